Source: an optimization exercise on an open RTL-to-GDS flow (aim: small area). Production flows keep margins and buffers that such runs may drop. Where RTL was checked, it was by simulation tests only, not by an equivalence proof against the original. Order is by start time. A run may have started before the one above it ended, and the first run may already hold edits. Some runs may be left out. An edit can pass the tests and still lose a function that they never use. Function not checked in runs 2 to 5 and 7: the RTL went through the layout flow alone.

## design.v

```verilog
`timescale 1ns / 1ps
module chacha20_quarter#(parameter N = 32)(
    input wire [N-1:0] a,
    input wire [N-1:0] b,
    input wire [N-1:0] c,
    input wire [N-1:0] d,
    output wire [N-1:0] a_out,
    output wire [N-1:0] b_out,
    output wire [N-1:0] c_out,
    output wire [N-1:0] d_out
);
function [N-1:0] rotate_left;
    input [N-1:0] value;
    input integer amount;
    begin
        rotate_left = (value << amount) | (value >> (32 - amount));
    end
endfunction
wire [N-1:0] a1, b1, c1, d1;
wire [N-1:0] a2, b2, c2, d2;
assign a1 = a + b;
assign d1 = rotate_left(d ^ a1, 16);
assign c1 = c + d1;
assign b1 = rotate_left(b ^ c1, 12);
assign a2 = a1 + b1;
assign d2 = rotate_left(d1 ^ a2, 8);
assign c2 = c1 + d2;
assign b2 = rotate_left(b1 ^ c2, 7);
assign a_out = a2;
assign b_out = b2;
assign c_out = c2;
assign d_out = d2;
endmodule
`timescale 1ns / 1ps
module multiple_rounds#(parameter N = 32, parameter M= 20)(
  input clk, input rst,
  input wire [N-1:0] a,
  input wire [N-1:0] b,
  input wire [N-1:0] c,
  input wire [N-1:0] d,
  output wire [N-1:0] a_out,
  output wire [N-1:0] b_out,
  output wire [N-1:0] c_out,
  output wire [N-1:0] d_out,
  output reg ready);
  reg [N-1:0] a_hold_0;
  reg [N-1:0] b_hold_0;
  reg [N-1:0] c_hold_0;
  reg [N-1:0] d_hold_0;
  wire [N-1:0] a_next_0;
  wire [N-1:0] b_next_0;
  wire [N-1:0] c_next_0;
  wire [N-1:0] d_next_0;
  reg [N-1:0] a_hold_1;
  reg [N-1:0] b_hold_1;
  reg [N-1:0] c_hold_1;
  reg [N-1:0] d_hold_1;
  wire [N-1:0] a_next_1;
  wire [N-1:0] b_next_1;
  wire [N-1:0] c_next_1;
  wire [N-1:0] d_next_1;
  reg [N-1:0] a_hold_2;
  reg [N-1:0] b_hold_2;
  reg [N-1:0] c_hold_2;
  reg [N-1:0] d_hold_2;
  wire [N-1:0] a_next_2;
  wire [N-1:0] b_next_2;
  wire [N-1:0] c_next_2;
  wire [N-1:0] d_next_2;
  reg [N-1:0] a_hold_3;
  reg [N-1:0] b_hold_3;
  reg [N-1:0] c_hold_3;
  reg [N-1:0] d_hold_3;
  wire [N-1:0] a_next_3;
  wire [N-1:0] b_next_3;
  wire [N-1:0] c_next_3;
  wire [N-1:0] d_next_3;
  reg [N-1:0] a_hold_4;
  reg [N-1:0] b_hold_4;
  reg [N-1:0] c_hold_4;
  reg [N-1:0] d_hold_4;
  wire [N-1:0] a_next_4;
  wire [N-1:0] b_next_4;
  wire [N-1:0] c_next_4;
  wire [N-1:0] d_next_4;
  reg [N-1:0] a_hold_5;
  reg [N-1:0] b_hold_5;
  reg [N-1:0] c_hold_5;
  reg [N-1:0] d_hold_5;
  wire [N-1:0] a_next_5;
  wire [N-1:0] b_next_5;
  wire [N-1:0] c_next_5;
  wire [N-1:0] d_next_5;
  reg [N-1:0] a_hold_6;
  reg [N-1:0] b_hold_6;
  reg [N-1:0] c_hold_6;
  reg [N-1:0] d_hold_6;
  wire [N-1:0] a_next_6;
  wire [N-1:0] b_next_6;
  wire [N-1:0] c_next_6;
  wire [N-1:0] d_next_6;
  reg [N-1:0] a_hold_7;
  reg [N-1:0] b_hold_7;
  reg [N-1:0] c_hold_7;
  reg [N-1:0] d_hold_7;
  wire [N-1:0] a_next_7;
  wire [N-1:0] b_next_7;
  wire [N-1:0] c_next_7;
  wire [N-1:0] d_next_7;
  reg [N-1:0] a_hold_8;
  reg [N-1:0] b_hold_8;
  reg [N-1:0] c_hold_8;
  reg [N-1:0] d_hold_8;
  wire [N-1:0] a_next_8;
  wire [N-1:0] b_next_8;
  wire [N-1:0] c_next_8;
  wire [N-1:0] d_next_8;
  reg [N-1:0] a_hold_9;
  reg [N-1:0] b_hold_9;
  reg [N-1:0] c_hold_9;
  reg [N-1:0] d_hold_9;
  wire [N-1:0] a_next_9;
  wire [N-1:0] b_next_9;
  wire [N-1:0] c_next_9;
  wire [N-1:0] d_next_9;
  reg [N-1:0] a_hold_10;
  reg [N-1:0] b_hold_10;
  reg [N-1:0] c_hold_10;
  reg [N-1:0] d_hold_10;
  reg [4:0] count;
  reg [4:0] count_next;
  chacha20_quarter rounds_dut0(.a(a_hold_0),.b(b_hold_0),
                              .c(c_hold_0),.d(d_hold_0),
                              .a_out(a_next_0),.b_out(b_next_0),
                              .c_out(c_next_0),.d_out(d_next_0));
  chacha20_quarter rounds_dut1(.a(a_hold_1),.b(b_hold_1),
                              .c(c_hold_1),.d(d_hold_1),
                              .a_out(a_next_1),.b_out(b_next_1),
                              .c_out(c_next_1),.d_out(d_next_1));
  chacha20_quarter rounds_dut2(.a(a_hold_2),.b(b_hold_2),
                              .c(c_hold_2),.d(d_hold_2),
                              .a_out(a_next_2),.b_out(b_next_2),
                              .c_out(c_next_2),.d_out(d_next_2));
  chacha20_quarter rounds_dut3(.a(a_hold_3),.b(b_hold_3),
                              .c(c_hold_3),.d(d_hold_3),
                              .a_out(a_next_3),.b_out(b_next_3),
                              .c_out(c_next_3),.d_out(d_next_3));
  chacha20_quarter rounds_dut4(.a(a_hold_4),.b(b_hold_4),
                              .c(c_hold_4),.d(d_hold_4),
                              .a_out(a_next_4),.b_out(b_next_4),
                              .c_out(c_next_4),.d_out(d_next_4));
  chacha20_quarter rounds_dut5(.a(a_hold_5),.b(b_hold_5),
                              .c(c_hold_5),.d(d_hold_5),
                              .a_out(a_next_5),.b_out(b_next_5),
                              .c_out(c_next_5),.d_out(d_next_5)); 
  chacha20_quarter rounds_dut6(.a(a_hold_6),.b(b_hold_6),
                              .c(c_hold_6),.d(d_hold_6),
                              .a_out(a_next_6),.b_out(b_next_6),
                              .c_out(c_next_6),.d_out(d_next_6));   
  chacha20_quarter rounds_dut7(.a(a_hold_7),.b(b_hold_7),
                              .c(c_hold_7),.d(d_hold_7),
                              .a_out(a_next_7),.b_out(b_next_7),
                              .c_out(c_next_7),.d_out(d_next_7)); 
  chacha20_quarter rounds_dut8(.a(a_hold_8),.b(b_hold_8),
                              .c(c_hold_8),.d(d_hold_8),
                              .a_out(a_next_8),.b_out(b_next_8),
                              .c_out(c_next_8),.d_out(d_next_8));
  chacha20_quarter rounds_dut9(.a(a_hold_9),.b(b_hold_9),
                              .c(c_hold_9),.d(d_hold_9),
                              .a_out(a_next_9),.b_out(b_next_9),
                              .c_out(c_next_9),.d_out(d_next_9));                                                     
  always@(posedge clk or negedge rst)begin
    if(~rst)begin
      a_hold_0 <= 'b0;
      b_hold_0 <= 'b0;
      c_hold_0 <= 'b0;
      d_hold_0 <= 'b0;
    end
    else begin
      a_hold_0 <= a;
      b_hold_0 <= b;
      c_hold_0 <= c;
      d_hold_0 <= d;
    end
  end
  always@(posedge clk or negedge rst)begin
    if(~rst)begin
      a_hold_1 <= 'b0;
      b_hold_1 <= 'b0;
      c_hold_1 <= 'b0;
      d_hold_1 <= 'b0;
    end
    else begin
      a_hold_1 <= a_next_0;
      b_hold_1 <= b_next_0;
      c_hold_1 <= c_next_0;
      d_hold_1 <= d_next_0;
    end
  end
  always@(posedge clk or negedge rst)begin
    if(~rst)begin
      a_hold_2 <= 'b0;
      b_hold_2 <= 'b0;
      c_hold_2 <= 'b0;
      d_hold_2 <= 'b0;
    end
    else begin
      a_hold_2 <= a_next_1;
      b_hold_2 <= b_next_1;
      c_hold_2 <= c_next_1;
      d_hold_2 <= d_next_1;
    end
  end
  always@(posedge clk or negedge rst)begin
    if(~rst)begin
      a_hold_3 <= 'b0;
      b_hold_3 <= 'b0;
      c_hold_3 <= 'b0;
      d_hold_3 <= 'b0;
    end
    else begin
      a_hold_3 <= a_next_2;
      b_hold_3 <= b_next_2;
      c_hold_3 <= c_next_2;
      d_hold_3 <= d_next_2;
    end
  end
  always@(posedge clk or negedge rst)begin
    if(~rst)begin
      a_hold_4 <= 'b0;
      b_hold_4 <= 'b0;
      c_hold_4 <= 'b0;
      d_hold_4 <= 'b0;
    end
    else begin
      a_hold_4 <= a_next_3;
      b_hold_4 <= b_next_3;
      c_hold_4 <= c_next_3;
      d_hold_4 <= d_next_3;
    end
  end
  always@(posedge clk or negedge rst)begin
    if(~rst)begin
      a_hold_5 <= 'b0;
      b_hold_5 <= 'b0;
      c_hold_5 <= 'b0;
      d_hold_5 <= 'b0;
    end
    else begin
      a_hold_5 <= a_next_4;
      b_hold_5 <= b_next_4;
      c_hold_5 <= c_next_4;
      d_hold_5 <= d_next_4;
    end
  end 
  always@(posedge clk or negedge rst)begin
    if(~rst)begin
      a_hold_6 <= 'b0;
      b_hold_6 <= 'b0;
      c_hold_6 <= 'b0;
      d_hold_6 <= 'b0;
    end
    else begin
      a_hold_6 <= a_next_5;
      b_hold_6 <= b_next_5;
      c_hold_6 <= c_next_5;
      d_hold_6 <= d_next_5;
    end
  end 
  always@(posedge clk or negedge rst)begin
    if(~rst)begin
      a_hold_7 <= 'b0;
      b_hold_7 <= 'b0;
      c_hold_7 <= 'b0;
      d_hold_7 <= 'b0;
    end
    else begin
      a_hold_7 <= a_next_6;
      b_hold_7 <= b_next_6;
      c_hold_7 <= c_next_6;
      d_hold_7 <= d_next_6;
    end
  end 
  always@(posedge clk or negedge rst)begin
    if(~rst)begin
      a_hold_8 <= 'b0;
      b_hold_8 <= 'b0;
      c_hold_8 <= 'b0;
      d_hold_8 <= 'b0;
    end
    else begin
      a_hold_8 <= a_next_7;
      b_hold_8 <= b_next_7;
      c_hold_8 <= c_next_7;
      d_hold_8 <= d_next_7;
    end
  end
  always@(posedge clk or negedge rst)begin
    if(~rst)begin
      a_hold_9 <= 'b0;
      b_hold_9 <= 'b0;
      c_hold_9 <= 'b0;
      d_hold_9 <= 'b0;
    end
    else begin
      a_hold_9 <= a_next_8;
      b_hold_9 <= b_next_8;
      c_hold_9 <= c_next_8;
      d_hold_9 <= d_next_8;
    end
  end
  always@(posedge clk or negedge rst)begin
    if(~rst)begin
      a_hold_10 <= 'b0;
      b_hold_10 <= 'b0;
      c_hold_10 <= 'b0;
      d_hold_10 <= 'b0;
      ready <= 'b0;
    end
    else begin
      a_hold_10 <= a_next_9;
      b_hold_10 <= b_next_9;
      c_hold_10 <= c_next_9;
      d_hold_10 <= d_next_9;
      ready <= 1'b1;
    end
  end
  assign a_out = a_hold_10;
  assign b_out = b_hold_10;
  assign c_out = c_hold_10;
  assign d_out = d_hold_10;
endmodule
```

## run.sh

```bash
#!/bin/bash
# synth_recipe.tcl (not shown) runs the flow's synth.tcl, then flattens the netlist and writes it again
# the make line also repeats each setting of config.mk as NAME=value (left out here)
make -C /OpenROAD-flow-scripts/flow DESIGN_CONFIG=/design/flow/config.mk WORK_HOME=/design/flow/orfs CLKGATE_MAP_FILE= SYNTH_SCRIPT=/design/flow/synth_recipe.tcl finish
```

## config.mk

```make
export PLATFORM = sky130hd
export DESIGN_NAME = multiple_rounds
export DESIGN_NICKNAME = multiple_rounds
export VERILOG_FILES = /design/flow/design.v
export SDC_FILE = /design/flow/constraint.sdc
export NUM_CORES = 4
export LEC_CHECK = 0
export CAP_MARGIN = 20
export CORE_MARGIN = 2
export CORE_UTILIZATION = 45
export PLACE_DENSITY = 0.6
export SLEW_MARGIN = 20
```

## constraint.sdc

```tcl
create_clock -name core_clock -period 18.0 [get_ports {clk}]
set_input_delay 3.6000 -clock core_clock [delete_from_list [all_inputs] [get_ports {clk}]]
set_output_delay 3.6000 -clock core_clock [all_outputs]
set_load 0.01 [all_outputs]
```

==> summary.txt, run 1 <==
Core ar.=233000 um^2; critical path's slowest cell=xor2_1; share of synthesized registers carrying an async set or reset=100%; Post-Syn Area per Cell=between 9 and 10 um^2; CP Class=flop to flop; full die area=~240000 um^2; cell depth of the worst hold path=2; RSZ-0062 raised after global routing=no; worst hold path class=flop to flop; Synth Area in Compound Gates=about a fifth; synthesized area=around 110000 um^2; WHS Endpoint=d_hold_8[22]; Synth area leader=dfrtp_1; Post-Synth Simple-Gate Area=9.04%; Final HPWL DP=about 410 mm; cts hold-fix bufs=0; routed wire length=480 mm; met1 WL=approximately 210 mm; post-CTS sizing=0; Synth area leaders=dfrtp_1 (33%), ha_1 (15%), xor2_1 (13%); hold_sp=d_hold_7[30]; PortBufs=roughly 260; GRT Overall Usage=39.2%; vias in the first global route=85000; Syn Inst Count=around 11000; crit-path max cell delay=between 0.8 and 0.9 ns; Post-synth EDFFs=0; fmax=about 65 MHz; htree depth=4; warning count from the yosys run=2; mux cell area share after synthesis=less than 1%; Sum Neg Setup Slack=0 ns; Worst Path Arrival=about 16 ns; Iter 0 DRT Violations=around 11000; Syn Nets=12100; Synth top area share=33.5%; DR vias/cell=roughly 6.2; Hold WS=approximately 0.7 ns; via count=89600; FP Rows=roughly 180; Starting Density=a little under half; Die Ht=between 400 and 500 um; DRC=0; clock latency (worst-skew pair)=around 0.86 ns; initial antenna violation count=48; Die X=just under 500 um; Final ANT Viol Nets=0; CP Launch Type=flop; TritonCTS buffer count=~160; crit-path max FO=5; most frequent CP cell=xnor2_1; footprint of the multi-input gates=just under 70000 um^2; Synth-to-Final Area Change=12.0%; most numerous cell in the Yosys netlist=xor2_1; Max Clock Skew=~0.04 ns; Fin. Hold Viols=0; Slew HR=approximately 14%; Clock transition at path regs=roughly 0.070 ns; Wirelength per Cell=approximately 33 um; Final #Nets=about 12000; CTS tree=built; fin. max-slew vios=0; Post-synth top flop=dfrtp_1; register area share after synthesis=33.5%; placed inst area=approximately 110000 um^2; Post-Synth Adder-Cell Area=between 10% and 20%; post-synthesis register bit count=around 1400; Worst R2R Start=b_hold_9[0]; first-pass GRT wire length=~650 mm; Reg area=35300 um^2; max-cap viol count=0; worst-margin pin slew=roughly 1.3 ns; worst-case clock buffer depth=3; share of cells above drive strength 1=4.10%; Placed Cells=around 14000; Distinct cells, synth=~100; Final setup viols=0; setup bufs post-CTS=0; Pre-antenna DRT Iters=7; r2r setup slk=2.63 ns; largest net degree at the start of global routing=~160; GP Congestion=roughly 1.1; TritonCTS Sinks=around 1400; total gr overflow=0; # IOs=about 260; fin crit share=~85%; xor and xnor area share after synthesis=a little over a fifth; largest family of logic cells by synthesized area=XOR/XNOR gates; outcome=complete, no violations; R2R depth=48; final instance area=118000 um^2; Highest Signal Layer=met5; WP data required=18.72 ns; Met2 Routed Length=slightly below 200 mm; critical path capture point type=flop; post-route minimum period=approximately 15 ns; CTS root buf=clkbuf_16; WL met3=a little over 50 mm; Finished Layout Cells=~14000; FF-to-FF End=b_hold_10[6]; synth cell count leaders=xor2_1 (1504), dfrtp_1 (1409), ha_1 (1266); Filler cells=approximately 21000
==> layout by cell type (no fill, tap or decap), types with 34 or more instances in the layout <==
cell type,netlist,final
nor2_1,567,567
o21a_1,152,152
nor3_1,124,124
o211ai_1,64,64
and2_1,40,40
o31ai_1,54,54
nand4_1,87,87
o21ai_1,34,34
inv_1,352,352
or3_1,36,36
clkbuf_16,0,164
xnor2_1,878,870
clkdlybuf4s50_1,0,257
nand2b_1,131,131
buf_4,0,34
o21ai_0,481,481
xor2_1,1504,1499
nand3_1,177,177
o21bai_1,157,157
fa_1,40,40
a211oi_1,118,118
dfrtp_1,1409,1409
a31oi_1,92,92
and3_1,100,100
nor2b_1,125,125
a21o_1,601,601
nand2_1,478,478
a21oi_1,966,966
ha_1,1266,1266
==> cells by family after synthesis <==
family	after synthesis
multiplexers	3
adder cells (fa/ha/maj)	1306
AO/OA/AOI/OAI	3122
other	1
flip-flops	1409
AND/OR/NAND/NOR	1976
XOR/XNOR	2435
buffers and inverters	391
==> critical path: cells and delay by family, from the launching register on <==
family	cells	cell delay (ns)
buf+inv	2	0.14
flops	1	0.37
fa+ha+maj	6	2.17
xor+xnor	9	4.09
compound gates	27	7.79
simple gates	4	0.70
==> metal layers <==
metal,vias up,global-route usage (%)
li1,39000,-
met2,5061,55.4
met3,1116,11.3
met1,44400,55.0
met5,-,0.551
met4,29,17.8
==> layout make-up <==
type	count	share of cell area [%]
multi-input cells	8843	58.3
flip-flops and latches	1409	29.9
clock buffers	207	3.84
well taps	3132	3.32
repair buffers	295	2.46
inverters	352	1.12
clock inverters	91	1.05
diodes	20	0.0424
==> worst max-delay path by stage <==
| stage | start | to | cells after the start |
|---|---|---|---|
| 2_1_floorplan | b_hold_6[0] | b_hold_7[5] | 45 |
| 3_3_place_gp | b_hold_9[0] | b_hold_10[6] | 47 |
| 3_5_place_dp | b_hold_9[0] | b_hold_10[6] | 47 |
| 4_1_cts | b_hold_9[0] | b_hold_10[6] | 48 |
| 5_1_grt | b_hold_9[0] | b_hold_10[6] | 48 |
| 6_report | b_hold_9[0] | b_hold_10[6] | 48 |
==> metrics by stage <==
| stage | utilization, % | setup slack, ns |
|---|---|---|
| global placement | 48.1 | 3.27 |
| global route | 50.6 | 2.37 |
| finish | 50.7 | 2.63 |
| CTS | 50.6 | 3.38 |
| detailed placement | 48.1 | 3.53 |
| floorplan | - | 7.62 |
Power of run 1 is left out: the tool's default activity adds up to more than one toggle a clock period on the data nets, which glitch-free logic cannot reach.
==> run 2: too many edits to list; what changed since run 1 <==
design.v: 332 -> 14133 lines; modules unchanged: 0
  qr_fa: new, 4 lines
  qr_ha: new, 4 lines
  qr_xor2: new, 3 lines
  qr_xnor2: new, 3 lines
  qr_nand2: new, 3 lines
  qr_aoi21: new, 3 lines
  qr_oai21: new, 3 lines
  qr_mux2i: new, 3 lines
  qr_inv: new, 3 lines
  multiple_rounds: edited, 298 -> 14104 lines, shown in part
  removed: chacha20_quarter
  code outside the modules changed too, not shown
==> module qr_fa as of run 2 <==
module qr_fa(input A, input B, input CI, output S, output CO);
  assign S = ~(~A ^ B ^ CI);
  assign CO = (A & B) | (A & CI) | (B & CI);
endmodule
==> module qr_ha as of run 2 <==
module qr_ha(input A, input B, output S, output CO);
  assign S = A ^ B;
  assign CO = A & B;
endmodule
==> module qr_xor2 as of run 2 <==
module qr_xor2(input A, input B, output Y);
  assign Y = A ^ B;
endmodule
==> module qr_xnor2 as of run 2 <==
module qr_xnor2(input A, input B, output Y);
  assign Y = ~(A ^ B);
endmodule
==> module qr_nand2 as of run 2 <==
module qr_nand2(input A, input B, output Y);
  assign Y = ~(A & B);
endmodule
==> module qr_aoi21 as of run 2 <==
module qr_aoi21(input A1, input A2, input B1, output Y);
  assign Y = ~((A1 & A2) | B1);
endmodule
==> module qr_oai21 as of run 2 <==
module qr_oai21(input A1, input A2, input B1, output Y);
  assign Y = ~((A1 | A2) & B1);
endmodule
==> module qr_mux2i as of run 2 <==
module qr_mux2i(input SEL, input A0, input A1, output Y);
  assign Y = ~(SEL ? A1 : A0);
endmodule
==> module qr_inv as of run 2 <==
module qr_inv(input A, output Y);
  assign Y = ~A;
endmodule
==> module multiple_rounds as of run 2, first 110 of 14104 lines <==
module multiple_rounds #(parameter N = 32, parameter M = 20)(
  input clk, input rst,
  input wire [N-1:0] a,
  input wire [N-1:0] b,
  input wire [N-1:0] c,
  input wire [N-1:0] d,
  output wire [N-1:0] a_out,
  output wire [N-1:0] b_out,
  output wire [N-1:0] c_out,
  output wire [N-1:0] d_out,
  output reg ready);
  wire k0_s0;
  wire k0_c1;
  wire k0_z16;
  wire k0_p1;
  wire k0_cn2;
  wire k0_s1;
  wire k0_z17;
  wire k0_pn2;
  wire k0_gn2;
  wire k0_c3;
  wire k0_s2;
  wire k0_z18;
  wire k0_p3;
  wire k0_cn4;
  wire k0_s3;
  wire k0_z19;
  wire k0_pn4;
  wire k0_gn4;
  wire k0_c5;
  wire k0_s4;
  wire k0_z20;
  wire k0_p5;
  wire k0_cn6;
  wire k0_s5;
  wire k0_z21;
  wire k0_pn6;
  wire k0_gn6;
  wire k0_c7;
  wire k0_s6;
  wire k0_z22;
  wire k0_p7;
  wire k0_cn8;
  wire k0_s7;
  wire k0_z23;
  wire k0_pn8;
  wire k0_gn8;
  wire k0_c9;
  wire k0_s8;
  wire k0_z24;
  wire k0_p9;
  wire k0_cn10;
  wire k0_s9;
  wire k0_z25;
  wire k0_pn10;
  wire k0_gn10;
  wire k0_c11;
  wire k0_s10;
  wire k0_z26;
  wire k0_p11;
  wire k0_cn12;
  wire k0_s11;
  wire k0_z27;
  wire k0_pn12;
  wire k0_gn12;
  wire k0_c13;
  wire k0_s12;
  wire k0_z28;
  wire k0_p13;
  wire k0_cn14;
  wire k0_s13;
  wire k0_z29;
  wire k0_pn14;
  wire k0_gn14;
  wire k0_c15;
  wire k0_s14;
  wire k0_z30;
  wire k0_p15;
  wire k0_cn16;
  wire k0_s15;
  wire k0_z31;
  wire k0_pn16;
  wire k0_gn16;
  wire k0_c17;
  wire k0_s16;
  wire k0_z0;
  wire k0_p17;
  wire k0_cn18;
  wire k0_s17;
  wire k0_z1;
  wire k0_pn18;
  wire k0_gn18;
  wire k0_c19;
  wire k0_s18;
  wire k0_z2;
  wire k0_p19;
  wire k0_cn20;
  wire k0_s19;
  wire k0_z3;
  wire k0_pn20;
  wire k0_gn20;
  wire k0_c21;
  wire k0_s20;
  wire k0_z4;
  wire k0_p21;
  wire k0_cn22;
  wire k0_s21;
  wire k0_z5;
  wire k0_pn22;
  wire k0_gn22;
--- a/config.mk
+++ b/config.mk
@@ -10,3 +10,5 @@
 export CORE_UTILIZATION = 45
 export PLACE_DENSITY = 0.6
 export SLEW_MARGIN = 20
+export SYNTH_HIERARCHICAL = 1
+export SYNTH_MINIMUM_KEEP_SIZE = 0
==> summary.txt, run 2 <==
R2R depth=124 (+160%); Final #Nets=11500 (-8.2%); Iter 0 DRT Violations=5049 (-56%); fmax=47.3 MHz (-27%); Core ar.=164000 um^2 (-29%); most numerous cell in the Yosys netlist=xor2_1; Post-synth EDFFs=0 (unchanged); Top reg by flops=valid; routed wire length=346 mm (-28%); CP Launch Type=flop; crit-path max FO=3 (-2); Post-Syn Area per Cell=10.4 um^2 (+4.7%); crit-path max cell delay=0.59 ns (-0.29 ns); Syn Nets=7342 (-39%); FF-to-FF End=r3_k11_z24; most frequent CP cell=buf_4; fin. max-slew vios=4 (+4); Synth area leaders=dfxtp_1 (38%), xor2_1 (37%), mux2i_1 (8.1%); largest net degree at the start of global routing=129 (-17%); commonest non-fill, non-tap cell in the layout=buf_4; Die X=410 um (-16%); crit path to=r3_k11_z24; warning count from the yosys run=7 (+5); Synth top area share=38.2% (+4.7 points); total gr overflow=0 (unchanged); FP Rows=149 (-16%); Final setup viols=302 (+302); Final ANT Viol Nets=0 (unchanged); DRC=0 (unchanged); SO Viols=max-capacitance violations, max-slew violations, negative setup slack; Synth area leader=dfxtp_1; TritonCTS Sinks=1429 (+1.4%); first-pass GRT wire length=454 mm (-31%); via count=67900 (-24%); Hold WS=0.316 ns (-0.375 ns); CP Buf/Inv Count=54 (+52); TritonCTS buffer count=157 (-3.1%); synth cell count leaders=xor2_1 (3160), dfxtp_1 (1418); worst setup path start=r2_k5_s15; Post-synth top flop=dfxtp_1; Clock transition at path regs=0.06 ns (about the same); Reg area=28700 um^2 (-19%); Pre-antenna DRT Iters=6 (-1); clock latency (worst-skew pair)=0.83 ns (-0.03 ns); worst-case clock buffer depth=3 (unchanged); Slew HR=-4.86% (-19 points); commonest non-fill, non-tap cells in the layout=buf_4 (3628), xor2_1 (2585), dfxtp_1 (1390); critical path capture point type=flop; full die area=168000 um^2 (-29%); register area share after synthesis=38.6% (+5.1 points); Worst Path Arrival=21.77 ns (+5.68 ns); htree depth=4 (unchanged); WP data required=18.65 ns (-0.07 ns); Filler cells=11400 (-46%); Distinct cells, synth=13 (-87%); GRT Overall Usage=37.9% (-1.3 points); initial antenna violation count=15 (-69%); Max Clock Skew=0.0269 ns (-0.0130 ns); post-route minimum period=21.12 ns (+5.75 ns); Worst Setup Slack, final=-3.12 ns (-5.75 ns); footprint of the multi-input gates=56100 um^2 (-18%); max FFs per register=10; DR vias/cell=4.99 (-20%); r2r setup slk=-3.12 ns (-5.75 ns); share of cells above drive strength 1=47.5% (+43 points); Synth-to-Final Area Change=66.7%; share of synthesized registers carrying an async set or reset=0.770% (-99 points); vias in the first global route=66600 (-22%); Fin. Hold Viols=0 (unchanged); synthesized area=74300 um^2 (-29%); Starting Density=45.2% (about the same); post-synthesis register bit count=1429 (+1.4%); family with the most delay on the worst path=buffers and inverters; Final HPWL DP=274 mm (-34%); Wirelength per Cell=25.4 um (-24%); worst hold path class=flop to flop; critical path's slowest cell=xor2_4; PortBufs=258 (unchanged); Critical Path Stages=124 (+160%); CTS tree=built; RSZ-0062 raised after global routing=yes; CP Class=flop to flop; Syn Inst Count=7172 (-33%); outcome=finished with violations; # IOs=259 (unchanged); worst-margin pin slew=1.57 ns (+0.280 ns); Worst R2R Start=r2_k5_s15; GP Congestion=1.00 (-9.7%); Die Ht=410 um (-16%); max-cap viol count=1 (+1); CTS root buf=clkbuf_16; fin crit share=117% (+32 points)
## run 2: cell types whose count changed in the layout (fill, tap and decap cells not counted), moves of 352 or more
cell	change
a21o_1	-601
a21oi_1	-966
buf_4	+3594
dfrtp_1	-1399
dfxtp_1	+1390
ha_1	-1231
inv_1	-352
nor2_1	-567
o21ai_0	-481
xor2_1	+1086
xor2_2	+416
## run 2: worst min-delay path by stage
stage / slack, ns / endpoint / depth (start not counted) / from
after floorplan: 0.31 / r11_k38_s0 / 0 / r10_k38_s0
after global placement: 0.31 / r11_k38_s7 / 0 / r10_k38_s7
after detailed placement: 0.31 / r11_k38_z23 / 0 / r10_k38_z23
after CTS: 0.32 / r11_k38_z1 / 0 / r10_k38_z1
after global routing: 0.33 / r11_k39_z1 / 0 / r10_k39_z1
final: 0.32 / r11_k38_z1 / 0 / r10_k38_z1
## run 2: per-module statistics from Yosys (local to each module, per instance)
module	times used	flops+latches	cell area, um^2	cells inside
qr_nand2	600	0	3.75	1
qr_ha	40	0	12.5	1
qr_oai21	600	0	5.00	1
qr_xor2	3160	0	8.76	1
qr_xnor2	600	0	8.76	1
qr_mux2i	600	0	10.0	1
multiple_rounds	1	1429	29700	1572
## run 2: kinds of logic after synthesis
group / after synthesis / synth area share [%]
XOR/XNOR: 3760 / 44.3
flip-flops: 1429 / 38.6
AND/OR/NAND/NOR: 728 / 4.15
AO/OA/AOI/OAI: 600 / 4.04
multiplexers: 600 / 8.08
adder cells (fa/ha/maj): 40 / 0.673
buffers and inverters: 14 / 0.207
other: 1 / 0.00504
## run 2: cell type report
| cell class | instances | area share (%) |
|---|---|---|
| Multi-Input combinational cell | 5729 | 45.3 |
| Timing Repair Buffer | 3981 | 25.0 |
| Sequential cell | 1429 | 23.2 |
| Clock buffer | 213 | 3.62 |
| Tap cell | 2189 | 2.21 |
| Clock inverter | 73 | 0.694 |
| Antenna cell | 7 | 0.0141 |
## run 2: repair_timing
action	in CTS	in global routing
hold buffers	0	0
gates resized for setup	534	1288
pin swaps	251	704
buffers inserted	512	543
endpoints found under the setup margin	460	547
## run 2: metal layers
metal  share of wire [%]  track usage [%]  wire (um)  vias to the layer above
met5               0.018                0         64                        -
met4                 7.1             20.9      24700                       12
met3                 5.9             5.26      20300                     1049
met2                  49             66.8     169000                     2567
met1                  38             44.2     132000                    33400
li1                    -                -          -                    30900
## run 2: metrics by stage
step	setup TNS, ns	setup slack [ns]	instances	area (um^2)	util, %
after floorplan	-0.270	-0.0838	7172	74500	-
after global placement	-802.09	-4.85	12400	100000	61.0
after detailed placement	-929.13	-4.88	12400	100000	61.0
after CTS	-426.20	-2.65	13100	112000	68.4
after global routing	-734.14	-3.89	13600	124000	75.3
final	-379.31	-3.12	13600	124000	75.4
Power of run 2 is left out for the same reason.
==> run 3, diff against run 2 <==
--- a/config.mk
+++ b/config.mk
@@ -7,8 +7,9 @@
 export LEC_CHECK = 0
 export CAP_MARGIN = 20
 export CORE_MARGIN = 2
-export CORE_UTILIZATION = 45
-export PLACE_DENSITY = 0.6
+export CORE_UTILIZATION = 65
+export GPL_TIMING_DRIVEN = 0
+export PLACE_DENSITY = 0.72
 export SLEW_MARGIN = 20
 export SYNTH_HIERARCHICAL = 1
 export SYNTH_MINIMUM_KEEP_SIZE = 0
==> summary.txt, run 3 <==
post-synthesis register bit count=1429 (unchanged); TritonCTS buffer count=148 (-5.7%); outcome=stopped before the end; warning count from the yosys run=7 (unchanged); synthesized area=74300 um^2 (unchanged); PortBufs=258 (unchanged); Post-synth EDFFs=0 (unchanged); placed inst area=79000 um^2 (-21%); Failed at=5_1_grt; TritonCTS Sinks=1429 (unchanged); cts hold-fix bufs=0 (unchanged); most numerous cell in the Yosys netlist=xor2_1; Synth top area share=38.2% (unchanged); FP Rows=124 (-17%); Synth area leaders=dfxtp_1 (38%), xor2_1 (37%), mux2i_1 (8.1%); Syn Inst Count=7172 (unchanged); CTS root buf=clkbuf_16; htree depth=4 (unchanged); Post-Syn Area per Cell=10.4 um^2 (unchanged); worst-case clock buffer depth=3 (unchanged); largest net degree at the start of global routing=17; share of synthesized registers carrying an async set or reset=0.770% (unchanged); Post-synth top flop=dfxtp_1; Starting Density=65.3% (+20 points); GP Congestion=1.04 (+3.9%); Final HPWL DP=224 mm (-18%); register area share after synthesis=38.6% (unchanged); Synth area leader=dfxtp_1; # IOs=259 (unchanged); First Err=[ERROR GRT-0232] Routing congestion too high. Check the congestion heatmap in the GUI.; Die Ht=342 um (-17%); synth cell count leaders=xor2_1 (3160), dfxtp_1 (1418); Die X=342 um (-17%); Distinct cells, synth=13 (unchanged); Syn Nets=7342 (unchanged)
## run 3: per-module statistics from Yosys (local to each module, per instance)
module | flip-flops and latches | cell area (um^2) | copies in the design
qr_xnor2 | 0 | 8.76 | 600
qr_xor2 | 0 | 8.76 | 3160
qr_mux2i | 0 | 10.0 | 600
qr_ha | 0 | 12.5 | 40
qr_nand2 | 0 | 3.75 | 600
multiple_rounds | 1429 | 29700 | 1
qr_oai21 | 0 | 5.00 | 600
## run 3: what timing repair did
| item | in CTS |
|---|---|
| pin swaps | 667 |
| setup endpoints to repair | 707 |
| buffers inserted | 995 |
| gates resized for setup | 1843 |
## run 3: worst max path at each step
stage,from,endpoint,slack (ns),cells past startpoint
2_1_floorplan,r6_k21_s30,r7_k28_z19,-0.08,101
3_3_place_gp,r4_k14_z22,r5_k19_z31,-8.87,102
3_5_place_dp,r4_k13_s22,r5_k19_z31,-9.23,102
4_1_cts,r5_k17_s26,r6_k23_z4,-2.78,108
## run 3: kinds of logic after synthesis
logic type / Yosys count / synth area share [%]
simple gates: 728 / 4.15
fa+ha+maj: 40 / 0.673
compound gates: 600 / 4.04
other cells: 1 / 0.00504
mux: 600 / 8.08
xor+xnor: 3760 / 44.3
buf+inv: 14 / 0.207
flops: 1429 / 38.6
## run 3: metrics by stage
| step | setup TNS, ns | hold WS [ns] | util, % | std cells | setup WS (ns) |
|---|---|---|---|---|---|
| 4_1_cts | -492.67 | 0.313 | 90.7 | 10200 | -2.78 |
| 2_1_floorplan | -0.270 | 0.310 | - | 7172 | -0.0838 |
| 3_3_place_gp | -2344.90 | 0.310 | 69.3 | 8942 | -8.87 |
| 3_5_place_dp | -2597.96 | 0.312 | 69.3 | 8942 | -9.23 |
## Run 4: large edit since run 3, in outline
design.v: 14133 -> 15901 lines; modules unchanged: 9
  qr_mux2: new, 3 lines
  qr_nand2b: new, 3 lines
  multiple_rounds: edited, 14104 -> 15866 lines, shown in part
==> module qr_mux2 as of run 4 <==
module qr_mux2(input SEL, input A0, input A1, output Y);
  assign Y = SEL ? A1 : A0;
endmodule
==> module qr_nand2b as of run 4 <==
module qr_nand2b(input A_N, input B, output Y);
  assign Y = ~(~A_N & B);
endmodule
==> module multiple_rounds, changes in run 4, first 112 of 25454 lines <==
@@ -12,140 +12,162 @@
   wire k0_s0;
   wire k0_c1;
   wire k0_z16;
+  wire k0_p2;
   wire k0_p1;
-  wire k0_cn2;
   wire k0_s1;
-  wire k0_z17;
-  wire k0_pn2;
-  wire k0_gn2;
-  wire k0_c3;
+  wire k0_pb1;
+  wire k0_cn2;
   wire k0_s2;
+  wire k0_G1;
+  wire k0_cn3;
+  wire k0_z17;
   wire k0_z18;
-  wire k0_p3;
-  wire k0_cn4;
+  wire k0_p4;
+  wire k0_pn3;
   wire k0_s3;
-  wire k0_z19;
-  wire k0_pn4;
-  wire k0_gn4;
-  wire k0_c5;
+  wire k0_pb3;
+  wire k0_gn3;
+  wire k0_c4;
   wire k0_s4;
+  wire k0_Gn3;
+  wire k0_c5;
+  wire k0_z19;
   wire k0_z20;
+  wire k0_p6;
   wire k0_p5;
-  wire k0_cn6;
   wire k0_s5;
-  wire k0_z21;
-  wire k0_pn6;
-  wire k0_gn6;
-  wire k0_c7;
+  wire k0_pb5;
+  wire k0_cn6;
   wire k0_s6;
+  wire k0_G5;
+  wire k0_cn7;
+  wire k0_z21;
   wire k0_z22;
-  wire k0_p7;
-  wire k0_cn8;
+  wire k0_p8;
+  wire k0_pn7;
   wire k0_s7;
-  wire k0_z23;
-  wire k0_pn8;
-  wire k0_gn8;
-  wire k0_c9;
+  wire k0_pb7;
+  wire k0_gn7;
+  wire k0_c8;
   wire k0_s8;
+  wire k0_Gn7;
+  wire k0_c9;
+  wire k0_z23;
   wire k0_z24;
+  wire k0_p10;
   wire k0_p9;
-  wire k0_cn10;
   wire k0_s9;
-  wire k0_z25;
-  wire k0_pn10;
-  wire k0_gn10;
-  wire k0_c11;
+  wire k0_pb9;
+  wire k0_cn10;
   wire k0_s10;
+  wire k0_G9;
+  wire k0_cn11;
+  wire k0_z25;
   wire k0_z26;
-  wire k0_p11;
-  wire k0_cn12;
+  wire k0_p12;
+  wire k0_pn11;
   wire k0_s11;
-  wire k0_z27;
-  wire k0_pn12;
-  wire k0_gn12;
-  wire k0_c13;
+  wire k0_pb11;
+  wire k0_gn11;
+  wire k0_c12;
   wire k0_s12;
+  wire k0_Gn11;
+  wire k0_c13;
+  wire k0_z27;
   wire k0_z28;
+  wire k0_p14;
   wire k0_p13;
-  wire k0_cn14;
   wire k0_s13;
-  wire k0_z29;
-  wire k0_pn14;
-  wire k0_gn14;
-  wire k0_c15;
+  wire k0_pb13;
+  wire k0_cn14;
   wire k0_s14;
+  wire k0_G13;
==> config.mk (replaced) <==
export PLATFORM = sky130hd
export DESIGN_NAME = multiple_rounds
export DESIGN_NICKNAME = multiple_rounds
export VERILOG_FILES = /design/flow/design.v
export SDC_FILE = /design/flow/constraint.sdc
export NUM_CORES = 4
export LEC_CHECK = 0
export CAP_MARGIN = 0
export CORE_MARGIN = 2
export CORE_UTILIZATION = 60
export GPL_TIMING_DRIVEN = 1
export PLACE_DENSITY = 0.7
export SLEW_MARGIN = 0
export SYNTH_HIERARCHICAL = 1
export SYNTH_MINIMUM_KEEP_SIZE = 0
==> summary.txt, run 4 <==
outcome=stopped before the end; Failed at=5_1_grt; First Err=[ERROR GRT-0232] Routing congestion too high. Check the congestion heatmap in the GUI.; GR repair worst EP=r8_k38_s18$_DFF_P_/D; placed inst area=108000 um^2 (+37%); share of synthesized registers carrying an async set or reset=0.769% (about the same); Post-synth EDFFs=0 (unchanged); Synth area leaders=dfxtp_1 (33%), xor2_1 (32%), mux2i_1 (14%); Starting Density=60.3% (-4.9 points); Worst EP kind=sequential cell input; Syn Nets=8223 (+12%); TritonCTS Sinks=1430 (+0.070%); post-synthesis register bit count=1430 (+0.070%); PortBufs=258 (unchanged); Die Ht=381 um (+11%); Final HPWL DP=290 mm (+29%); synthesized area=85300 um^2 (+15%); Syn Inst Count=8053 (+12%); Post-synth top flop=dfxtp_1; CTS root buf=clkbuf_16; worst-case clock buffer depth=3 (unchanged); Post-Syn Area per Cell=10.6 um^2 (+2.2%); # IOs=259 (unchanged); register area share after synthesis=33.6% (-4.9 points); Distinct cells, synth=15 (+2); FP Rows=138 (+11%); Die X=381 um (+11%); TritonCTS buffer count=150 (+1.4%); synth cell count leaders=xor2_1 (3120), dfxtp_1 (1419), mux2i_1 (1200); most numerous cell in the Yosys netlist=xor2_1; Synth area leader=dfxtp_1; htree depth=4 (unchanged); warning count from the yosys run=7 (unchanged); largest net degree at the start of global routing=between 100 and 150; GP Congestion=1.06 (+2.0%); Synth top area share=33.3% (-4.9 points)
-- run 4: cell count changes after synthesis, sizes merged --
cell,previous run,this run
mux2i,600,1200
mux2,0,320
o21ai,600,280
nand2b,0,280
xnor2,600,640
xor2,3160,3120
dfxtp,1418,1419
-- run 4: modules after synthesis (local to each module, per instance), excerpt --
module | area (um^2) | cells inside | flops+latches | copies in the design
qr_nand2 | 3.75 | 1 | 0 | 600
qr_mux2i | 10.0 | 1 | 0 | 1200
qr_ha | 12.5 | 1 | 0 | 40
qr_xor2 | 8.76 | 1 | 0 | 3120
qr_mux2 | 15.0 | 1 | 0 | 320
multiple_rounds | 29700 | 1573 | 1430 | 1
-- run 4: worst min-delay path by stage --
stage           startpoint           to  slack [ns]  cells after the start
3_5_place_dp     r9_k38_z0   r10_k38_z0        0.31                      0
3_3_place_gp   r10_k39_z16  r11_k39_z16        0.31                      0
4_1_cts          r9_k38_z6   r10_k38_z6        0.28                      0
2_1_floorplan    r9_k38_s0   r10_k38_s0        0.31                      0
-- run 4: cell families after synthesis --
family | share of synthesized area, %
DFF | 33.6
AOI/OAI and AO/OA | 1.64
and+or+nand+nor | 5.67
xor gates and xnor gates | 38.6
adders and majority gates | 0.587
muxes | 19.7
buffers and inverters | 0.180
other | 0.00439
-- run 4: timing repair --
| action | 4_1_cts |
|---|---|
| resized for setup | 528 |
| buffers inserted | 420 |
| pin swaps | 220 |
| hold buffers | 0 |
| endpoints found under the setup margin | 300 |
| cloned | 0 |
-- run 4: through the flow --
| step | setup WS (ns) | std cells | setup TNS [ns] |
|---|---|---|---|
| global placement | -2.72 | 12600 | -218.08 |
| detailed placement | -2.98 | 12600 | -309.71 |
| CTS | -0.0824 | 13300 | -0.238 |
| floorplan | 0.472 | 8053 | 0 |
==> run 5, diff against run 4 <==
--- a/config.mk
+++ b/config.mk
@@ -7,9 +7,10 @@
 export LEC_CHECK = 0
 export CAP_MARGIN = 0
 export CORE_MARGIN = 2
-export CORE_UTILIZATION = 60
+export CORE_UTILIZATION = 80
+export GPL_ROUTABILITY_DRIVEN = 0
 export GPL_TIMING_DRIVEN = 1
-export PLACE_DENSITY = 0.7
+export PLACE_DENSITY = 0.9
 export SLEW_MARGIN = 0
 export SYNTH_HIERARCHICAL = 1
 export SYNTH_MINIMUM_KEEP_SIZE = 0
==> summary.txt, run 5 <==
outcome=stopped before the end; Failed at=4_1_cts; First Err=[ERROR DPL-0038] Utilization greater than 100%, impossible to legalize; PortBufs=258 (unchanged); Synth top area share=33.3% (unchanged); share of synthesized registers carrying an async set or reset=0.769% (unchanged); # IOs=259 (unchanged); Post-Synth Simple-Gate Area=5.67% (unchanged); post-synthesis register bit count=1430 (unchanged); synthesized area=85300 um^2 (unchanged); Die Ht=331 um (-13%); register area share after synthesis=33.6% (unchanged); Final HPWL DP=300 mm (+3.5%); Post-synth top flop=dfxtp_1; Post-synth EDFFs=0 (unchanged); Starting Density=80.8% (+20 points); largest family of logic cells by synthesized area=XOR/XNOR gates; Syn Nets=8223 (unchanged); Synth area leader=dfxtp_1; xor and xnor area share after synthesis=38.6% (unchanged); htree depth=4 (unchanged); CTS root buf=clkbuf_16; TritonCTS Sinks=1430 (unchanged); mux cell area share after synthesis=19.7% (unchanged); synth cell count leaders=xor2_1 (3120), dfxtp_1 (1419), mux2i_1 (1200); Post-Syn Area per Cell=10.6 um^2 (unchanged); most numerous cell in the Yosys netlist=xor2_1; Post-Synth Adder-Cell Area=0.587% (unchanged); TritonCTS buffer count=143 (-4.7%); Syn Inst Count=8053 (unchanged); Distinct cells, synth=15 (unchanged); Synth Area in Compound Gates=1.64% (unchanged); FP Rows=119 (-14%); warning count from the yosys run=7 (unchanged); Synth area leaders=dfxtp_1 (33%), xor2_1 (32%), mux2i_1 (14%); pre-CTS setup slack=-3.22 ns (-0.234 ns); worst-case clock buffer depth=3 (unchanged); Die X=331 um (-13%)
-- run 5: cell counts after synthesis --
Identical to the previous run, type by type.
-- run 5: kinds of logic after synthesis --
family	Yosys count
buffers and inverters	14
other	1
flip-flops	1430
adder cells (fa/ha/maj)	40
AO/OA/AOI/OAI	280
multiplexers	1520
AND/OR/NAND/NOR	1008
XOR/XNOR	3760
-- run 5: through the flow --
step	cells	area (um^2)	setup TNS, ns	util (%)	hold slack, ns
global placement	11200	101000	-70.08	95.5	0.310
floorplan	8053	85300	0	-	0.310
detailed placement	11200	101000	-490.92	95.5	0.312
-- run 5: how the worst max path moves through the flow --
stage,to,cells past startpoint
2_1_floorplan,r6_k28_z1,79
3_3_place_gp,r3_k13_z7,101
3_5_place_dp,r8_k38_z25,87
-- run 5: Yosys stat by module (local to each module, per instance) --
| module | times used | cells | area (um^2) | flip-flops and latches |
|---|---|---|---|---|
| qr_xor2 | 3120 | 1 | 8.76 | 0 |
| qr_xnor2 | 640 | 1 | 8.76 | 0 |
| qr_oai21 | 280 | 1 | 5.00 | 0 |
| qr_mux2 | 320 | 1 | 15.0 | 0 |
| qr_nand2b | 280 | 1 | 6.26 | 0 |
| qr_nand2 | 600 | 1 | 3.75 | 0 |
| multiple_rounds | 1 | 1573 | 29700 | 1430 |
| qr_mux2i | 1200 | 1 | 10.0 | 0 |
| qr_ha | 40 | 1 | 12.5 | 0 |
==> run 6, diff against run 5 <==
==> design.v (replaced) <==
`timescale 1ns / 1ps
module chacha20_quarter#(parameter N = 32)(
    input wire [N-1:0] a,
    input wire [N-1:0] b,
    input wire [N-1:0] c,
    input wire [N-1:0] d,
    output wire [N-1:0] a_out,
    output wire [N-1:0] b_out,
    output wire [N-1:0] c_out,
    output wire [N-1:0] d_out
);
function [N-1:0] rotate_left;
    input [N-1:0] value;
    input integer amount;
    begin
        rotate_left = (value << amount) | (value >> (32 - amount));
    end
endfunction
wire [N-1:0] a1, b1, c1, d1;
wire [N-1:0] a2, b2, c2, d2;
assign a1 = a + b;
assign d1 = rotate_left(d ^ a1, 16);
assign c1 = c + d1;
assign b1 = rotate_left(b ^ c1, 12);
assign a2 = a1 + b1;
assign d2 = rotate_left(d1 ^ a2, 8);
assign c2 = c1 + d2;
assign b2 = rotate_left(b1 ^ c2, 7);
assign a_out = a2;
assign b_out = b2;
assign c_out = c2;
assign d_out = d2;
endmodule
module multiple_rounds#(parameter N = 32, parameter M= 20)(
  input clk, input rst,
  input wire [N-1:0] a,
  input wire [N-1:0] b,
  input wire [N-1:0] c,
  input wire [N-1:0] d,
  output wire [N-1:0] a_out,
  output wire [N-1:0] b_out,
  output wire [N-1:0] c_out,
  output wire [N-1:0] d_out,
  output reg ready);
  reg [4*N-1:0] hold_0;
  reg [10:1] valid;
  genvar i;
  generate for (i = 0; i < 10; i = i + 1) begin : rounds
    wire [4*N-1:0] cur;
    wire [4*N-1:0] nxt;
    reg [4*N-1:0] hold;
    if (i == 0) begin : first
      assign cur = hold_0;
    end else begin : later
      assign cur = rounds[i-1].hold;
    end
    chacha20_quarter #(.N(N)) qr(.a(cur[4*N-1:3*N]), .b(cur[3*N-1:2*N]),
                                 .c(cur[2*N-1:N]), .d(cur[N-1:0]),
                                 .a_out(nxt[4*N-1:3*N]), .b_out(nxt[3*N-1:2*N]),
                                 .c_out(nxt[2*N-1:N]), .d_out(nxt[N-1:0]));
    always @(posedge clk)
      hold <= nxt;
  end endgenerate
  always @(posedge clk)
    hold_0 <= {a, b, c, d};
  always @(posedge clk or negedge rst) begin
    if (~rst) begin
      ready <= 1'b0;
      valid <= 10'b0;
    end else begin
      ready <= 1'b1;
      valid <= {valid[9:1], ready};
    end
  end
  assign {a_out, b_out, c_out, d_out} = rounds[9].hold & {4*N{valid[10]}};
endmodule
==> config.mk (replaced) <==
export PLATFORM = sky130hd
export DESIGN_NAME = multiple_rounds
export DESIGN_NICKNAME = multiple_rounds
export VERILOG_FILES = /design/flow/design.v
export SDC_FILE = /design/flow/constraint.sdc
export NUM_CORES = 4
export LEC_CHECK = 0
export CAP_MARGIN = 20
export CORE_MARGIN = 2
export CORE_UTILIZATION = 45
export PLACE_DENSITY = 0.6
export SLEW_MARGIN = 20
==> summary.txt, run 6 <==
outcome=complete, no violations; gr busiest metal=met2; setup bufs post-CTS=0; cell depth of the worst hold path=0; crit-path max cell delay=between 1 and 1.5 ns; first-pass GRT wire length=~640 mm; Wirelength per Cell=about 32 um; M1 GR Usage=between 50% and 60%; Filler cells=around 21000; initial antenna violation count=43; Final HPWL DP=411 mm (+37%); clock latency (worst-skew pair)=between 0.8 and 0.9 ns; Core ar.=about 220000 um^2; Distinct cells, synth=106 (+91); RSZ-0062 raised after global routing=no; Post-Syn Area per Cell=9.11 um^2 (-14%); Synth Area in Compound Gates=20.7% (+19 points); Synth top area share=28.1% (-5.2 points); Post-synth EDFFs=0 (unchanged); max FFs per register=1280; largest family of logic cells by synthesized area=XOR/XNOR gates; worst-case clock buffer depth=3 (unchanged); Max Clock Skew=0.0481 ns; WHS Endpoint=valid[9]; htree depth=4 (unchanged); critical path's slowest cell=xor2_1; largest net degree at the start of global routing=approximately 130; Clock transition at path regs=about 0.06 ns; WP data required=between 15 and 20 ns; Starting Density=45.2% (-36 points); GP Congestion=between 1 and 1.5; Fin. Hold Viols=0; Final #Nets=~13000; hold_sp=valid[8]; register area share after synthesis=28.4% (-5.2 points); final instance area=between 100000 and 150000 um^2; via count=about 90000; Die Ht=476 um (+44%); max-cap viol count=0; post-route minimum period=approximately 16 ns; Post-Synth Adder-Cell Area=16.6% (+16 points); Synth area leader=dfxtp_1; FP Rows=173 (+45%); CP Class=flop to flop; Slew HR=11.3%; worst-margin pin slew=1.33 ns; Final setup viols=0; DRC=0; crit-path max FO=7; # IOs=259 (unchanged); PortBufs=258 (unchanged); fin. max-slew vios=0; fmax=about 62 MHz; most frequent CP cell=o21ai_0; Pre-antenna DRT Iters=6; vias in the first global route=between 80000 and 90000; most numerous cell in the Yosys netlist=xor2_1; r2r setup slk=1.97 ns; synth cell count leaders=xor2_1 (1515), dfxtp_1 (1408), ha_1 (1266); DR vias/cell=between 6 and 7; share of synthesized registers carrying an async set or reset=0.775% (+0.0060 points); mux cell area share after synthesis=0.0312% (-20 points); TritonCTS Sinks=1419 (-0.77%); Worst R2R Start=rounds[3].hold[74]; CTS tree=built; synthesized area=100000 um^2 (+18%); warning count from the yosys run=2 (-5); Post-synth top flop=dfxtp_1; FF-to-FF End=rounds[4].hold[70]; GRT Overall Usage=between 30 and 40%; CP Launch Type=flop; Sum Neg Setup Slack=0 ns; full die area=between 200000 and 250000 um^2; cts hold-fix bufs=0; Synth area leaders=dfxtp_1 (28%), ha_1 (16%), xor2_1 (13%); biggest regs=rounds.hold x1280, hold_0 x128, valid x10; CTS root buf=clkbuf_16; Worst Path Arrival=between 15 and 20 ns; routed wire length=between 400 and 500 mm; met3 Resource Use GR=between 10% and 20%; Die X=476 um (+44%); post-CTS sizing=0; share of cells above drive strength 1=under 10%; Final ANT Viol Nets=0; Syn Nets=12400 (+51%); R2R depth=46; Synth-to-Final Area Change=11.8%; fin crit share=around 90%; Syn Inst Count=11000 (+37%); total gr overflow=0; commonest non-fill, non-tap cells in the layout=xor2_1 (1509), dfxtp_1 (1408), ha_1 (1266); placed inst area=106000 um^2 (+5.5%); worst hold path class=flop to flop; xor and xnor area share after synthesis=21.8% (-17 points); commonest non-fill, non-tap cell in the layout=xor2_1; Iter 0 DRT Violations=11400; worst setup path start=rounds[3].hold[74]; post-synthesis register bit count=1419 (-0.77%); Top reg by flops=rounds.hold; critical path capture point type=flop; Post-Synth Simple-Gate Area=10.8% (+5.2 points); met2 usage=between 50 and 60%; TritonCTS buffer count=164 (+15%)
==> run 6: critical path: cells and delay by family, from the launching register on <==
family / cells / cell delay, ns
AOI/OAI and AO/OA: 24 / 7.38
xor gates and xnor gates: 9 / 4.55
and+or+nand+nor: 9 / 1.86
adders and majority gates: 4 / 1.64
DFF: 1 / 0.46
==> run 6: cell families (layout without fill, tap and decap cells) <==
kind of cell	after synthesis	after routing
other cells	1	20
simple gates	2196	2196
xor+xnor	2447	2447
compound gates	3205	3205
buf+inv	427	916
fa+ha+maj	1306	1306
flops	1419	1419
mux	3	3
==> run 6: worst max path at each step <==
stage | end | slack (ns) | cells after the start
6_report | rounds[4].hold[70] | 1.97 | 46
5_1_grt | rounds[4].hold[70] | 1.96 | 46
4_1_cts | rounds[4].hold[70] | 2.61 | 46
3_5_place_dp | rounds[4].hold[70] | 2.77 | 46
3_3_place_gp | rounds[4].hold[70] | 2.81 | 46
2_1_floorplan | rounds[3].hold[95] | 7.73 | 49
==> run 6: per-stage QoR <==
| stage | util [%] | setup slack (ns) | hold WS, ns | std cells |
|---|---|---|---|---|
| 2_1_floorplan | - | 7.73 | 0.331 | 11000 |
| 3_3_place_gp | 47.9 | 2.81 | 0.334 | 14200 |
| 3_5_place_dp | 48.0 | 2.77 | 0.335 | 14200 |
| 4_1_cts | 50.5 | 2.61 | 0.352 | 14500 |
| 5_1_grt | 50.5 | 1.96 | 0.355 | 14500 |
| 6_report | 50.6 | 1.97 | 0.348 | 14500 |
==> run 6: routing by layer <==
metal | vias to the layer above | share of wire (%)
met5 | - | 0.069
met4 | 24 | 6.1
met3 | 1111 | 11
met2 | 5308 | 40
met1 | 43500 | 43
li1 | 40100 | -
==> run 6: cell type report <==
cell class              instances  area, um^2  share of cell area [%]
diodes                         19        47.5                  0.0424
clock buffers                 207        4570                    4.08
clock inverters                92        1030                   0.918
inverters                     348        1310                    1.16
multi-input cells            9158       70300                    62.7
flip-flops and latches       1419       28500                    25.4
well taps                    2975        3720                    3.32
repair buffers                269        2670                    2.38
Power of run 6 is left out for the same reason.
--- run 7: outline of the changes from run 6 ---
design.v: 76 -> 12967 lines; modules unchanged: 0
  qr_fa: new, 4 lines
  qr_ha: new, 4 lines
  qr_xor2: new, 3 lines
  qr_xnor2: new, 3 lines
  qr_nand2: new, 3 lines
  qr_aoi21: new, 3 lines
  qr_oai21: new, 3 lines
  qr_mux2i: new, 3 lines
  qr_mux2: new, 3 lines
  qr_nand2b: new, 3 lines
  qr_inv: new, 3 lines
  multiple_rounds: edited, 43 -> 12932 lines, shown in part
  removed: chacha20_quarter
  code outside the modules changed too, not shown
==> module qr_fa as of run 7 <==
module qr_fa(input A, input B, input CI, output S, output CO);
  assign S = ~(~A ^ B ^ CI);
  assign CO = (A & B) | (A & CI) | (B & CI);
endmodule
==> module qr_ha as of run 7 <==
module qr_ha(input A, input B, output S, output CO);
  assign S = A ^ B;
  assign CO = A & B;
endmodule
==> module qr_xor2 as of run 7 <==
module qr_xor2(input A, input B, output Y);
  assign Y = A ^ B;
endmodule
==> module qr_xnor2 as of run 7 <==
module qr_xnor2(input A, input B, output Y);
  assign Y = ~(A ^ B);
endmodule
==> module qr_nand2 as of run 7 <==
module qr_nand2(input A, input B, output Y);
  assign Y = ~(A & B);
endmodule
==> module qr_aoi21 as of run 7 <==
module qr_aoi21(input A1, input A2, input B1, output Y);
  assign Y = ~((A1 & A2) | B1);
endmodule
==> module qr_oai21 as of run 7 <==
module qr_oai21(input A1, input A2, input B1, output Y);
  assign Y = ~((A1 | A2) & B1);
endmodule
==> module qr_mux2i as of run 7 <==
module qr_mux2i(input SEL, input A0, input A1, output Y);
  assign Y = ~(SEL ? A1 : A0);
endmodule
==> module qr_mux2 as of run 7 <==
module qr_mux2(input SEL, input A0, input A1, output Y);
  assign Y = SEL ? A1 : A0;
endmodule
==> module qr_nand2b as of run 7 <==
module qr_nand2b(input A_N, input B, output Y);
  assign Y = ~(~A_N & B);
endmodule
==> module qr_inv as of run 7 <==
module qr_inv(input A, output Y);
  assign Y = ~A;
endmodule
==> module multiple_rounds, changes in run 7, first 103 of 12950 lines <==
@@ -1,4 +1,4 @@
-module multiple_rounds#(parameter N = 32, parameter M= 20)(
+module multiple_rounds #(parameter N = 32, parameter M = 20)(
   input clk, input rst,
   input wire [N-1:0] a,
   input wire [N-1:0] b,
@@ -9,27 +9,12913 @@
   output wire [N-1:0] c_out,
   output wire [N-1:0] d_out,
   output reg ready);
-  reg [4*N-1:0] hold_0;
+  wire k0_s0;
+  wire k0_c1;
+  wire k0_z16;
+  wire k0_s1;
+  wire k0_c2;
+  wire k0_z17;
+  wire k0_s2;
+  wire k0_c3;
+  wire k0_z18;
+  wire k0_s3;
+  wire k0_c4;
+  wire k0_z19;
+  wire k0_s4;
+  wire k0_c5;
+  wire k0_z20;
+  wire k0_s5;
+  wire k0_c6;
+  wire k0_z21;
+  wire k0_s6;
+  wire k0_c7;
+  wire k0_z22;
+  wire k0_s7;
+  wire k0_c8;
+  wire k0_z23;
+  wire k0_s8;
+  wire k0_c9;
+  wire k0_z24;
+  wire k0_s9;
+  wire k0_c10;
+  wire k0_z25;
+  wire k0_s10;
+  wire k0_c11;
+  wire k0_z26;
+  wire k0_s11;
+  wire k0_c12;
+  wire k0_z27;
+  wire k0_s12;
+  wire k0_c13;
+  wire k0_z28;
+  wire k0_s13;
+  wire k0_c14;
+  wire k0_z29;
+  wire k0_s14;
+  wire k0_c15;
+  wire k0_z30;
+  wire k0_s15;
+  wire k0_c16;
+  wire k0_z31;
+  wire k0_s16;
+  wire k0_c17;
+  wire k0_z0;
+  wire k0_s17;
+  wire k0_c18;
+  wire k0_z1;
+  wire k0_s18;
+  wire k0_c19;
+  wire k0_z2;
+  wire k0_s19;
+  wire k0_c20;
+  wire k0_z3;
+  wire k0_s20;
+  wire k0_c21;
+  wire k0_z4;
+  wire k0_s21;
+  wire k0_c22;
+  wire k0_z5;
+  wire k0_s22;
+  wire k0_c23;
+  wire k0_z6;
+  wire k0_s23;
+  wire k0_c24;
+  wire k0_z7;
+  wire k0_s24;
+  wire k0_c25;
+  wire k0_z8;
+  wire k0_s25;
+  wire k0_c26;
+  wire k0_z9;
+  wire k0_s26;
+  wire k0_c27;
+  wire k0_z10;
+  wire k0_s27;
+  wire k0_c28;
+  wire k0_z11;
+  wire k0_s28;
+  wire k0_c29;
+  wire k0_z12;
+  wire k0_s29;
+  wire k0_c30;
+  wire k0_z13;
+  wire k0_s30;
+  wire k0_c31;
--- a/config.mk
+++ b/config.mk
@@ -7,6 +7,8 @@
 export LEC_CHECK = 0
 export CAP_MARGIN = 20
 export CORE_MARGIN = 2
-export CORE_UTILIZATION = 45
-export PLACE_DENSITY = 0.6
+export CORE_UTILIZATION = 60
+export PLACE_DENSITY = 0.7
 export SLEW_MARGIN = 20
+export SYNTH_HIERARCHICAL = 1
+export SYNTH_MINIMUM_KEEP_SIZE = 0
==> summary.txt, run 7 <==
Synth area leaders=dfxtp_1 (63%), fa_1 (23%), xor2_1 (12%); DRC=0 (unchanged); Die Ht=417 um (-12%); worst-case clock buffer depth=4 (+1); Pre-antenna DRT Iters=5 (-1); Worst Path Arrival=18.61 ns (+1.87 ns); # IOs=259 (unchanged); total gr overflow=0 (unchanged); Die X=417 um (-12%); post-route minimum period=17.82 ns (+1.79 ns); share of cells above drive strength 1=7.76% (+4.1 points); Reg area=65000 um^2 (+130%); outcome=complete, no violations; register area share after synthesis=63.5% (+35 points); initial antenna violation count=32 (-26%); cts hold-fix bufs=0 (unchanged); CP Launch Type=flop; Clock transition at path regs=0.06 ns (about the same); Final HPWL DP=246 mm (-40%); CTS tree=built; max-cap viol count=0 (unchanged); GRT Overall Usage=34.8% (-4.9 points); Synth-to-Final Area Change=15.5%; critical path capture point type=flop; most frequent CP cell=fa_1; Synth Area in Compound Gates=0% (-21 points); CP Buf/Inv Count=0 (unchanged); synth cell count leaders=dfxtp_1 (3232), xor2_1 (1360), fa_1 (1200); via count=46600 (-48%); critical path's slowest cell=xor2_1; TritonCTS Sinks=3243 (+130%); largest family of logic cells by synthesized area=adder cells; largest net degree at the start of global routing=129 (unchanged); Post-synth EDFFs=0 (unchanged); worst-margin pin slew=0.972 ns (-0.354 ns); post-synthesis register bit count=3243 (+130%); Syn Nets=7356 (-41%); synthesized area=102000 um^2 (+2.1%); Syn Inst Count=5986 (-46%); GP Congestion=0.951 (-17%); setup bufs post-CTS=0 (unchanged); Final setup viols=0 (unchanged); Final #Nets=7931 (-38%); TritonCTS buffer count=319 (+95%); Slew HR=35.2% (+24 points); Wirelength per Cell=32.8 um (+1.0%); footprint of the multi-input gates=37300 um^2 (-47%); vias in the first global route=50700 (-40%); htree depth=5 (+1); Filler cells=11200 (-46%); PortBufs=258 (unchanged); Distinct cells, synth=10 (-91%); Top reg by flops=valid; Post-Synth Adder-Cell Area=23.9% (+7.4 points); Core ar.=169000 um^2 (-24%); family with the most delay on the worst path=adder cells; first-pass GRT wire length=404 mm (-37%); CTS root buf=clkbuf_16; max FFs per register=10 (-99%); Post-Syn Area per Cell=17.1 um^2 (+88%); fmax=56.1 MHz (-10%); DR vias/cell=5.17 (-17%); Fin. Hold Viols=0 (unchanged); crit-path max FO=2 (-5); Final ANT Viol Nets=0 (unchanged); FP Rows=151 (-13%); mux cell area share after synthesis=0% (-0.031 points); full die area=174000 um^2 (-23%); Starting Density=60.4% (+15 points); fin crit share=99.0% (+9.9 points); most numerous cell in the Yosys netlist=dfxtp_1; routed wire length=296 mm (-37%); post-CTS sizing=0 (unchanged); Max Clock Skew=0.0362 ns (-0.0119 ns); commonest non-fill, non-tap cell in the layout=dfxtp_1; WP data required=18.78 ns (+0.07 ns); Iter 0 DRT Violations=4637 (-59%); commonest non-fill, non-tap cells in the layout=dfxtp_1 (3232), xor2_1 (1360), fa_1 (1200); fin. max-slew vios=0 (unchanged); clock latency (worst-skew pair)=0.93 ns (+0.06 ns); CP Class=flop to flop; Post-synth top flop=dfxtp_1; Post-Synth Simple-Gate Area=0.815% (-10 points); warning count from the yosys run=7 (+5); Synth top area share=63.2% (+35 points); Sum Neg Setup Slack=0 ns (unchanged); share of synthesized registers carrying an async set or reset=0.339% (-0.44 points); RSZ-0062 raised after global routing=no; xor and xnor area share after synthesis=11.6% (-10 points); worst hold path class=flop to flop; crit-path max cell delay=0.73 ns (-0.33 ns); Synth area leader=dfxtp_1
## run 7: Yosys stat by module (local to each module, per instance)
module           area [um^2]  times used  flip-flops and latches
multiple_rounds        66000           1                    3243
qr_fa                   20.0        1200                       0
qr_ha                   12.5          40                       0
qr_xor2                 8.76        1360                       0
## run 7: worst paths after layout
check	from	endpoint	slack, ns	cells after the start
worst max register to register	r13_k20_z16	r14_k23_z13	0.18	40
worst max-delay path	r13_k20_z16	r14_k23_z13	0.18	40
worst min register to register	r24_k38_z4	r25_k38_z4	0.32	0
max in group asynchronous	rst	valid[10]	14.61	1
worst min-delay path	r24_k38_z4	r25_k38_z4	0.32	0
min in group asynchronous	rst	valid[8]	3.02	1
## run 7: logic make-up (layout without fill, tap and decap cells)
kind of cell | count (synthesis) | count (layout)
xor gates and xnor gates | 1360 | 1360
adders and majority gates | 1240 | 1240
buffers and inverters | 14 | 809
DFF | 3243 | 3243
other | 1 | 15
and+or+nand+nor | 128 | 128
## run 7: routing by layer
layer	GRT usage, %	share of wire, %
met5	0	0.0037
met4	11.9	3.6
met3	11.1	10
met2	50.2	43
met1	50.2	43
## run 7: through the flow
step / hold WS [ns] / std cells / instance area [um^2] / utilization [%] / worst slack [ns]
after global routing: 0.310 / 8999 / 118000 / 69.7 / 0.0226
after detailed placement: 0.312 / 8458 / 108000 / 63.5 / 0.556
after floorplan: 0.310 / 5986 / 102000 / - / 2.38
final: 0.316 / 9013 / 118000 / 69.8 / 0.179
after global placement: 0.310 / 8458 / 108000 / 63.5 / 0.547
after CTS: 0.305 / 8999 / 118000 / 69.7 / 0.471
## run 7: final cells by class
type,count,area share [%]
flip-flops and latches,3243,55.0
multi-input cells,2729,31.5
clock buffers,445,7.85
well taps,2218,2.35
repair buffers,268,2.25
clock inverters,96,1.05
diodes,14,0.0296
Power of run 7 is left out for the same reason.
==> run 8, diff against run 7 <==
==> design.v (replaced) <==
module chacha20_quarter#(parameter N = 32)(
    input wire [N-1:0] a,
    input wire [N-1:0] b,
    input wire [N-1:0] c,
    input wire [N-1:0] d,
    output wire [N-1:0] a_out,
    output wire [N-1:0] b_out,
    output wire [N-1:0] c_out,
    output wire [N-1:0] d_out
);
function [N-1:0] rotate_left;
    input [N-1:0] value;
    input integer amount;
    begin
        rotate_left = (value << amount) | (value >> (32 - amount));
    end
endfunction
function [31:0] add32;
    input [31:0] x, y;
    reg [31:0] g, p, G, P, G2, P2;
    integer i, s;
    begin
        g = x & y; p = x ^ y;
        G = g; P = p;
        for (s = 1; s < 32; s = s * 2) begin
            G2 = G; P2 = P;
            for (i = 0; i < 32; i = i + 1)
                if ((i / s) % 2 == 1) begin
                    G2[i] = G[i] | (P[i] & G[(i / s) * s - 1]);
                    P2[i] = P[i] & P[(i / s) * s - 1];
                end
            G = G2; P = P2;
        end
        add32 = p ^ {G[30:0], 1'b0};
    end
endfunction
wire [N-1:0] a1, b1, c1, d1, a2, b2, c2, d2;
assign a1 = add32(a, b);
assign d1 = rotate_left(d ^ a1, 16);
assign c1 = add32(c, d1);
assign b1 = rotate_left(b ^ c1, 12);
assign a2 = add32(a1, b1);
assign d2 = rotate_left(d1 ^ a2, 8);
assign c2 = add32(c1, d2);
assign b2 = rotate_left(b1 ^ c2, 7);
assign a_out = a2;
assign b_out = b2;
assign c_out = c2;
assign d_out = d2;
endmodule
module multiple_rounds#(parameter N = 32, parameter M= 20)(
  input clk, input rst,
  input wire [N-1:0] a,
  input wire [N-1:0] b,
  input wire [N-1:0] c,
  input wire [N-1:0] d,
  output wire [N-1:0] a_out,
  output wire [N-1:0] b_out,
  output wire [N-1:0] c_out,
  output wire [N-1:0] d_out,
  output reg ready);
  reg [4*N-1:0] hold_0;
  reg [10:1] valid;
  genvar i;
  generate for (i = 0; i < 10; i = i + 1) begin : rounds
    wire [4*N-1:0] cur;
    wire [4*N-1:0] nxt;
    reg [4*N-1:0] hold;
    if (i == 0) begin : first
      assign cur = hold_0;
    end else begin : later
      assign cur = rounds[i-1].hold;
    end
    chacha20_quarter #(.N(N)) qr(.a(cur[4*N-1:3*N]), .b(cur[3*N-1:2*N]),
                                 .c(cur[2*N-1:N]), .d(cur[N-1:0]),
                                 .a_out(nxt[4*N-1:3*N]), .b_out(nxt[3*N-1:2*N]),
                                 .c_out(nxt[2*N-1:N]), .d_out(nxt[N-1:0]));
    always @(posedge clk)
      hold <= nxt;
  end endgenerate
  always @(posedge clk)
    hold_0 <= {a, b, c, d};
  always @(posedge clk or negedge rst) begin
    if (~rst) begin
      ready <= 1'b0;
      valid <= 10'b0;
    end else begin
      ready <= 1'b1;
      valid <= {valid[9:1], ready};
    end
  end
  assign {a_out, b_out, c_out, d_out} = rounds[9].hold & {4*N{valid[10]}};
endmodule
--- a/config.mk
+++ b/config.mk
@@ -7,8 +7,6 @@
 export LEC_CHECK = 0
 export CAP_MARGIN = 20
 export CORE_MARGIN = 2
-export CORE_UTILIZATION = 60
-export PLACE_DENSITY = 0.7
+export CORE_UTILIZATION = 45
+export PLACE_DENSITY = 0.6
 export SLEW_MARGIN = 20
-export SYNTH_HIERARCHICAL = 1
-export SYNTH_MINIMUM_KEEP_SIZE = 0
==> summary.txt, run 8 <==
outcome=complete, no violations; Starting Density=45.3% (-15 points); Syn Nets=10600 (+44%); synthesized area=90400 um^2 (-12%); largest net degree at the start of global routing=129 (unchanged); DR vias/cell=5.97 (+15%); post-route minimum period=14.50 ns (-3.33 ns); PortBufs=258 (unchanged); cell depth of the worst hold path=0 (unchanged); placed inst area=96500 um^2 (-10%); synth cell count leaders=dfxtp_1 (1408), xor2_1 (1370), ha_1 (1200); first-pass GRT wire length=580 mm (+44%); share of synthesized registers carrying an async set or reset=0.775% (+0.44 points); commonest non-fill, non-tap cell in the layout=dfxtp_1; r2r setup slk=3.50 ns (+3.33 ns); Sum Neg Setup Slack=0 ns (unchanged); crit-path max cell delay=1.05 ns (+0.32 ns); CP Launch Type=flop; Synth-to-Final Area Change=13.4%; final instance area=103000 um^2 (-13%); Iter 0 DRT Violations=7822 (+69%); Synth area leaders=dfxtp_1 (31%), ha_1 (17%), xor2_1 (13%); Syn Inst Count=9074 (+52%); DRC=0 (unchanged); critical path's slowest cell=xnor2_1; FF-to-FF End=rounds[8].hold[70]; Final HPWL DP=381 mm (+55%); pre-CTS setup slack=4.09 ns (+3.53 ns); max-cap viol count=0 (unchanged); worst-margin pin slew=1.41 ns (+0.440 ns); WHS Endpoint=valid[3]; CTS root buf=clkbuf_16; CP Class=flop to flop; Worst Path Arrival=15.23 ns (-3.38 ns); initial antenna violation count=34 (+6.3%); Final setup viols=0 (unchanged); total gr overflow=0 (unchanged); # IOs=259 (unchanged); Slew HR=5.50% (-30 points); htree depth=4 (-1); mux cell area share after synthesis=0.0111% (+0.011 points); Pre-antenna DRT Iters=6 (+1); commonest non-fill, non-tap cells in the layout=dfxtp_1 (1408), xor2_1 (1362), ha_1 (1200); fin. max-slew vios=0 (unchanged); Synth area leader=dfxtp_1; TritonCTS Sinks=1419 (-56%); xor and xnor area share after synthesis=22.8% (+11 points); post-CTS sizing=0 (unchanged); GRT Overall Usage=41.4% (+6.5 points); crit-path max FO=6 (+4); GP Congestion=1.14 (+20%); routed wire length=433 mm (+46%); post-synthesis register bit count=1419 (-56%); Hold WS=0.349 ns (+0.0326 ns); warning count from the yosys run=2 (-5); RSZ-0062 raised after global routing=no; Post-synth top flop=dfxtp_1; Post-Syn Area per Cell=9.97 um^2 (-42%); WP data required=18.73 ns (-0.05 ns); most numerous cell in the Yosys netlist=dfxtp_1; TritonCTS buffer count=163 (-49%); fmax=69.0 MHz (+23%); fin crit share=80.5% (-18 points); worst hold path class=flop to flop; worst-case clock buffer depth=3 (-1); Post-synth EDFFs=0 (unchanged); Synth Area in Compound Gates=13.5% (+13 points); Post-Synth Adder-Cell Area=21.0% (-2.9 points); Fin. Hold Viols=0 (unchanged); Top reg by flops=rounds.hold; Distinct cells, synth=88 (+78); CTS tree=built; biggest regs=rounds.hold x1280, hold_0 x128, valid x10; critical path capture point type=flop; Die X=452 um (+8.4%); Final ANT Viol Nets=0 (unchanged); register area share after synthesis=31.5% (-32 points); vias in the first global route=71000 (+40%); Max Clock Skew=0.0419 ns (+0.00568 ns); Die Ht=452 um (+8.4%); hold_sp=valid[2]; Worst R2R Start=rounds[7].hold[64]; Synth top area share=31.2% (-32 points); Final #Nets=11000 (+39%); max FFs per register=1280 (+1270); Wirelength per Cell=35.1 um (+6.9%); full die area=205000 um^2 (+18%); R2R depth=47 (+18%); largest family of logic cells by synthesized area=XOR/XNOR gates; Worst Setup Slack, final=3.50 ns (+3.33 ns); share of cells above drive strength 1=3.99% (-3.8 points); via count=73600 (+58%); Clock transition at path regs=0.06 ns (about the same); clock latency (worst-skew pair)=0.86 ns (-0.07 ns); FP Rows=164 (+8.6%); Post-Synth Simple-Gate Area=8.81% (+8.0 points); Core ar.=200000 um^2 (+18%); cts hold-fix bufs=0 (unchanged); setup bufs post-CTS=0 (unchanged)
run 8: cell types whose count changed after synthesis, sizes merged, moves of 148 or more:
cell	change
a21o	+341
a21oi	+583
dfxtp	-1824
fa	-1000
ha	+1160
inv	+542
nand2	+261
nor2	+455
nor3	+148
o21a	+155
o21ai	+280
xnor2	+797
run 8: critical path: cells and delay by family (launching register included):
family	cells	cell delay (ns)
AOI/OAI and AO/OA	25	7.34
xor gates and xnor gates	8	3.24
adders and majority gates	5	1.67
and+or+nand+nor	6	1.31
buffers and inverters	3	0.43
DFF	1	0.32
run 8: worst max-delay path by stage:
| stage | from | end | cells past startpoint |
|---|---|---|---|
| floorplan | hold_0[64] | rounds[0].hold[70] | 42 |
| global placement | rounds[6].hold[64] | rounds[7].hold[88] | 42 |
| detailed placement | rounds[7].hold[64] | rounds[8].hold[70] | 48 |
| CTS | rounds[7].hold[64] | rounds[8].hold[70] | 48 |
| global route | rounds[6].hold[64] | rounds[7].hold[69] | 44 |
| finish | rounds[7].hold[64] | rounds[8].hold[70] | 47 |
run 8: logic make-up (layout without fill, tap and decap cells):
family	count (synthesis)	after routing
AO/OA/AOI/OAI	1869	1869
other	1	25
XOR/XNOR	2240	2240
buffers and inverters	561	1137
multiplexers	1	1
adder cells (fa/ha/maj)	1400	1400
flip-flops	1419	1419
AND/OR/NAND/NOR	1583	1583
run 8: layer usage:
layer	global-route usage, %	vias up	wire length (um)
met1	47.0	35700	159000
met4	33.4	10	42300
met3	10.8	1393	38800
met2	65.7	4148	192000
met5	0	-	65
li1	-	32400	-
run 8: stage by stage:
step / utilization (%) / cells
2_1_floorplan: - / 9074
3_3_place_gp: 48.3 / 12000
3_5_place_dp: 48.4 / 12000
4_1_cts: 51.3 / 12300
5_1_grt: 51.3 / 12300
6_report: 51.4 / 12300
run 8: area by class of cell:
class	instances	area, um^2
clock inverters	88	1250
well taps	2656	3320
fillers	18100	97100
multi-input cells	7094	60000
repair buffers	291	2840
diodes	24	60.1
inverters	542	2030
flip-flops and latches	1419	28500
clock buffers	216	4570
Power of run 8 is left out for the same reason.
==> run 9, diff against run 8 <==
--- a/config.mk
+++ b/config.mk
@@ -7,6 +7,7 @@
 export LEC_CHECK = 0
 export CAP_MARGIN = 20
 export CORE_MARGIN = 2
-export CORE_UTILIZATION = 45
-export PLACE_DENSITY = 0.6
+export CORE_UTILIZATION = 60
+export CTS_BUF_LIST = sky130_fd_sc_hd__clkbuf_4 sky130_fd_sc_hd__clkbuf_8
+export PLACE_DENSITY = 0.7
 export SLEW_MARGIN = 20
==> summary.txt, run 9 <==
largest net degree at the start of global routing=129 (unchanged); Synth-to-Final Area Change=11.7%; Wirelength per Cell=30.8 um (-12%); Synth area leaders=dfxtp_1 (31%), ha_1 (17%), xor2_1 (13%); GRT Overall Usage=46.1% (+4.7 points); synth cell count leaders=dfxtp_1 (1408), xor2_1 (1370), ha_1 (1200); outcome=complete, no violations; Post-Syn Area per Cell=9.97 um^2 (unchanged); Synth top area share=31.2% (unchanged); Die X=392 um (-13%); family with the most delay on the worst path=compound AO/OA/AOI/OAI gates; warning count from the yosys run=2 (unchanged); Clock transition at path regs=0.07 ns (about the same); Final ANT Viol Nets=0 (unchanged); clock latency (worst-skew pair)=1.02 ns (+0.16 ns); total gr overflow=0 (unchanged); Worst Path Arrival=15.01 ns (-0.22 ns); R2R depth=44 (-6.4%); fmax=70.7 MHz (+2.5%); share of cells above drive strength 1=5.00% (+1.0 points); max-cap viol count=0 (unchanged); cell depth of the worst hold path=0 (unchanged); post-route minimum period=14.14 ns (-0.358 ns); FF-to-FF End=rounds[0].hold[70]; register area share after synthesis=31.5% (unchanged); most numerous cell in the Yosys netlist=dfxtp_1; CP Launch Type=flop; CP Class=flop to flop; Post-synth EDFFs=0 (unchanged); max FFs per register=1280 (unchanged); CP Buf/Inv Count=1 (-2); routed wire length=362 mm (-16%); Max Clock Skew=0.0823 ns (+0.0404 ns); WHS Endpoint=valid[10]; crit-path max FO=4 (-2); Pre-antenna DRT Iters=8 (+2); Distinct cells, synth=88 (unchanged); critical path's slowest cell=o31ai_1; Syn Inst Count=9074 (unchanged); share of synthesized registers carrying an async set or reset=0.775% (unchanged); setup bufs post-CTS=0 (unchanged); worst hold path class=flop to flop; FP Rows=142 (-13%); RSZ-0062 raised after global routing=no; Sum Neg Setup Slack=0 ns (unchanged); via count=74600 (+1.4%); CTS root buf=clkbuf_8; post-synthesis register bit count=1419 (unchanged); worst-case clock buffer depth=3 (unchanged); # IOs=259 (unchanged); CTS tree=built; htree depth=4 (unchanged); fin crit share=78.5% (-2.0 points); Slew HR=16.5% (+11 points); Die Ht=392 um (-13%); Fin. Hold Viols=0 (unchanged); r2r setup slk=3.86 ns (+0.36 ns); cts hold-fix bufs=0 (unchanged); Post-synth top flop=dfxtp_1; initial antenna violation count=29 (-15%); WP data required=18.87 ns (+0.14 ns); Worst R2R Start=hold_0[64]; crit-path max cell delay=0.86 ns (-0.19 ns); TritonCTS Sinks=1419 (unchanged); fin. max-slew vios=0 (unchanged); critical path capture point type=flop; PortBufs=258 (unchanged); Syn Nets=10600 (unchanged); Top reg by flops=rounds.hold; commonest non-fill, non-tap cells in the layout=dfxtp_1 (1408), xor2_1 (1370), ha_1 (1200); full die area=154000 um^2 (-25%); worst-margin pin slew=1.24 ns (-0.170 ns); GP Congestion=1.16 (+1.7%); TritonCTS buffer count=230 (+41%); first-pass GRT wire length=502 mm (-13%); Final setup viols=0 (unchanged); Synth area leader=dfxtp_1; commonest non-fill, non-tap cell in the layout=dfxtp_1; post-CTS sizing=0 (unchanged); Final HPWL DP=309 mm (-19%); Final #Nets=11100 (+0.39%); synthesized area=90400 um^2 (unchanged); Starting Density=60.4% (+15 points); biggest regs=rounds.hold x1280, hold_0 x128, valid x10; DRC=0 (unchanged); Iter 0 DRT Violations=9795 (+25%); hold_sp=valid[9]; vias in the first global route=72200 (+1.7%); DR vias/cell=6.34 (+6.2%); Filler cells=11700 (-35%); Core ar.=150000 um^2 (-25%)
-- run 9: cell counts after synthesis --
Identical to the previous run, type by type.
-- run 9: how the worst max path moves through the flow --
stage	slack, ns	startpoint	depth (start not counted)	endpoint
after floorplan	7.93	hold_0[64]	42	rounds[0].hold[70]
after global placement	4.56	hold_0[64]	43	rounds[0].hold[70]
after detailed placement	4.57	hold_0[64]	44	rounds[0].hold[70]
after CTS	4.48	hold_0[64]	44	rounds[0].hold[70]
after global routing	3.51	hold_0[64]	45	rounds[0].hold[70]
final	3.86	hold_0[64]	44	rounds[0].hold[70]
-- run 9: cell type report --
| class | count | area, um^2 | area share, % |
|---|---|---|---|
| multi-input cells | 7094 | 59900 | 59.3 |
| repair buffers | 267 | 2650 | 2.62 |
| inverters | 542 | 2030 | 2.01 |
| clock inverters | 94 | 1220 | 1.20 |
| well taps | 2016 | 2520 | 2.50 |
| flip-flops and latches | 1419 | 28500 | 28.2 |
| diodes | 10 | 25.0 | 0.0248 |
| clock buffers | 326 | 4240 | 4.20 |
-- run 9: stage by stage --
stage	hold WS (ns)	area [um^2]	instances	worst slack [ns]	utilization, %
after CTS	0.348	101000	11800	4.48	67.4
after detailed placement	0.337	95500	11300	4.57	63.8
after global placement	0.332	95500	11300	4.56	63.8
after global routing	0.348	101000	11800	3.51	67.4
final	0.350	101000	11800	3.86	67.4
after floorplan	0.331	90400	9074	7.93	-
-- run 9: cells by family after synthesis --
logic type,Yosys count,synth area share (%)
muxes,1,0.0111
buffers and inverters,561,2.33
and+or+nand+nor,1583,8.81
other,1,0.00415
xor gates and xnor gates,2240,22.8
adders and majority gates,1400,21.0
DFF,1419,31.5
AOI/OAI and AO/OA,1869,13.5
-- run 9: worst reg2reg max path, delay by kind of cell, from the launching register on --
family / cells / cell delay [ns]
compound gates: 23 / 7.09
buf+inv: 1 / 0.05
simple gates: 8 / 2.24
fa+ha+maj: 5 / 1.78
xor+xnor: 7 / 2.48
flops: 1 / 0.39
-- run 9: per-layer routing --
layer	GRT usage, %	vias up	wire length (um)
li1	-	32400	-
met1	60.3	35500	141000
met2	64.6	5235	142000
met3	15.2	1413	49700
met4	29.9	16	28700
met5	0	-	93
Power of run 9 is left out for the same reason.
==> run 10, diff against run 9 <==
--- a/config.mk
+++ b/config.mk
@@ -7,7 +7,7 @@
 export LEC_CHECK = 0
 export CAP_MARGIN = 20
 export CORE_MARGIN = 2
-export CORE_UTILIZATION = 60
-export CTS_BUF_LIST = sky130_fd_sc_hd__clkbuf_4 sky130_fd_sc_hd__clkbuf_8
-export PLACE_DENSITY = 0.7
+export CORE_UTILIZATION = 70
+export CTS_BUF_LIST = sky130_fd_sc_hd__clkbuf_2 sky130_fd_sc_hd__clkbuf_4
+export PLACE_DENSITY = 0.8
 export SLEW_MARGIN = 20
==> summary.txt, run 10 <==
Syn Nets=10600 (unchanged); commonest non-fill, non-tap cells in the layout=dfxtp_1 (1408), xor2_1 (1362), ha_1 (1200); Worst Path Arrival=14.78 ns (-0.23 ns); Post-Syn Area per Cell=9.97 um^2 (unchanged); Iter 0 DRT Violations=11500 (+17%); full die area=132000 um^2 (-14%); critical path's slowest cell=fa_1; share of cells above drive strength 1=6.32% (+1.3 points); cts hold-fix bufs=0 (unchanged); CTS root buf=clkbuf_4; DRC=0 (unchanged); Hold WS=0.339 ns (-0.0115 ns); synthesized area=90400 um^2 (unchanged); htree depth=5 (+1); Final setup viols=0 (unchanged); first-pass GRT wire length=495 mm (-1.4%); post-synthesis register bit count=1419 (unchanged); worst-margin pin slew=1.34 ns (+0.0984 ns); DR vias/cell=6.66 (+5.0%); fin crit share=75.5% (-3.0 points); r2r setup slk=4.41 ns (+0.55 ns); share of synthesized registers carrying an async set or reset=0.775% (unchanged); crit-path max cell delay=0.63 ns (-0.23 ns); Synth top area share=31.2% (unchanged); Post-synth top flop=dfxtp_1; Clock transition at path regs=0.08 ns (about the same); Wirelength per Cell=30.3 um (-1.6%); most frequent CP cell=a21oi_1; Util after Layout=78.0% (+11 points); max FFs per register=1280 (unchanged); GRT Overall Usage=52.3% (+6.2 points); Slew HR=10.3% (-6.3 points); PortBufs=258 (unchanged); total gr overflow=0 (unchanged); max-cap viol count=0 (unchanged); CP Class=flop to flop; fmax=73.6 MHz (+4.0%); register area share after synthesis=31.5% (unchanged); Distinct cells, synth=88 (unchanged); Worst Setup Slack, final=4.41 ns (+0.545 ns); clock latency (worst-skew pair)=1.45 ns (+0.43 ns); most numerous cell in the Yosys netlist=dfxtp_1; Syn Inst Count=9074 (unchanged); setup bufs post-CTS=0 (unchanged); CP Launch Type=flop; Die Ht=363 um (-7.3%); RSZ-0062 raised after global routing=no; vias in the first global route=75000 (+3.9%); Max Clock Skew=0.171 ns (+0.0890 ns); Sum Neg Setup Slack=0 ns (unchanged); critical path capture point type=flop; worst-case clock buffer depth=4 (+1); crit-path max FO=5 (+1); routed wire length=352 mm (-2.7%); initial antenna violation count=42 (+45%); commonest non-fill, non-tap cell in the layout=dfxtp_1; Final #Nets=11200 (+1.3%); Filler cells=8573 (-27%); CTS tree=built; Final HPWL DP=294 mm (-5.0%); outcome=complete, no violations; pre-CTS setup slack=5.02 ns (+0.447 ns); Pre-antenna DRT Iters=12 (+4); Synth area leaders=dfxtp_1 (31%), ha_1 (17%), xor2_1 (13%); biggest regs=rounds.hold x1280, hold_0 x128, valid x10; TritonCTS Sinks=1419 (unchanged); warning count from the yosys run=2 (unchanged); WP data required=19.19 ns (+0.32 ns); Starting Density=70.7% (+10 points); Final ANT Viol Nets=0 (unchanged); synth cell count leaders=dfxtp_1 (1408), xor2_1 (1370), ha_1 (1200); largest net degree at the start of global routing=129 (unchanged); # IOs=259 (unchanged); Top reg by flops=rounds.hold; post-CTS sizing=0 (unchanged); Synth area leader=dfxtp_1; Core ar.=128000 um^2 (-15%); GP Congestion=1.22 (+4.8%); post-route minimum period=13.59 ns (-0.545 ns); via count=77500 (+3.8%); FP Rows=131 (-7.7%); Fin. Hold Viols=0 (unchanged); worst hold path class=flop to flop; Synth-to-Final Area Change=10.3%; fin. max-slew vios=0 (unchanged); Die X=363 um (-7.3%); TritonCTS buffer count=370 (+61%); Post-synth EDFFs=0 (unchanged)
## run 10: per-layer routing
| layer | track usage, % | up-vias | routed length, um |
|---|---|---|---|
| met1 | 64.3 | 36000 | 127000 |
| met3 | 23.6 | 1949 | 58400 |
| li1 | - | 32900 | - |
| met4 | 40.8 | 28 | 33700 |
| met5 | 0.581 | - | 208 |
| met2 | 70.5 | 6557 | 133000 |
## run 10: area by class of cell
cell class | instances | area, um^2 | share of cell area, %
multi-input combinational | 7094 | 60000 | 60.1
sequential | 1419 | 28500 | 28.5
clock buffer | 509 | 3820 | 3.83
timing repair buffer | 267 | 2650 | 2.66
tap | 1662 | 2080 | 2.08
inverter | 542 | 2030 | 2.04
clock inverter | 116 | 687 | 0.689
antenna | 26 | 65.1 | 0.0652
## run 10: path summary, 6_finish.rpt
| kind | from | endpoint | cells past startpoint |
|---|---|---|---|
| min in group asynchronous | rst | valid[7] | 1 |
| max in group asynchronous | rst | valid[10] | 1 |
| min reg2reg | valid[8] | valid[9] | 0 |
| max | hold_0[64] | rounds[0].hold[70] | 43 |
| min | valid[8] | valid[9] | 0 |
| max reg2reg | hold_0[64] | rounds[0].hold[70] | 43 |
## run 10: critical path, delay by kind of cell, from the launching register on
family / cells / cell delay [ns]
AOI/OAI and AO/OA: 25 / 7.09
adders and majority gates: 7 / 2.53
xor gates and xnor gates: 7 / 2.52
and+or+nand+nor: 3 / 0.84
DFF: 1 / 0.41
buffers and inverters: 1 / 0.05
## run 10: kinds of logic after synthesis
logic type,after synthesis,synth area share (%)
other,1,0.00415
muxes,1,0.0111
DFF,1419,31.5
xor gates and xnor gates,2240,22.8
AOI/OAI and AO/OA,1869,13.5
adders and majority gates,1400,21.0
buffers and inverters,561,2.33
and+or+nand+nor,1583,8.81
## run 10: stage by stage
stage,cells,cell area [um^2]
finish,11600,99800
global placement,11000,95100
floorplan,9074,90400
global route,11600,99700
detailed placement,11000,95100
CTS,11600,99600
Power of run 10 is left out for the same reason.
--- run 11: outline of the changes from run 10 ---
design.v: 93 -> 7043 lines; modules unchanged: 0
  qr_fa: new, 4 lines
  qr_ha: new, 4 lines
  qr_xor2: new, 3 lines
  qr_xnor2: new, 3 lines
  qr_nand2: new, 3 lines
  qr_aoi21: new, 3 lines
  qr_oai21: new, 3 lines
  qr_mux2i: new, 3 lines
  qr_mux2: new, 3 lines
  qr_nand2b: new, 3 lines
  qr_add32: new, 22 lines
  qr_inv: new, 3 lines
  multiple_rounds: edited, 43 -> 6986 lines, shown in part
  removed: chacha20_quarter
==> module qr_fa as of run 11 <==
module qr_fa(input A, input B, input CI, output S, output CO);
  assign S = ~(~A ^ B ^ CI);
  assign CO = (A & B) | (A & CI) | (B & CI);
endmodule
==> module qr_ha as of run 11 <==
module qr_ha(input A, input B, output S, output CO);
  assign S = A ^ B;
  assign CO = A & B;
endmodule
==> module qr_xor2 as of run 11 <==
module qr_xor2(input A, input B, output Y);
  assign Y = A ^ B;
endmodule
==> module qr_xnor2 as of run 11 <==
module qr_xnor2(input A, input B, output Y);
  assign Y = ~(A ^ B);
endmodule
==> module qr_nand2 as of run 11 <==
module qr_nand2(input A, input B, output Y);
  assign Y = ~(A & B);
endmodule
==> module qr_aoi21 as of run 11 <==
module qr_aoi21(input A1, input A2, input B1, output Y);
  assign Y = ~((A1 & A2) | B1);
endmodule
==> module qr_oai21 as of run 11 <==
module qr_oai21(input A1, input A2, input B1, output Y);
  assign Y = ~((A1 | A2) & B1);
endmodule
==> module qr_mux2i as of run 11 <==
module qr_mux2i(input SEL, input A0, input A1, output Y);
  assign Y = ~(SEL ? A1 : A0);
endmodule
==> module qr_mux2 as of run 11 <==
module qr_mux2(input SEL, input A0, input A1, output Y);
  assign Y = SEL ? A1 : A0;
endmodule
==> module qr_nand2b as of run 11 <==
module qr_nand2b(input A_N, input B, output Y);
  assign Y = ~(~A_N & B);
endmodule
==> module qr_add32 as of run 11 <==
module qr_add32(input [31:0] A, input [31:0] B, output [31:0] Y);
  reg [31:0] g, p, G, P, G2, P2;
  integer i, s;
  always @(*) begin
    g = A & B;
    p = A ^ B;
    G = g;
    P = p;
    for (s = 1; s < 32; s = s * 2) begin
      G2 = G;
      P2 = P;
      for (i = 0; i < 32; i = i + 1)
        if ((i / s) % 2 == 1) begin
          G2[i] = G[i] | (P[i] & G[(i / s) * s - 1]);
          P2[i] = P[i] & P[(i / s) * s - 1];
        end
      G = G2;
      P = P2;
    end
  end
  assign Y = p ^ {G[30:0], 1'b0};
endmodule
==> module qr_inv as of run 11 <==
module qr_inv(input A, output Y);
  assign Y = ~A;
endmodule
==> module multiple_rounds, changes in run 11, first 103 of 7004 lines <==
@@ -1,4 +1,4 @@
-module multiple_rounds#(parameter N = 32, parameter M= 20)(
+module multiple_rounds #(parameter N = 32, parameter M = 20)(
   input clk, input rst,
   input wire [N-1:0] a,
   input wire [N-1:0] b,
@@ -9,27 +9,6967 @@
   output wire [N-1:0] c_out,
   output wire [N-1:0] d_out,
   output reg ready);
-  reg [4*N-1:0] hold_0;
+  wire k0_s0;
+  wire k0_s1;
+  wire k0_s2;
+  wire k0_s3;
+  wire k0_s4;
+  wire k0_s5;
+  wire k0_s6;
+  wire k0_s7;
+  wire k0_s8;
+  wire k0_s9;
+  wire k0_s10;
+  wire k0_s11;
+  wire k0_s12;
+  wire k0_s13;
+  wire k0_s14;
+  wire k0_s15;
+  wire k0_s16;
+  wire k0_s17;
+  wire k0_s18;
+  wire k0_s19;
+  wire k0_s20;
+  wire k0_s21;
+  wire k0_s22;
+  wire k0_s23;
+  wire k0_s24;
+  wire k0_s25;
+  wire k0_s26;
+  wire k0_s27;
+  wire k0_s28;
+  wire k0_s29;
+  wire k0_s30;
+  wire k0_s31;
+  wire k0_z16;
+  wire k0_z17;
+  wire k0_z18;
+  wire k0_z19;
+  wire k0_z20;
+  wire k0_z21;
+  wire k0_z22;
+  wire k0_z23;
+  wire k0_z24;
+  wire k0_z25;
+  wire k0_z26;
+  wire k0_z27;
+  wire k0_z28;
+  wire k0_z29;
+  wire k0_z30;
+  wire k0_z31;
+  wire k0_z0;
+  wire k0_z1;
+  wire k0_z2;
+  wire k0_z3;
+  wire k0_z4;
+  wire k0_z5;
+  wire k0_z6;
+  wire k0_z7;
+  wire k0_z8;
+  wire k0_z9;
+  wire k0_z10;
+  wire k0_z11;
+  wire k0_z12;
+  wire k0_z13;
+  wire k0_z14;
+  wire k0_z15;
+  wire k1_s0;
+  wire k1_s1;
+  wire k1_s2;
+  wire k1_s3;
+  wire k1_s4;
+  wire k1_s5;
+  wire k1_s6;
+  wire k1_s7;
+  wire k1_s8;
+  wire k1_s9;
+  wire k1_s10;
+  wire k1_s11;
+  wire k1_s12;
+  wire k1_s13;
+  wire k1_s14;
+  wire k1_s15;
+  wire k1_s16;
+  wire k1_s17;
+  wire k1_s18;
+  wire k1_s19;
+  wire k1_s20;
+  wire k1_s21;
+  wire k1_s22;
+  wire k1_s23;
+  wire k1_s24;
+  wire k1_s25;
+  wire k1_s26;
+  wire k1_s27;
--- a/config.mk
+++ b/config.mk
@@ -7,7 +7,6 @@
 export LEC_CHECK = 0
 export CAP_MARGIN = 20
 export CORE_MARGIN = 2
-export CORE_UTILIZATION = 70
-export CTS_BUF_LIST = sky130_fd_sc_hd__clkbuf_2 sky130_fd_sc_hd__clkbuf_4
-export PLACE_DENSITY = 0.8
+export CORE_UTILIZATION = 60
+export PLACE_DENSITY = 0.7
 export SLEW_MARGIN = 20
==> summary.txt, run 11 <==
commonest non-fill, non-tap cell in the layout=dfxtp_1; Synth Area in Compound Gates=12.4% (-1.1 points); family with the most delay on the worst path=adder cells; first-pass GRT wire length=489 mm (-1.2%); # IOs=259 (unchanged); Distinct cells, synth=93 (+5.7%); fin. max-slew vios=0 (unchanged); Iter 0 DRT Violations=9601 (-17%); r2r setup slk=0.28 ns (-4.13 ns); Synth-to-Final Area Change=12.3%; Post-Synth Adder-Cell Area=22.4% (+1.4 points); CTS tree=built; Final #Nets=10500 (-6.8%); Syn Inst Count=8549 (-5.8%); share of synthesized registers carrying an async set or reset=0.774% (-0.0016 points); synth cell count leaders=dfxtp_1 (1411), xor2_1 (1288), ha_1 (1084); FF-to-FF End=r7_k24_z29; post-synthesis register bit count=1422 (+0.21%); post-route minimum period=17.72 ns (+4.13 ns); initial antenna violation count=37 (-12%); Worst Path Arrival=18.43 ns (+3.65 ns); CTS root buf=clkbuf_16; critical path's slowest cell=fa_2; Worst R2R Start=r6_k22_z3; clock latency (worst-skew pair)=0.85 ns (-0.60 ns); CP Launch Type=flop; Util after Layout=68.0% (-10 points); Top reg by flops=valid; Synth area leader=dfxtp_1; TritonCTS buffer count=151 (-59%); Die X=385 um (+6.0%); largest family of logic cells by synthesized area=adder cells; worst setup path start=r6_k22_z3; DR vias/cell=6.39 (-4.1%); Post-Synth Simple-Gate Area=7.77% (-1.0 points); Post-Syn Area per Cell=10.2 um^2 (+2.3%); synthesized area=87200 um^2 (-3.6%); warning count from the yosys run=2 (unchanged); outcome=complete, no violations; CP Buf/Inv Count=6 (+5); max-cap viol count=0 (unchanged); max FFs per register=10 (-99%); share of cells above drive strength 1=4.45% (-1.9 points); Slew HR=15.9% (+5.7 points); crit-path max FO=2 (-3); Post-synth top flop=dfxtp_1; vias in the first global route=67500 (-10%); xor and xnor area share after synthesis=22.0% (-0.84 points); Pre-antenna DRT Iters=6 (-6); Final HPWL DP=303 mm (+3.0%); Reg area=28500 um^2 (+0.21%); Clock transition at path regs=0.08 ns (about the same); TritonCTS Sinks=1422 (+0.21%); Fin. Hold Viols=0 (unchanged); Max Clock Skew=0.0667 ns (-0.104 ns); Final ANT Viol Nets=0 (unchanged); WP data required=18.72 ns (-0.47 ns); Filler cells=10900 (+27%); Placed Cells=10700 (-2.6%); Finished Layout Cells=11000 (-5.5%); most frequent CP cell=fa_1; Core ar.=144000 um^2 (+13%); via count=70300 (-9.3%); GRT Overall Usage=47.2% (-5.1 points); Final setup viols=0 (unchanged); crit-path max cell delay=0.66 ns (+0.03 ns); Syn Nets=10100 (-5.1%); commonest non-fill, non-tap cells in the layout=dfxtp_1 (1411), xor2_1 (1279), ha_1 (1084); Synth top area share=32.4% (+1.2 points); most numerous cell in the Yosys netlist=dfxtp_1; Wirelength per Cell=32.6 um (+7.6%); largest net degree at the start of global routing=83 (-36%); R2R depth=45 (+4.7%); worst hold path class=flop to flop; CP Class=flop to flop; routed wire length=358 mm (+1.7%); DRC=0 (unchanged); Critical Path Stages=45 (+4.7%); Die Ht=385 um (+6.0%); crit path to=r7_k24_z29; full die area=148000 um^2 (+12%); mux cell area share after synthesis=0.0115% (+0.00041 points); PortBufs=258 (unchanged); htree depth=4 (-1); total gr overflow=0 (unchanged); worst-case clock buffer depth=3 (-1); fmax=56.4 MHz (-23%); fin crit share=98.4% (+23 points); register area share after synthesis=32.7% (+1.2 points); FP Rows=139 (+6.1%); Synth area leaders=dfxtp_1 (32%), ha_1 (16%), xor2_1 (13%); worst-margin pin slew=1.26 ns (-0.0846 ns); Post-synth EDFFs=0 (unchanged); Starting Density=60.5% (-10 points); critical path capture point type=flop; footprint of the multi-input gates=56500 um^2 (-5.7%); GP Congestion=1.14 (-6.8%)
[run 11: worst min-delay path by stage]
stage	startpoint	endpoint	slack, ns	cells past startpoint
after global routing	r6_k22_s14	r7_k22_s14	0.33	0
after detailed placement	r6_k22_s14	r7_k22_s14	0.31	0
after floorplan	r6_k22_s14	r7_k22_s14	0.31	0
after CTS	r6_k22_s27	r7_k22_s27	0.32	0
final	r6_k22_s27	r7_k22_s27	0.32	0
after global placement	r6_k23_s1	r7_k23_s1	0.31	0
[run 11: area by class of cell]
cell class                      count  area share, %
Multi-Input combinational cell   6511           57.7
Clock buffer                      179           4.14
Inverter                          597           2.29
Antenna cell                       19         0.0485
Clock inverter                     99           1.56
Sequential cell                  1422           29.1
Timing Repair Buffer              269           2.72
Tap cell                         1903           2.43
[run 11: per-stage QoR]
step           cell area [um^2]  hold slack (ns)  setup WS (ns)  setup TNS [ns]
4_1_cts                   97800            0.324         0.0492               0
6_report                  98000            0.324          0.283               0
5_1_grt                   97900            0.331        -0.0608         -0.0621
3_3_place_gp              92200            0.311          0.275               0
3_5_place_dp              92200            0.312         -0.482          -0.951
2_1_floorplan             87200            0.310           1.22               0
[run 11: cells by family after synthesis]
family	count (synthesis)
AO/OA/AOI/OAI	1624
multiplexers	1
flip-flops	1422
adder cells (fa/ha/maj)	1384
AND/OR/NAND/NOR	1374
other	1
buffers and inverters	616
XOR/XNOR	2127
[run 11: what timing repair did]
action / CTS / global route
hold buffers: 0 / 0
buffers inserted: 0 / 1
gates resized for setup: 13 / 20
pin swaps: 0 / 7
endpoints found under the setup margin: 5 / 7
[run 11: metal layers]
metal | track usage, % | routed length [um]
met2 | 64.7 | 138000
met1 | 61.4 | 140000
met4 | 26.4 | 24900
met5 | 0.715 | 483
met3 | 21.0 | 55000
Power of run 11 is left out for the same reason.
==> run 12, diff against run 11 <==
==> design.v: back to that of run 8 <==
==> flow/run.sh (new file) <==
#!/bin/bash
# The standard layout, with minimum-size buffers on the ports instead of
# the delay-cell buffers buffer_ports picks by default. The whole make output
# is kept in standard_flow.log; ORFS keeps each tool's log under orfs/logs/.
bash standard.sh "BUFFER_PORTS_ARGS=-buffer_cell sky130_fd_sc_hd__buf_1" finish > standard_flow.log 2>&1
==> standard.sh (new file) <==
#!/bin/bash
# synth_recipe.tcl (not shown) runs the flow's synth.tcl, then flattens the netlist and writes it again
# the make line also repeats each setting of config.mk as NAME=value (left out here)
make -C /OpenROAD-flow-scripts/flow DESIGN_CONFIG=/design/flow/config.mk WORK_HOME=/design/flow/orfs CLKGATE_MAP_FILE= SYNTH_SCRIPT=/design/flow/synth_recipe.tcl "${@:-finish}"
--- a/config.mk
+++ b/config.mk
@@ -8,5 +8,6 @@
 export CAP_MARGIN = 20
 export CORE_MARGIN = 2
 export CORE_UTILIZATION = 60
+export CTS_BUF_LIST = sky130_fd_sc_hd__clkbuf_4 sky130_fd_sc_hd__clkbuf_8
 export PLACE_DENSITY = 0.7
 export SLEW_MARGIN = 20
removed: run.sh
==> summary.txt, run 12 <==
GP Congestion=1.14 (+0.75%); full die area=154000 um^2 (+3.7%); share of cells above drive strength 1=5.03% (+0.58 points); Top reg by flops=rounds.hold; htree depth=4 (unchanged); PortBufs=258 (unchanged); initial antenna violation count=26 (-30%); Post-synth top flop=dfxtp_1; post-CTS sizing=0 (-13); commonest non-fill, non-tap cell in the layout=dfxtp_1; TritonCTS buffer count=226 (+50%); Die X=392 um (+1.8%); Syn Nets=10600 (+5.4%); Max Clock Skew=0.0761 ns (+0.00941 ns); Slew HR=18.7% (+2.8 points); cell depth of the worst hold path=0 (unchanged); FF-to-FF End=rounds[7].hold[70]; Worst R2R Start=rounds[6].hold[64]; max FFs per register=1280 (+1270); Final ANT Viol Nets=0 (unchanged); Distinct cells, synth=88 (-5.4%); post-route minimum period=13.66 ns (-4.06 ns); TritonCTS Sinks=1419 (-0.21%); routed wire length=363 mm (+1.2%); setup bufs post-CTS=0 (unchanged); largest net degree at the start of global routing=129 (+55%); register area share after synthesis=31.5% (-1.2 points); fin crit share=75.9% (-23 points); FP Rows=142 (+2.2%); WP data required=18.86 ns (+0.14 ns); WHS Endpoint=valid[8]; Core ar.=150000 um^2 (+4.0%); Worst Path Arrival=14.51 ns (-3.92 ns); GRT Overall Usage=46.3% (-0.95 points); Die Ht=392 um (+1.8%); Pre-antenna DRT Iters=6 (unchanged); fin. max-slew vios=0 (unchanged); Clock transition at path regs=0.07 ns (about the same); outcome=complete, no violations; Iter 0 DRT Violations=9344 (-2.7%); total gr overflow=0 (unchanged); R2R depth=45 (unchanged); worst hold path class=flop to flop; pre-CTS setup slack=4.91 ns (+5.39 ns); CP Class=flop to flop; Synth area leaders=dfxtp_1 (31%), ha_1 (17%), xor2_1 (13%); CTS root buf=clkbuf_8; RSZ-0062 raised after global routing=no; Final #Nets=11100 (+5.9%); Synth-to-Final Area Change=10.1%; fmax=73.2 MHz (+30%); Final HPWL DP=310 mm (+2.4%); synth cell count leaders=dfxtp_1 (1408), xor2_1 (1370), ha_1 (1200); post-synthesis register bit count=1419 (-0.21%); synthesized area=90400 um^2 (+3.7%); worst-case clock buffer depth=3 (unchanged); r2r setup slk=4.34 ns (+4.06 ns); via count=74300 (+5.7%); worst-margin pin slew=1.22 ns (-0.0412 ns); Sum Neg Setup Slack=0 ns (unchanged); CTS tree=built; max-cap viol count=0 (unchanged); Starting Density=60.4% (-0.17 points); Synth top area share=31.2% (-1.2 points); most numerous cell in the Yosys netlist=dfxtp_1; most frequent CP cell=a21oi_1; vias in the first global route=71800 (+6.3%); Final setup viols=0 (unchanged); crit-path max FO=6 (+4); cts hold-fix bufs=0 (unchanged); first-pass GRT wire length=505 mm (+3.2%); commonest non-fill, non-tap cells in the layout=dfxtp_1 (1408), xor2_1 (1369), ha_1 (1200); Post-Syn Area per Cell=9.97 um^2 (-2.3%); warning count from the yosys run=2 (unchanged); CP Launch Type=flop; hold_sp=valid[7]; DR vias/cell=6.31 (-1.2%); Hold WS=0.350 ns (+0.0257 ns); critical path's slowest cell=a2111oi_0; share of synthesized registers carrying an async set or reset=0.775% (+0.0016 points); critical path capture point type=flop; clock latency (worst-skew pair)=0.98 ns (+0.13 ns); Util after Layout=66.5% (-1.6 points); DRC=0 (unchanged); biggest regs=rounds.hold x1280, hold_0 x128, valid x10; # IOs=259 (unchanged); Fin. Hold Viols=0 (unchanged); Post-synth EDFFs=0 (unchanged); Syn Inst Count=9074 (+6.1%); Wirelength per Cell=30.8 um (-5.4%); crit-path max cell delay=0.81 ns (+0.15 ns); Worst Setup Slack, final=4.34 ns (+4.06 ns); Synth area leader=dfxtp_1
==> run 12: stage by stage <==
step | instance area (um^2) | cells
after global placement | 93900 | 11300
final | 99500 | 11800
after detailed placement | 93900 | 11300
after CTS | 99500 | 11800
after global routing | 99500 | 11800
after floorplan | 90400 | 9074
==> run 12: how the worst max path moves through the flow <==
stage | cells after the start | to | from | slack (ns)
5_1_grt | 44 | rounds[0].hold[70] | hold_0[64] | 4.05
4_1_cts | 45 | rounds[7].hold[70] | rounds[6].hold[64] | 4.83
3_3_place_gp | 41 | rounds[4].hold[70] | rounds[3].hold[71] | 5.06
3_5_place_dp | 45 | rounds[7].hold[70] | rounds[6].hold[64] | 4.91
2_1_floorplan | 42 | rounds[0].hold[70] | hold_0[64] | 7.93
6_report | 45 | rounds[7].hold[70] | rounds[6].hold[64] | 4.34
==> run 12: final cells by class <==
class,instances,area (um^2)
multi-input combinational,7094,59900
fill,11800,50200
sequential,1419,28500
clock buffer,335,4310
tap,2016,2520
inverter,542,2030
clock inverter,86,1270
timing repair buffer,266,1030
antenna,10,25.0
==> run 12: cell families (layout without fill, tap and decap cells) <==
family	after synthesis	after routing	share of synthesized area, %
XOR/XNOR	2240	2240	22.8
adder cells (fa/ha/maj)	1400	1400	21.0
multiplexers	1	1	0.0111
AND/OR/NAND/NOR	1583	1583	8.81
flip-flops	1419	1419	31.5
buffers and inverters	561	1229	2.33
AO/OA/AOI/OAI	1869	1869	13.5
other	1	11	0.00415
==> run 12: metal layers <==
layer	share of wire (%)	GRT usage, %	vias to the layer above
met4	7.8	30.0	8
met3	14	15.1	1334
met5	0.017	0	-
met1	39	60.8	35300
met2	39	64.7	5169
li1	-	-	32500
==> run 12: critical path, delay by kind of cell, from the launching register on <==
| kind | cells | cell delay (ns) |
|---|---|---|
| buf+inv | 3 | 0.35 |
| flops | 1 | 0.46 |
| compound gates | 24 | 7.08 |
| xor+xnor | 8 | 3.00 |
| simple gates | 4 | 0.62 |
| fa+ha+maj | 6 | 2.00 |
Power of run 12 is left out for the same reason.
==> run 13: too many edits to list; what changed since run 12 <==
design.v: 93 -> 7241 lines; modules unchanged: 0
  qr_fa: new, 4 lines
  qr_ha: new, 4 lines
  qr_xor2: new, 3 lines
  qr_xnor2: new, 3 lines
  qr_nand2: new, 3 lines
  qr_aoi21: new, 3 lines
  qr_oai21: new, 3 lines
  qr_mux2i: new, 3 lines
  qr_mux2: new, 3 lines
  qr_nand2b: new, 3 lines
  qr_add32: new, 22 lines
  qr_inv: new, 3 lines
  multiple_rounds: edited, 43 -> 7184 lines, shown in part
  removed: chacha20_quarter
==> module qr_fa as of run 13 <==
module qr_fa(input A, input B, input CI, output S, output CO);
  assign S = ~(~A ^ B ^ CI);
  assign CO = (A & B) | (A & CI) | (B & CI);
endmodule
==> module qr_ha as of run 13 <==
module qr_ha(input A, input B, output S, output CO);
  assign S = A ^ B;
  assign CO = A & B;
endmodule
==> module qr_xor2 as of run 13 <==
module qr_xor2(input A, input B, output Y);
  assign Y = A ^ B;
endmodule
==> module qr_xnor2 as of run 13 <==
module qr_xnor2(input A, input B, output Y);
  assign Y = ~(A ^ B);
endmodule
==> module qr_nand2 as of run 13 <==
module qr_nand2(input A, input B, output Y);
  assign Y = ~(A & B);
endmodule
==> module qr_aoi21 as of run 13 <==
module qr_aoi21(input A1, input A2, input B1, output Y);
  assign Y = ~((A1 & A2) | B1);
endmodule
==> module qr_oai21 as of run 13 <==
module qr_oai21(input A1, input A2, input B1, output Y);
  assign Y = ~((A1 | A2) & B1);
endmodule
==> module qr_mux2i as of run 13 <==
module qr_mux2i(input SEL, input A0, input A1, output Y);
  assign Y = ~(SEL ? A1 : A0);
endmodule
==> module qr_mux2 as of run 13 <==
module qr_mux2(input SEL, input A0, input A1, output Y);
  assign Y = SEL ? A1 : A0;
endmodule
==> module qr_nand2b as of run 13 <==
module qr_nand2b(input A_N, input B, output Y);
  assign Y = ~(~A_N & B);
endmodule
==> module qr_add32 as of run 13 <==
module qr_add32(input [31:0] A, input [31:0] B, output [31:0] Y);
  reg [31:0] g, p, G, P, G2, P2;
  integer i, s;
  always @(*) begin
    g = A & B;
    p = A ^ B;
    G = g;
    P = p;
    for (s = 1; s < 32; s = s * 2) begin
      G2 = G;
      P2 = P;
      for (i = 0; i < 32; i = i + 1)
        if ((i / s) % 2 == 1) begin
          G2[i] = G[i] | (P[i] & G[(i / s) * s - 1]);
          P2[i] = P[i] & P[(i / s) * s - 1];
        end
      G = G2;
      P = P2;
    end
  end
  assign Y = p ^ {G[30:0], 1'b0};
endmodule
==> module qr_inv as of run 13 <==
module qr_inv(input A, output Y);
  assign Y = ~A;
endmodule
==> module multiple_rounds, changes in run 13, first 103 of 7202 lines <==
@@ -1,4 +1,4 @@
-module multiple_rounds#(parameter N = 32, parameter M= 20)(
+module multiple_rounds #(parameter N = 32, parameter M = 20)(
   input clk, input rst,
   input wire [N-1:0] a,
   input wire [N-1:0] b,
@@ -9,27 +9,7165 @@
   output wire [N-1:0] c_out,
   output wire [N-1:0] d_out,
   output reg ready);
-  reg [4*N-1:0] hold_0;
+  wire k0_s0;
+  wire k0_c1;
+  wire k0_z16;
+  wire k0_s1;
+  wire k0_c2;
+  wire k0_z17;
+  wire k0_s2;
+  wire k0_c3;
+  wire k0_z18;
+  wire k0_s3;
+  wire k0_c4;
+  wire k0_z19;
+  wire k0_s4;
+  wire k0_c5;
+  wire k0_z20;
+  wire k0_s5;
+  wire k0_c6;
+  wire k0_z21;
+  wire k0_s6;
+  wire k0_c7;
+  wire k0_z22;
+  wire k0_s7;
+  wire k0_c8;
+  wire k0_z23;
+  wire k0_s8;
+  wire k0_c9;
+  wire k0_z24;
+  wire k0_s9;
+  wire k0_c10;
+  wire k0_z25;
+  wire k0_s10;
+  wire k0_c11;
+  wire k0_z26;
+  wire k0_s11;
+  wire k0_c12;
+  wire k0_z27;
+  wire k0_s12;
+  wire k0_c13;
+  wire k0_z28;
+  wire k0_s13;
+  wire k0_c14;
+  wire k0_z29;
+  wire k0_s14;
+  wire k0_c15;
+  wire k0_z30;
+  wire k0_s15;
+  wire k0_c16;
+  wire k0_z31;
+  wire k0_s16;
+  wire k0_c17;
+  wire k0_z0;
+  wire k0_s17;
+  wire k0_c18;
+  wire k0_z1;
+  wire k0_s18;
+  wire k0_c19;
+  wire k0_z2;
+  wire k0_s19;
+  wire k0_c20;
+  wire k0_z3;
+  wire k0_s20;
+  wire k0_c21;
+  wire k0_z4;
+  wire k0_s21;
+  wire k0_c22;
+  wire k0_z5;
+  wire k0_s22;
+  wire k0_c23;
+  wire k0_z6;
+  wire k0_s23;
+  wire k0_c24;
+  wire k0_z7;
+  wire k0_s24;
+  wire k0_c25;
+  wire k0_z8;
+  wire k0_s25;
+  wire k0_c26;
+  wire k0_z9;
+  wire k0_s26;
+  wire k0_c27;
+  wire k0_z10;
+  wire k0_s27;
+  wire k0_c28;
+  wire k0_z11;
+  wire k0_s28;
+  wire k0_c29;
+  wire k0_z12;
+  wire k0_s29;
+  wire k0_c30;
+  wire k0_z13;
+  wire k0_s30;
+  wire k0_c31;
--- a/config.mk
+++ b/config.mk
@@ -7,7 +7,7 @@
 export LEC_CHECK = 0
 export CAP_MARGIN = 20
 export CORE_MARGIN = 2
-export CORE_UTILIZATION = 60
-export CTS_BUF_LIST = sky130_fd_sc_hd__clkbuf_4 sky130_fd_sc_hd__clkbuf_8
-export PLACE_DENSITY = 0.7
+export CORE_UTILIZATION = 70
+export CTS_BUF_LIST = sky130_fd_sc_hd__clkbuf_2 sky130_fd_sc_hd__clkbuf_4
+export PLACE_DENSITY = 0.8
 export SLEW_MARGIN = 20
==> summary.txt, run 13 <==
Final HPWL DP=277 mm (-11%); Post-synth EDFFs=0 (unchanged); Post-Syn Area per Cell=10.4 um^2 (+4.6%); FP Rows=127 (-11%); Synth top area share=33.3% (+2.1 points); Starting Density=70.7% (+10 points); CTS root buf=clkbuf_4; Post-synth top flop=dfxtp_1; Synth area leader=dfxtp_1; register area share after synthesis=33.6% (+2.1 points); placed inst area=88200 um^2 (-6.1%); Die Ht=353 um (-10%); Placed Cells=10000 (-11%); most numerous cell in the Yosys netlist=dfxtp_1; outcome=stopped before the end; setup bufs post-CTS=0 (unchanged); synthesized area=85100 um^2 (-5.9%); TritonCTS buffer count=372 (+65%); First Err=[ERROR GRT-0232] Routing congestion too high. Check the congestion heatmap in the GUI.; Die X=353 um (-10%); GP Congestion=1.14 (about the same); PortBufs=258 (unchanged); GR repair worst EP=r9_k27_z6$_DFF_P_/D; post-synthesis register bit count=1425 (+0.42%); largest net degree at the start of global routing=76; Syn Inst Count=8159 (-10%); warning count from the yosys run=2 (unchanged); Worst EP kind=sequential cell input; htree depth=5 (+1); synth cell count leaders=dfxtp_1 (1414), xor2_1 (1258), ha_1 (997); Synth area leaders=dfxtp_1 (33%), ha_1 (15%), xor2_1 (13%); Syn Nets=9661 (-8.9%); # IOs=259 (unchanged); Distinct cells, synth=104 (+18%); worst-case clock buffer depth=4 (+1); share of synthesized registers carrying an async set or reset=0.772% (-0.0033 points); TritonCTS Sinks=1425 (+0.42%); cts hold-fix bufs=0 (unchanged); Failed at=5_1_grt
run 13: worst max path at each step:
| stage | start | end | slack (ns) | depth (start not counted) |
|---|---|---|---|---|
| floorplan | r7_k23_z7 | r8_k26_z12 | 0.76 | 43 |
| global placement | r7_k23_z7 | r8_k26_z12 | 0.28 | 43 |
| detailed placement | r7_k23_z7 | r8_k26_z12 | -0.51 | 44 |
| CTS | r7_k22_s7 | r8_k26_z12 | 0.004 | 44 |
run 13: kinds of logic after synthesis:
kind of cell | share of synthesized area, %
compound gates | 11.4
xor+xnor | 21.5
fa+ha+maj | 23.5
buf+inv | 2.47
flops | 33.6
mux | 0.0132
other cells | 0.00441
simple gates | 7.54
run 13: what timing repair did:
| item | in CTS |
|---|---|
| pin swaps | 3 |
| endpoints found under the setup margin | 8 |
| resized for setup | 13 |
| cloned | 0 |
run 13: stage by stage:
step	util, %	TNS [ns]	worst slack (ns)	hold WS (ns)
3_5_place_dp	73.3	-0.826	-0.513	0.312
2_1_floorplan	-	0	0.760	0.310
3_3_place_gp	73.3	0	0.285	0.312
4_1_cts	77.0	0	0.00379	0.313
## Run 14: large edit since run 13, in outline
design.v: 7241 -> 7309 lines; modules unchanged: 12
  multiple_rounds: edited, 7184 -> 7252 lines, shown in part
==> module multiple_rounds, changes in run 14, first 112 of 8857 lines <==
@@ -10,388 +10,260 @@
   output wire [N-1:0] d_out,
   output reg ready);
   wire k0_s0;
-  wire k0_c1;
-  wire k0_z16;
   wire k0_s1;
-  wire k0_c2;
-  wire k0_z17;
   wire k0_s2;
-  wire k0_c3;
-  wire k0_z18;
   wire k0_s3;
-  wire k0_c4;
-  wire k0_z19;
   wire k0_s4;
-  wire k0_c5;
-  wire k0_z20;
   wire k0_s5;
-  wire k0_c6;
-  wire k0_z21;
   wire k0_s6;
-  wire k0_c7;
-  wire k0_z22;
   wire k0_s7;
-  wire k0_c8;
-  wire k0_z23;
   wire k0_s8;
-  wire k0_c9;
-  wire k0_z24;
   wire k0_s9;
-  wire k0_c10;
-  wire k0_z25;
   wire k0_s10;
-  wire k0_c11;
-  wire k0_z26;
   wire k0_s11;
-  wire k0_c12;
-  wire k0_z27;
   wire k0_s12;
-  wire k0_c13;
-  wire k0_z28;
   wire k0_s13;
-  wire k0_c14;
-  wire k0_z29;
   wire k0_s14;
-  wire k0_c15;
-  wire k0_z30;
   wire k0_s15;
-  wire k0_c16;
-  wire k0_z31;
   wire k0_s16;
-  wire k0_c17;
-  wire k0_z0;
   wire k0_s17;
-  wire k0_c18;
-  wire k0_z1;
   wire k0_s18;
-  wire k0_c19;
-  wire k0_z2;
   wire k0_s19;
-  wire k0_c20;
-  wire k0_z3;
   wire k0_s20;
-  wire k0_c21;
-  wire k0_z4;
   wire k0_s21;
-  wire k0_c22;
-  wire k0_z5;
   wire k0_s22;
-  wire k0_c23;
-  wire k0_z6;
   wire k0_s23;
-  wire k0_c24;
-  wire k0_z7;
   wire k0_s24;
-  wire k0_c25;
-  wire k0_z8;
   wire k0_s25;
-  wire k0_c26;
-  wire k0_z9;
   wire k0_s26;
-  wire k0_c27;
-  wire k0_z10;
   wire k0_s27;
-  wire k0_c28;
-  wire k0_z11;
   wire k0_s28;
-  wire k0_c29;
-  wire k0_z12;
   wire k0_s29;
-  wire k0_c30;
-  wire k0_z13;
   wire k0_s30;
-  wire k0_c31;
-  wire k0_z14;
-  wire k0_p31;
   wire k0_s31;
+  wire k0_z16;
+  wire k0_z17;
+  wire k0_z18;
+  wire k0_z19;
+  wire k0_z20;
+  wire k0_z21;
+  wire k0_z22;
+  wire k0_z23;
+  wire k0_z24;
+  wire k0_z25;
+  wire k0_z26;
+  wire k0_z27;
+  wire k0_z28;
+  wire k0_z29;
--- a/config.mk
+++ b/config.mk
@@ -7,7 +7,9 @@
 export LEC_CHECK = 0
 export CAP_MARGIN = 20
 export CORE_MARGIN = 2
-export CORE_UTILIZATION = 70
-export CTS_BUF_LIST = sky130_fd_sc_hd__clkbuf_2 sky130_fd_sc_hd__clkbuf_4
-export PLACE_DENSITY = 0.8
+export CORE_UTILIZATION = 60
+export CTS_BUF_LIST = sky130_fd_sc_hd__clkbuf_16
+export CTS_CLUSTER_DIAMETER = 60
+export CTS_CLUSTER_SIZE = 20
+export PLACE_DENSITY = 0.7
 export SLEW_MARGIN = 20
==> summary.txt, run 14 <==
outcome=complete, no violations; footprint of the multi-input gates=54300 um^2; worst-margin pin slew=between 1 and 1.5 ns; Reg area=28600 um^2; Post-synth EDFFs=0 (unchanged); total gr overflow=0; DRC=0; CTS tree=built; Synth-to-Final Area Change=9.11%; fmax=about 56 MHz; Syn Inst Count=8185 (+0.32%); Clock transition at path regs=around 0.090 ns; most numerous cell in the Yosys netlist=dfxtp_1; Slew HR=13.5%; Synth area leader=dfxtp_1; Syn Nets=9683 (+0.23%); full die area=~150000 um^2; Synth area leaders=dfxtp_1 (33%), ha_1 (14%), xor2_1 (13%); DR vias/cell=around 6.3; Starting Density=60.3% (-10 points); first-pass GRT wire length=483 mm; critical path capture point type=flop; Synth top area share=33.2% (-0.056 points); warning count from the yosys run=2 (unchanged); fin crit share=98.6%; placed inst area=88900 um^2 (+0.77%); Final ANT Viol Nets=0; Wirelength per Cell=around 33 um; via count=between 60000 and 70000; post-route minimum period=between 15 and 20 ns; routed wire length=~350 mm; Post-synth top flop=dfxtp_1; crit-path max FO=2; Iter 0 DRT Violations=~9400; most frequent CP cell=fa_1; Die X=381 um (+8.1%); synthesized area=85300 um^2 (+0.31%); Pre-antenna DRT Iters=8; Core ar.=roughly 140000 um^2; max-cap viol count=0; # IOs=259 (unchanged); fin. max-slew vios=0; CTS root buf=clkbuf_16; crit-path max cell delay=between 0.5 and 0.6 ns; Final HPWL DP=301 mm (+8.9%); Die Ht=381 um (+8.1%); clock latency (worst-skew pair)=approximately 0.83 ns; worst-case clock buffer depth=3 (-1); GP Congestion=1.15 (+0.34%); Filler cells=between 10000 and 15000; share of cells above drive strength 1=3.71%; Distinct cells, synth=91 (-13%); initial antenna violation count=30; final instance area=93100 um^2; Final setup viols=0; largest net degree at the start of global routing=89; share of synthesized registers carrying an async set or reset=0.771% (-0.0011 points); PortBufs=258 (unchanged); Fin. Hold Viols=0; Util after Layout=between 60 and 70%; register area share after synthesis=33.5% (-0.057 points); htree depth=3 (-2); max FFs per register=10; vias in the first global route=65400; Worst Path Arrival=18.43 ns; Max Clock Skew=between 0.09 and 0.1 ns; Post-Syn Area per Cell=10.4 um^2 (about the same); critical path's slowest cell=fa_1; CP Launch Type=flop; TritonCTS Sinks=1427 (+0.14%); FP Rows=138 (+8.7%); post-synthesis register bit count=1427 (+0.14%); CP Class=flop to flop; commonest non-fill, non-tap cells in the layout=dfxtp_1 (1415), xor2_1 (1214), ha_1 (968); synth cell count leaders=dfxtp_1 (1416), xor2_1 (1220), ha_1 (968); GRT Overall Usage=47.5%; worst hold path class=flop to flop; commonest non-fill, non-tap cell in the layout=dfxtp_1; WP data required=18.67 ns; Top reg by flops=valid; Final #Nets=10100; TritonCTS buffer count=115 (-69%); cts hold-fix bufs=0 (unchanged); Sum Neg Setup Slack=0 ns
run 14: metal layers:
layer  up-vias  part of all wire (%)  GRT usage [%]
met5         -                 0.040              0
met4        22                   7.3           27.9
met3      1293                    15           19.5
met2      4934                    39           65.1
met1     32400                    39           62.5
li1      28300                     -              -
run 14: worst paths after layout:
check	slack, ns	cells after the start	from	endpoint
min in group asynchronous	2.73	1	rst	valid[6]
worst min register to register	0.31	0	r8_k28_s1	r9_k28_s1
worst max register to register	0.25	44	r8_k26_z29	r9_k30_z8
max in group asynchronous	14.88	1	rst	valid[10]
worst max-delay path	0.25	44	r8_k26_z29	r9_k30_z8
worst min-delay path	0.31	0	r8_k28_s1	r9_k28_s1
run 14: through the flow:
step / instances / hold slack [ns] / setup WS (ns)
after floorplan: 8185 / 0.310 / 1.48
after global placement: 10400 / 0.310 / 0.795
after detailed placement: 10400 / 0.312 / 0.387
after CTS: 10600 / 0.307 / 0.0229
after global routing: 10600 / 0.330 / -0.106
final: 10600 / 0.308 / 0.246
run 14: kinds of logic after synthesis:
group	synth area share (%)
AO/OA/AOI/OAI	11.2
XOR/XNOR	21.7
other	0.00439
multiplexers	0.0235
AND/OR/NAND/NOR	6.98
buffers and inverters	2.98
flip-flops	33.5
adder cells (fa/ha/maj)	23.6
run 14: area by class of cell:
cell class / count / share of cell area (%)
tap: 1890 / 2.54
timing repair buffer: 297 / 1.35
clock inverter: 77 / 1.17
antenna: 15 / 0.0403
clock buffer: 116 / 3.12
multi-input combinational: 6081 / 58.4
inverter: 664 / 2.68
sequential: 1427 / 30.7
run 14: timing repair:
action | 4_1_cts | 5_1_grt
endpoints found under the setup margin | 1 | 11
resized for setup | 1 | 19
cloned | 0 | 0
pin swaps | 1 | 2
setup buffers | 1 | 2
run 14: worst max-delay path, delay by kind of cell (launching register included):
family | cells | cell delay, ns
adders and majority gates | 36 | 15.93
xor gates and xnor gates | 4 | 0.86
DFF | 1 | 0.39
buffers and inverters | 4 | 0.41
Power of run 14 is left out for the same reason.
==> run 15, diff against run 14 <==
==> design.v: back to that of run 11 <==
==> summary.txt, run 15 <==
outcome=complete, no violations; Post-Syn Area per Cell=10.2 um^2 (-2.2%); Wirelength per Cell=32.2 um (-3.6%); cts hold-fix bufs=0 (unchanged); Syn Nets=10100 (+3.9%); GRT Overall Usage=47.1% (-0.41 points); Placed Cells=10700 (+3.3%); fin. max-slew vios=0 (unchanged); Core ar.=144000 um^2 (+1.8%); Syn Inst Count=8549 (+4.4%); # IOs=259 (unchanged); worst-margin pin slew=1.27 ns (-0.0226 ns); Highest Signal Layer=met5; Final HPWL DP=301 mm (-0.27%); crit-path max FO=2 (unchanged); Synth area leader=dfxtp_1; DRC=0 (unchanged); Top reg by flops=valid; fin crit share=98.1% (-0.50 points); Clock transition at path regs=0.08 ns (about the same); most frequent CP cell=fa_1; RSZ-0062 raised after global routing=yes; Final ANT Viol Nets=0 (unchanged); DR vias/cell=6.27 (-0.98%); full die area=148000 um^2 (+2.2%); share of synthesized registers carrying an async set or reset=0.774% (+0.0027 points); CTS tree=built; CP Buf/Inv Count=6 (+2); Distinct cells, synth=93 (+2.2%); max FFs per register=10 (unchanged); TritonCTS Sinks=1422 (-0.35%); fmax=56.6 MHz (+0.51%); Synth-to-Final Area Change=8.87%; Die Ht=385 um (+1.1%); most numerous cell in the Yosys netlist=dfxtp_1; Worst Setup Slack, final=0.336 ns (+0.0898 ns); first-pass GRT wire length=488 mm (+1.0%); TritonCTS buffer count=116 (+0.87%); PortBufs=258 (unchanged); share of cells above drive strength 1=3.84% (+0.13 points); Synth top area share=32.4% (-0.83 points); Finished Layout Cells=10900 (+3.4%); Post-synth top flop=dfxtp_1; pre-CTS setup slack=-0.0753 ns (-0.462 ns); GP Congestion=1.15 (+0.40%); post-route minimum period=17.66 ns (-0.0898 ns); Pre-antenna DRT Iters=6 (-2); initial antenna violation count=18 (-40%); Starting Density=60.5% (+0.21 points); critical path capture point type=flop; synth cell count leaders=dfxtp_1 (1411), xor2_1 (1288), ha_1 (1084); commonest non-fill, non-tap cell in the layout=dfxtp_1; worst-case clock buffer depth=3 (unchanged); CP Launch Type=flop; via count=68500 (+2.4%); met1 WL=127 mm (-8.2%); Final #Nets=10400 (+3.6%); Slew HR=15.0% (+1.5 points); Die X=385 um (+1.1%); worst hold path class=flop to flop; Worst Path Arrival=18.31 ns (-0.12 ns); Post-synth EDFFs=0 (unchanged); CTS root buf=clkbuf_16; htree depth=3 (unchanged); FP Rows=139 (+0.72%); post-synthesis register bit count=1422 (-0.35%); Max Clock Skew=0.0712 ns (-0.0246 ns); placed inst area=90500 um^2 (+1.9%); warning count from the yosys run=2 (unchanged); total gr overflow=0 (unchanged); final instance area=94900 um^2 (+2.0%); Fin. Hold Viols=0 (unchanged); routed wire length=352 mm (-0.30%); crit-path max cell delay=0.60 ns (+0.04 ns); commonest non-fill, non-tap cells in the layout=dfxtp_1 (1411), xor2_1 (1273), ha_1 (1084); family with the most delay on the worst path=adder cells; max-cap viol count=0 (unchanged); synthesized area=87200 um^2 (+2.2%); WL met3=38.3 mm (-26%); critical path's slowest cell=fa_1; largest net degree at the start of global routing=83 (-6.7%); WP data required=18.65 ns (-0.02 ns); Met2 Routed Length=151 mm (+9.9%); CP Class=flop to flop; Final setup viols=0 (unchanged); vias in the first global route=67000 (+2.5%); Synth area leaders=dfxtp_1 (32%), ha_1 (16%), xor2_1 (13%); Filler cells=11300 (+5.2%); Iter 0 DRT Violations=7755 (-17%); clock latency (worst-skew pair)=0.80 ns (-0.03 ns); register area share after synthesis=32.7% (-0.83 points)
==> run 15: final timing paths <==
path / startpoint / end / slack, ns / cells after the start
max: r7_k23_z14 / r8_k26_z19 / 0.34 / 46
min: r6_k22_s23 / r7_k22_s23 / 0.29 / 0
max reg2reg: r7_k23_z14 / r8_k26_z19 / 0.34 / 46
min reg2reg: r6_k22_s23 / r7_k22_s23 / 0.29 / 0
max in group asynchronous: rst / valid[10] / 14.85 / 1
min in group asynchronous: rst / ready / 2.76 / 1
==> run 15: per-stage QoR <==
stage | setup TNS, ns | utilization (%) | hold WS [ns]
floorplan | 0 | - | 0.310
global placement | 0 | 62.9 | 0.311
detailed placement | -0.0753 | 62.9 | 0.313
CTS | 0 | 65.7 | 0.296
global route | -0.0308 | 65.9 | 0.300
finish | 0 | 65.9 | 0.295
==> run 15: metal layers <==
layer / vias to the layer above / GRT usage (%)
li1: 29900 / -
met1: 32800 / 54.9
met2: 4351 / 71.3
met3: 1457 / 14.9
met4: 10 / 38.0
met5: - / 0
==> run 15: timing repair <==
item,4_1_cts,5_1_grt
endpoints found under the setup margin,2,6
setup buffers,5,1
pin swaps,1,2
gates resized for setup,5,13
cloned,0,0
==> run 15: logic make-up (layout without fill, tap and decap cells) <==
logic type,count (synthesis),after routing,share of synthesized area (%)
adder cells (fa/ha/maj),1384,1384,22.4
buffers and inverters,616,1080,2.65
other,1,9,0.00430
flip-flops,1422,1422,32.7
XOR/XNOR,2127,2127,22.0
AND/OR/NAND/NOR,1374,1374,7.77
multiplexers,1,1,0.0115
AO/OA/AOI/OAI,1624,1624,12.4
==> run 15: area by class of cell <==
class | count | area, um^2 | area share [%]
antenna | 8 | 20.0 | 0.0211
multi-input combinational | 6511 | 56600 | 59.6
clock inverter | 86 | 1110 | 1.17
tap | 1903 | 2380 | 2.51
timing repair buffer | 281 | 1180 | 1.24
clock buffer | 116 | 2900 | 3.06
inverter | 597 | 2240 | 2.36
sequential | 1422 | 28500 | 30.0
==> run 15: worst register-to-register path, delay by kind of cell, from the launching register on <==
family	cells	cell delay [ns]
flip-flops	1	0.33
XOR/XNOR	5	0.86
buffers and inverters	6	0.50
adder cells (fa/ha/maj)	35	15.81
Power of run 15 is left out for the same reason.
==> run 16, diff against run 15 <==
==> design.v: back to that of run 14 <==
--- a/config.mk
+++ b/config.mk
@@ -9,7 +9,7 @@
 export CORE_MARGIN = 2
 export CORE_UTILIZATION = 60
 export CTS_BUF_LIST = sky130_fd_sc_hd__clkbuf_16
-export CTS_CLUSTER_DIAMETER = 60
-export CTS_CLUSTER_SIZE = 20
+export CTS_CLUSTER_DIAMETER = 70
+export CTS_CLUSTER_SIZE = 30
 export PLACE_DENSITY = 0.7
 export SLEW_MARGIN = 20
==> summary.txt, run 16 <==
Pre-antenna DRT Iters=8 (+2); Slew HR=16.4% (+1.5 points); CP Class=flop to flop; Clock transition at path regs=0.11 ns (+0.03 ns); Synth top area share=33.2% (+0.83 points); TritonCTS Sinks=1427 (+0.35%); fin. max-slew vios=0 (unchanged); cts hold-fix bufs=0 (unchanged); total gr overflow=0 (unchanged); htree depth=3 (unchanged); CP Buf/Inv Count=5 (-1); first-pass GRT wire length=474 mm (-2.7%); Core ar.=141000 um^2 (-1.8%); Final setup viols=0 (unchanged); critical path capture point type=flop; share of cells above drive strength 1=3.14% (-0.70 points); initial antenna violation count=35 (+17); max-cap viol count=0 (unchanged); outcome=complete, no violations; synthesized area=85300 um^2 (-2.1%); post-synthesis register bit count=1427 (+0.35%); CP Launch Type=flop; Finished Layout Cells=10500 (-3.7%); xor and xnor area share after synthesis=21.7% (-0.28 points); routed wire length=346 mm (-1.6%); vias in the first global route=64200 (-4.1%); mux cell area share after synthesis=0.0235% (+0.012 points); FP Rows=138 (-0.72%); Die Ht=381 um (-1.1%); family with the most delay on the worst path=adder cells; warning count from the yosys run=2 (unchanged); worst hold path class=flop to flop; clock latency (worst-skew pair)=0.79 ns (about the same); GRT Overall Usage=46.7% (-0.44 points); Final HPWL DP=301 mm (+0.27%); full die area=145000 um^2 (-2.1%); Post-synth top flop=dfxtp_1; most frequent CP cell=fa_1; Top reg by flops=valid; CTS tree=built; most numerous cell in the Yosys netlist=dfxtp_1; Synth Area in Compound Gates=11.2% (-1.2 points); crit-path max cell delay=0.59 ns (about the same); largest family of logic cells by synthesized area=adder cells; Final ANT Viol Nets=0 (unchanged); Distinct cells, synth=91 (-2.2%); WP data required=18.67 ns (+0.02 ns); Util after Layout=65.3% (-0.64 points); Synth-to-Final Area Change=8.19%; Syn Nets=9683 (-3.8%); commonest non-fill, non-tap cell in the layout=dfxtp_1; PortBufs=258 (unchanged); Synth area leaders=dfxtp_1 (33%), ha_1 (14%), xor2_1 (13%); register area share after synthesis=33.5% (+0.83 points); GP Congestion=1.15 (-0.40%); largest net degree at the start of global routing=89 (+7.2%); DR vias/cell=6.28 (+0.10%); max FFs per register=10 (unchanged); synth cell count leaders=dfxtp_1 (1416), xor2_1 (1220), ha_1 (968); Post-synth EDFFs=0 (unchanged); TritonCTS buffer count=87 (-25%); Post-Synth Adder-Cell Area=23.6% (+1.1 points); Post-Syn Area per Cell=10.4 um^2 (+2.2%); Starting Density=60.3% (-0.21 points); Filler cells=10900 (-3.6%); fmax=56.9 MHz (+0.49%); Placed Cells=10400 (-3.2%); fin crit share=97.7% (-0.47 points); worst-margin pin slew=1.24 ns (-0.0267 ns); worst-case clock buffer depth=3 (unchanged); Wirelength per Cell=32.9 um (+2.2%); critical path's slowest cell=fa_1; Max Clock Skew=0.0786 ns (+0.00736 ns); CTS root buf=clkbuf_16; commonest non-fill, non-tap cells in the layout=dfxtp_1 (1416), xor2_1 (1215), ha_1 (968); Fin. Hold Viols=0 (unchanged); # IOs=259 (unchanged); crit-path max FO=2 (unchanged); via count=66100 (-3.6%); Worst Path Arrival=18.25 ns (-0.06 ns); Final #Nets=10100 (-3.7%); Die X=381 um (-1.1%); Post-Synth Simple-Gate Area=6.98% (-0.78 points); Synth area leader=dfxtp_1; DRC=0 (unchanged); Iter 0 DRT Violations=9116 (+18%); share of synthesized registers carrying an async set or reset=0.771% (-0.0027 points); post-route minimum period=17.58 ns (-0.0853 ns); Syn Inst Count=8185 (-4.3%)
-- run 16: cells by family after synthesis --
kind of cell | after synthesis
mux | 2
other cells | 1
fa+ha+maj | 1368
compound gates | 1445
xor+xnor | 2065
simple gates | 1200
flops | 1427
buf+inv | 677
-- run 16: path summary, 6_finish.rpt --
path	start	to	slack, ns	depth (start not counted)
worst max register to register	r6_k23_z19	r7_k26_z24	0.42	44
max in group asynchronous	rst	valid[10]	14.85	1
worst min-delay path	r7_k26_s8	r8_k26_s8	0.34	0
min in group asynchronous	rst	valid[6]	2.76	1
worst max-delay path	r6_k23_z19	r7_k26_z24	0.42	44
worst min register to register	r7_k26_s8	r8_k26_s8	0.34	0
-- run 16: what timing repair did --
item                                    CTS  global route
endpoints found under the setup margin    0             6
resized for setup                         0            11
setup buffers                             0             1
hold endpoints to repair                  0             0
-- run 16: final cells by class --
class                   instances  area [um^2]  share of cell area [%]
diodes                         11         27.5                  0.0298
inverters                     664         2490                    2.70
multi-input cells            6081        54300                    58.8
repair buffers                295         1250                    1.35
clock inverters                65         1080                    1.18
clock buffers                  88         2200                    2.39
well taps                    1890         2360                    2.56
flip-flops and latches       1427        28600                    31.0
-- run 16: per-layer routing --
layer / wire, um / track usage, % / up-vias
li1: - / - / 28200
met1: 137000 / 62.1 / 31800
met2: 134000 / 63.6 / 4780
met3: 50200 / 18.8 / 1246
met4: 25000 / 26.7 / 28
met5: 189 / 0 / -
-- run 16: through the flow --
step | setup WS (ns) | setup TNS (ns) | area, um^2 | hold slack (ns)
CTS | 0.0999 | 0 | 92200 | 0.336
floorplan | 1.48 | 0 | 85300 | 0.310
global route | -0.126 | -0.224 | 92300 | 0.339
global placement | 0.795 | 0 | 88900 | 0.310
detailed placement | 0.387 | 0 | 88900 | 0.312
finish | 0.421 | 0 | 92300 | 0.336
Power of run 16 is left out for the same reason.
==> run 17, diff against run 16 <==
--- a/config.mk
+++ b/config.mk
@@ -9,7 +9,7 @@
 export CORE_MARGIN = 2
 export CORE_UTILIZATION = 60
 export CTS_BUF_LIST = sky130_fd_sc_hd__clkbuf_16
-export CTS_CLUSTER_DIAMETER = 70
-export CTS_CLUSTER_SIZE = 30
+export CTS_CLUSTER_DIAMETER = 60
+export CTS_CLUSTER_SIZE = 25
 export PLACE_DENSITY = 0.7
 export SLEW_MARGIN = 20
==> summary.txt, run 17 <==
first-pass GRT wire length=480 mm (+1.1%); synthesized area=85300 um^2 (unchanged); CP Launch Type=flop; crit-path max FO=2 (unchanged); final instance area=93100 um^2 (+0.90%); Synth Area in Compound Gates=11.2% (unchanged); TritonCTS Sinks=1427 (unchanged); placed inst area=88900 um^2 (unchanged); initial antenna violation count=35 (unchanged); pre-CTS setup slack=0.387 ns (unchanged); Synth-to-Final Area Change=9.16%; clock latency (worst-skew pair)=0.82 ns (+0.03 ns); Syn Nets=9683 (unchanged); outcome=complete, no violations; warning count from the yosys run=2 (unchanged); Worst Setup Slack, final=0.377 ns (-0.0447 ns); Sum Neg Setup Slack=0 ns (unchanged); routed wire length=350 mm (+1.1%); Die X=381 um (unchanged); Pre-antenna DRT Iters=6 (-2); register area share after synthesis=33.5% (unchanged); DRC=0 (unchanged); worst-margin pin slew=1.28 ns (+0.0376 ns); FP Rows=138 (unchanged); Starting Density=60.3% (unchanged); WP data required=18.69 ns (+0.02 ns); # IOs=259 (unchanged); share of cells above drive strength 1=3.69% (+0.55 points); DR vias/cell=6.31 (+0.45%); htree depth=3 (unchanged); Final ANT Viol Nets=0 (unchanged); GRT Overall Usage=47.2% (+0.51 points); via count=66600 (+0.82%); post-synthesis register bit count=1427 (unchanged); Fin. Hold Viols=0 (unchanged); vias in the first global route=65100 (+1.3%); Die Ht=381 um (unchanged); total gr overflow=0 (unchanged); critical path capture point type=flop; Iter 0 DRT Violations=9133 (+0.19%); xor and xnor area share after synthesis=21.7% (unchanged); cell depth of the worst hold path=0 (unchanged); fin. max-slew vios=0 (unchanged); Final setup viols=0 (unchanged); Distinct cells, synth=91 (unchanged); Clock transition at path regs=0.10 ns (about the same); Worst Path Arrival=18.31 ns (+0.06 ns); crit-path max cell delay=0.55 ns (-0.04 ns); share of synthesized registers carrying an async set or reset=0.771% (unchanged); GP Congestion=1.15 (unchanged); commonest non-fill, non-tap cell in the layout=dfxtp_1; Slew HR=13.9% (-2.5 points); most frequent CP cell=fa_1; Core ar.=141000 um^2 (unchanged); worst hold path class=flop to flop; Synth area leader=dfxtp_1; CTS root buf=clkbuf_16; PortBufs=258 (unchanged); synth cell count leaders=dfxtp_1 (1416), xor2_1 (1220), ha_1 (968); most numerous cell in the Yosys netlist=dfxtp_1; largest net degree at the start of global routing=89 (unchanged); TritonCTS buffer count=110 (+26%); commonest non-fill, non-tap cells in the layout=dfxtp_1 (1415), xor2_1 (1214), ha_1 (968); critical path's slowest cell=fa_1; Post-Syn Area per Cell=10.4 um^2 (unchanged); Wirelength per Cell=33.2 um (+0.74%); Post-Synth Adder-Cell Area=23.6% (unchanged); Post-synth top flop=dfxtp_1; post-route minimum period=17.62 ns (+0.0447 ns); Synth top area share=33.2% (unchanged); mux cell area share after synthesis=0.0235% (unchanged); Final HPWL DP=301 mm (unchanged); CTS tree=built; max-cap viol count=0 (unchanged); largest family of logic cells by synthesized area=adder cells; R2R depth=44 (unchanged); Synth area leaders=dfxtp_1 (33%), ha_1 (14%), xor2_1 (13%); worst-case clock buffer depth=3 (unchanged); max FFs per register=10 (unchanged); full die area=145000 um^2 (unchanged); fmax=56.7 MHz (-0.25%); Post-synth EDFFs=0 (unchanged); fin crit share=97.9% (+0.25 points); Syn Inst Count=8185 (unchanged); Post-Synth Simple-Gate Area=6.98% (unchanged); Top reg by flops=valid; Max Clock Skew=0.0877 ns (+0.00910 ns); r2r setup slk=0.38 ns (-0.04 ns); Final #Nets=10100 (+0.24%); cts hold-fix bufs=0 (unchanged); CP Class=flop to flop
==> run 17: cell counts after synthesis <==
No cell type changed its count.
==> run 17: path summary, 6_finish.rpt <==
path / startpoint / to
hold / removal: r8_k28_s1 / r9_k28_s1
min in group asynchronous: rst / valid[5]
setup / recovery: r8_k26_z29 / r9_k30_z8
max in group asynchronous: rst / valid[10]
hold reg to reg: r8_k28_s1 / r9_k28_s1
setup reg to reg: r8_k26_z29 / r9_k30_z8
==> run 17: final cells by class <==
type | instances | area [um^2]
diodes | 7 | 17.5
clock buffers | 111 | 2780
clock inverters | 84 | 1320
fillers | 10800 | 48300
inverters | 664 | 2490
multi-input cells | 6081 | 54300
flip-flops and latches | 1427 | 28600
well taps | 1890 | 2360
repair buffers | 296 | 1260
==> run 17: cell families (layout without fill, tap and decap cells) <==
kind of cell             count (synthesis)  after routing
XOR/XNOR                              2065           2065
AO/OA/AOI/OAI                         1445           1445
flip-flops                            1427           1427
adder cells (fa/ha/maj)               1368           1368
AND/OR/NAND/NOR                       1200           1200
buffers and inverters                  677           1155
multiplexers                             2              2
other                                    1              8
==> run 17: per-stage QoR <==
| stage | cells | util (%) | hold WS [ns] |
|---|---|---|---|
| 6_report | 10600 | 65.9 | 0.325 |
| 5_1_grt | 10600 | 65.9 | 0.329 |
| 4_1_cts | 10600 | 65.8 | 0.308 |
| 3_5_place_dp | 10400 | 62.9 | 0.312 |
| 3_3_place_gp | 10400 | 62.9 | 0.310 |
| 2_1_floorplan | 8185 | - | 0.310 |
==> run 17: worst max-delay path, delay by kind of cell (launching register included) <==
family	cells	cell delay (ns)
flip-flops	1	0.38
adder cells (fa/ha/maj)	36	15.89
buffers and inverters	4	0.34
XOR/XNOR	4	0.89
==> run 17: layer usage <==
layer | wire length (um) | GRT usage, % | vias up
met1 | 138000 | 62.1 | 32200
met5 | 256 | 0 | -
met4 | 24800 | 26.7 | 32
met3 | 51100 | 19.6 | 1256
met2 | 136000 | 64.8 | 4751
li1 | - | - | 28300
==> run 17: timing repair <==
item	CTS	global route
endpoints found under the hold margin	0	0
endpoints found under the setup margin	0	7
resized for setup	0	13
setup buffers	0	1
Power of run 17 is left out for the same reason.
==> run 18, diff against run 17 <==
--- a/config.mk
+++ b/config.mk
@@ -9,7 +9,7 @@
 export CORE_MARGIN = 2
 export CORE_UTILIZATION = 60
 export CTS_BUF_LIST = sky130_fd_sc_hd__clkbuf_16
-export CTS_CLUSTER_DIAMETER = 60
-export CTS_CLUSTER_SIZE = 25
+export CTS_CLUSTER_DIAMETER = 75
+export CTS_CLUSTER_SIZE = 35
 export PLACE_DENSITY = 0.7
 export SLEW_MARGIN = 20
==> summary.txt, run 18 <==
FP Rows=138 (unchanged); fin crit share=97.6% (-0.29 points); Pre-antenna DRT Iters=8 (+2); Clock transition at path regs=0.12 ns (+0.02 ns); CTS tree=built; cts hold-fix bufs=0 (unchanged); Starting Density=60.3% (unchanged); most numerous cell in the Yosys netlist=dfxtp_1; most frequent CP cell=fa_1; Synth area leader=dfxtp_1; WP data required=18.63 ns (-0.06 ns); critical path's slowest cell=fa_1; PortBufs=258 (unchanged); largest net degree at the start of global routing=89 (unchanged); via count=66200 (-0.62%); routed wire length=348 mm (-0.79%); full die area=145000 um^2 (unchanged); htree depth=3 (unchanged); initial antenna violation count=35 (unchanged); TritonCTS buffer count=80 (-27%); mux cell area share after synthesis=0.0235% (unchanged); commonest non-fill, non-tap cells in the layout=dfxtp_1 (1415), xor2_1 (1214), ha_1 (968); synthesized area=85300 um^2 (unchanged); Slew HR=17.9% (+4.0 points); Final #Nets=10000 (-0.30%); crit-path max FO=2 (unchanged); post-synthesis register bit count=1427 (unchanged); # IOs=259 (unchanged); Synth area leaders=dfxtp_1 (33%), ha_1 (14%), xor2_1 (13%); Final HPWL DP=301 mm (unchanged); Util after Layout=65.2% (-0.66 points); clock latency (worst-skew pair)=0.78 ns (-0.04 ns); crit-path max cell delay=0.55 ns (about the same); Placed Cells=10400 (unchanged); CP Launch Type=flop; total gr overflow=0 (unchanged); vias in the first global route=64700 (-0.56%); critical path capture point type=flop; Top reg by flops=valid; CTS root buf=clkbuf_16; largest family of logic cells by synthesized area=adder cells; Die X=381 um (unchanged); Max Clock Skew=0.0606 ns (-0.0271 ns); Syn Inst Count=8185 (unchanged); share of cells above drive strength 1=3.12% (-0.57 points); outcome=complete, no violations; commonest non-fill, non-tap cell in the layout=dfxtp_1; worst-margin pin slew=1.22 ns (-0.0595 ns); Post-Syn Area per Cell=10.4 um^2 (unchanged); DR vias/cell=6.29 (-0.22%); GRT Overall Usage=47.0% (-0.22 points); max FFs per register=10 (unchanged); Syn Nets=9683 (unchanged); Post-synth top flop=dfxtp_1; Core ar.=141000 um^2 (unchanged); Distinct cells, synth=91 (unchanged); synth cell count leaders=dfxtp_1 (1416), xor2_1 (1220), ha_1 (968); Iter 0 DRT Violations=9279 (+1.6%); GP Congestion=1.15 (unchanged); CP Class=flop to flop; Final ANT Viol Nets=0 (unchanged); Wirelength per Cell=33.0 um (-0.39%); Synth Area in Compound Gates=11.2% (unchanged); first-pass GRT wire length=477 mm (-0.53%); warning count from the yosys run=2 (unchanged); Sum Neg Setup Slack=0 ns (unchanged); register area share after synthesis=33.5% (unchanged); Post-synth EDFFs=0 (unchanged); TritonCTS Sinks=1427 (unchanged); fmax=56.9 MHz (+0.30%); max-cap viol count=0 (unchanged); worst-case clock buffer depth=3 (unchanged); xor and xnor area share after synthesis=21.7% (unchanged); share of synthesized registers carrying an async set or reset=0.771% (unchanged); Worst Path Arrival=18.20 ns (-0.11 ns); Post-Synth Simple-Gate Area=6.98% (unchanged); Synth top area share=33.2% (unchanged); Synth-to-Final Area Change=8.07%; worst hold path class=flop to flop; Fin. Hold Viols=0 (unchanged); Final setup viols=0 (unchanged); Finished Layout Cells=10500 (-0.40%); DRC=0 (unchanged); fin. max-slew vios=0 (unchanged); Post-Synth Adder-Cell Area=23.6% (unchanged); post-route minimum period=17.57 ns (-0.0525 ns); Die Ht=381 um (unchanged)
[run 18: changes by cell type in the layout (fill, tap and decap cells not counted), sizes merged]
cell      previous run  this run
bufinv               4         3
clkbuf             112        82
clkinv              27        33
clkinvlp             4         2
diode                7        13
inv                713       692
[run 18: per-layer routing]
layer / global-route usage (%) / wire length, um
met1: 62.5 / 137000
met3: 18.5 / 50400
met2: 64.3 / 135000
met4: 27.1 / 24300
met5: 0.0331 / 200
[run 18: worst paths after layout]
check / from / end / slack (ns) / depth (start not counted)
worst max-delay path: r8_k26_z29 / r9_k30_z8 / 0.43 / 44
worst min-delay path: r5_k22_s30 / r6_k22_s30 / 0.34 / 0
worst max register to register: r8_k26_z29 / r9_k30_z8 / 0.43 / 44
worst min register to register: r5_k22_s30 / r6_k22_s30 / 0.34 / 0
max in group asynchronous: rst / valid[10] / 14.81 / 1
min in group asynchronous: rst / valid[4] / 2.80 / 1
[run 18: final cells by class]
type / instances / area [um^2]
clock buffer: 81 / 2030
tap: 1890 / 2360
clock inverter: 66 / 1120
timing repair buffer: 296 / 1260
antenna: 13 / 32.5
fill: 10900 / 49200
multi-input combinational: 6081 / 54300
sequential: 1427 / 28600
inverter: 664 / 2490
[run 18: cell families after synthesis]
family | count (synthesis)
other | 1
xor gates and xnor gates | 2065
and+or+nand+nor | 1200
DFF | 1427
buffers and inverters | 677
AOI/OAI and AO/OA | 1445
adders and majority gates | 1368
muxes | 2
[run 18: repair_timing]
action	in CTS	in global routing
endpoints found under the setup margin	0	7
setup buffers	0	1
hold endpoints to repair	0	0
gates resized for setup	0	11
[run 18: worst max-delay path: cells and delay by family, from the launching register on]
family	cells	cell delay (ns)
buf+inv	4	0.33
xor+xnor	4	0.80
flops	1	0.40
fa+ha+maj	36	15.86
[run 18: through the flow]
step	cell area, um^2	hold slack [ns]	setup slack, ns
final	92200	0.340	0.429
after global routing	92200	0.341	-0.0432
after CTS	92000	0.339	0.182
after detailed placement	88900	0.312	0.387
after global placement	88900	0.310	0.795
after floorplan	85300	0.310	1.48
Power of run 18 is left out for the same reason.
==> run 19, diff against run 18 <==
--- a/config.mk
+++ b/config.mk
@@ -8,8 +8,8 @@
 export CAP_MARGIN = 20
 export CORE_MARGIN = 2
 export CORE_UTILIZATION = 60
-export CTS_BUF_LIST = sky130_fd_sc_hd__clkbuf_16
-export CTS_CLUSTER_DIAMETER = 75
-export CTS_CLUSTER_SIZE = 35
+export CTS_BUF_LIST = sky130_fd_sc_hd__clkbuf_8 sky130_fd_sc_hd__clkbuf_16
+export CTS_CLUSTER_DIAMETER = 70
+export CTS_CLUSTER_SIZE = 30
 export PLACE_DENSITY = 0.7
 export SLEW_MARGIN = 20
==> summary.txt, run 19 <==
routed wire length=348 mm (+0.24%); via count=66300 (+0.18%); commonest non-fill, non-tap cells in the layout=dfxtp_1 (1416), xor2_1 (1214), ha_1 (968); warning count from the yosys run=2 (unchanged); Post-synth EDFFs=0 (unchanged); FF-to-FF End=r8_k28_z17; post-synthesis register bit count=1427 (unchanged); fin crit share=98.4% (+0.80 points); crit-path max FO=2 (unchanged); Slew HR=15.8% (-2.1 points); worst-margin pin slew=1.25 ns (+0.0317 ns); Synth area leaders=dfxtp_1 (33%), ha_1 (14%), xor2_1 (13%); Final HPWL DP=301 mm (unchanged); Wirelength per Cell=33.1 um (+0.20%); Iter 0 DRT Violations=9419 (+1.5%); Final #Nets=10100 (+0.060%); CTS tree=built; CP Class=flop to flop; # IOs=259 (unchanged); WHS Endpoint=r6_k23_s2; CP Launch Type=flop; register area share after synthesis=33.5% (unchanged); GP Congestion=1.15 (unchanged); R2R depth=45 (+2.3%); Final ANT Viol Nets=0 (unchanged); Clock transition at path regs=0.11 ns (about the same); final instance area=92300 um^2 (+0.15%); clock latency (worst-skew pair)=0.79 ns (about the same); share of synthesized registers carrying an async set or reset=0.771% (unchanged); crit-path max cell delay=0.62 ns (+0.07 ns); Synth top area share=33.2% (unchanged); synth cell count leaders=dfxtp_1 (1416), xor2_1 (1220), ha_1 (968); placed inst area=88900 um^2 (unchanged); family with the most delay on the worst path=adder cells; CTS root buf=clkbuf_16; critical path's slowest cell=fa_1; footprint of the multi-input gates=54300 um^2 (about the same); outcome=complete, no violations; Synth area leader=dfxtp_1; TritonCTS buffer count=87 (+8.8%); Pre-antenna DRT Iters=6 (-2); synthesized area=85300 um^2 (unchanged); htree depth=3 (unchanged); FP Rows=138 (unchanged); Distinct cells, synth=91 (unchanged); fmax=56.4 MHz (-0.81%); hold_sp=r5_k23_s2; Core ar.=141000 um^2 (unchanged); Die Ht=381 um (unchanged); worst-case clock buffer depth=3 (unchanged); critical path capture point type=flop; total gr overflow=0 (unchanged); share of cells above drive strength 1=3.17% (+0.045 points); worst hold path class=flop to flop; first-pass GRT wire length=477 mm (-0.12%); Die X=381 um (unchanged); WP data required=18.67 ns (+0.04 ns); Syn Inst Count=8185 (unchanged); TritonCTS Sinks=1427 (unchanged); full die area=145000 um^2 (unchanged); most frequent CP cell=fa_1; fin. max-slew vios=0 (unchanged); PortBufs=258 (unchanged); commonest non-fill, non-tap cell in the layout=dfxtp_1; Reg area=28600 um^2 (about the same); vias in the first global route=64500 (-0.34%); Max Clock Skew=0.0836 ns (+0.0230 ns); Final setup viols=0 (unchanged); most numerous cell in the Yosys netlist=dfxtp_1; Worst R2R Start=r7_k25_z17; CP Buf/Inv Count=6 (+2); GRT Overall Usage=46.9% (-0.067 points); DR vias/cell=6.30 (+0.14%); largest net degree at the start of global routing=89 (unchanged); Post-Syn Area per Cell=10.4 um^2 (unchanged); Syn Nets=9683 (unchanged); DRC=0 (unchanged); cell depth of the worst hold path=0 (unchanged); max-cap viol count=0 (unchanged); max FFs per register=10 (unchanged); Post-synth top flop=dfxtp_1; post-route minimum period=17.72 ns (+0.144 ns); Starting Density=60.3% (unchanged); initial antenna violation count=32 (-8.6%); r2r setup slk=0.28 ns (-0.14 ns); Top reg by flops=valid; Synth-to-Final Area Change=8.22%; Filler cells=10900 (-0.17%); Fin. Hold Viols=0 (unchanged); Worst Path Arrival=18.39 ns (+0.19 ns)
run 19: timing repair:
action,CTS,global route
resized for setup,0,11
hold buffers,0,0
setup endpoints to repair,0,7
setup buffers,0,1
run 19: layout make-up:
type / count / share of cell area (%)
tap: 1890 / 2.56
timing repair buffer: 295 / 1.35
clock buffer: 90 / 2.41
sequential: 1427 / 31.0
inverter: 664 / 2.70
multi-input combinational: 6081 / 58.8
antenna: 12 / 0.0325
clock inverter: 63 / 1.17
run 19: cell families (layout without fill, tap and decap cells):
group,Yosys count,after routing,share of synthesized area (%)
XOR/XNOR,2065,2065,21.7
AO/OA/AOI/OAI,1445,1445,11.2
flip-flops,1427,1427,33.5
adder cells (fa/ha/maj),1368,1368,23.6
AND/OR/NAND/NOR,1200,1200,6.98
buffers and inverters,677,1112,2.98
multiplexers,2,2,0.0235
other,1,13,0.00439
run 19: through the flow:
step | setup slack, ns | utilization, % | instances | TNS (ns) | hold slack [ns]
final | 0.285 | 65.3 | 10500 | 0 | 0.336
after global routing | -0.109 | 65.3 | 10500 | -0.248 | 0.340
after CTS | 0.113 | 65.2 | 10500 | 0 | 0.336
after detailed placement | 0.387 | 62.9 | 10400 | 0 | 0.312
after global placement | 0.795 | 62.9 | 10400 | 0 | 0.310
after floorplan | 1.48 | - | 8185 | 0 | 0.310
run 19: worst reg2reg max path: cells and delay by family (launching register included):
kind                       cells  cell delay, ns
xor gates and xnor gates       4            0.76
adders and majority gates     35           15.93
buffers and inverters          6            0.57
DFF                            1            0.35
run 19: per-layer routing:
metal	vias to the layer above	routed length, um	share of wire, %	GRT usage (%)
met5	-	168	0.048	0
met4	24	25000	7.2	27.1
met3	1224	50700	15	19.2
met2	4742	135000	39	63.8
met1	32100	138000	40	62.2
li1	28300	-	-	-
run 19: worst max path at each step:
stage                          start         end  slack [ns]  depth (start not counted)
after floorplan           r7_k25_z17  r8_k28_z17        1.48                         45
after global placement    r7_k25_z17  r8_k28_z17        0.79                         45
after detailed placement  r7_k25_z17  r8_k28_z17        0.39                         45
after CTS                 r7_k25_z17  r8_k28_z17        0.11                         45
after global routing      r7_k25_z17  r8_k28_z17       -0.11                         45
final                     r7_k25_z17  r8_k28_z17        0.28                         45
Power of run 19 is left out for the same reason.

[afterwards: timing with drivers on the ports]
The results above use ideal ports. As a check the final layouts listed here were re-extracted and re-timed, cells and wires unchanged.
Step 1 assumes that a clkbuf_16 drives the clock port and a buf_2 every other input.
Step 2 adds t to the input delays and takes it off the output delays; t is the mean of the earliest and latest rising clock arrival at the registers after step 1. Input paths then give back, and output paths get back, about the clock's delay inside the block.
Three values: ideal, step 1, step 2; two values: the first two.
run | t, ns | slack for setup (ns) | worst hold slack (ns) | slew at the worst register clock pin (ns)
run 1 | 0.936 | 2.626 / 2.626 / 2.626 | 0.691 / 0.691 / 0.691 | 0.08 / 0.08
run 2 | 0.909 | -3.121 / -3.121 / -3.121 | 0.316 / 0.316 / 0.316 | 0.07 / 0.07
run 6 | 0.939 | 1.966 / 1.966 / 1.966 | 0.348 / 0.348 / 0.348 | 0.08 / 0.08
run 7 | 0.996 | 0.179 / 0.179 / 0.179 | 0.316 / 0.316 / 0.316 | 0.07 / 0.07
run 8 | 0.938 | 3.505 / 3.505 / 3.505 | 0.349 / 0.349 / 0.349 | 0.07 / 0.07
run 9 | 1.062 | 3.863 / 3.863 / 3.863 | 0.350 / 0.350 / 0.350 | 0.08 / 0.08
run 10 | 1.442 | 4.408 / 4.408 / 4.408 | 0.339 / 0.339 / 0.339 | 0.09 / 0.09
run 11 | 0.901 | 0.283 / 0.283 / 0.283 | 0.324 / 0.324 / 0.324 | 0.08 / 0.08
run 12 | 1.042 | 4.344 / 4.344 / 4.344 | 0.350 / 0.350 / 0.350 | 0.08 / 0.08
run 14 | 0.866 | 0.246 / 0.246 / 0.047 | 0.308 / 0.308 / 0.308 | 0.09 / 0.09
run 15 | 0.844 | 0.336 / 0.336 / 0.336 | 0.295 / 0.295 / 0.295 | 0.09 / 0.09
run 16 | 0.842 | 0.421 / 0.421 / 0.016 | 0.336 / 0.336 / 0.336 | 0.12 / 0.12
run 17 | 0.867 | 0.377 / 0.377 / 0.057 | 0.325 / 0.325 / 0.325 | 0.10 / 0.10
run 18 | 0.837 | 0.429 / 0.429 / 0.079 | 0.340 / 0.340 / 0.340 | 0.12 / 0.12
run 19 | 0.834 | 0.285 / 0.285 / 0.103 | 0.336 / 0.336 / 0.336 | 0.12 / 0.12
The setup slack of run 16, which loses most, moves by 0.000 ns with the drivers and by -0.405 ns with both steps.
